From an optimization exercise on the open Yosys and OpenROAD flow, aimed at small area; shortcuts taken in it are not production practice. At most, simulation tests tie the RTL to the original design; equivalence was not proved. Order is by start time. A run may have started before the one above it ended, and the first run may already hold edits. The series may have gaps, and a smaller design here may also do less where the tests do not look. The RTL of runs 2, 5 and 6 was laid out without a check of its function. The clock cells of runs 5 to 11 and 14 to 18 come from the design's own scripts or RTL, not from TritonCTS. No driver is modelled on the clock port, so clock power and skew are understated where the tree is cut down; a real chip needs a root buffer or a tree. Power is estimated from default activity; no workload was simulated.

**design/flow/design.v**
```verilog
module alarm_clock_pv (input CLK,SW5,SW4,SW3,SW2,SW1,SW0,KEY1,KEY0,
output logic [6:0] SEC_LSB,SEC_MSB,MIN_LSB,MIN_MSB,HR_LSB,HR_MSB,
output logic LED7,LED5,LED4,LED3,LED2,LED1,LED0);
parameter DIV_SIZE = 4;
parameter [DIV_SIZE-1:0] DIV_MAX_1HZ = 4'd12;
parameter [DIV_SIZE-1:0] DIV_MAX_2HZ = 4'd6;
logic clk,reset,clkout,time_set,alarm_set,sethrs1min0,run_clock,activatealarm,alarmreset,runset,alrmA,alrm,clkout1,carry,Maxval,count2,clkt;
logic tick1,tick2,rise2;
logic [7:0]sec,min,hrs,min_alrm,hrs_alrm,secH,secL,minH,minL,hrsH,hrsL,AminH,AminL,AhrsH,AhrsL;
logic [7:0] count2_full;
logic [DIV_SIZE-1:0]count_max,count,count_max1,count1;
logic [6:0] HexSeg0,HexSeg1,HexSeg2,HexSeg3,HexSeg4,HexSeg5;
assign count_max = DIV_MAX_1HZ;
assign count_max1 = DIV_MAX_2HZ;
assign clk = CLK;
assign alarmreset = KEY0;
assign runset = KEY1;
assign activatealarm = SW5;
assign run_clock = SW4;
assign sethrs1min0 = SW3;
assign alarm_set = SW2;
assign time_set = SW1;
assign reset = SW0;
assign SEC_LSB = HexSeg0;
assign SEC_MSB = HexSeg1;
assign MIN_LSB = HexSeg2;
assign MIN_MSB = HexSeg3;
assign HR_LSB = HexSeg4;
assign HR_MSB = HexSeg5;
assign Maxval = 1'b1;
assign count2 = count2_full[0];
always_comb begin
clkt = tick1;
	if (time_set || alarm_set)
	clkt = tick2;
	else
	clkt = tick1;
end
always_comb begin
	HexSeg0 = 0;
	if (alarm_set == 1)
		HexSeg0 [6] = 1;
	 else if (secL == 8'b0)begin
		HexSeg0[6] = 1;
		end
	else if (secL == 8'd1)begin
		HexSeg0[0] = 1; HexSeg0[3] = 1; HexSeg0[4] = 1; HexSeg0[5] = 1; HexSeg0[6] = 1;
		end
	else if (secL == 8'd2)begin
		HexSeg0[2] = 1; HexSeg0[5] = 1;
		end
	else if (secL == 8'd3)begin
		HexSeg0[4] = 1; HexSeg0[5] = 1;
		end
	else if (secL == 8'd4)begin
		HexSeg0[0] = 1; HexSeg0[3] = 1; HexSeg0[4] = 1;
		end
	else if (secL == 8'd5)begin
		HexSeg0[1] = 1; HexSeg0[4] = 1;
		end
	else if (secL == 8'd6)begin
		HexSeg0[1] = 1;
		end
	else if (secL == 8'd7)begin
		HexSeg0[3] = 1; HexSeg0[4] = 1; HexSeg0[5] = 1; HexSeg0[6] = 1;
		end
	else if (secL == 8'd8)begin
		end
	else if (secL == 8'd9)begin
		HexSeg0[4] = 1;
		end
   end
always_comb begin
	HexSeg1 = 0;
	if (alarm_set == 1)
		HexSeg1[6] = 1;
	else if (secH == 8'b0)begin
		HexSeg1[6] = 1;
		end
	else if (secH == 8'd1)begin
		HexSeg1[0] = 1; HexSeg1[3] = 1; HexSeg1[4] = 1; HexSeg1[5] = 1; HexSeg1[6] = 1;
		end
	else if (secH == 8'd2)begin
		HexSeg1[2] = 1; HexSeg1[5] = 1;
		end
	else if (secH == 8'd3)begin
		HexSeg1[4] = 1; HexSeg1[5] = 1;
		end
	else if (secH == 8'd4)begin
		HexSeg1[0] = 1; HexSeg1[3] = 1; HexSeg1[4] = 1;
		end
	else if (secH == 8'd5)begin
		HexSeg1[1] = 1; HexSeg1[4] = 1;
		end
	else if (secH == 8'd6)begin
		HexSeg1[1] = 1;
		end
	else if (secH == 8'd7)begin
		HexSeg1[3] = 1; HexSeg1[4] = 1; HexSeg1[5] = 1; HexSeg1[6] = 1;
		end
	else if (secH == 8'd8)begin
		end
	else if (secH == 8'd9)begin
		HexSeg1[4] = 1;
		end
   end
always_comb begin
	HexSeg2 = 0;
	     if (alarm_set == 1 && AminL == 8'b0)begin
		HexSeg2[6] = 1;
		end
	else if (alarm_set == 0 && minL == 8'b0)begin
		HexSeg2[6] = 1;
		end
	else if (alarm_set == 1 && AminL == 8'd1)begin
		HexSeg2[0] = 1; HexSeg2[3] = 1; HexSeg2[4] = 1; HexSeg2[5] = 1; HexSeg2[6] = 1;
		end
	else if (alarm_set == 0 && minL == 8'd1)begin
		HexSeg2[0] = 1; HexSeg2[3] = 1; HexSeg2[4] = 1; HexSeg2[5] = 1; HexSeg2[6] = 1;
		end
	else if (alarm_set == 1 && AminL == 8'd2)begin
		HexSeg2[2] = 1; HexSeg2[5] = 1;
		end
	else if (alarm_set == 0 && minL == 8'd2)begin
		HexSeg2[2] = 1; HexSeg2[5] = 1;
		end
	else if (alarm_set == 1 && AminL == 8'd3)begin
		HexSeg2[4] = 1; HexSeg2[5] = 1;
		end
	else if (alarm_set == 0 && minL == 8'd3)begin
		HexSeg2[4] = 1; HexSeg2[5] = 1;
		end
	else if (alarm_set == 1 && AminL == 8'd4)begin
		HexSeg2[0] = 1; HexSeg2[3] = 1; HexSeg2[4] = 1;
		end
	else if (alarm_set == 0 && minL == 8'd4)begin
		HexSeg2[0] = 1; HexSeg2[3] = 1; HexSeg2[4] = 1;
		end
	else if (alarm_set == 1 && AminL == 8'd5)begin
		HexSeg2[1] = 1; HexSeg2[4] = 1;
		end
	else if (alarm_set == 0 && minL == 8'd5)begin
		HexSeg2[1] = 1; HexSeg2[4] = 1;
		end
	else if (alarm_set == 1 && AminL == 8'd6)begin
		HexSeg2[1] = 1;
		end
	else if (alarm_set == 0 && minL == 8'd6)begin
		HexSeg2[1] = 1;
		end
	else if (alarm_set == 1 && AminL == 8'd7)begin
		HexSeg2[3] = 1; HexSeg2[4] = 1; HexSeg2[5] = 1; HexSeg2[6] = 1;
		end
	else if (alarm_set == 0 && minL == 8'd7)begin
		HexSeg2[3] = 1; HexSeg2[4] = 1; HexSeg2[5] = 1; HexSeg2[6] = 1;
		end
	else if (alarm_set == 1 && AminL == 8'd8)begin
		end
	else if (alarm_set == 0 && minL == 8'd8)begin
		end
	else if (alarm_set == 1 && AminL == 8'd9)begin
		HexSeg2[4] = 1;
		end
	else if (alarm_set == 0 && minL == 8'd9)begin
		HexSeg2[4] = 1;
		end
   end
always_comb begin
	HexSeg3 = 0;
	     if (alarm_set == 1 && AminH == 8'b0)begin
		HexSeg3[6] = 1;
		end
	else if (alarm_set == 0 && minH == 8'b0)begin
		HexSeg3[6] = 1;
		end
	else if (alarm_set == 1 && AminH == 8'd1)begin
		HexSeg3[0] = 1; HexSeg3[3] = 1; HexSeg3[4] = 1; HexSeg3[5] = 1; HexSeg3[6] = 1;
		end
	else if (alarm_set == 0 && minH == 8'd1)begin
		HexSeg3[0] = 1; HexSeg3[3] = 1; HexSeg3[4] = 1; HexSeg3[5] = 1; HexSeg3[6] = 1;
		end
	else if (alarm_set == 1 && AminH == 8'd2)begin
		HexSeg3[2] = 1; HexSeg3[5] = 1;
		end
	else if (alarm_set == 0 && minH == 8'd2)begin
		HexSeg3[2] = 1; HexSeg3[5] = 1;
		end
	else if (alarm_set == 1 && AminH == 8'd3)begin
		HexSeg3[4] = 1; HexSeg3[5] = 1;
		end
	else if (alarm_set == 0 && minH == 8'd3)begin
		HexSeg3[4] = 1; HexSeg3[5] = 1;
		end
	else if (alarm_set == 1 && AminH == 8'd4)begin
		HexSeg3[0] = 1; HexSeg3[3] = 1; HexSeg3[4] = 1;
		end
	else if (alarm_set == 0 && minH == 8'd4)begin
		HexSeg3[0] = 1; HexSeg3[3] = 1; HexSeg3[4] = 1;
		end
	else if (alarm_set == 1 && AminH == 8'd5)begin
		HexSeg3[1] = 1; HexSeg3[4] = 1;
		end
	else if (alarm_set == 0 && minH == 8'd5)begin
		HexSeg3[1] = 1; HexSeg3[4] = 1;
		end
	else if (alarm_set == 1 && AminH == 8'd6)begin
		HexSeg3[1] = 1;
		end
	else if (alarm_set == 0 && minH == 8'd6)begin
		HexSeg3[1] = 1;
		end
	else if (alarm_set == 1 && AminH == 8'd7)begin
		HexSeg3[3] = 1; HexSeg3[4] = 1; HexSeg3[5] = 1; HexSeg3[6] = 1;
		end
	else if (alarm_set == 0 && minH == 8'd7)begin
		HexSeg3[3] = 1; HexSeg3[4] = 1; HexSeg3[5] = 1; HexSeg3[6] = 1;
		end
	else if (alarm_set == 1 && AminH == 8'd8)begin
		end
	else if (alarm_set == 0 && minH == 8'd8)begin
		end
	else if (alarm_set == 1 && AminH == 8'd9)begin
		HexSeg3[4] = 1;
		end
	else if (alarm_set == 0 && minH == 8'd9)begin
		HexSeg3[4] = 1;
		end
   end
always_comb begin
	HexSeg4 = 0;
	     if (alarm_set == 1 && AhrsL == 8'b0)begin
		HexSeg4[6] = 1;
		end
	else if (alarm_set == 0 && hrsL == 8'b0)begin
		HexSeg4[6] = 1;
		end
	else if (alarm_set == 1 && AhrsL == 8'd1)begin
		HexSeg4[0] = 1; HexSeg4[3] = 1; HexSeg4[4] = 1; HexSeg4[5] = 1; HexSeg4[6] = 1;
		end
	else if (alarm_set == 0 && hrsL == 8'd1)begin
		HexSeg4[0] = 1; HexSeg4[3] = 1; HexSeg4[4] = 1; HexSeg4[5] = 1; HexSeg4[6] = 1;
		end
	else if (alarm_set == 1 && AhrsL == 8'd2)begin
		HexSeg4[2] = 1; HexSeg4[5] = 1;
		end
	else if (alarm_set == 0 && hrsL == 8'd2)begin
		HexSeg4[2] = 1; HexSeg4[5] = 1;
		end
	else if (alarm_set == 1 && AhrsL == 8'd3)begin
		HexSeg4[4] = 1; HexSeg4[5] = 1;
		end
	else if (alarm_set == 0 && hrsL == 8'd3)begin
		HexSeg4[4] = 1; HexSeg4[5] = 1;
		end
	else if (alarm_set == 1 && AhrsL == 8'd4)begin
		HexSeg4[0] = 1; HexSeg4[3] = 1; HexSeg4[4] = 1;
		end
	else if (alarm_set == 0 && hrsL == 8'd4)begin
		HexSeg4[0] = 1; HexSeg4[3] = 1; HexSeg4[4] = 1;
		end
	else if (alarm_set == 1 && AhrsL == 8'd5)begin
		HexSeg4[1] = 1; HexSeg4[4] = 1;
		end
	else if (alarm_set == 0 && hrsL == 8'd5)begin
		HexSeg4[1] = 1; HexSeg4[4] = 1;
		end
	else if (alarm_set == 1 && AhrsL == 8'd6)begin
		HexSeg4[1] = 1;
		end
	else if (alarm_set == 0 && hrsL == 8'd6)begin
		HexSeg4[1] = 1;
		end
	else if (alarm_set == 1 && AhrsL == 8'd7)begin
		HexSeg4[3] = 1; HexSeg4[4] = 1; HexSeg4[5] = 1; HexSeg4[6] = 1;
		end
	else if (alarm_set == 0 && hrsL == 8'd7)begin
		HexSeg4[3] = 1; HexSeg4[4] = 1; HexSeg4[5] = 1; HexSeg4[6] = 1;
		end
	else if (alarm_set == 1 && AhrsL == 8'd8)begin
		end
	else if (alarm_set == 0 && hrsL == 8'd8)begin
		end
	else if (alarm_set == 1 && AhrsL == 8'd9)begin
		HexSeg4[4] = 1;
		end
	else if (alarm_set == 0 && hrsL == 8'd9)begin
		HexSeg4[4] = 1;
		end
   end
always_comb begin
	HexSeg5 = 0;
	     if (alarm_set == 1 && AhrsH == 8'b0) begin
		HexSeg5[6] = 1;
		end
	else if (alarm_set == 0 && hrsH == 8'b0)begin
		HexSeg5[6] = 1;
		end
	else if (alarm_set == 1 && AhrsH == 8'd1)begin
		HexSeg5[0] = 1; HexSeg5[3] = 1; HexSeg5[4] = 1; HexSeg5[5] = 1; HexSeg5[6] = 1;
		end
	else if (alarm_set == 0 && hrsH == 8'd1)begin
		HexSeg5[0] = 1; HexSeg5[3] = 1; HexSeg5[4] = 1; HexSeg5[5] = 1; HexSeg5[6] = 1;
		end
	else if (alarm_set == 1 && AhrsH == 8'd2)begin
		HexSeg5[2] = 1; HexSeg5[5] = 1;
		end
	else if (alarm_set == 0 && hrsH == 8'd2)begin
		HexSeg5[2] = 1; HexSeg5[5] = 1;
		end
	else if (alarm_set == 1 && AhrsH == 8'd3)begin
		HexSeg5[4] = 1; HexSeg5[5] = 1;
		end
	else if (alarm_set == 0 && hrsH == 8'd3)begin
		HexSeg5[4] = 1; HexSeg5[5] = 1;
		end
	else if (alarm_set == 1 && AhrsH == 8'd4)begin
		HexSeg5[0] = 1; HexSeg5[3] = 1; HexSeg5[4] = 1;
		end
	else if (alarm_set == 0 && hrsH == 8'd4)begin
		HexSeg5[0] = 1; HexSeg5[3] = 1; HexSeg5[4] = 1;
		end
	else if (alarm_set == 1 && AhrsH == 8'd5)begin
		HexSeg5[1] = 1; HexSeg5[4] = 1;
		end
	else if (alarm_set == 0 && hrsH == 8'd5)begin
		HexSeg5[1] = 1; HexSeg5[4] = 1;
		end
	else if (alarm_set == 1 && AhrsH == 8'd6)begin
		HexSeg5[1] = 1;
		end
	else if (alarm_set == 0 && hrsH == 8'd6)begin
		HexSeg5[1] = 1;
		end
	else if (alarm_set == 1 && AhrsH == 8'd7)begin
		HexSeg5[3] = 1; HexSeg5[4] = 1; HexSeg5[5] = 1; HexSeg5[6] = 1;
		end
	else if (alarm_set == 0 && hrsH == 8'd7)begin
		HexSeg5[3] = 1; HexSeg5[4] = 1; HexSeg5[5] = 1; HexSeg5[6] = 1;
		end
	else if (alarm_set == 1 && AhrsH == 8'd8)begin
		end
	else if (alarm_set == 0 && hrsH == 8'd8)begin
		end
	else if (alarm_set == 1 && AhrsH == 8'd9)begin
		HexSeg5[4] = 1;
		end
	else if (alarm_set == 0 && hrsH == 8'd9)begin
		HexSeg5[4] = 1;
		end
end
always_comb begin
	LED0 = 0;LED1 = 0; LED2 =0; LED3 = 0; LED4 = 0; LED5 = 0;
	if (SW5)
	LED5 = 1;
	if (SW4)
	LED4 = 1;
	if (SW3)
	LED3 = 1;
	if (SW2)
	LED2 = 1;
	if (SW1)
	LED1 = 1;
	if (SW0)
	LED0 = 1;
   end
always_ff @ (posedge clk or posedge reset) begin
	if (reset)
		LED7 <= 1'b0;
	else if (tick2) begin
		if (alrm == 1)
			LED7 <= count2;
		else
			LED7 <= 1'b0;
		end
   end
alarm_clock A1 (clk,clkt,reset,time_set,alarm_set,sethrs1min0,run_clock,activatealarm,alarmreset,runset,sec,min,hrs,min_alrm,hrs_alrm,alrm);
FreqDiv #(DIV_SIZE) F1 (clk, reset, count_max, count, clkout, tick1);
FreqDiv #(DIV_SIZE) F2 (clk, reset, count_max1, count1, clkout1, tick2);
mlsb_finder s1 (sec,secH,secL);
mlsb_finder m1 (min,minH,minL);
mlsb_finder h1 (hrs,hrsH,hrsL);
mlsb_finder Am1 (min_alrm,AminH,AminL);
mlsb_finder Ah1 (hrs_alrm,AhrsH,AhrsL);
clocktime c1(clk,tick2,alrm,reset,1'b0,{7'b0,Maxval},count2_full,carry,rise2);
endmodule
module alarm_clock(input clk,tick,reset,time_set,alarm_set,sethrs1min0,run_clock,activatealarm,alarmreset,runset,
output logic [7:0] sec,min,hrs,min_alrm,hrs_alrm,
output logic alrm);
logic carry_scl_1,carry_mcl_1,carry_hcl_1,carry_scl_2,carry_mcl_2,carry_hcl_2,minset,hrset,minsetA,hrsetA,runset_A;
logic [7:0] sec2;
	always_comb begin
	minset = 0; hrset =0;
		if (sethrs1min0 == 1 && time_set == 1 && runset == 0)begin
			minset = 0;
			hrset  = 1;
			end
		if (sethrs1min0 == 0 && time_set == 1 && runset == 0)begin
			minset = 1;
			hrset = 0;
			end
		end
	always_comb begin
	minsetA = 0; hrsetA = 0;
		if (sethrs1min0 == 1 && alarm_set == 1 && runset == 0)begin
			minsetA = 0;
			hrsetA  = 1;
			end
		if (sethrs1min0 == 0 && alarm_set == 1 && runset == 0)begin
			minsetA = 1;
			hrsetA  = 0;
			end
		end
	always_comb 
		begin
		alrm = 0;
		if (run_clock == 1 && activatealarm == 1 && alarmreset == 1 && hrs_alrm == hrs && min_alrm == min && hrs != 0 && min != 0)begin
			alrm = 1;
			end
		else if (run_clock == 1 && alarmreset == 0)begin
			alrm = 0;
			end
		end
timer t1 (clk,tick,run_clock,reset,1'b0,time_set,minset,hrset,sec,min,hrs,carry_scl_1,carry_mcl_1,carry_hcl_1);
timer a1 (clk,tick,!runset,reset,!alarmreset,alarm_set,minsetA,hrsetA,sec2,min_alrm,hrs_alrm,carry_scl_2,carry_mcl_2,carry_hcl_2);
endmodule
module timer (input clk, tick, freerun_t, reset_t, clear_t, set, minset, hrset, output logic [7:0] seconds,minutes,hours, output carry_scl_1, carry_mcl_1, carry_hcl_1);
localparam fiftynine = 8'd59, twentythree = 8'd23;
logic set_min_t,set_hr_t,carry_scl, carry_mcl, carry_hcl, carry_scl_, carry_mcl_;
logic rise_scl, rise_mcl, rise_hcl;
assign set_min_t = minset;
assign set_hr_t = hrset;
assign carry_scl_1 = carry_scl;
assign carry_mcl_1 = carry_mcl;
assign carry_hcl_1 = carry_hcl;
	always_comb begin
		if (set&&minset)
		carry_scl_ = tick;
		else
		carry_scl_ = rise_scl;
		end
	always_comb begin
		if (set&&hrset)
		carry_mcl_ = tick;
		else
		carry_mcl_ = rise_mcl;
		end
clocktime SecClock (clk, tick, freerun_t, reset_t, clear_t, fiftynine, seconds, carry_scl, rise_scl);
clocktime MinClock (clk, carry_scl_, freerun_t|set_min_t,reset_t, clear_t, fiftynine, minutes, carry_mcl, rise_mcl);
clocktime HrClock (clk, carry_mcl_, freerun_t|set_hr_t,reset_t, clear_t, twentythree, hours, carry_hcl, rise_hcl);
endmodule
module clocktime (input clk, en, freerun, reset, clear, input [7:0] Maxval, output logic [7:0] count, output logic carry, output logic rise);
   always_ff @ (posedge clk or posedge reset)begin
	if (reset) begin
	   count <= 0;
	   carry <= 0;
	   end
	else if (clear) begin
	   count <= 0;
	   carry <= 0;
	   end
	else if (en)
	   if (freerun)
		if (count < Maxval) begin
		   count <= count + 8'd1;
		   carry <= 0;
		   end
		else begin
		    count <=0;
		    carry <=1;
		    end
	end
   assign rise = en && freerun && !clear && !(count < Maxval) && !carry;
endmodule
module FreqDiv #(parameter Size = 5)(input clk, reset, input [Size-1:0] count_max, output logic [Size-1:0] count, output logic clkout, output logic tick);
always_ff @ (posedge clk or posedge reset)begin
	if (reset) begin
		count <= {Size{1'b0}};
		clkout <= 1'b0;
		end
	else if(count < count_max)
		count <= count + {{(Size-1){1'b0}},1'b1};
	else 	begin 
		count <= {Size{1'b0}};
		clkout <= ~clkout;
		end
	end
assign tick = !(count < count_max) && !clkout;
endmodule
module mlsb_finder (input [7:0] num, output logic [7:0] numH, numL);
function [7:0] msblsb;
input [7:0] A;
integer i;
msblsb = 0;
for (i=0;i<=9;i=i+1)
	if (A>=8'd10*(i[7:0]+8'd1))
	   msblsb = i[7:0]+8'd1;
endfunction
always_comb begin
	numH = msblsb(num);
	numL = num-numH*10;
end
endmodule
```
**design/flow/config.mk**
```make
export PLATFORM = sky130hd
export DESIGN_NAME = alarm_clock_pv
export DESIGN_NICKNAME = alarm_clock_pv
export VERILOG_FILES = /design/flow/design.v
export SDC_FILE = /design/flow/constraint.sdc
export NUM_CORES = 4
export LEC_CHECK = 0
export CAP_MARGIN = 20
export CORE_MARGIN = 2
export CORE_UTILIZATION = 40
export SLEW_MARGIN = 20
```
**design/flow/run.sh**
```bash
#!/bin/bash
# synth_recipe.tcl (not shown) runs the flow's synth.tcl, then flattens the netlist and writes it again
# the make line also repeats each setting of config.mk as NAME=value (left out here)
make -C /OpenROAD-flow-scripts/flow DESIGN_CONFIG=/design/flow/config.mk WORK_HOME=/design/flow/orfs CLKGATE_MAP_FILE= SYNTH_SCRIPT=/design/flow/synth_recipe.tcl finish
```
**design/flow/constraint.sdc**
```tcl
create_clock -name core_clock -period 50.0 [get_ports {CLK}]
set_input_delay 10.0000 -clock core_clock [delete_from_list [all_inputs] [get_ports {CLK}]]
set_output_delay 10.0000 -clock core_clock [all_outputs]
set_load 0.01 [all_outputs]
```
==> results of run 1 <==
-- Yosys cell counts (24+ instances only) --
| master | number |
|---|---|
| dfrtp_1 | 71 |
| nand2b_1 | 30 |
| a21oi_1 | 74 |
| nor2_1 | 62 |
| inv_1 | 66 |
| xor2_1 | 34 |
| ha_1 | 68 |
| nor3_1 | 37 |
| nand2_1 | 76 |
| o21ai_0 | 57 |
| clkbuf_1 | 54 |
| nand3_1 | 36 |
| and2_1 | 24 |
-- worst paths after layout --
| kind | startpoint | end | cells after the start |
|---|---|---|---|
| worst max-delay path | SW2 | MIN_LSB[5] | 9 |
| worst min register to register | F2.count[3]$_DFF_PP0_ | F2.count[2]$_DFF_PP0_ | 1 |
| max in group asynchronous | SW0 | A1.a1.MinClock.count[4]$_DFFE_PP0P_ | 3 |
| worst max register to register | F2.count[1]$_DFF_PP0_ | A1.a1.HrClock.count[3]$_DFFE_PP0P_ | 7 |
| min in group asynchronous | SW0 | c1.count[2]$_DFFE_PP0P_ | 3 |
| worst min-delay path | F2.count[3]$_DFF_PP0_ | F2.count[2]$_DFF_PP0_ | 1 |
-- sequential cells by signal (all words and copies together), names as in the netlist, 4 cells and up --
signal,cells
c1.count,8
F1.count,4
A1.a1.HrClock.count,8
A1.a1.MinClock.count,8
A1.a1.SecClock.count,8
A1.t1.SecClock.count,8
F2.count,4
A1.t1.MinClock.count,8
A1.t1.HrClock.count,8
-- per-stage QoR --
step	std cells	area [um^2]	util (%)	total power [W]	setup slack, ns
finish	1284	8800	45.4	0.000378	27.11
global route	1284	8800	45.4	0.000416	26.97
CTS	1283	8800	45.4	0.000379	27.20
detailed placement	1269	8510	43.9	0.000315	27.20
global placement	1268	8510	43.9	0.000315	27.28
floorplan	1015	7900	-	0.000260	28.65
-- placed cells by master (no fill, tap or decap), types with 11 or more instances in the layout --
cell type,count
nand2b_1,30
nor4_1,11
o31ai_1,15
xor2_1,34
a21o_1,13
and2_1,24
o21ai_0,57
or3_1,11
nor2_1,62
and3_1,13
a21oi_1,74
inv_1,65
ha_1,68
dfrtp_1,71
nor2b_1,18
clkdlybuf4s50_1,57
nand3_1,36
xnor2_1,19
nor3_1,37
nand2_1,76
a31oi_1,13
-- area by class of cell --
cell class	instances	share of cell area, %
multi-input combinational	805	63.1
sequential	71	20.2
timing repair buffer	61	6.80
clock inverter	5	0.697
antenna	1	0.0284
clock buffer	9	2.56
inverter	67	2.86
tap	265	3.77
-- cell families after synthesis --
kind of cell             count (synthesis)  synth area share (%)
AND/OR/NAND/NOR                        372                  25.0
AO/OA/AOI/OAI                          286                  24.0
buffers and inverters                  139                  7.16
adder cells (fa/ha/maj)                 81                  13.7
flip-flops                              71                  22.5
XOR/XNOR                                53                  5.88
multiplexers                            12                  1.73
other                                    1                0.0475
-- metal layers --
metal | vias up | global-route usage (%) | share of wire [%]
met3 | 10 | 2.58 | 3.6
met4 | 0 | 3.47 | 0.58
li1 | 3683 | - | -
met5 | - | 0 | 0
met2 | 143 | 29.1 | 45
met1 | 3377 | 28.0 | 50
-- report_power, final --
part,leakage [nW],internal (W),switching (W)
logic,2.73,0.000105,0.000126
registers,0.922,0.0000642,0.0000206
clock network,0.130,0.0000381,0.0000238
-- critical path: stages --
cell	delay [ns]
clkdlybuf4s50_1	0.39
buf_4	0.26
inv_1	0.37
o221a_2	0.26
o221ai_1	0.12
nor3_1	0.50
a32oi_1	0.25
o211ai_1	0.15
clkdlybuf4s50_1	0.56
==> summary.txt, run 1 <==
Skew-Pair Late Insertion Delay - 0.33 ns
Antenna-violating nets left - 0
CP arrival - 12.89 ns
Via count - 7213
Gpl congestion - 0.883
Final setup TNS - 0 ns
H-Tree Level Count - 3
R2r setup slk - 47.25 ns
I/O Pins - 58
Share of the synthesized area in the top cell type - 22.5%
Die Width - 145 um
Die H - 145 um
Clk pin slew, worst setup/hold paths - 0.06 ns
Relative slew slack - 35.3%
DR DRC count - 0
# port buffers - 57
Wire per inst - 14.9 um
Die Area - 20900 um^2
CTS Sinks - 71
Final Hold Viols - 0
Total Wirelength - 19.1 mm
CTS tree - built
Final Net Count - 1102
CTS Buf Count - 9
Yosys top cell by area - dfrtp_1
Largest driver fanout on the critical path - 36
Pwr Density - 42.9 nW/um^2
Drt first pass iters - 5
Synth Flop Type - dfrtp_1
Routed vias/inst - 5.62
Final slew viol count - 0
DP HPWL - 13.9 mm
Critical path class - input pin to output pin
Tightest Hold Check Type - flop to flop
Maximum operating frequency - 43.7 MHz
Startpoint Class - input pin
Synthesized area per cell - 7.78 um^2
Total track usage - 18.8%
# hold bufs at CTS - 0
Mapped Area - 7900 um^2
Post-CTS setup buffer count - 0
Hold_ws - 0.429 ns
Leakage power - 3.78 nW
CTS Buffer Depth - 2
EDFF count, synth - 0
Final setup fails - 0
Num rows - 51
WP data required - 40.00 ns
Synth Instances - 1015
Sequential Area - 1780 um^2
Core box area - 19400 um^2
Area of the multi-input gates - 5550 um^2
Tcrit/Tclk final - 45.8%
Sequential share of the synthesized area - 22.5%
Least-Margin Pin Slew - 0.955 ns
Fill count - 1973
Fraction of layout instances using a drive strength above 1 - 3.93%
Post-cts resize count - 0
Clock Tree Root - clkbuf_16
Distinct cell type count after synthesis - 85
Yosys reg bits - 71
Initial DRC count - 510
Number of global-route vias before repair - 6508
Setup Skew - 0.00795 ns
Worst setup EP type - output pin
Top post-synthesis cells by area - dfrtp_1 23%, ha_1 11%, a21oi_1 4.7%
Period minus WS final - 22.89 ns
Global-route wire length before repair - 32.3 mm
Worst IR Drop VDD - 0.0727 mV
Yosys warnings - 6
Status - complete, no violations
GRT overflow - 0
Ys async rst share - 100%
RSZ-0062 raised after global routing - false
Largest net degree at the start of global routing - 72
Initial antenna violation count - 1
Max-cap violations - 0
Area grow syn2layout - 11.5%
Initial core utilization - 40.7%
==> run 2: changes to the inputs <==
==> design/flow/design.v (replaced) <==
module alarm_clock_pv (input CLK,SW5,SW4,SW3,SW2,SW1,SW0,KEY1,KEY0,
output logic [6:0] SEC_LSB,SEC_MSB,MIN_LSB,MIN_MSB,HR_LSB,HR_MSB,
output logic LED7,LED5,LED4,LED3,LED2,LED1,LED0);
function automatic [3:0] inc4(input [3:0] v);   
  case (v)
    4'd0: inc4 = 4'd1;  4'd1: inc4 = 4'd2;  4'd2: inc4 = 4'd3;  4'd3: inc4 = 4'd4;
    4'd4: inc4 = 4'd5;  4'd5: inc4 = 4'd6;  4'd6: inc4 = 4'd7;  4'd7: inc4 = 4'd8;
    4'd8: inc4 = 4'd9;  4'd9: inc4 = 4'd10; 4'd10: inc4 = 4'd11; 4'd11: inc4 = 4'd12;
    4'd12: inc4 = 4'd13; 4'd13: inc4 = 4'd14; 4'd14: inc4 = 4'd15; default: inc4 = 4'd0;
  endcase
endfunction
function automatic [2:0] inc3(input [2:0] v);
  case (v)
    3'd0: inc3 = 3'd1; 3'd1: inc3 = 3'd2; 3'd2: inc3 = 3'd3; 3'd3: inc3 = 3'd4;
    3'd4: inc3 = 3'd5; 3'd5: inc3 = 3'd6; 3'd6: inc3 = 3'd7; default: inc3 = 3'd0;
  endcase
endfunction
function automatic [1:0] inc2(input [1:0] v);
  inc2 = {v[1] ^ v[0], ~v[0]};
endfunction
logic [3:0] d1; logic k1;
logic [2:0] d2; logic k2;
logic tick1, tick2, tick;
always_ff @(posedge CLK or posedge SW0)
  if (SW0) begin d1 <= 0; k1 <= 0; d2 <= 0; k2 <= 0; end
  else begin
    if (d1 == 4'd12) begin d1 <= 0; k1 <= ~k1; end else d1 <= inc4(d1);
    if (d2 == 3'd6)  begin d2 <= 0; k2 <= ~k2; end else d2 <= inc3(d2);
  end
assign tick1 = (d1 == 4'd12) && !k1;
assign tick2 = (d2 == 3'd6) && !k2;
assign tick = (SW1 || SW2) ? tick2 : tick1;
wire minset_in = !SW3 && !KEY1;
wire hrset_in  = SW3 && !KEY1;
logic [3:0] tso, tmo, tho; logic [2:0] tst, tmt; logic [1:0] tht;
wire t_minset = SW1 && minset_in;
wire t_hrset  = SW1 && hrset_in;
wire ts_max = tso == 4'd9 && tst == 3'd5;
wire tm_max = tmo == 4'd9 && tmt == 3'd5;
wire th_max = tho == 4'd3 && tht == 2'd2;
wire ts_step = tick && SW4;
wire ts_wrap = ts_step && ts_max;
wire tm_step = (t_minset ? tick : ts_wrap) && (SW4 || t_minset);
wire tm_wrap = tm_step && tm_max;
wire th_step = (t_hrset ? tick : tm_wrap) && (SW4 || t_hrset);
always_ff @(posedge CLK or posedge SW0)
  if (SW0) begin tso <= 0; tst <= 0; tmo <= 0; tmt <= 0; tho <= 0; tht <= 0; end
  else begin
    if (ts_step) begin
      tso <= (tso == 4'd9) ? 4'd0 : inc4(tso);
      if (tso == 4'd9) tst <= (tst == 3'd5) ? 3'd0 : inc3(tst);
    end
    if (tm_step) begin
      tmo <= (tmo == 4'd9) ? 4'd0 : inc4(tmo);
      if (tmo == 4'd9) tmt <= (tmt == 3'd5) ? 3'd0 : inc3(tmt);
    end
    if (th_step) begin
      tho <= (tho == 4'd9 || th_max) ? 4'd0 : inc4(tho);
      if (tho == 4'd9 || th_max) tht <= th_max ? 2'd0 : inc2(tht);
    end
  end
logic [5:0] as; logic [3:0] amo, aho; logic [2:0] amt; logic [1:0] aht;
wire a_run = !KEY1;
wire a_clr = !KEY0;
wire a_minset = SW2 && minset_in;
wire a_hrset  = SW2 && hrset_in;
wire as_max = as == 6'd59;
wire am_max = amo == 4'd9 && amt == 3'd5;
wire ah_max = aho == 4'd3 && aht == 2'd2;
wire as_step = tick && a_run;
wire as_wrap = as_step && as_max;
wire am_step = (a_minset ? tick : as_wrap) && a_run;
wire am_wrap = am_step && am_max;
wire ah_step = (a_hrset ? tick : am_wrap) && a_run;
always_ff @(posedge CLK or posedge SW0)
  if (SW0) begin as <= 0; amo <= 0; amt <= 0; aho <= 0; aht <= 0; end
  else if (a_clr) begin as <= 0; amo <= 0; amt <= 0; aho <= 0; aht <= 0; end
  else begin
    if (as_step) as <= as_max ? 6'd0 : {as[3:0] == 4'd15 ? inc2(as[5:4]) : as[5:4], inc4(as[3:0])};
    if (am_step) begin
      amo <= (amo == 4'd9) ? 4'd0 : inc4(amo);
      if (amo == 4'd9) amt <= (amt == 3'd5) ? 3'd0 : inc3(amt);
    end
    if (ah_step) begin
      aho <= (aho == 4'd9 || ah_max) ? 4'd0 : inc4(aho);
      if (aho == 4'd9 || ah_max) aht <= ah_max ? 2'd0 : inc2(aht);
    end
  end
wire alrm = SW4 && SW5 && KEY0 && ({aht,aho} == {tht,tho}) && ({amt,amo} == {tmt,tmo})
            && ({tht,tho} != 0) && ({tmt,tmo} != 0);
logic f;
always_ff @(posedge CLK or posedge SW0)
  if (SW0) begin f <= 0; LED7 <= 0; end
  else if (tick2) begin
    if (alrm) f <= ~f;
    LED7 <= alrm ? f : 1'b0;
  end
function automatic [6:0] seg(input [3:0] v);
  case (v)
    4'd0: seg = 7'b1000000; 4'd1: seg = 7'b1111001; 4'd2: seg = 7'b0100100;
    4'd3: seg = 7'b0110000; 4'd4: seg = 7'b0011001; 4'd5: seg = 7'b0010010;
    4'd6: seg = 7'b0000010; 4'd7: seg = 7'b1111000; 4'd8: seg = 7'b0000000;
    4'd9: seg = 7'b0010000; default: seg = 7'b0000000;
  endcase
endfunction
wire [3:0] dmo = SW2 ? amo : tmo;
wire [2:0] dmt = SW2 ? amt : tmt;
wire [3:0] dho = SW2 ? aho : tho;
wire [1:0] dht = SW2 ? aht : tht;
assign SEC_LSB = seg(SW2 ? 4'd0 : tso);
assign SEC_MSB = seg(SW2 ? 4'd0 : {1'b0,tst});
assign MIN_LSB = seg(dmo);
assign MIN_MSB = seg({1'b0,dmt});
assign HR_LSB = seg(dho);
assign HR_MSB = seg({2'b0,dht});
assign {LED5,LED4,LED3,LED2,LED1,LED0} = {SW5,SW4,SW3,SW2,SW1,SW0};
endmodule
==> run 2 against run 1 <==
Compared with the run above:
- flip-flop and latch count down 21
- sequential share of layout area rose by 5.1 points
- fmax up 2.2%
- via count is 51% lower
- routed wire length down 51%
- sequential power fell by 43%
- cell area is 44% lower
- largest cell class unchanged
- clock power fell by 53%
- setup slack improved by 0.50 ns
- critical endpoint is now HR_LSB[3]
- synthesized area decreased by 46%
==> summary.txt, run 2 <==
Final Total Pwr - 0.000112 W (-70%)
Ys async rst share - 100% (unchanged)
DR DRC count - 0 (unchanged)
Sequential share of the synthesized area - 29.5% (+7.0 points)
Sequential Area - 1250 um^2 (-30%)
CTS Buffer Depth - 2 (unchanged)
Pwr Density - 22.7 nW/um^2 (-47%)
Delay-heaviest family, CP - buffers and inverters
Number of global-route vias before repair - 3380 (-48%)
Die H - 107 um (-26%)
Largest register FFs - 6
Drt first pass iters - 4 (-1)
Final worst slack - 27.61 ns (+0.501 ns)
Yosys warnings - 1 (-5)
CTS Sinks - 50 (-30%)
Fraction of layout instances using a drive strength above 1 - 4.91% (+0.98 points)
Via count - 3570 (-51%)
Setup Skew - 0.00397 ns (-0.00398 ns)
Commonest cells after routing, fill and taps aside - 56 x clkdlybuf4s50_1, 54 x ha_1, 50 x dfrtp_1
Final Net Count - 592 (-46%)
Largest stage delay, worst path - 0.53 ns (-0.03 ns)
CTS Buf Count - 5 (-4)
Tightest Hold Check Type - flop to flop
Max-cap violations - 0 (unchanged)
Top post-synthesis cells by area - dfrtp_1 29%, ha_1 16%, nand2_1 4.2%
Final slew viol count - 0 (unchanged)
Clk pwr share - 25.9% (+9.5 points)
Leakage power - 2.14 nW (-43%)
Global-route wire length before repair - 15.9 mm (-51%)
I/O Pins - 58 (unchanged)
Status - complete, no violations
# port buffers - 56 (-1.8%)
Cell Int Power - 0.0000755 W (-63%)
Initial antenna violation count - 0 (-1)
Ant diodes - 0 (-1)
Share of the synthesized area in the top cell type - 29.5% (+7.0 points)
Area grow syn2layout - 16.4%
CTS tree - built
Fill count - 1010 (-49%)
GRT overflow - 0 (unchanged)
Least-Margin Pin Slew - 0.811 ns (-0.144 ns)
Crit-path cells - clkdlybuf4s50_1 > buf_4 > nand2_1 > o21ai_0 > inv_1 > ha_1 > o21ai_0 > and2_1 > clkdlybuf4s50_1
Die Width - 107 um (-26%)
Skew-Pair Late Insertion Delay - 0.30 ns (-0.03 ns)
WP data required - 40.00 ns (about the same)
Routed vias/inst - 5.36 (-4.6%)
WP buf/inv - 4 (unchanged)
Largest driver fanout on the critical path - 31 (-14%)
Startpoint Class - input pin
H-Tree Level Count - 2 (-1)
Distinct cell type count after synthesis - 64 (-25%)
Die Area - 11500 um^2 (-45%)
Total track usage - 16.9% (-1.9 points)
Clock Tree Root - clkbuf_8
DP HPWL - 7.06 mm (-49%)
Critical path class - input pin to output pin
Wire per inst - 14.1 um (-4.8%)
Initial DRC count - 192 (-62%)
Synthesized area per cell - 8.60 um^2 (+11%)
Initial core utilization - 41.1% (+0.44 points)
Biggest register - as
# hold bufs at CTS - 0 (unchanged)
Gpl congestion - 0.773 (-12%)
Maximum operating frequency - 44.7 MHz (+2.2%)
Yosys top cell by area - dfrtp_1
Largest net degree at the start of global routing - 51 (-29%)
Slowest library cell on the worst path - clkdlybuf4s50_1
Final Hold Viols - 0 (unchanged)
Tcrit/Tclk final - 44.8% (-1.0 points)
Psw - 0.0000369 W (-78%)
Comb pwr share - 31.1% (-30 points)
Clk pin slew, worst setup/hold paths - 0.09 ns (+0.03 ns)
Share of power burned in registers - 43.0% (+21 points)
Area of the multi-input gates - 2700 um^2 (-51%)
Count leader, synth - ha_1
Period minus WS final - 22.39 ns (-0.501 ns)
EDFF count, synth - 0 (unchanged)
Commonest non-fill, non-tap cell in the layout - clkdlybuf4s50_1
Final setup fails - 0 (unchanged)
Post-CTS setup buffer count - 0 (unchanged)
Worst IR Drop VDD - 0.0129 mV (-82%)
Synth Flop Type - dfrtp_1
Switching Share - 32.8% (-12 points)
Post-synth top cells - 54 x ha_1, 50 x dfrtp_1, 47 x nand2_1
Mapped Area - 4250 um^2 (-46%)
CP arrival - 12.39 ns (-0.50 ns)
Num rows - 37 (-27%)
Synth Instances - 494 (-51%)
Total Wirelength - 9.41 mm (-51%)
Final setup TNS - 0 ns (unchanged)
Pre-CTS setup slack - 27.60 ns (+0.404 ns)
Yosys reg bits - 50 (-30%)
RSZ-0062 raised after global routing - false
Relative slew slack - 45.5% (+10 points)
Core box area - 10300 um^2 (-47%)
Post-cts resize count - 0 (unchanged)
Antenna-violating nets left - 0 (unchanged)
Worst setup EP type - output pin
run 2: changes by cell type after synthesis, sizes merged, moves of 29 or more:
cell	change
a21oi	-49
clkbuf	-40
xor2	-32
nor3	-30
nand2b	-29
run 2: final timing paths:
path	to	from	slack, ns	depth (start not counted)
hold / removal	f$_DFFE_PP0P_	f$_DFFE_PP0P_	0.48	1
max in group asynchronous	aho[0]$_DFFE_PP0P_	SW0	39.34	3
setup reg to reg	tmt[1]$_DFFE_PP0P_	d2[0]$_DFF_PP0_	47.36	5
setup / recovery	HR_LSB[3]	SW2	27.61	9
min in group asynchronous	tst[0]$_DFFE_PP0P_	SW0	10.22	3
hold reg to reg	f$_DFFE_PP0P_	f$_DFFE_PP0P_	0.48	1
run 2: cell families (layout without fill, tap and decap cells):
| family | count (synthesis) | in the layout | synth area share [%] |
|---|---|---|---|
| buffers and inverters | 68 | 104 | 7.07 |
| other | 1 | 1 | 0.0883 |
| adder cells (fa/ha/maj) | 54 | 54 | 15.9 |
| flip-flops | 50 | 50 | 29.5 |
| AND/OR/NAND/NOR | 165 | 165 | 20.2 |
| XOR/XNOR | 19 | 19 | 3.92 |
| AO/OA/AOI/OAI | 117 | 117 | 18.4 |
| multiplexers | 20 | 20 | 4.98 |
run 2: layer usage:
metal	part of all wire (%)	global-route usage [%]	wire length [um]
met3	3.9	2.74	364
met4	0.88	3.71	83
met5	0	0	0
met2	47	28.3	4410
met1	48	22.9	4560
run 2: metrics by stage:
stage	instances	utilization, %	hold WS [ns]	instance area, um^2
after floorplan	494	-	0.442	4250
after global placement	658	46.8	0.455	4840
after detailed placement	658	46.8	0.466	4840
after CTS	666	47.9	0.483	4950
after global routing	666	47.9	0.498	4950
final	666	47.9	0.480	4950
run 2: power groups by stage:
| stage | sequential, W | clock (W) | combinational, W |
|---|---|---|---|
| 2_1_floorplan | 0.0000463 | 0 | 0.0000235 |
| 3_3_place_gp | 0.0000490 | 0 | 0.0000348 |
| 3_5_place_dp | 0.0000491 | 0 | 0.0000353 |
| 4_1_cts | 0.0000484 | 0.0000301 | 0.0000354 |
| 5_1_grt | 0.0000491 | 0.0000315 | 0.0000391 |
| 6_report | 0.0000483 | 0.0000292 | 0.0000349 |
run 2: worst register-to-register path, cell delays in order (launching register included):
cell,delay (ns)
dfrtp_1,0.43
nand4bb_1,0.55
o22ai_2,0.60
a22o_1,0.44
nand3_1,0.19
mux2_1,0.33
run 2: final cells by class:
cell class	instances	share of cell area, %
Clock buffer	6	1.47
Clock inverter	2	0.759
Inverter	38	2.88
Multi-Input combinational cell	376	54.5
Sequential cell	50	25.3
Tap cell	136	3.44
Timing Repair Buffer	58	11.6
==> run 3: changes to the inputs <==
==> design/flow/design.v (replaced) <==
module alarm_clock_pv (input CLK,SW5,SW4,SW3,SW2,SW1,SW0,KEY1,KEY0,
output logic [6:0] SEC_LSB,SEC_MSB,MIN_LSB,MIN_MSB,HR_LSB,HR_MSB,
output logic LED7,LED5,LED4,LED3,LED2,LED1,LED0);
function automatic [3:0] nx13(input [3:0] q);
  nx13 = {((q[2])), ((q[1])), ((q[0])), ~((q[3] & ~q[0]) | (~q[3] & q[0]) | (~q[2] & q[1] & ~q[0]))};
endfunction
function automatic last13(input [3:0] q);
  last13 = ((q[3] & ~q[2] & ~q[0]));
endfunction
function automatic [2:0] nx7(input [2:0] q);
  nx7 = {((q[1])), ((q[0])), ((~q[2] & ~q[0]) | (q[2] & q[0]))};
endfunction
function automatic last7(input [2:0] q);
  last7 = ((q[2] & ~q[1] & ~q[0]));
endfunction
function automatic [3:0] nxo(input [3:0] q);
  nxo = {((q[2])), ((q[1])), ((q[0])), ((~q[3] & q[2]) | (~q[3] & ~q[0]) | (~q[2] & q[1]))};
endfunction
function automatic is9(input [3:0] q);
  is9 = ((q[3] & ~q[2] & ~q[0]));
endfunction
function automatic is3(input [3:0] q);
  is3 = ((~q[3] & q[2] & ~q[1]));
endfunction
function automatic is0o(input [3:0] q);
  is0o = ((~q[3] & ~q[1] & ~q[0]));
endfunction
function automatic [2:0] nxj(input [2:0] q);
  nxj = {((q[1])), ((q[0])), ((~q[2]))};
endfunction
function automatic is5(input [2:0] q);
  is5 = ((q[2] & ~q[1]));
endfunction
function automatic is0j(input [2:0] q);
  is0j = ((~q[2] & ~q[0]));
endfunction
function automatic [1:0] nxh(input [1:0] q);
  nxh = {((~q[1] & q[0])), ((~q[1]))};
endfunction
function automatic is2(input [1:0] q);
  is2 = ((q[1]));
endfunction
function automatic is0h(input [1:0] q);
  is0h = ((~q[0]));
endfunction
function automatic [6:0] sego(input [3:0] q);
  sego = {((~q[3] & ~q[2] & ~q[1]) | (q[3] & q[1] & ~q[0])), ((~q[1] & q[0]) | (q[1] & ~q[0])), ((~q[3] & q[0]) | (q[3] & ~q[2]) | (q[2] & q[1] & ~q[0])), ((~q[2] & q[0]) | (q[2] & q[1] & ~q[0])), ((~q[3] & q[1] & ~q[0])), ((q[2] & q[1] & q[0])), ((~q[2] & q[0]))};
endfunction
function automatic [6:0] segj(input [2:0] q);
  segj = {((~q[2] & ~q[1])), ((q[0])), ((q[2]) | (~q[1] & q[0])), ((~q[1] & q[0]) | (q[1] & ~q[0])), ((~q[2] & q[1])), ((q[2] & ~q[1])), ((~q[1] & q[0]) | (q[1] & ~q[0]))};
endfunction
function automatic [6:0] segh(input [1:0] q);
  segh = {((~q[1])), ((q[0])), ((~q[1] & q[0])), ((~q[1] & q[0])), ((q[1])), (1'b0), ((~q[1] & q[0]))};
endfunction
function automatic [1:0] nx4(input [1:0] q);
  nx4 = {((q[0])), ((~q[1]))};
endfunction
function automatic last4(input [1:0] q);
  last4 = ((q[1] & ~q[0]));
endfunction
function automatic [3:0] nx15(input [3:0] q);
  nx15 = {((q[2])), ((q[1])), ((q[0])), ((~q[3] & ~q[0]) | (q[3] & q[0]))};
endfunction
function automatic last15(input [3:0] q);
  last15 = ((q[3] & ~q[2] & ~q[1] & ~q[0]));
endfunction
logic p; logic [3:0] m13; logic [2:0] m7;
always_ff @(posedge CLK or posedge SW0)
  if (SW0) begin p <= 1'b0; m13 <= 4'd0; m7 <= 3'd0; end
  else begin p <= ~p; m13 <= nx13(m13); m7 <= nx7(m7); end
wire tick1 = ~p & last13(m13);
wire tick2 = ~p & last7(m7);
wire tick = (SW1 | SW2) ? tick2 : tick1;
wire minset_in = ~SW3 & ~KEY1;
wire hrset_in  = SW3 & ~KEY1;
logic [3:0] tso, tmo, tho; logic [2:0] tst, tmt; logic [1:0] tht;
wire t_minset = SW1 & minset_in;
wire t_hrset  = SW1 & hrset_in;
wire ts_step = tick & SW4;
wire ts_wrap = ts_step & is9(tso) & is5(tst);
wire tm_step = (t_minset ? tick : ts_wrap) & (SW4 | t_minset);
wire tm_wrap = tm_step & is9(tmo) & is5(tmt);
wire th_step = (t_hrset ? tick : tm_wrap) & (SW4 | t_hrset);
wire th_23 = is3(tho) & is2(tht);
always_ff @(posedge CLK or posedge SW0)
  if (SW0) begin tso <= 4'd0; tst <= 3'd0; tmo <= 4'd0; tmt <= 3'd0; tho <= 4'd0; tht <= 2'd0; end
  else begin
    if (ts_step) begin tso <= nxo(tso); if (is9(tso)) tst <= nxj(tst); end
    if (tm_step) begin tmo <= nxo(tmo); if (is9(tmo)) tmt <= nxj(tmt); end
    if (th_step) begin
      if (th_23) begin tho <= 4'd0; tht <= 2'd0; end
      else begin tho <= nxo(tho); if (is9(tho)) tht <= nxh(tht); end
    end
  end
logic [1:0] as4; logic [3:0] as15;
logic [3:0] amo, aho; logic [2:0] amt; logic [1:0] aht;
wire a_run = ~KEY1;
wire a_minset = SW2 & minset_in;
wire a_hrset  = SW2 & hrset_in;
wire as_step = tick & a_run;
wire as_wrap = as_step & last4(as4) & last15(as15);
wire am_step = (a_minset ? tick : as_wrap) & a_run;
wire am_wrap = am_step & is9(amo) & is5(amt);
wire ah_step = (a_hrset ? tick : am_wrap) & a_run;
wire ah_23 = is3(aho) & is2(aht);
always_ff @(posedge CLK or posedge SW0)
  if (SW0) begin as4 <= 2'd0; as15 <= 4'd0; amo <= 4'd0; amt <= 3'd0; aho <= 4'd0; aht <= 2'd0; end
  else if (~KEY0) begin as4 <= 2'd0; as15 <= 4'd0; amo <= 4'd0; amt <= 3'd0; aho <= 4'd0; aht <= 2'd0; end
  else begin
    if (as_step) begin as4 <= nx4(as4); as15 <= nx15(as15); end
    if (am_step) begin amo <= nxo(amo); if (is9(amo)) amt <= nxj(amt); end
    if (ah_step) begin
      if (ah_23) begin aho <= 4'd0; aht <= 2'd0; end
      else begin aho <= nxo(aho); if (is9(aho)) aht <= nxh(aht); end
    end
  end
wire alrm = SW4 & SW5 & KEY0 & (aho == tho) & (aht == tht) & (amo == tmo) & (amt == tmt)
            & ~(is0o(tho) & is0h(tht)) & ~(is0o(tmo) & is0j(tmt));
logic f;
always_ff @(posedge CLK or posedge SW0)
  if (SW0) begin f <= 1'b0; LED7 <= 1'b0; end
  else if (tick2) begin
    if (alrm) f <= ~f;
    LED7 <= alrm & f;
  end
assign SEC_LSB = SW2 ? 7'b1000000 : sego(tso);
assign SEC_MSB = SW2 ? 7'b1000000 : segj(tst);
assign MIN_LSB = sego(SW2 ? amo : tmo);
assign MIN_MSB = segj(SW2 ? amt : tmt);
assign HR_LSB = sego(SW2 ? aho : tho);
assign HR_MSB = segh(SW2 ? aht : tht);
always_comb begin
  LED0 = 0; LED1 = 0; LED2 = 0; LED3 = 0; LED4 = 0; LED5 = 0;
  if (SW5) LED5 = 1;
  if (SW4) LED4 = 1;
  if (SW3) LED3 = 1;
  if (SW2) LED2 = 1;
  if (SW1) LED1 = 1;
  if (SW0) LED0 = 1;
end
endmodule
==> run 3 against run 2 <==
Compared with the run above:
- still clean on timing, DRC and antenna
- critical path depth is 3 lower
- cell area shrank 25%
- utilization is 2.8 points higher
- synthesized cell count shrank 33%
- clock power barely moved
- clock skew is 0.0080 ns higher
- combinational power shrank 44%
- final cell count shrank 30%
- sequential power shrank 7.7%
- non-clock buffer count shrank 1
- die area is 27% lower
- register-to-register slack worse by 0.14 ns
- largest cell class unchanged
==> summary.txt, run 3 <==
WP data required - 40.00 ns (about the same)
Slowest library cell on the worst path - clkdlybuf4s50_1
Critical path class - input pin to output pin
Yosys warnings - 1 (unchanged)
Final slew viol count - 0 (unchanged)
Sequential Area - 1230 um^2 (-2.0%)
Relative slew slack - 43.9% (-1.6 points)
Maximum operating frequency - 45.0 MHz (+0.75%)
Ys async rst share - 100% (unchanged)
Status - complete, no violations
Sequential share of the synthesized area - 40.0% (+11 points)
Largest net degree at the start of global routing - 50 (-2.0%)
I/O Pins - 58 (unchanged)
Num rows - 31 (-16%)
Global-route met3 utilization - 2.99% (+0.25 points)
Comb pwr share - 20.8% (-10 points)
EDFF count, synth - 0 (unchanged)
Final setup TNS - 0 ns (unchanged)
Setup Skew - 0.0120 ns (+0.00801 ns)
Commonest cells after routing, fill and taps aside - 56 x clkdlybuf4s50_1, 49 x dfrtp_1, 35 x nor2_1
Top post-synthesis cells by area - dfrtp_1 40%, mux2i_1 7.2%, mux2_2 4.8%
GR Util met1 - 24.7% (+1.8 points)
Post-synth top cells - 49 x dfrtp_1, 35 x nor2_1, 22 x mux2i_1
Number of global-route vias before repair - 2220 (-34%)
Cell Int Power - 0.0000671 W (-11%)
# port buffers - 56 (unchanged)
Skew-Pair Late Insertion Delay - 0.30 ns (about the same)
Area grow syn2layout - 21.2%
Largest driver fanout on the critical path - 35 (+13%)
CTS Buf Count - 5 (unchanged)
Die Width - 91.6 um (-14%)
RSZ-0062 raised after global routing - false
Area of the multi-input gates - 1610 um^2 (-40%)
Commonest non-fill, non-tap cell in the layout - clkdlybuf4s50_1
Wire per inst - 14.4 um (+2.0%)
Mapped Area - 3070 um^2 (-28%)
Initial core utilization - 41.9% (+0.70 points)
# hold bufs at CTS - 0 (unchanged)
Startpoint Class - input pin
Die H - 91.6 um (-14%)
Worst setup EP type - output pin
Tcrit/Tclk final - 44.4% (-0.34 points)
Least-Margin Pin Slew - 0.841 ns (+0.0300 ns)
Largest stage delay, worst path - 0.57 ns (+0.04 ns)
Yosys reg bits - 49 (-2.0%)
Clk pwr share - 31.4% (+5.5 points)
Placed Area - 3600 um^2 (-26%)
Core box area - 7330 um^2 (-29%)
Post-CTS setup buffer count - 0 (unchanged)
Clock Tree Root - clkbuf_8
Initial antenna violation count - 0 (unchanged)
CTS Buffer Depth - 2 (unchanged)
Final Cell Area - 3720 um^2 (-25%)
Pwr Density - 25.1 nW/um^2 (+10%)
Ant diodes - 0 (unchanged)
Tightest Hold Check Type - flop to flop
Count leader, synth - dfrtp_1
Die Area - 8390 um^2 (-27%)
CTS Sinks - 49 (-2.0%)
CTS tree - built
Psw - 0.0000262 W (-29%)
Final setup fails - 0 (unchanged)
Final Net Count - 375 (-37%)
Synth Flop Type - dfrtp_1
Non-Filler Instances - 464 (-30%)
Leakage power - 1.55 nW (-27%)
Distinct cell type count after synthesis - 54 (-16%)
Switching Share - 28.0% (-4.8 points)
GR Util met2 - 25.2% (-3.0 points)
Clk pin slew, worst setup/hold paths - 0.10 ns (about the same)
Total track usage - 16.5% (-0.37 points)
GR peak layer - met2
Cell mode on critical path - clkdlybuf4s50_1
Fill count - 694 (-31%)
Period minus WS final - 22.22 ns (-0.168 ns)
H-Tree Level Count - 2 (unchanged)
DP HPWL - 4.88 mm (-31%)
Max-cap violations - 0 (unchanged)
Fraction of layout instances using a drive strength above 1 - 10.1% (+5.2 points)
Antenna-violating nets left - 0 (unchanged)
Worst IR Drop VDD - 0.0143 mV (+11%)
Via count - 2431 (-32%)
Yosys top cell by area - dfrtp_1
Total Wirelength - 6.69 mm (-29%)
Global-route wire length before repair - 11.3 mm (-29%)
Routed vias/inst - 5.24 (-2.3%)
Share of the synthesized area in the top cell type - 40.0% (+11 points)
Drt first pass iters - 4 (unchanged)
CP arrival - 12.22 ns (-0.17 ns)
Share of power burned in registers - 47.9% (+4.9 points)
DR DRC count - 0 (unchanged)
Placed Instances - 456 (-31%)
Post-cts resize count - 0 (unchanged)
Synthesized area per cell - 9.30 um^2 (+8.1%)
Crit-path cells - clkdlybuf4s50_1 > buf_4 > mux2i_1 > nand2b_1 > o21ai_0 > clkdlybuf4s50_1
Gpl congestion - 0.739 (-4.4%)
Synth Instances - 330 (-33%)
Initial DRC count - 61 (-68%)
Final Hold Viols - 0 (unchanged)
GRT overflow - 0 (unchanged)
run 3: cell types whose count changed in the layout (fill, tap and decap cells not counted), moves of 6 or more:
cell      delta
nand2_1     -28
a22o_1       -6
and2_1       -7
and3_1       -6
a31oi_1      -6
nand3_1      -8
inv_1       -19
ha_1        -52
nand3b_1     -6
xnor2_1      -6
a21oi_1     -16
mux2i_1     +11
o21ai_0     -14
run 3: logic make-up (layout without fill, tap and decap cells):
logic type      count (synthesis)  after routing  share of synthesized area [%]
mux                            36             36                           12.4
fa+ha+maj                       2              2                          0.816
compound gates                 62             62                           14.5
simple gates                  114            114                           19.7
xor+xnor                       17             17                           4.85
other cells                     1              1                          0.122
flops                          49             49                           40.0
buf+inv                        49             84                           7.63
run 3: routing by layer:
metal,wire (um),vias up
met5,0,-
met4,23,0
met1,3410,1172
met3,194,2
met2,3060,42
li1,-,1215
run 3: metrics by stage:
| stage | setup slack, ns | util, % | hold slack [ns] | total power [W] |
|---|---|---|---|---|
| 2_1_floorplan | 27.97 | - | 0.350 | 0.0000567 |
| 3_3_place_gp | 27.86 | 49.1 | 0.354 | 0.0000648 |
| 3_5_place_dp | 27.78 | 49.1 | 0.367 | 0.0000649 |
| 4_1_cts | 27.78 | 50.7 | 0.392 | 0.0000945 |
| 5_1_grt | 27.58 | 50.7 | 0.404 | 0.0000986 |
| 6_report | 27.78 | 50.7 | 0.390 | 0.0000932 |
run 3: worst paths after layout:
kind | from | endpoint | slack, ns | depth (start not counted)
min in group asynchronous | SW0 | m13[2]$_DFF_PP0_ | 10.18 | 2
worst max register to register | p$_DFF_PP0_ | tht[1]$_DFFE_PP0P_ | 47.22 | 5
max in group asynchronous | SW0 | tmt[2]$_DFFE_PP0P_ | 39.32 | 2
worst min-delay path | m13[1]$_DFF_PP0_ | m13[2]$_DFF_PP0_ | 0.39 | 0
worst max-delay path | SW2 | MIN_LSB[6] | 27.78 | 6
worst min register to register | m13[1]$_DFF_PP0_ | m13[2]$_DFF_PP0_ | 0.39 | 0
run 3: worst max-delay path, delay by kind of cell:
family | cells | cell delay, ns
buffers and inverters | 3 | 1.38
multiplexers | 1 | 0.45
AO/OA/AOI/OAI | 1 | 0.20
AND/OR/NAND/NOR | 1 | 0.17
run 3: power by group through the flow:
stage | Combinational [W] | Clock, W | Sequential (W)
floorplan | 0.0000135 | 0 | 0.0000431
finish | 0.0000194 | 0.0000292 | 0.0000446
global placement | 0.0000194 | 0 | 0.0000454
CTS | 0.0000197 | 0.0000303 | 0.0000446
global route | 0.0000214 | 0.0000321 | 0.0000451
detailed placement | 0.0000196 | 0 | 0.0000454
run 3: final cells by class:
type / count / area share (%)
multi-input cells: 232 / 43.3
flip-flops and latches: 49 / 33.0
repair buffers: 57 / 15.3
well taps: 99 / 3.33
inverters: 19 / 1.95
clock buffers: 5 / 1.85
clock inverters: 3 / 1.35
==> run 4: changes to the inputs <==
==> design/flow/flow/run.sh (new file) <==
#!/bin/bash
# Own layout flow: the standard flow, with an area-oriented synthesis
# (ABC area script, no half-adder extraction), the smallest buffer on
# every port and a smaller clock tree. Each tool's output goes to a log here.
set -uo pipefail
R=orfs/results/$FLOW_PLATFORM/alarm_clock_pv/base

bash standard.sh synth > log_1_standard_synth.log 2>&1 || exit 1
cp $R/1_2_yosys.v std_1_2_yosys.v

# 2. own synthesis: same yosys script with another ABC script and no adder mapping
rm -rf myscripts; cp -r $FLOW_HOME/scripts myscripts
cp flow/abc_area.script myscripts/abc_speed.script
mkdir -p std_results; cp $R/1_* std_results/
rm -f $R/1_*
if bash standard.sh ADDER_MAP_FILE= SCRIPTS_DIR=$PWD/myscripts synth > log_2_own_synth.log 2>&1 \
   && python3 flow/cmpff.py std_1_2_yosys.v $R/1_2_yosys.v > log_2_cmpff.log 2>&1; then
  echo "own synthesis used" >> log_2_cmpff.log
else
  echo "own synthesis rejected, using the standard one" >> log_2_cmpff.log
  rm -f $R/1_*; cp std_results/1_* $R/
fi

# 3. layout
bash standard.sh \
  BUFFER_PORTS_ARGS="-buffer_cell sky130_fd_sc_hd__buf_1" \
  CTS_ARGS="-sink_clustering_enable -repair_clock_nets -dont_use_dummy_load -buf_list sky130_fd_sc_hd__clkbuf_8 -sink_clustering_size 30 -sink_clustering_max_diameter 100" \
  finish > log_3_layout.log 2>&1
==> design/flow/flow/abc_area.script (new file) <==
strash
&get -n
&deepsyn -T 20
&put
dch -f
amap
==> design/flow/flow/cmpff.py (new file) <==
# Compare the flip-flops of two synthesized netlists: same instance names, same cell
# types up to drive strength. Exit 1 if they differ.
import re, sys
def ffs(path):
    src = open(path).read()
    out = {}
    for typ, name in re.findall(r'^\s*(sky130_fd_sc_hd__\w+)\s+(\\?\S+)\s*\(', src, re.M):
        base = re.sub(r'_\d+$', '', typ)
        if re.search(r'__(df|sdf|edf|dl|sedf)', typ):
            out[name] = base
    return out
a, b = ffs(sys.argv[1]), ffs(sys.argv[2])
if a != b or not a:
    print('flip-flops differ:', len(a), len(b), sorted(set(a.items()) ^ set(b.items()))[:10])
    sys.exit(1)
print('flip-flops match:', len(a))
==> design/flow/standard.sh (new file) <==
#!/bin/bash
# synth_recipe.tcl (not shown) runs the flow's synth.tcl, then flattens the netlist and writes it again
# the make line also repeats each setting of config.mk as NAME=value (left out here)
make -C /OpenROAD-flow-scripts/flow DESIGN_CONFIG=/design/flow/config.mk WORK_HOME=/design/flow/orfs CLKGATE_MAP_FILE= SYNTH_SCRIPT=/design/flow/synth_recipe.tcl "${@:-finish}"
removed: design/flow/run.sh
==> run 4 against run 3 <==
Compared with the run above:
- synthesized cell count down 2.7%
- register-to-register slack lost 2.1 ns
- critical endpoint is now MIN_LSB[4]
- clock-buffer cell count is the same
- flip-flop and latch count stayed put
- combinational power grew 11%
- hold slack worse by 0.026 ns
- total power down 6.1%
- sequential power grew 0.9%
- die area shrank 14%
- final cell count shrank 3.2%
==> summary.txt, run 4 <==
Worst R2R End - tht[1]$_DFFE_PP0P_
Final Cell Area - 2920 um^2 (-22%)
Final Net Count - 383 (+2.1%)
Hold path depth - 0 (unchanged)
WP data required - 40.00 ns (about the same)
Ys async rst share - 100% (unchanged)
CP arrival - 11.94 ns (-0.28 ns)
Yosys reg bits - 49 (unchanged)
Period minus WS final - 21.94 ns (-0.277 ns)
Tightest Hold Check Type - flop to flop
Clk pin slew, worst setup/hold paths - 0.10 ns (about the same)
Placed Area - 2850 um^2 (-21%)
Hold endpoint - m7[2]$_DFF_PP0_
R2r setup slk - 45.08 ns (-2.14 ns)
Startpoint Class - input pin
Count leader, synth - clkinv_1
Die Width - 84.8 um (-7.4%)
Synth Instances - 321 (-2.7%)
Crit-path cells - buf_1 > buf_4 > clkinv_1 > o22ai_1 > clkinv_1 > nor2_1 > nor2_1 > o22ai_1 > buf_1
Via count - 2441 (+0.41%)
Final setup TNS - 0 ns (unchanged)
DR DRC count - 0 (unchanged)
Initial core utilization - 41.2% (-0.69 points)
Synth Flop Type - dfrtp_1
Worst setup EP type - output pin
GRT overflow - 0 (unchanged)
Leakage power - 1.11 nW (-29%)
Sequential share of the synthesized area - 46.9% (+6.9 points)
Mapped Area - 2610 um^2 (-15%)
Slowest library cell on the worst path - clkinv_1
Ant diodes - 0 (unchanged)
Final Total Pwr - 0.0000876 W (-6.1%)
Initial DRC count - 130 (+110%)
Distinct cell type count after synthesis - 30 (-44%)
Drt first pass iters - 4 (unchanged)
Routed vias/inst - 5.44 (+3.8%)
Fill count - 664 (-4.3%)
Sequential Area - 1230 um^2 (unchanged)
Non-Filler Instances - 449 (-3.2%)
WP buf/inv - 5 (+2)
Core Util, Final - 45.9% (-4.8 points)
Top post-synthesis cells by area - dfrtp_1 47%, o22ai_1 11%, clkinv_1 9.3%
Clock Tree Root - clkbuf_8
Skew-Pair Late Insertion Delay - 0.31 ns (about the same)
Antenna-violating nets left - 0 (unchanged)
Post-CTS setup buffer count - 0 (unchanged)
Commonest non-fill, non-tap cell in the layout - clkinv_1
Placed Instances - 444 (-2.6%)
Area grow syn2layout - 11.5%
Least-Margin Pin Slew - 0.888 ns (+0.0469 ns)
Share of the synthesized area in the top cell type - 46.9% (+6.9 points)
Status - complete, no violations
Pwr Density - 30.0 nW/um^2 (+20%)
Gpl congestion - 0.835 (+13%)
Reg2reg path depth - 20 (+15)
CTS Buffer Depth - 2 (unchanged)
Num rows - 29 (-6.5%)
Synthesized area per cell - 8.14 um^2 (-12%)
EDFF count, synth - 0 (unchanged)
CTS Sinks - 49 (unchanged)
Maximum operating frequency - 45.6 MHz (+1.3%)
RSZ-0062 raised after global routing - false
Critical path class - input pin to output pin
Largest stage delay, worst path - 0.49 ns (-0.08 ns)
Post-synth top cells - 65 x clkinv_1, 55 x nor2_1, 49 x dfrtp_1
Relative slew slack - 40.2% (-3.7 points)
Worst Hold Launch - m7[1]$_DFF_PP0_
Core box area - 6350 um^2 (-13%)
Final slew viol count - 0 (unchanged)
Final setup fails - 0 (unchanged)
Largest driver fanout on the critical path - 21 (-40%)
Global-route wire length before repair - 10.8 mm (-4.5%)
Wire per inst - 14.1 um (-2.0%)
Worst IR Drop VDD - 0.0128 mV (-10%)
Final Hold Viols - 0 (unchanged)
Fraction of layout instances using a drive strength above 1 - 1.88% (-8.3 points)
Total track usage - 18.7% (+2.2 points)
# port buffers - 56 (unchanged)
Initial antenna violation count - 0 (unchanged)
Tcrit/Tclk final - 43.9% (-0.55 points)
CTS Buf Count - 5 (unchanged)
Total Wirelength - 6.34 mm (-5.1%)
Post-cts resize count - 0 (unchanged)
Yosys top cell by area - dfrtp_1
CTS tree - built
Setup Skew - 0.0202 ns (+0.00818 ns)
Die H - 84.8 um (-7.4%)
DP HPWL - 4.72 mm (-3.3%)
Yosys warnings - 1 (unchanged)
Number of global-route vias before repair - 2248 (+1.3%)
Die Area - 7200 um^2 (-14%)
I/O Pins - 58 (unchanged)
# hold bufs at CTS - 0 (unchanged)
Commonest cells after routing, fill and taps aside - 64 x clkinv_1, 56 x buf_1, 55 x nor2_1
Area of the multi-input gates - 1060 um^2 (-34%)
Delay-heaviest family, CP - buffers and inverters
Worst r2r src - m7[2]$_DFF_PP0_
H-Tree Level Count - 2 (unchanged)
Largest net degree at the start of global routing - 50 (unchanged)
Max-cap violations - 0 (unchanged)
-- run 4: where the power goes --
group	switching (W)	internal, W	total [W]
Clock	0.0000121	0.00000905	0.0000211
Combinational	0.0000143	0.00000712	0.0000215
Sequential	0.00000271	0.0000423	0.0000450
-- run 4: final cells by class --
class	instances	share of cell area, %
Clock buffer	5	2.36
Multi-Input combinational cell	196	36.4
Tap cell	77	3.30
Sequential cell	49	42.1
Timing Repair Buffer	57	7.47
Inverter	65	8.41
-- run 4: kinds of logic (layout without fill, tap and decap cells) --
logic type / Yosys count / in the layout / synth area share [%]
other: 1 / 1 / 0.143
and+or+nand+nor: 96 / 96 / 15.9
DFF: 49 / 49 / 46.9
buffers and inverters: 76 / 127 / 12.5
AOI/OAI and AO/OA: 99 / 99 / 24.6
-- run 4: routing by layer --
| layer | track usage (%) | wire, um | vias up |
|---|---|---|---|
| met2 | 28.8 | 2820 | 61 |
| li1 | - | - | 1222 |
| met5 | 0 | 0 | - |
| met4 | 6.93 | 141 | 0 |
| met3 | 3.50 | 287 | 10 |
| met1 | 26.6 | 3100 | 1148 |
-- run 4: worst max path at each step --
stage               slack [ns]  from          to  cells after the start
floorplan                28.77   SW2  MIN_MSB[3]                      5
global placement         28.21   SW2  MIN_LSB[2]                      8
detailed placement       28.11   SW2  MIN_LSB[4]                      9
CTS                      28.10   SW2  MIN_LSB[4]                      9
global route             27.88   SW2  MIN_LSB[4]                      9
finish                   28.06   SW2  MIN_LSB[4]                      9
-- run 4: worst reg2reg max path, stage by stage (launching register included) --
cell	delay, ns
dfrtp_1	0.35
clkinv_1	0.08
nor2_1	0.14
nand2_1	0.11
nor2_1	0.10
a41oi_1	0.06
nor2b_1	0.43
nand3_1	0.28
o32ai_1	0.71
clkinv_1	0.32
nor2_1	0.21
clkinv_1	0.13
nor3_1	0.33
clkinv_1	0.21
nor2_1	0.16
nand3_1	0.09
o21ai_0	0.35
clkinv_1	0.35
nor2_1	0.24
nand2_1	0.09
o22ai_1	0.10
-- run 4: stage by stage --
stage | hold WS [ns] | setup slack [ns]
after floorplan | 0.355 | 28.77
after global placement | 0.361 | 28.21
after detailed placement | 0.371 | 28.11
after CTS | 0.360 | 28.10
after global routing | 0.385 | 27.88
final | 0.364 | 28.06
==> run 5: changes to the inputs <==
--- a/design/flow/design.v
+++ b/design/flow/design.v
@@ -14,13 +14,13 @@
   last7 = ((q[2] & ~q[1] & ~q[0]));
 endfunction
 function automatic [3:0] nxo(input [3:0] q);
-  nxo = {((q[2])), ((q[1])), ((q[0])), ((~q[3] & q[2]) | (~q[3] & ~q[0]) | (~q[2] & q[1]))};
+  nxo = {((q[2])), ((q[1])), ((~q[3] & ~q[2])), ((~q[0]))};
 endfunction
 function automatic is9(input [3:0] q);
-  is9 = ((q[3] & ~q[2] & ~q[0]));
+  is9 = ((q[3] & ~q[2] & q[0]));
 endfunction
 function automatic is3(input [3:0] q);
-  is3 = ((~q[3] & q[2] & ~q[1]));
+  is3 = ((q[2] & ~q[1] & q[0]));
 endfunction
 function automatic is0o(input [3:0] q);
   is0o = ((~q[3] & ~q[1] & ~q[0]));
@@ -44,7 +44,7 @@
   is0h = ((~q[0]));
 endfunction
 function automatic [6:0] sego(input [3:0] q);
-  sego = {((~q[3] & ~q[2] & ~q[1]) | (q[3] & q[1] & ~q[0])), ((~q[1] & q[0]) | (q[1] & ~q[0])), ((~q[3] & q[0]) | (q[3] & ~q[2]) | (q[2] & q[1] & ~q[0])), ((~q[2] & q[0]) | (q[2] & q[1] & ~q[0])), ((~q[3] & q[1] & ~q[0])), ((q[2] & q[1] & q[0])), ((~q[2] & q[0]))};
+  sego = {((q[1] & q[0]) | (~q[3] & ~q[1] & ~q[0])), ((~q[3] & q[2]) | (q[2] & q[0]) | (q[1] & q[0])), ((q[0]) | (q[3] & ~q[2])), ((q[1] & q[0]) | (q[3] & ~q[2] & ~q[0])), ((~q[3] & q[2] & ~q[0])), ((~q[3] & ~q[1] & q[0]) | (~q[2] & q[1] & ~q[0])), ((q[3] & ~q[2] & ~q[0]) | (~q[2] & q[1] & q[0]))};
 endfunction
 function automatic [6:0] segj(input [2:0] q);
   segj = {((~q[2] & ~q[1])), ((q[0])), ((q[2]) | (~q[1] & q[0])), ((~q[1] & q[0]) | (q[1] & ~q[0])), ((~q[2] & q[1])), ((q[2] & ~q[1])), ((~q[1] & q[0]) | (q[1] & ~q[0]))};
--- a/design/flow/flow/run.sh
+++ b/design/flow/flow/run.sh
@@ -1,7 +1,8 @@
 #!/bin/bash
 # Own layout flow: the standard flow, with an area-oriented synthesis
 # (ABC area script, no half-adder extraction), the smallest buffer on
-# every port and a smaller clock tree. Each tool's output goes to a log here.
+# every port and a small hand-built clock tree. Each tool's output goes
+# to a log file here.
 set -uo pipefail
 R=orfs/results/$FLOW_PLATFORM/alarm_clock_pv/base
 
@@ -21,8 +22,11 @@
   rm -f $R/1_*; cp std_results/1_* $R/
 fi
 
-# 3. layout
-bash standard.sh \
+# 3. layout; clock_tree_synthesis replaced by manual_cts
+CTS_K=${CTS_K:-4}; CTS_CELL=${CTS_CELL:-sky130_fd_sc_hd__clkbuf_8}
+[ -f flow/cts.conf ] && . flow/cts.conf
+sed -i "s|^log_cmd clock_tree_synthesis.*|source $PWD/flow/manual_cts.tcl\nmanual_cts CLK $CTS_K $CTS_CELL\nset_propagated_clock [all_clocks]|" myscripts/cts.tcl
+grep -n manual_cts myscripts/cts.tcl > log_3_cts_patch.log
+bash standard.sh SCRIPTS_DIR=$PWD/myscripts \
   BUFFER_PORTS_ARGS="-buffer_cell sky130_fd_sc_hd__buf_1" \
-  CTS_ARGS="-sink_clustering_enable -repair_clock_nets -dont_use_dummy_load -buf_list sky130_fd_sc_hd__clkbuf_8 -sink_clustering_size 30 -sink_clustering_max_diameter 100" \
   finish > log_3_layout.log 2>&1
==> design/flow/flow/cts.conf (new file) <==
CTS_K=4; CTS_CELL=sky130_fd_sc_hd__clkbuf_8
==> design/flow/flow/manual_cts.tcl (new file) <==
# Clock buffering in place of clock_tree_synthesis: the flip-flops are split
# into k groups of equal size by recursive bisection of their locations, and
# each group gets one clock buffer at its centroid, driven by the clock port.
proc mcts_split {pts k} {
  if {$k <= 1} { return [list $pts] }
  set xs {}; set ys {}
  foreach q $pts { lappend xs [lindex $q 1]; lappend ys [lindex $q 2] }
  set dx [expr {[tcl::mathfunc::max {*}$xs] - [tcl::mathfunc::min {*}$xs]}]
  set dy [expr {[tcl::mathfunc::max {*}$ys] - [tcl::mathfunc::min {*}$ys]}]
  set idx [expr {$dx >= $dy ? 1 : 2}]
  set s [lsort -real -index $idx $pts]
  set k1 [expr {$k / 2}]
  set n1 [expr {int(round([llength $s] * double($k1) / $k))}]
  return [concat [mcts_split [lrange $s 0 [expr {$n1 - 1}]] $k1] \
                 [mcts_split [lrange $s $n1 end] [expr {$k - $k1}]]]
}
proc manual_cts {clk k cell} {
  set pts {}
  foreach p [get_pins -of_objects [get_nets $clk]] {
    if {[get_property $p direction] != "input"} continue
    set b [[sta::sta_to_db_inst [get_cells -of_objects $p]] getBBox]
    lappend pts [list $p [expr {([$b xMin] + [$b xMax]) / 2000.0}] [expr {([$b yMin] + [$b yMax]) / 2000.0}]]
  }
  set j 0
  foreach grp [mcts_split $pts $k] {
    set lp {}; set sx 0; set sy 0
    foreach q $grp { lappend lp [lindex $q 0]; set sx [expr {$sx + [lindex $q 1]}]; set sy [expr {$sy + [lindex $q 2]}] }
    set n [llength $grp]
    set loc [list [expr {$sx / $n}] [expr {$sy / $n}]]
    puts "manual_cts: group $j, $n sinks, buffer at $loc"
    insert_buffer -buffer_cell $cell -load_pins $lp -location $loc -buffer_name clkbuf_m_$j -net_name clknet_m_$j
    incr j
  }
}
--- a/design/flow/config.mk
+++ b/design/flow/config.mk
@@ -7,5 +7,6 @@
 export LEC_CHECK = 0
 export CAP_MARGIN = 20
 export CORE_MARGIN = 2
-export CORE_UTILIZATION = 40
+export CORE_UTILIZATION = 70
+export PLACE_DENSITY = 0.8
 export SLEW_MARGIN = 20
==> run 5 against run 4 <==
Compared with the run above:
- still clean
- sequential share of layout area rose by 1.9 points
- die area fell by 43%
- total power fell by 7.4%
- sequential power fell by 1%
- critical path depth fell by 1
- utilization rose by 36 points
- fmax fell by 3.9%
- clock power fell by 18%
- hold slack improved by 0.032 ns
- synthesized cell count fell by 5.3%
- critical endpoint is now HR_LSB[1]
==> summary.txt, run 5 <==
Worst IR Drop VDD - 0.0228 mV (+77%)
Routed vias/inst - 6.08 (+12%)
Final slew viol count - 0 (unchanged)
Mapped Area - 2550 um^2 (-2.6%)
Critical path class - input pin to output pin
Least-Margin Pin Slew - 0.914 ns (+0.0260 ns)
Synth Instances - 304 (-5.3%)
Initial antenna violation count - 0 (unchanged)
Largest family of logic cells by synthesized area - compound AO/OA/AOI/OAI gates
Initial DRC count - 222 (+71%)
Largest net degree at the start of global routing - 50 (unchanged)
Count leader, synth - clkinv_1
Sequential share of the synthesized area - 48.2% (+1.2 points)
Top post-synthesis cells by area - dfrtp_1 48%, o22ai_1 10%, clkinv_1 9.4%
Pre-CTS setup slack - 27.32 ns (-0.793 ns)
Delay-heaviest family, CP - buffers and inverters
Core box area - 3420 um^2 (-46%)
Yosys reg bits - 49 (unchanged)
GRT overflow - 0 (unchanged)
Die H - 64.3 um (-24%)
# hold bufs at CTS - 0 (unchanged)
WP data required - 40.00 ns (about the same)
Slowest library cell on the worst path - clkinv_1
Synth Flop Type - dfrtp_1
Commonest cells after routing, fill and taps aside - 63 x clkinv_1, 56 x buf_1, 49 x dfrtp_1
Total track usage - 29.9% (+11 points)
EDFF count, synth - 0 (unchanged)
Initial core utilization - 74.5% (+33 points)
Yosys top cell by area - dfrtp_1
Global-route wire length before repair - 10.1 mm (-6.9%)
Final setup TNS - 0 ns (unchanged)
Crit-path cells - buf_1 > clkinv_1 > o22ai_1 > clkinv_1 > nor2_1 > nor2_1 > a32o_1 > buf_1
Final setup fails - 0 (unchanged)
CP arrival - 12.83 ns (+0.89 ns)
Yosys warnings - 1 (unchanged)
Setup Skew - 0.0115 ns (-0.00866 ns)
Largest stage delay, worst path - 0.80 ns (+0.31 ns)
Status - complete, no violations
Ant diodes - 0 (unchanged)
Synthesized area per cell - 8.38 um^2 (+2.9%)
I/O Pins - 58 (unchanged)
Share of the synthesized area in the top cell type - 48.2% (+1.2 points)
Final worst slack - 27.17 ns (-0.887 ns)
Adder-cell area share of the yosys netlist - 0% (unchanged)
Gpl congestion - 0.884 (+5.8%)
Total Wirelength - 5.81 mm (-8.4%)
Num rows - 21 (-28%)
Final Net Count - 364 (-5.0%)
Maximum operating frequency - 43.8 MHz (-3.9%)
Period minus WS final - 22.83 ns (+0.887 ns)
Tcrit/Tclk final - 45.7% (+1.8 points)
DP HPWL - 4.42 mm (-6.3%)
Commonest non-fill, non-tap cell in the layout - clkinv_1
Relative slew slack - 39.1% (-1.1 points)
Wire per inst - 14.6 um (+3.1%)
Area grow syn2layout - 9.48%
Final Hold Viols - 0 (unchanged)
Skew-Pair Late Insertion Delay - 0.15 ns (-0.16 ns)
Non-Filler Instances - 399 (-11%)
Post-synthesis mux area share - 0% (unchanged)
Pwr Density - 29.1 nW/um^2 (-3.2%)
Synth Area in Compound Gates - 24.3% (-0.28 points)
Startpoint Class - input pin
# port buffers - 56 (unchanged)
Die Width - 64.3 um (-24%)
Worst setup EP type - output pin
Post-CTS setup buffer count - 0 (unchanged)
Max-cap violations - 0 (unchanged)
Antenna-violating nets left - 0 (unchanged)
Largest driver fanout on the critical path - 20 (-4.8%)
Clk pin slew, worst setup/hold paths - 0.07 ns (-0.03 ns)
Final Total Pwr - 0.0000811 W (-7.4%)
DR DRC count - 0 (unchanged)
Synth Area in Simple Gates - 14.7% (-1.2 points)
Drt first pass iters - 4 (unchanged)
Fraction of layout instances using a drive strength above 1 - 1.42% (-0.47 points)
Post-synth top cells - 64 x clkinv_1, 49 x dfrtp_1, 42 x o22ai_1
Placed Instances - 395 (-11%)
Number of global-route vias before repair - 2306 (+2.6%)
Ys async rst share - 100% (unchanged)
WP buf/inv - 4 (-1)
Die Area - 4140 um^2 (-43%)
Post-cts resize count - 0 (unchanged)
Distinct cell type count after synthesis - 32 (+6.7%)
Fill count - 255 (-62%)
Leakage power - 1.09 nW (-1.6%)
XOR/XNOR share of the synthesized area - 0% (unchanged)
Via count - 2426 (-0.61%)
RSZ-0062 raised after global routing - false
Tightest Hold Check Type - flop to flop
[run 5: changes by cell type after synthesis, sizes merged, moves of 3 or more]
| cell | delta |
|---|---|
| nor3 | +4 |
| o32ai | +3 |
| a21oi | -5 |
| nor4 | -3 |
| nand3 | -3 |
| nand2 | +9 |
| nor2 | -19 |
| a22oi | -4 |
[run 5: path summary, 6_finish.rpt]
path                                   from            endpoint  slack, ns  depth (start not counted)
max                                     SW2           HR_LSB[1]      27.17                          8
min in group asynchronous               SW0  amt[0]$_DFFE_PP0P_       9.98                          2
max reg2reg                m13[0]$_DFF_PP0_  tht[1]$_DFFE_PP0P_      46.09                         16
max in group asynchronous               SW0  tht[1]$_DFFE_PP0P_      39.53                          2
min reg2reg                 m7[1]$_DFF_PP0_     m7[2]$_DFF_PP0_       0.40                          0
min                         m7[1]$_DFF_PP0_     m7[2]$_DFF_PP0_       0.40                          0
[run 5: layout make-up, without the clock buffers]
type                            count  area [um^2]  area share (%)
Multi-Input combinational cell    180          997            35.8
Sequential cell                    49         1230            44.0
Inverter                           64          241            8.66
Tap cell                           46         57.6            2.06
Timing Repair Buffer               56          210            7.54
[run 5: power by group]
group          internal (W)   total, W  switching (W)
Combinational    0.00000630  0.0000192      0.0000129
Sequential        0.0000421  0.0000445     0.00000246
Clock            0.00000734  0.0000173     0.00000998
Total             0.0000557  0.0000811      0.0000254
[run 5: metal layers]
metal	track usage [%]	share of wire [%]	wire length [um]	vias to the layer above
li1	-	-	-	1160
met1	40.2	42	2420	1152
met2	52.6	49	2830	106
met3	3.52	8.1	470	8
met4	6.38	1.6	91	0
met5	0	0	0	-
[run 5: logic make-up after synthesis]
family | count (synthesis)
other | 1
flip-flops | 49
buffers and inverters | 75
AND/OR/NAND/NOR | 86
AO/OA/AOI/OAI | 93
[run 5: metrics by stage]
stage / area (um^2) / hold slack [ns] / util (%)
3_5_place_dp: 2730 / 0.363 / 80.0
5_1_grt: 2790 / 0.407 / 81.6
2_1_floorplan: 2550 / 0.354 / -
6_report: 2790 / 0.396 / 81.6
4_1_cts: 2790 / 0.393 / 81.6
3_3_place_gp: 2730 / 0.362 / 80.0
==> run 6: changes to the inputs <==
--- a/design/flow/config.mk
+++ b/design/flow/config.mk
@@ -7,6 +7,5 @@
 export LEC_CHECK = 0
 export CAP_MARGIN = 20
 export CORE_MARGIN = 2
-export CORE_UTILIZATION = 70
-export PLACE_DENSITY = 0.8
+export CORE_UTILIZATION = 40
 export SLEW_MARGIN = 20
==> run 6 against run 5 <==
Compared with the run above:
- highest routed layer unchanged
- utilization down 36 points
- largest cell class unchanged
- sequential power about the same
- setup slack better by 0.58 ns
==> summary.txt, run 6 <==
Status - complete, no violations
Largest net degree at the start of global routing - 50 (unchanged)
Total Wirelength - 5.90 mm (+1.6%)
EDFF count, synth - 0 (unchanged)
Crit-path cells - buf_1 > buf_4 > clkinv_1 > o22ai_1 > clkinv_1 > nor2_1 > nor2_1 > a32o_1 > buf_1
Pwr Density - 28.7 nW/um^2 (-1.4%)
Final setup TNS - 0 ns (unchanged)
Number of global-route vias before repair - 2063 (-11%)
DP HPWL - 4.42 mm (+0.12%)
Ant diodes - 0 (unchanged)
Max-cap violations - 0 (unchanged)
Hold_ws - 0.381 ns (-0.0147 ns)
Final slew viol count - 0 (unchanged)
Yosys top cell by area - dfrtp_1
Slowest library cell on the worst path - o22ai_1
Clk pin slew, worst setup/hold paths - 0.08 ns (about the same)
Largest stage delay, worst path - 0.56 ns (-0.24 ns)
Period minus WS final - 22.24 ns (-0.585 ns)
Post-synth top cells - 64 x clkinv_1, 49 x dfrtp_1, 42 x o22ai_1
Antenna-violating nets left - 0 (unchanged)
Commonest non-fill, non-tap cell in the layout - clkinv_1
Die Width - 83.8 um (+30%)
Tightest Hold Check Type - flop to flop
Ys async rst share - 100% (unchanged)
Placed Instances - 427 (+8.1%)
Least-Margin Pin Slew - 0.842 ns (-0.0718 ns)
Global-route wire length before repair - 9.87 mm (-1.9%)
# port buffers - 56 (unchanged)
Post-CTS setup buffer count - 0 (unchanged)
Drt first pass iters - 4 (unchanged)
Count leader, synth - clkinv_1
Leakage power - 1.10 nW (+0.44%)
Tcrit/Tclk final - 44.5% (-1.2 points)
Synth Instances - 304 (unchanged)
Initial core utilization - 40.8% (-34 points)
Mapped Area - 2550 um^2 (unchanged)
Gpl congestion - 0.827 (-6.4%)
Yosys warnings - 1 (unchanged)
WP data required - 40.00 ns (about the same)
Critical path class - input pin to output pin
Share of the synthesized area in the top cell type - 48.2% (unchanged)
# hold bufs at CTS - 0 (unchanged)
Final Net Count - 365 (+0.27%)
Initial antenna violation count - 0 (unchanged)
CP arrival - 12.24 ns (-0.59 ns)
Area grow syn2layout - 11.3%
Distinct cell type count after synthesis - 32 (unchanged)
Final Hold Viols - 0 (unchanged)
Die H - 83.8 um (+30%)
GRT overflow - 0 (unchanged)
Die Area - 7020 um^2 (+70%)
Worst setup EP type - output pin
Top post-synthesis cells by area - dfrtp_1 48%, o22ai_1 10%, clkinv_1 9.4%
Maximum operating frequency - 45.0 MHz (+2.6%)
Non-Filler Instances - 431 (+8.0%)
Wire per inst - 13.7 um (-6.0%)
Routed vias/inst - 5.34 (-12%)
Via count - 2302 (-5.1%)
Post-cts resize count - 0 (unchanged)
Relative slew slack - 43.8% (+4.7 points)
Placed Area - 2780 um^2 (+1.7%)
Commonest cells after routing, fill and taps aside - 63 x clkinv_1, 56 x buf_1, 49 x dfrtp_1
Final setup fails - 0 (unchanged)
Fill count - 611 (+140%)
Yosys reg bits - 49 (unchanged)
Startpoint Class - input pin
DR DRC count - 0 (unchanged)
Worst IR Drop VDD - 0.0195 mV (-15%)
Fraction of layout instances using a drive strength above 1 - 1.69% (+0.28 points)
RSZ-0062 raised after global routing - false
Num rows - 29 (+38%)
Total track usage - 16.6% (-13 points)
Skew-Pair Late Insertion Delay - 0.14 ns (about the same)
I/O Pins - 58 (unchanged)
Largest driver fanout on the critical path - 20 (unchanged)
Final Cell Area - 2830 um^2 (+1.7%)
Synth Flop Type - dfrtp_1
Sequential share of the synthesized area - 48.2% (unchanged)
Core box area - 6240 um^2 (+83%)
Setup Skew - 0.00707 ns (-0.00443 ns)
Initial DRC count - 125 (-44%)
Synthesized area per cell - 8.38 um^2 (unchanged)
==> run 6: changes by cell type in the layout (fill, tap and decap cells not counted), sizes merged <==
| cell | change |
|---|---|
| buf | +1 |
==> run 6: path summary, 6_finish.rpt <==
kind,startpoint,to,slack [ns],cells past startpoint
setup / recovery,SW2,HR_LSB[1],27.76,9
hold / removal,m13[1]$_DFF_PP0_,m13[2]$_DFF_PP0_,0.38,0
setup reg to reg,m13[0]$_DFF_PP0_,tht[1]$_DFFE_PP0P_,46.21,16
hold reg to reg,m13[1]$_DFF_PP0_,m13[2]$_DFF_PP0_,0.38,0
max in group asynchronous,SW0,amt[0]$_DFFE_PP0P_,39.52,2
min in group asynchronous,SW0,as4[1]$_DFFE_PP0P_,9.99,2
==> run 6: kinds of logic (layout without fill, tap and decap cells) <==
| kind of cell | count (synthesis) | in the layout | share of synthesized area [%] |
|---|---|---|---|
| AO/OA/AOI/OAI | 93 | 93 | 24.3 |
| flip-flops | 49 | 49 | 48.2 |
| buffers and inverters | 75 | 125 | 12.7 |
| AND/OR/NAND/NOR | 86 | 86 | 14.7 |
| other | 1 | 1 | 0.147 |
==> run 6: where the power goes <==
| group | switching (W) | internal [W] | total, W |
|---|---|---|---|
| combinational | 0.0000132 | 0.00000636 | 0.0000195 |
| sequential | 0.00000233 | 0.0000421 | 0.0000444 |
| clock | 0.0000101 | 0.00000734 | 0.0000174 |
==> run 6: final cells by class, without the clock buffers <==
cell class                 count  area [um^2]  share of cell area (%)
sequential                    49         1230                    43.3
tap                           77         96.3                    3.40
multi-input combinational    180          997                    35.2
inverter                      64          241                    8.52
timing repair buffer          57          218                    7.68
==> run 6: metal layers <==
layer | vias to the layer above | global-route usage [%] | wire length [um]
met3 | 2 | 1.29 | 332
met5 | - | 0 | 0
li1 | 1159 | - | -
met1 | 1082 | 24.3 | 2840
met4 | 0 | 1.47 | 14
met2 | 59 | 28.1 | 2720
==> run 6: worst max-delay path: cells and delay by family <==
kind | cells | cell delay, ns
AO/OA/AOI/OAI | 2 | 0.79
AND/OR/NAND/NOR | 2 | 0.26
buffers and inverters | 5 | 1.18
==> run 6: metrics by stage <==
stage	utilization, %	total power [W]	setup slack [ns]
after floorplan	-	0.0000589	28.70
after global placement	44.5	0.0000644	27.93
after detailed placement	44.5	0.0000646	27.79
after CTS	45.4	0.0000819	27.78
after global routing	45.4	0.0000865	27.48
final	45.4	0.0000813	27.76
==> run 7: changes to the inputs <==
--- a/design/flow/design.v
+++ b/design/flow/design.v
@@ -14,13 +14,13 @@
   last7 = ((q[2] & ~q[1] & ~q[0]));
 endfunction
 function automatic [3:0] nxo(input [3:0] q);
-  nxo = {((q[2])), ((q[1])), ((~q[3] & ~q[2])), ((~q[0]))};
+  nxo = {((q[2])), ((q[1])), ((q[0])), ((~q[3] & q[2]) | (~q[3] & ~q[0]) | (~q[2] & q[1]))};
 endfunction
 function automatic is9(input [3:0] q);
-  is9 = ((q[3] & ~q[2] & q[0]));
+  is9 = ((q[3] & ~q[2] & ~q[0]));
 endfunction
 function automatic is3(input [3:0] q);
-  is3 = ((q[2] & ~q[1] & q[0]));
+  is3 = ((~q[3] & q[2] & ~q[1]));
 endfunction
 function automatic is0o(input [3:0] q);
   is0o = ((~q[3] & ~q[1] & ~q[0]));
@@ -44,7 +44,7 @@
   is0h = ((~q[0]));
 endfunction
 function automatic [6:0] sego(input [3:0] q);
-  sego = {((q[1] & q[0]) | (~q[3] & ~q[1] & ~q[0])), ((~q[3] & q[2]) | (q[2] & q[0]) | (q[1] & q[0])), ((q[0]) | (q[3] & ~q[2])), ((q[1] & q[0]) | (q[3] & ~q[2] & ~q[0])), ((~q[3] & q[2] & ~q[0])), ((~q[3] & ~q[1] & q[0]) | (~q[2] & q[1] & ~q[0])), ((q[3] & ~q[2] & ~q[0]) | (~q[2] & q[1] & q[0]))};
+  sego = {((~q[3] & ~q[2] & ~q[1]) | (q[3] & q[1] & ~q[0])), ((~q[1] & q[0]) | (q[1] & ~q[0])), ((~q[3] & q[0]) | (q[3] & ~q[2]) | (q[2] & q[1] & ~q[0])), ((~q[2] & q[0]) | (q[2] & q[1] & ~q[0])), ((~q[3] & q[1] & ~q[0])), ((q[2] & q[1] & q[0])), ((~q[2] & q[0]))};
 endfunction
 function automatic [6:0] segj(input [2:0] q);
   segj = {((~q[2] & ~q[1])), ((q[0])), ((q[2]) | (~q[1] & q[0])), ((~q[1] & q[0]) | (q[1] & ~q[0])), ((~q[2] & q[1])), ((q[2] & ~q[1])), ((~q[1] & q[0]) | (q[1] & ~q[0]))};
@@ -64,6 +64,18 @@
 function automatic last15(input [3:0] q);
   last15 = ((q[3] & ~q[2] & ~q[1] & ~q[0]));
 endfunction
+function automatic [4:0] nxhr(input [4:0] q);
+  nxhr = {~((~q[4] & q[2]) | (~q[4] & ~q[3]) | (~q[4] & q[0]) | (q[3] & q[2] & ~q[1] & q[0])), ~((~q[2]) | (q[3] & ~q[1] & q[0])), ((q[1]) | (q[4] & q[3] & ~q[2])), ~((~q[0]) | (q[3] & q[2] & ~q[1])), ((~q[3] & q[2]) | (~q[3] & ~q[0]) | (~q[2] & q[1]))};
+endfunction
+function automatic is0hr(input [4:0] q);
+  is0hr = ((~q[4] & ~q[3] & ~q[1] & ~q[0]));
+endfunction
+function automatic [6:0] seghro(input [3:0] q);
+  seghro = {((~q[2] & ~q[1] & q[0]) | (~q[3] & ~q[1] & ~q[0]) | (q[3] & q[1] & ~q[0])), ((~q[1] & q[0]) | (q[1] & ~q[0])), ~((~q[3] & ~q[0]) | (q[2] & ~q[1] & ~q[0]) | (q[3] & q[2] & q[1] & q[0])), ((~q[2] & q[0]) | (q[3] & q[1] & ~q[0])), ((~q[3] & q[1] & ~q[0])), ((q[2] & q[1] & q[0])), ((~q[2] & q[0]))};
+endfunction
+function automatic [6:0] seghrt(input [4:0] q);
+  seghrt = {~((~q[3] & q[2] & ~q[0]) | (q[3] & ~q[1] & q[0])), ((q[4])), ~((~q[4]) | (~q[3] & q[2] & ~q[0]) | (q[3] & ~q[1] & q[0])), ~((~q[4]) | (~q[3] & q[2] & ~q[0]) | (q[3] & ~q[1] & q[0])), ((~q[3] & q[2] & ~q[0]) | (q[3] & ~q[1] & q[0])), (1'b0), ~((~q[4]) | (~q[3] & q[2] & ~q[0]) | (q[3] & ~q[1] & q[0]))};
+endfunction
 logic p; logic [3:0] m13; logic [2:0] m7;
 always_ff @(posedge CLK or posedge SW0)
   if (SW0) begin p <= 1'b0; m13 <= 4'd0; m7 <= 3'd0; end
@@ -73,7 +85,7 @@
 wire tick = (SW1 | SW2) ? tick2 : tick1;
 wire minset_in = ~SW3 & ~KEY1;
 wire hrset_in  = SW3 & ~KEY1;
-logic [3:0] tso, tmo, tho; logic [2:0] tst, tmt; logic [1:0] tht;
+logic [3:0] tso, tmo; logic [2:0] tst, tmt; logic [4:0] th;
 wire t_minset = SW1 & minset_in;
 wire t_hrset  = SW1 & hrset_in;
 wire ts_step = tick & SW4;
@@ -81,19 +93,15 @@
 wire tm_step = (t_minset ? tick : ts_wrap) & (SW4 | t_minset);
 wire tm_wrap = tm_step & is9(tmo) & is5(tmt);
 wire th_step = (t_hrset ? tick : tm_wrap) & (SW4 | t_hrset);
-wire th_23 = is3(tho) & is2(tht);
 always_ff @(posedge CLK or posedge SW0)
-  if (SW0) begin tso <= 4'd0; tst <= 3'd0; tmo <= 4'd0; tmt <= 3'd0; tho <= 4'd0; tht <= 2'd0; end
+  if (SW0) begin tso <= 4'd0; tst <= 3'd0; tmo <= 4'd0; tmt <= 3'd0; th <= 5'd0; end
   else begin
     if (ts_step) begin tso <= nxo(tso); if (is9(tso)) tst <= nxj(tst); end
     if (tm_step) begin tmo <= nxo(tmo); if (is9(tmo)) tmt <= nxj(tmt); end
-    if (th_step) begin
-      if (th_23) begin tho <= 4'd0; tht <= 2'd0; end
-      else begin tho <= nxo(tho); if (is9(tho)) tht <= nxh(tht); end
-    end
+    if (th_step) th <= nxhr(th);
   end
 logic [1:0] as4; logic [3:0] as15;
-logic [3:0] amo, aho; logic [2:0] amt; logic [1:0] aht;
+logic [3:0] amo; logic [2:0] amt; logic [4:0] ah;
 wire a_run = ~KEY1;
 wire a_minset = SW2 & minset_in;
 wire a_hrset  = SW2 & hrset_in;
@@ -102,20 +110,16 @@
 wire am_step = (a_minset ? tick : as_wrap) & a_run;
 wire am_wrap = am_step & is9(amo) & is5(amt);
 wire ah_step = (a_hrset ? tick : am_wrap) & a_run;
-wire ah_23 = is3(aho) & is2(aht);
 always_ff @(posedge CLK or posedge SW0)
-  if (SW0) begin as4 <= 2'd0; as15 <= 4'd0; amo <= 4'd0; amt <= 3'd0; aho <= 4'd0; aht <= 2'd0; end
-  else if (~KEY0) begin as4 <= 2'd0; as15 <= 4'd0; amo <= 4'd0; amt <= 3'd0; aho <= 4'd0; aht <= 2'd0; end
+  if (SW0) begin as4 <= 2'd0; as15 <= 4'd0; amo <= 4'd0; amt <= 3'd0; ah <= 5'd0; end
+  else if (~KEY0) begin as4 <= 2'd0; as15 <= 4'd0; amo <= 4'd0; amt <= 3'd0; ah <= 5'd0; end
   else begin
     if (as_step) begin as4 <= nx4(as4); as15 <= nx15(as15); end
     if (am_step) begin amo <= nxo(amo); if (is9(amo)) amt <= nxj(amt); end
-    if (ah_step) begin
-      if (ah_23) begin aho <= 4'd0; aht <= 2'd0; end
-      else begin aho <= nxo(aho); if (is9(aho)) aht <= nxh(aht); end
-    end
+    if (ah_step) ah <= nxhr(ah);
   end
-wire alrm = SW4 & SW5 & KEY0 & (aho == tho) & (aht == tht) & (amo == tmo) & (amt == tmt)
-            & ~(is0o(tho) & is0h(tht)) & ~(is0o(tmo) & is0j(tmt));
+wire alrm = SW4 & SW5 & KEY0 & (ah == th) & (amo == tmo) & (amt == tmt)
+            & ~is0hr(th) & ~(is0o(tmo) & is0j(tmt));
 logic f;
 always_ff @(posedge CLK or posedge SW0)
   if (SW0) begin f <= 1'b0; LED7 <= 1'b0; end
@@ -127,8 +131,9 @@
 assign SEC_MSB = SW2 ? 7'b1000000 : segj(tst);
 assign MIN_LSB = sego(SW2 ? amo : tmo);
 assign MIN_MSB = segj(SW2 ? amt : tmt);
-assign HR_LSB = sego(SW2 ? aho : tho);
-assign HR_MSB = segh(SW2 ? aht : tht);
+wire [4:0] dh = SW2 ? ah : th;
+assign HR_LSB = seghro(dh[3:0]);
+assign HR_MSB = seghrt(dh);
 always_comb begin
   LED0 = 0; LED1 = 0; LED2 = 0; LED3 = 0; LED4 = 0; LED5 = 0;
   if (SW5) LED5 = 1;
--- a/design/flow/config.mk
+++ b/design/flow/config.mk
@@ -7,5 +7,6 @@
 export LEC_CHECK = 0
 export CAP_MARGIN = 20
 export CORE_MARGIN = 2
-export CORE_UTILIZATION = 40
+export CORE_UTILIZATION = 70
+export PLACE_DENSITY = 0.8
 export SLEW_MARGIN = 20
==> run 7 against run 6 <==
Compared with the run above:
- clock power is 7% lower
- cell area shrank 2.6%
- global-route usage rose by 13 points
==> summary.txt, run 7 <==
Top post-synthesis cells by area - dfrtp_1 47%, o22ai_1 11%, clkinv_1 9.0%
Synth Instances - 302 (-0.66%)
Period minus WS final - 22.03 ns (-0.213 ns)
Ant diodes - 0 (unchanged)
Reg2reg path depth - 15 (-1)
Share of the synthesized area in the top cell type - 47.0% (-1.2 points)
Clk pin slew, worst setup/hold paths - 0.07 ns (about the same)
R2r setup slk - 44.76 ns (-1.45 ns)
Skew-Pair Late Insertion Delay - 0.14 ns (about the same)
Yosys reg bits - 47 (-4.1%)
Clk pwr share - 14.7% (-6.7 points)
Worst IR Drop VDD - 0.0288 mV (+48%)
Leakage power - 1.04 nW (-5.3%)
Post-synth top cells - 60 x clkinv_1, 47 x dfrtp_1, 43 x o22ai_1
DP HPWL - 4.19 mm (-5.2%)
Sequential Area - 1180 um^2 (-4.1%)
Ys async rst share - 100% (unchanged)
Cell Int Power - 0.0000657 W (+18%)
Antenna-violating nets left - 0 (unchanged)
Startpoint Class - input pin
GRT overflow - 0 (unchanged)
Switching Share - 39.6% (+8.2 points)
Total track usage - 29.1% (+13 points)
CP arrival - 12.03 ns (-0.21 ns)
Maximum operating frequency - 45.4 MHz (+0.97%)
Comb pwr share - 35.9% (+12 points)
Global-route wire length before repair - 9.70 mm (-1.7%)
RSZ-0062 raised after global routing - false
Post-cts resize count - 0 (unchanged)
Setup Skew - 0.00569 ns (-0.00138 ns)
# hold bufs at CTS - 0 (unchanged)
Post-CTS setup buffer count - 0 (unchanged)
Area of the multi-input gates - 1020 um^2 (+2.3%)
Final Total Pwr - 0.000109 W (+34%)
Hold_ws - 0.377 ns (-0.00409 ns)
Biggest registers after layout - ah: 5 flops, th: 5 flops
Critical path class - input pin to output pin
Yosys warnings - 1 (unchanged)
Worst setup EP type - output pin
Tightest Hold Check Type - flop to flop
Psw - 0.0000432 W (+69%)
Synth Flop Type - dfrtp_1
Die Width - 63.8 um (-24%)
Share of power burned in registers - 49.3% (-5.3 points)
Worst R2R End - th[4]$_DFFE_PP0P_
Initial antenna violation count - 0 (unchanged)
WP data required - 40.00 ns (about the same)
I/O Pins - 58 (unchanged)
Wire per inst - 14.2 um (+3.5%)
Drt first pass iters - 5 (+1)
Initial DRC count - 182 (+46%)
Via count - 2414 (+4.9%)
Tcrit/Tclk final - 44.1% (-0.43 points)
Relative slew slack - 45.2% (+1.3 points)
Synthesized area per cell - 8.29 um^2 (-1.0%)
Sequential share of the synthesized area - 47.0% (-1.2 points)
Gpl congestion - 0.915 (+11%)
Mapped Area - 2500 um^2 (-1.7%)
Hold endpoint - m7[2]$_DFF_PP0_
DR DRC count - 0 (unchanged)
Commonest cells after routing, fill and taps aside - 60 x clkinv_1, 56 x buf_1, 47 x dfrtp_1
Pwr Density - 39.5 nW/um^2 (+38%)
Largest net degree at the start of global routing - 48 (-4.0%)
Final setup TNS - 0 ns (unchanged)
Distinct cell type count after synthesis - 35 (+9.4%)
Area grow syn2layout - 10.2%
Status - complete, no violations
Die Area - 4070 um^2 (-42%)
EDFF count, synth - 0 (unchanged)
Initial core utilization - 73.9% (+33 points)
Final Hold Viols - 0 (unchanged)
Largest driver fanout on the critical path - 21 (+5.0%)
Least-Margin Pin Slew - 0.820 ns (-0.0218 ns)
Fraction of layout instances using a drive strength above 1 - 1.70% (+0.0048 points)
Hold path depth - 0 (unchanged)
Core box area - 3390 um^2 (-46%)
Num rows - 21 (-28%)
Max-cap violations - 0 (unchanged)
Number of global-route vias before repair - 2151 (+4.3%)
Commonest non-fill, non-tap cell in the layout - clkinv_1
Total Wirelength - 5.66 mm (-4.2%)
Final setup fails - 0 (unchanged)
Fill count - 231 (-62%)
Final slew viol count - 0 (unchanged)
# port buffers - 56 (unchanged)
Yosys top cell by area - dfrtp_1
Final Net Count - 364 (-0.27%)
Worst r2r src - m7[2]$_DFF_PP0_
Routed vias/inst - 6.05 (+13%)
Die H - 63.8 um (-24%)
Worst Hold Launch - m7[1]$_DFF_PP0_
Count leader, synth - clkinv_1
==> run 7: cell count changes after synthesis, moves of 3 or more <==
cell	change
a21oi_1	+6
nor3_1	-5
a22oi_1	-4
clkinv_1	-4
nand2_1	-4
nor4_1	+3
==> run 7: layout make-up, without the clock buffers <==
class	count	area share (%)
Sequential cell	47	42.6
Tap cell	46	2.09
Timing Repair Buffer	58	8.16
Multi-Input combinational cell	184	37.0
Inverter	60	8.16
==> run 7: kinds of logic (layout without fill, tap and decap cells) <==
logic type / Yosys count / in the layout / synth area share, %
compound gates: 102 / 102 / 26.4
simple gates: 81 / 81 / 14.1
buf+inv: 71 / 122 / 12.3
flops: 47 / 47 / 47.0
other cells: 1 / 1 / 0.150
==> run 7: worst max-delay path by stage <==
stage | to | start | cells past startpoint | slack, ns
detailed placement | HR_MSB[4] | SW2 | 9 | 28.01
global route | HR_MSB[4] | SW2 | 9 | 27.74
global placement | HR_MSB[0] | SW2 | 9 | 28.10
finish | HR_MSB[4] | SW2 | 9 | 27.97
floorplan | HR_MSB[3] | SW2 | 7 | 28.46
CTS | HR_MSB[4] | SW2 | 9 | 28.01
==> run 7: power groups by stage <==
stage	combinational, W	clock [W]	sequential, W
final	0.0000392	0.0000161	0.0000537
after global routing	0.0000443	0.0000178	0.0000545
after CTS	0.0000388	0.0000163	0.0000530
after detailed placement	0.0000384	0	0.0000536
after global placement	0.0000375	0	0.0000535
after floorplan	0.0000297	0	0.0000514
==> run 7: metal layers <==
metal	vias up	share of wire (%)	GRT usage, %
met2	123	47	48.3
met5	-	0	0
met4	0	2.5	7.34
li1	1176	-	-
met3	17	7.1	2.29
met1	1098	43	42.0
==> run 7: worst max-delay path, stage by stage <==
cell      delay [ns]
buf_1           0.07
buf_4           0.24
clkinv_1        0.43
o22ai_1         0.37
clkinv_1        0.17
or2_0           0.27
o22ai_1         0.24
nor2_1          0.10
buf_1           0.14
==> run 7: stage by stage <==
| stage | worst slack [ns] | util, % | area [um^2] | std cells |
|---|---|---|---|---|
| 6_report | 27.97 | 81.4 | 2760 | 399 |
| 5_1_grt | 27.74 | 81.4 | 2760 | 399 |
| 4_1_cts | 28.01 | 81.4 | 2760 | 399 |
| 3_5_place_dp | 28.01 | 79.8 | 2700 | 395 |
| 3_3_place_gp | 28.10 | 79.8 | 2700 | 395 |
| 2_1_floorplan | 28.46 | - | 2500 | 302 |
==> run 8: changes to the inputs <==
==> design/flow/flow/cts.conf (replaced) <==
CTS_K=3; CTS_CELL=sky130_fd_sc_hd__clkbuf_8
==> run 8 against run 7 <==
Compared with the run above:
- total power decreased by 2.3%
- register-to-register slack got worse by 0.21 ns
- critical path depth unchanged
- setup slack got worse by 0.0021 ns
- flip-flop and latch count unchanged
- synthesized area unchanged
==> summary.txt, run 8 <==
Drt first pass iters - 4 (-1)
Die H - 63.8 um (unchanged)
Tcrit/Tclk final - 44.1% (about the same)
Critical path class - input pin to output pin
Fraction of layout instances using a drive strength above 1 - 1.42% (-0.28 points)
Antenna-violating nets left - 0 (unchanged)
Core box area - 3390 um^2 (unchanged)
Maximum operating frequency - 45.4 MHz (about the same)
Die Width - 63.8 um (unchanged)
Via count - 2372 (-1.7%)
Ys async rst share - 100% (unchanged)
Initial core utilization - 73.9% (unchanged)
Total track usage - 28.4% (-0.69 points)
Clk pin slew, worst setup/hold paths - 0.09 ns (+0.02 ns)
Global-route wire length before repair - 9.51 mm (-2.0%)
DP HPWL - 4.19 mm (unchanged)
Sequential share of the synthesized area - 47.0% (unchanged)
Sequential Area - 1180 um^2 (unchanged)
Commonest non-fill, non-tap cell in the layout - clkinv_1
Share of the synthesized area in the top cell type - 47.0% (unchanged)
Final setup TNS - 0 ns (unchanged)
Count leader, synth - clkinv_1
# hold bufs at CTS - 0 (unchanged)
Yosys reg bits - 47 (unchanged)
Synthesized area per cell - 8.29 um^2 (unchanged)
Ant diodes - 0 (unchanged)
Worst IR Drop VDD - 0.0249 mV (-14%)
Gpl congestion - 0.915 (unchanged)
Status - complete, no violations
Yosys warnings - 1 (unchanged)
Commonest cells after routing, fill and taps aside - 60 x clkinv_1, 56 x buf_1, 47 x dfrtp_1
Pwr Density - 38.7 nW/um^2 (-1.9%)
GRT overflow - 0 (unchanged)
Max-cap violations - 0 (unchanged)
Top post-synthesis cells by area - dfrtp_1 47%, o22ai_1 11%, clkinv_1 9.0%
Largest driver fanout on the critical path - 21 (unchanged)
Synth Flop Type - dfrtp_1
RSZ-0062 raised after global routing - false
Largest net degree at the start of global routing - 48 (unchanged)
# port buffers - 56 (unchanged)
Biggest registers after layout - ah: 5 flops, th: 5 flops
Die Area - 4070 um^2 (unchanged)
Final slew viol count - 0 (unchanged)
Least-Margin Pin Slew - 0.827 ns (+0.00683 ns)
Num rows - 21 (unchanged)
EDFF count, synth - 0 (unchanged)
Post-CTS setup buffer count - 0 (unchanged)
Wire per inst - 13.9 um (-2.2%)
Initial DRC count - 207 (+14%)
Setup Skew - 0.00211 ns (-0.00358 ns)
Initial antenna violation count - 0 (unchanged)
CP arrival - 12.03 ns (about the same)
Period minus WS final - 22.03 ns (+0.00210 ns)
Final setup fails - 0 (unchanged)
Leakage power - 1.03 nW (-0.69%)
Routed vias/inst - 5.96 (-1.5%)
Relative slew slack - 44.7% (-0.46 points)
Worst setup EP type - output pin
Area grow syn2layout - 9.65%
Hold_ws - 0.383 ns (+0.00538 ns)
Mapped Area - 2500 um^2 (unchanged)
Tightest Hold Check Type - flop to flop
Area of the multi-input gates - 1020 um^2 (unchanged)
DR DRC count - 0 (unchanged)
Startpoint Class - input pin
Yosys top cell by area - dfrtp_1
Distinct cell type count after synthesis - 35 (unchanged)
Fill count - 234 (+1.3%)
Post-synth top cells - 60 x clkinv_1, 47 x dfrtp_1, 43 x o22ai_1
Number of global-route vias before repair - 2111 (-1.9%)
Post-cts resize count - 0 (unchanged)
WP data required - 40.00 ns (about the same)
Final Hold Viols - 0 (unchanged)
Skew-Pair Late Insertion Delay - 0.15 ns (about the same)
Final Net Count - 363 (-0.27%)
I/O Pins - 58 (unchanged)
Synth Instances - 302 (unchanged)
Total Wirelength - 5.52 mm (-2.4%)
[run 8: cell count changes in the layout (fill, tap and decap cells not counted), sizes merged]
cell / delta
clkbuf: -1
[run 8: area by class of cell, without the clock buffers]
class / count / share of cell area (%)
sequential: 47 / 42.8
timing repair buffer: 58 / 8.20
multi-input combinational: 184 / 37.1
inverter: 60 / 8.20
tap: 46 / 2.10
[run 8: cell families (layout without fill, tap and decap cells)]
logic type	after synthesis	after routing	synth area share, %
other cells	1	1	0.150
buf+inv	71	121	12.3
simple gates	81	81	14.1
compound gates	102	102	26.4
flops	47	47	47.0
[run 8: metal layers]
metal / up-vias / GRT usage, % / part of all wire, %
met3: 10 / 2.46 / 8.2
met2: 115 / 46.9 / 47
met5: - / 0 / 0
met1: 1075 / 41.8 / 43
met4: 0 / 5.71 / 1.8
li1: 1172 / - / -
[run 8: worst max-delay path, cell delays in order]
cell      delay (ns)
buf_1           0.07
buf_4           0.24
clkinv_1        0.43
o22ai_1         0.36
clkinv_1        0.17
or2_0           0.27
o22ai_1         0.24
nor2_1          0.10
buf_1           0.14
[run 8: through the flow]
stage / power [W] / util, % / cell area [um^2] / instances / setup WS (ns)
CTS: 0.000106 / 81.0 / 2750 / 398 / 28.01
global placement: 0.0000911 / 79.8 / 2700 / 395 / 28.10
finish: 0.000106 / 81.0 / 2750 / 398 / 27.97
floorplan: 0.0000811 / - / 2500 / 302 / 28.46
global route: 0.000115 / 81.0 / 2750 / 398 / 27.74
detailed placement: 0.0000921 / 79.8 / 2700 / 395 / 28.01
[run 8: worst paths after layout]
check | startpoint | end | cells past startpoint | slack [ns]
worst max-delay path | SW2 | HR_MSB[4] | 9 | 27.97
worst min-delay path | m7[1]$_DFF_PP0_ | m7[2]$_DFF_PP0_ | 0 | 0.38
worst max register to register | m7[2]$_DFF_PP0_ | th[4]$_DFFE_PP0P_ | 15 | 44.55
worst min register to register | m7[1]$_DFF_PP0_ | m7[2]$_DFF_PP0_ | 0 | 0.38
max in group asynchronous | SW0 | amo[0]$_DFFE_PP0P_ | 3 | 39.67
min in group asynchronous | SW0 | m13[3]$_DFF_PP0_ | 3 | 9.96
[run 8: power by group]
group | switching [W] | total [W] | internal [W]
Clock | 0.00000887 | 0.0000144 | 0.00000555
Combinational | 0.0000249 | 0.0000387 | 0.0000139
Sequential | 0.00000868 | 0.0000532 | 0.0000446
==> run 9: changes to the inputs <==
==> design/flow/flow/run.sh (replaced) <==
#!/bin/bash
# Own layout flow: the standard flow, with an area-oriented synthesis
# (several ABC area scripts, the smallest result kept, no half-adder
# extraction), the smallest buffer on every port and a small hand-built
# clock tree. Each tool's output goes to a log file here.
set -uo pipefail
R=orfs/results/$FLOW_PLATFORM/alarm_clock_pv/base

bash standard.sh synth > log_1_standard_synth.log 2>&1 || exit 1
cp $R/1_2_yosys.v std_1_2_yosys.v

# 2. own synthesis: ORFS's yosys script with the ABC step replaced and no adder mapping
rm -rf myscripts; cp -r $FLOW_HOME/scripts myscripts
sed -i "s|^\(\s*\)log_cmd abc {\*}\$abc_args|\1source $PWD/flow/multi_abc.tcl|" myscripts/synth.tcl
grep -n multi_abc myscripts/synth.tcl > log_2_synth_patch.log
mkdir -p std_results; cp $R/1_* std_results/
rm -f $R/1_*
if MULTI_ABC_DIR=$PWD/flow bash standard.sh ADDER_MAP_FILE= SCRIPTS_DIR=$PWD/myscripts synth > log_2_own_synth.log 2>&1 \
   && python3 flow/cmpff.py std_1_2_yosys.v $R/1_2_yosys.v > log_2_cmpff.log 2>&1; then
  echo "own synthesis used" >> log_2_cmpff.log
else
  echo "own synthesis rejected, using the standard one" >> log_2_cmpff.log
  rm -f $R/1_*; cp std_results/1_* $R/
fi

# 3. layout; clock_tree_synthesis replaced by manual_cts
CTS_K=4; CTS_CELL=sky130_fd_sc_hd__clkbuf_8
[ -f flow/cts.conf ] && . flow/cts.conf
sed -i "s|^log_cmd clock_tree_synthesis.*|source $PWD/flow/manual_cts.tcl\nmanual_cts CLK $CTS_K $CTS_CELL\nset_propagated_clock [all_clocks]|" myscripts/cts.tcl
grep -n manual_cts myscripts/cts.tcl > log_3_cts_patch.log
bash standard.sh SCRIPTS_DIR=$PWD/myscripts \
  BUFFER_PORTS_ARGS="-buffer_cell sky130_fd_sc_hd__buf_1" \
  finish > log_3_layout.log 2>&1
==> design/flow/flow/abc_try_1.script (new file) <==
strash
balance; rewrite; refactor; balance; rewrite; rewrite -z; balance; refactor -z; rewrite -z; balance
dch -f
amap
==> design/flow/flow/abc_try_2.script (new file) <==
strash
balance; rewrite; refactor; balance; rewrite; rewrite -z; balance; refactor -z; rewrite -z; balance
dch -f
amap -F 100 -A 100
==> design/flow/flow/abc_try_3.script (new file) <==
strash
&get -n
&deepsyn -T 20
&put
dch -f
amap
==> design/flow/flow/abc_try_4.script (new file) <==
strash
&get -n
&deepsyn -T 20
&put
balance; rewrite; refactor; balance; rewrite; rewrite -z; balance; refactor -z; rewrite -z; balance
dch -f
amap -F 100 -A 100
==> design/flow/flow/abc_try_5.script (new file) <==
strash
balance; rewrite; refactor; balance; rewrite; rewrite -z; balance; refactor -z; rewrite -z; balance
if -K 4 -a
mfs2
strash
dch -f
amap
==> design/flow/flow/abc_try_6.script (new file) <==
strash
dc2
dc2
dc2
dch -f
amap -F 100 -A 100
==> design/flow/flow/abc_try_7.script (new file) <==
strash
&get -n
&deepsyn -T 20 -S 11
&put
balance; rewrite; refactor; balance; rewrite; rewrite -z; balance; refactor -z; rewrite -z; balance
dch -f
amap -F 100 -A 100
==> design/flow/flow/abc_try_8.script (new file) <==
strash
&get -n
&deepsyn -T 30 -S 23
&put
dch -f
amap
==> design/flow/flow/multi_abc.tcl (new file) <==
# Run ABC with each abc_try_*.script in flow/ on the same design and keep the
# mapping with the smallest cell area (replaces the single abc call in synth.tcl).
design -save pre_multi_abc
set best_area 1e30
set best_script ""
foreach s [lsort [glob $::env(MULTI_ABC_DIR)/abc_try_*.script]] {
  design -load pre_multi_abc
  abc {*}[lreplace $abc_args 1 1 $s]
  set st [tee -q -s result.string stat {*}$lib_args]
  if {[regexp {Chip area for module[^:]*:\s+([0-9.eE+]+)} $st -> area]} {
    puts "multi_abc: $s area $area"
    if {$area < $best_area} {
      set best_area $area; set best_script $s
      design -save best_multi_abc
    }
  }
}
design -load best_multi_abc
puts "multi_abc: using $best_script area $best_area"
removed: design/flow/flow/abc_area.script
==> run 9 against run 8 <==
Compared with the run above:
- still clean
- synthesized area decreased by 1.1%
- setup slack got worse by 0.20 ns
- global-route usage increased by 0.81 points
- register-to-register slack improved by 0.38 ns
- flip-flop and latch count unchanged
- clock power increased by 4%
- utilization decreased by 0.19 points
- clock skew increased by 0.0020 ns
- first-iteration DRC count increased by 25%
- sequential share of layout area increased by 0.43 points
- die area decreased by 1.0%
- critical path type unchanged
==> summary.txt, run 9 <==
Status - complete, no violations
Maximum operating frequency - 45.0 MHz (-0.89%)
Commonest non-fill, non-tap cell in the layout - clkinv_1
Relative slew slack - 30.9% (-14 points)
Startpoint Class - input pin
Max-cap violations - 0 (unchanged)
Via count - 2388 (+0.67%)
Worst IR Drop VDD - 0.0190 mV (-24%)
CP arrival - 12.23 ns (+0.20 ns)
GRT overflow - 0 (unchanged)
Placed Area - 2680 um^2 (-1.0%)
Post-cts resize count - 0 (unchanged)
Die Area - 4030 um^2 (-1.0%)
Final Hold Viols - 0 (unchanged)
Yosys top cell by area - dfrtp_1
Skew-Pair Late Insertion Delay - 0.15 ns (about the same)
Tcrit/Tclk final - 44.5% (+0.40 points)
Mapped Area - 2480 um^2 (-1.1%)
Num rows - 21 (unchanged)
Sequential share of the synthesized area - 47.5% (+0.52 points)
Reg2reg path depth - 16 (+1)
Initial antenna violation count - 0 (unchanged)
Leakage power - 0.991 nW (-3.9%)
Final slew viol count - 0 (unchanged)
Fill count - 252 (+7.7%)
Critical path class - input pin to output pin
Placed Instances - 384 (-2.8%)
EDFF count, synth - 0 (unchanged)
Number of global-route vias before repair - 2153 (+2.0%)
Final worst slack - 27.77 ns (-0.198 ns)
Worst R2R End - th[4]$_DFFE_PP0P_
Die H - 63.5 um (-0.52%)
# port buffers - 56 (unchanged)
Largest stage delay, worst path - 0.50 ns (+0.07 ns)
# hold bufs at CTS - 0 (unchanged)
Drt first pass iters - 5 (+1)
Area grow syn2layout - 9.75% (about the same)
Antenna-violating nets left - 0 (unchanged)
Pwr Density - 30.9 nW/um^2 (-20%)
WP data required - 40.00 ns (about the same)
Fraction of layout instances using a drive strength above 1 - 1.47% (+0.046 points)
Worst setup EP type - output pin
Crit path launch - SW2
Yosys warnings - 1 (unchanged)
Non-Filler Instances - 387 (-2.8%)
Area of the multi-input gates - 992 um^2 (-2.7%)
Ys async rst share - 100% (unchanged)
Initial core utilization - 73.6% (-0.24 points)
Post-synth top cells - 60 x clkinv_1, 52 x o22ai_1, 47 x dfrtp_1
Commonest cells after routing, fill and taps aside - 60 x clkinv_1, 56 x buf_1, 52 x o22ai_1
Ant diodes - 0 (unchanged)
Synth Instances - 291 (-3.6%)
Wire per inst - 14.6 um (+5.2%)
Yosys reg bits - 47 (unchanged)
Post-CTS setup buffer count - 0 (unchanged)
Synth Flop Type - dfrtp_1
RSZ-0062 raised after global routing - false
Hold path depth - 0 (unchanged)
R2r setup slk - 44.93 ns (+0.38 ns)
Final Cell Area - 2720 um^2 (-1.0%)
Count leader, synth - clkinv_1
Biggest registers after layout - ah: 5 flops, th: 5 flops
Final setup fails - 0 (unchanged)
Gpl congestion - 0.917 (+0.23%)
Die Width - 63.5 um (-0.52%)
Total track usage - 29.2% (+0.81 points)
Tightest Hold Check Type - flop to flop
Total Wirelength - 5.64 mm (+2.2%)
DP HPWL - 4.24 mm (+1.1%)
DR DRC count - 0 (unchanged)
Synthesized area per cell - 8.51 um^2 (+2.6%)
Routed vias/inst - 6.17 (+3.5%)
Final Net Count - 352 (-3.0%)
Global-route wire length before repair - 9.69 mm (+1.9%)
Clk pin slew, worst setup/hold paths - 0.09 ns (about the same)
Share of the synthesized area in the top cell type - 47.5% (+0.52 points)
Top post-synthesis cells by area - dfrtp_1 47%, o22ai_1 13%, clkinv_1 9.1%
Period minus WS final - 22.23 ns (+0.198 ns)
Largest driver fanout on the critical path - 23 (+9.5%)
Least-Margin Pin Slew - 1.03 ns (+0.207 ns)
Sequential Area - 1180 um^2 (unchanged)
Initial DRC count - 258 (+25%)
Final setup TNS - 0 ns (unchanged)
Distinct cell type count after synthesis - 32 (-8.6%)
Crit-path cells - buf_1 > buf_4 > clkinv_1 > o22ai_1 > clkinv_1 > o32ai_1 > nor2b_1 > buf_1
I/O Pins - 58 (unchanged)
Final Total Pwr - 0.0000839 W (-21%)
Pre-CTS setup slack - 27.81 ns (-0.198 ns)
Setup Skew - 0.00410 ns (+0.00199 ns)
Worst r2r src - m7[2]$_DFF_PP0_
Slowest library cell on the worst path - o32ai_1
Core box area - 3360 um^2 (-0.78%)
Largest net degree at the start of global routing - 48 (unchanged)
Worst Setup EP - HR_MSB[3]
==> run 9: changes by cell type in the layout (fill, tap and decap cells not counted), moves of 3 or more <==
cell	delta
nor2_1	-15
o22ai_1	+9
a21oi_1	-5
nand2_1	-5
nor3_1	+3
o21ai_0	+3
==> run 9: stage by stage <==
step / utilization, % / hold slack, ns
after global routing: 80.8 / 0.412
after floorplan: - / 0.354
after global placement: 79.6 / 0.368
after detailed placement: 79.6 / 0.363
final: 80.8 / 0.389
after CTS: 80.8 / 0.393
==> run 9: routing by layer <==
layer  share of wire [%]  wire length [um]  global-route usage (%)
met5                   0                 0                       0
met3                 7.4               416                    1.43
met4                 1.0                57                    2.99
met1                  44              2480                    43.9
met2                  48              2690                    49.3
==> run 9: cells by family (layout without fill, tap and decap cells) <==
family / after synthesis / in the layout / share of synthesized area (%)
compound gates: 107 / 107 / 27.8
flops: 47 / 47 / 47.5
other cells: 1 / 1 / 0.151
simple gates: 65 / 65 / 12.1
buf+inv: 71 / 121 / 12.4
==> run 9: how the worst min path moves through the flow <==
stage,startpoint,endpoint
after CTS,m13[1]$_DFF_PP0_,m13[2]$_DFF_PP0_
after detailed placement,m13[1]$_DFF_PP0_,m13[2]$_DFF_PP0_
after floorplan,m13[1]$_DFF_PP0_,m13[2]$_DFF_PP0_
after global routing,m13[1]$_DFF_PP0_,m13[2]$_DFF_PP0_
final,m13[1]$_DFF_PP0_,m13[2]$_DFF_PP0_
after global placement,m13[2]$_DFF_PP0_,m13[3]$_DFF_PP0_
==> run 9: critical path, delay by kind of cell <==
kind	cells	cell delay (ns)
buffers and inverters	5	1.16
AO/OA/AOI/OAI	2	0.93
AND/OR/NAND/NOR	1	0.13
==> run 9: report_power, final <==
group	total, W	switching, W	internal, W
Clock	0.0000150	0.00000948	0.00000556
Sequential	0.0000444	0.00000336	0.0000411
Combinational	0.0000244	0.0000164	0.00000807
==> run 9: final cells by class, without the clock buffers <==
| type | instances | area share (%) |
|---|---|---|
| inverters | 60 | 8.29 |
| multi-input cells | 173 | 36.5 |
| flip-flops and latches | 47 | 43.3 |
| well taps | 46 | 2.12 |
| repair buffers | 58 | 8.29 |
==> run 10: changes to the inputs <==
--- a/design/flow/flow/run.sh
+++ b/design/flow/flow/run.sh
@@ -28,6 +28,6 @@
 [ -f flow/cts.conf ] && . flow/cts.conf
 sed -i "s|^log_cmd clock_tree_synthesis.*|source $PWD/flow/manual_cts.tcl\nmanual_cts CLK $CTS_K $CTS_CELL\nset_propagated_clock [all_clocks]|" myscripts/cts.tcl
 grep -n manual_cts myscripts/cts.tcl > log_3_cts_patch.log
-bash standard.sh SCRIPTS_DIR=$PWD/myscripts \
+bash standard.sh SCRIPTS_DIR=$PWD/myscripts MATCH_CELL_FOOTPRINT=0 \
   BUFFER_PORTS_ARGS="-buffer_cell sky130_fd_sc_hd__buf_1" \
   finish > log_3_layout.log 2>&1
==> run 10 against run 9 <==
Compared with the run above:
- synthesized area did not move
- sequential power barely moved
- global-route usage did not move
- fmax did not move
- register-to-register slack barely moved
- via count did not move
- sequential share of layout area did not move
- largest cell class unchanged
- hold slack did not move
- critical path depth did not move
- die area did not move
- first-iteration DRC count did not move
- final cell count did not move
==> summary.txt, run 10 <==
Final Net Count - 352 (unchanged)
Worst R2R End - th[4]$_DFFE_PP0P_
Distinct cell type count after synthesis - 32 (unchanged)
Final worst slack - 27.77 ns (unchanged)
Area grow syn2layout - 9.75% (unchanged)
Status - complete, no violations
Fraction of layout instances using a drive strength above 1 - 1.47% (unchanged)
Final Cell Area - 2720 um^2 (unchanged)
WP data required - 40.00 ns (about the same)
Gpl congestion - 0.917 (unchanged)
DR DRC count - 0 (unchanged)
Initial core utilization - 73.6% (unchanged)
Synth Instances - 291 (unchanged)
Share of the synthesized area in the top cell type - 47.5% (unchanged)
Startpoint Class - input pin
Final setup fails - 0 (unchanged)
Yosys reg bits - 47 (unchanged)
Synth Flop Type - dfrtp_1
Post-cts resize count - 0 (unchanged)
Num rows - 21 (unchanged)
Die H - 63.5 um (unchanged)
Via count - 2388 (unchanged)
Clk pin slew, worst setup/hold paths - 0.09 ns (about the same)
Number of global-route vias before repair - 2153 (unchanged)
GR peak layer - met2
Global-route wire length before repair - 9.69 mm (unchanged)
Setup Skew - 0.00410 ns (unchanged)
Max-cap violations - 0 (unchanged)
Placed Area - 2680 um^2 (unchanged)
R2r setup slk - 44.93 ns (about the same)
Post-synth top cells - 60 x clkinv_1, 52 x o22ai_1, 47 x dfrtp_1
Largest net degree at the start of global routing - 48 (unchanged)
GR Util met1 - 43.9% (unchanged)
Period minus WS final - 22.23 ns (unchanged)
Top post-synthesis cells by area - dfrtp_1 47%, o22ai_1 13%, clkinv_1 9.1%
Hold_ws - 0.389 ns (unchanged)
Leakage power - 0.991 nW (unchanged)
Yosys top cell by area - dfrtp_1
Wire per inst - 14.6 um (unchanged)
Worst Setup EP - HR_MSB[3]
Least-Margin Pin Slew - 1.03 ns (unchanged)
Worst r2r src - m7[2]$_DFF_PP0_
I/O Pins - 58 (unchanged)
Core box area - 3360 um^2 (unchanged)
Mapped Area - 2480 um^2 (unchanged)
Total Wirelength - 5.64 mm (unchanged)
Final slew viol count - 0 (unchanged)
RSZ-0062 raised after global routing - false
Tightest Hold Check Type - flop to flop
Post-CTS setup buffer count - 0 (unchanged)
Critical path class - input pin to output pin
Count leader, synth - clkinv_1
Skew-Pair Late Insertion Delay - 0.15 ns (about the same)
Initial antenna violation count - 0 (unchanged)
Commonest cells after routing, fill and taps aside - 60 x clkinv_1, 56 x buf_1, 52 x o22ai_1
EDFF count, synth - 0 (unchanged)
Die Width - 63.5 um (unchanged)
CP arrival - 12.23 ns (about the same)
Ys async rst share - 100% (unchanged)
Routed vias/inst - 6.17 (unchanged)
Reg2reg path depth - 16 (unchanged)
Die Area - 4030 um^2 (unchanged)
Largest driver fanout on the critical path - 23 (unchanged)
DP HPWL - 4.24 mm (unchanged)
Relative slew slack - 30.9% (unchanged)
Sequential share of the synthesized area - 47.5% (unchanged)
Commonest non-fill, non-tap cell in the layout - clkinv_1
Synthesized area per cell - 8.51 um^2 (unchanged)
Yosys warnings - 1 (unchanged)
Antenna-violating nets left - 0 (unchanged)
Pwr Density - 30.9 nW/um^2 (unchanged)
Final setup TNS - 0 ns (unchanged)
Non-Filler Instances - 387 (unchanged)
# hold bufs at CTS - 0 (unchanged)
# port buffers - 56 (unchanged)
Worst IR Drop VDD - 0.0190 mV (unchanged)
Biggest registers after layout - ah: 5 flops, th: 5 flops
GR Util met2 - 49.3% (unchanged)
Total track usage - 29.2% (unchanged)
Pre-CTS setup slack - 27.81 ns (unchanged)
Placed Instances - 384 (unchanged)
Drt first pass iters - 5 (unchanged)
Final Hold Viols - 0 (unchanged)
Ant diodes - 0 (unchanged)
Initial DRC count - 258 (unchanged)
Maximum operating frequency - 45.0 MHz (unchanged)
GRT overflow - 0 (unchanged)
Tcrit/Tclk final - 44.5% (unchanged)
Worst setup EP type - output pin
Global-route met3 utilization - 1.43% (unchanged)
Crit path launch - SW2
-- run 10: cell counts after synthesis --
Identical to the previous run, type by type.
-- run 10: power by group --
group	internal [W]	switching, W	total [W]
Combinational	0.00000807	0.0000164	0.0000244
Clock	0.00000556	0.00000948	0.0000150
Sequential	0.0000411	0.00000336	0.0000444
-- run 10: kinds of logic (layout without fill, tap and decap cells) --
family | after synthesis | count (layout) | synth area share (%)
compound gates | 107 | 107 | 27.8
buf+inv | 71 | 121 | 12.4
other cells | 1 | 1 | 0.151
simple gates | 65 | 65 | 12.1
flops | 47 | 47 | 47.5
-- run 10: worst max-delay path: stages --
cell      delay [ns]
buf_1           0.06
buf_4           0.25
clkinv_1        0.47
o22ai_1         0.43
clkinv_1        0.23
o32ai_1         0.50
nor2b_1         0.13
buf_1           0.15
-- run 10: stage by stage --
stage,power [W],util (%)
final,0.0000839,80.8
after global routing,0.0000888,80.8
after CTS,0.0000837,80.8
after detailed placement,0.0000692,79.6
after global placement,0.0000688,79.6
after floorplan,0.0000622,-
-- run 10: worst min-delay path by stage --
stage                     slack [ns]  depth (start not counted)             start                to
after floorplan                 0.35                          0  m13[1]$_DFF_PP0_  m13[2]$_DFF_PP0_
after global placement          0.37                          0  m13[2]$_DFF_PP0_  m13[3]$_DFF_PP0_
after detailed placement        0.36                          0  m13[1]$_DFF_PP0_  m13[2]$_DFF_PP0_
after CTS                       0.39                          0  m13[1]$_DFF_PP0_  m13[2]$_DFF_PP0_
after global routing            0.41                          0  m13[1]$_DFF_PP0_  m13[2]$_DFF_PP0_
final                           0.39                          0  m13[1]$_DFF_PP0_  m13[2]$_DFF_PP0_
-- run 10: final cells by class, without the clock buffers --
cell class              count  area (um^2)
fillers                   252          646
inverters                  60          225
multi-input cells         173          992
flip-flops and latches     47         1180
well taps                  46         57.6
repair buffers             58          225
-- run 10: metal layers --
| layer | vias to the layer above | wire [um] |
|---|---|---|
| met1 | 1119 | 2480 |
| li1 | 1154 | - |
| met5 | - | 0 |
| met2 | 103 | 2690 |
| met4 | 0 | 57 |
| met3 | 12 | 416 |
==> run 11: changes to the inputs <==
--- a/design/flow/flow/run.sh
+++ b/design/flow/flow/run.sh
@@ -28,6 +28,6 @@
 [ -f flow/cts.conf ] && . flow/cts.conf
 sed -i "s|^log_cmd clock_tree_synthesis.*|source $PWD/flow/manual_cts.tcl\nmanual_cts CLK $CTS_K $CTS_CELL\nset_propagated_clock [all_clocks]|" myscripts/cts.tcl
 grep -n manual_cts myscripts/cts.tcl > log_3_cts_patch.log
-bash standard.sh SCRIPTS_DIR=$PWD/myscripts MATCH_CELL_FOOTPRINT=0 \
+bash standard.sh SCRIPTS_DIR=$PWD/myscripts REMOVE_ABC_BUFFERS=1 \
   BUFFER_PORTS_ARGS="-buffer_cell sky130_fd_sc_hd__buf_1" \
   finish > log_3_layout.log 2>&1
--- a/design/flow/config.mk
+++ b/design/flow/config.mk
@@ -8,5 +8,6 @@
 export CAP_MARGIN = 20
 export CORE_MARGIN = 2
 export CORE_UTILIZATION = 70
+export GPL_TIMING_DRIVEN = 0
 export PLACE_DENSITY = 0.8
 export SLEW_MARGIN = 20
==> run 11 against run 10 <==
Compared with the run above:
- utilization rose by 0.19 points
- clock power barely moved
- first-iteration DRC count fell by 26%
- flip-flop and latch count did not move
- sequential share of layout area fell by 0.099 points
- synthesized area did not move
- via count fell by 0.54%
- cell area rose by 0.23%
- combinational power barely moved
- highest routed layer unchanged
==> summary.txt, run 11 <==
Status - complete, no violations
Number of global-route vias before repair - 2160 (+0.33%)
Die Area - 4030 um^2 (unchanged)
Crit-path cells - buf_1 > clkinv_1 > o22ai_1 > clkinv_1 > o32ai_1 > nor2b_1 > buf_1
Synth Flop Type - dfrtp_1
Final setup fails - 0 (unchanged)
# port buffers - 56 (unchanged)
Final slew viol count - 0 (unchanged)
Global-route wire length before repair - 9.74 mm (+0.50%)
Skew-Pair Late Insertion Delay - 0.15 ns (about the same)
# hold bufs at CTS - 0 (unchanged)
Delay-heaviest family, CP - buffers and inverters
Final Hold Viols - 0 (unchanged)
Synthesized area per cell - 8.51 um^2 (unchanged)
Post-synth top cells - 60 x clkinv_1, 52 x o22ai_1, 47 x dfrtp_1
Core Util, Final - 81.0% (+0.19 points)
Gpl congestion - 0.894 (-2.5%)
Cell Int Power - 0.0000548 W (about the same)
Routed vias/inst - 6.15 (-0.29%)
GRT overflow - 0 (unchanged)
Relative slew slack - 27.4% (-3.4 points)
Pwr Density - 30.8 nW/um^2 (-0.40%)
Die Width - 63.5 um (unchanged)
Commonest cells after routing, fill and taps aside - 59 x clkinv_1, 56 x buf_1, 52 x o22ai_1
Largest stage delay, worst path - 0.83 ns (+0.33 ns)
CP arrival - 13.07 ns (+0.84 ns)
Setup Skew - 0.00619 ns (+0.00209 ns)
Ys async rst share - 100% (unchanged)
Num rows - 21 (unchanged)
DP HPWL - 4.11 mm (-2.9%)
Max-cap violations - 0 (unchanged)
WP data required - 40.00 ns (about the same)
Final Net Count - 351 (-0.28%)
Total track usage - 29.7% (+0.48 points)
I/O Pins - 58 (unchanged)
Antenna-violating nets left - 0 (unchanged)
Worst IR Drop VDD - 0.0248 mV (+30%)
EDFF count, synth - 0 (unchanged)
Count leader, synth - clkinv_1
Die H - 63.5 um (unchanged)
Tcrit/Tclk final - 46.1% (+1.7 points)
Clk pin slew, worst setup/hold paths - 0.09 ns (about the same)
Clk pwr share - 17.7% (-0.2 points)
Critical path class - input pin to output pin
Tightest Hold Check Type - flop to flop
Core box area - 3360 um^2 (unchanged)
Post-CTS setup buffer count - 0 (unchanged)
Least-Margin Pin Slew - 1.09 ns (+0.0548 ns)
Top post-synthesis cells by area - dfrtp_1 47%, o22ai_1 13%, clkinv_1 9.1%
Leakage power - 0.993 nW (+0.22%)
Wire per inst - 14.6 um (+0.44%)
Drt first pass iters - 4 (-1)
Largest net degree at the start of global routing - 28 (-42%)
Post-cts resize count - 0 (unchanged)
Maximum operating frequency - 43.3 MHz (-3.6%)
Initial core utilization - 73.6% (unchanged)
Sequential share of the synthesized area - 47.5% (unchanged)
Yosys top cell by area - dfrtp_1
Commonest non-fill, non-tap cell in the layout - clkinv_1
Biggest registers after layout - ah: 5 flops, th: 5 flops
Total Wirelength - 5.65 mm (+0.18%)
Period minus WS final - 23.07 ns (+0.840 ns)
Distinct cell type count after synthesis - 32 (unchanged)
Share of the synthesized area in the top cell type - 47.5% (unchanged)
WP buf/inv - 4 (-1)
Ant diodes - 0 (unchanged)
Switching Share - 34.6% (-0.16 points)
Worst setup EP type - output pin
Share of power burned in registers - 53.1% (about the same)
Initial DRC count - 191 (-26%)
Largest driver fanout on the critical path - 23 (unchanged)
Synth Instances - 291 (unchanged)
Yosys reg bits - 47 (unchanged)
RSZ-0062 raised after global routing - false
Fraction of layout instances using a drive strength above 1 - 1.47% (+0.0043 points)
Slowest library cell on the worst path - clkinv_1
Yosys warnings - 1 (unchanged)
Area grow syn2layout - 10.0%
Startpoint Class - input pin
Mapped Area - 2480 um^2 (unchanged)
Psw - 0.0000290 W (-0.64%)
Initial antenna violation count - 0 (unchanged)
Via count - 2375 (-0.54%)
Final setup TNS - 0 ns (unchanged)
Comb pwr share - 29.2% (about the same)
DR DRC count - 0 (unchanged)
==> run 11: cell counts after synthesis <==
No cell type changed its count.
==> run 11: layout make-up, without the clock buffers <==
| class | count | area [um^2] |
|---|---|---|
| inverter | 60 | 226 |
| timing repair buffer | 57 | 230 |
| multi-input combinational | 173 | 992 |
| tap | 46 | 57.6 |
| fill | 258 | 639 |
| sequential | 47 | 1180 |
==> run 11: through the flow <==
| step | worst slack [ns] | hold slack [ns] | power (W) | area, um^2 | cells |
|---|---|---|---|---|---|
| 2_1_floorplan | 28.40 | 0.354 | 0.0000609 | 2390 | 280 |
| 3_5_place_dp | 27.04 | 0.373 | 0.0000691 | 2680 | 383 |
| 6_report | 26.93 | 0.401 | 0.0000838 | 2720 | 386 |
| 5_1_grt | 26.61 | 0.408 | 0.0000889 | 2720 | 386 |
| 3_3_place_gp | 27.11 | 0.357 | 0.0000682 | 2660 | 382 |
| 4_1_cts | 26.98 | 0.397 | 0.0000837 | 2720 | 386 |
==> run 11: worst reg2reg max path, stage by stage, from the launching register on <==
cell	delay (ns)
dfrtp_1	0.34
clkinv_1	0.07
nor2_1	0.13
nand2_1	0.13
o32a_1	0.22
nor2b_1	0.30
clkinv_1	0.25
nor3_1	0.47
clkinv_1	0.25
o32ai_1	0.55
clkinv_1	0.29
nor4_1	0.81
nand4_1	0.16
o21ai_0	0.36
nand2_1	0.17
nor4_1	0.34
o32ai_1	0.14
==> run 11: power groups by stage <==
| stage | Sequential, W | Combinational (W) | Clock [W] |
|---|---|---|---|
| after floorplan | 0.0000442 | 0.0000167 | 0 |
| after global placement | 0.0000450 | 0.0000233 | 0 |
| final | 0.0000445 | 0.0000245 | 0.0000148 |
| after detailed placement | 0.0000450 | 0.0000241 | 0 |
| after CTS | 0.0000443 | 0.0000243 | 0.0000150 |
| after global routing | 0.0000450 | 0.0000276 | 0.0000163 |
==> run 11: cells by family (layout without fill, tap and decap cells) <==
| logic type | Yosys count | after routing | share of synthesized area (%) |
|---|---|---|---|
| AO/OA/AOI/OAI | 107 | 107 | 27.8 |
| flip-flops | 47 | 47 | 47.5 |
| other | 1 | 1 | 0.151 |
| AND/OR/NAND/NOR | 65 | 65 | 12.1 |
| buffers and inverters | 71 | 120 | 12.4 |
==> run 11: final timing paths <==
kind                                  startpoint  slack (ns)  cells past startpoint                 end
worst min register to register  m13[2]$_DFF_PP0_        0.40                      0    m13[3]$_DFF_PP0_
worst max-delay path                         SW2       26.93                      7           HR_MSB[4]
worst min-delay path            m13[2]$_DFF_PP0_        0.40                      0    m13[3]$_DFF_PP0_
max in group asynchronous                    SW0       39.75                      3  tso[1]$_DFFE_PP0P_
min in group asynchronous                    SW0        9.80                      2  amt[0]$_DFFE_PP0P_
worst max register to register   m7[2]$_DFF_PP0_       44.89                     16   th[4]$_DFFE_PP0P_
==> run 11: routing by layer <==
layer	wire [um]	GRT usage [%]
met1	2580	44.3
met2	2540	47.4
met3	427	1.79
met4	102	9.24
met5	0	0
==> run 12: changes to the inputs <==
--- a/design/flow/flow/run.sh
+++ b/design/flow/flow/run.sh
@@ -28,6 +28,6 @@
 [ -f flow/cts.conf ] && . flow/cts.conf
 sed -i "s|^log_cmd clock_tree_synthesis.*|source $PWD/flow/manual_cts.tcl\nmanual_cts CLK $CTS_K $CTS_CELL\nset_propagated_clock [all_clocks]|" myscripts/cts.tcl
 grep -n manual_cts myscripts/cts.tcl > log_3_cts_patch.log
-bash standard.sh SCRIPTS_DIR=$PWD/myscripts REMOVE_ABC_BUFFERS=1 \
+bash standard.sh SCRIPTS_DIR=$PWD/myscripts \
   BUFFER_PORTS_ARGS="-buffer_cell sky130_fd_sc_hd__buf_1" \
   finish > log_3_layout.log 2>&1
==> design/flow/flow/cts.conf (replaced) <==
CTS_K=2; CTS_CELL=sky130_fd_sc_hd__clkbuf_8
--- a/design/flow/config.mk
+++ b/design/flow/config.mk
@@ -7,7 +7,6 @@
 export LEC_CHECK = 0
 export CAP_MARGIN = 20
 export CORE_MARGIN = 2
-export CORE_UTILIZATION = 70
-export GPL_TIMING_DRIVEN = 0
-export PLACE_DENSITY = 0.8
+export CORE_UTILIZATION = 85
+export PLACE_DENSITY = 0.92
 export SLEW_MARGIN = 20
==> run 12 against run 11 <==
Compared with the run above:
- the flow now stops in global placement without I/O (3_1_place_gp_skip_io)
- synthesized cell count is the same
- synthesized area stayed put
==> summary.txt, run 12 <==
EDFF count, synth - 0 (unchanged)
Yosys top cell by area - dfrtp_1
Exit stage - global placement without I/O (3_1_place_gp_skip_io)
Yosys warnings - 1 (unchanged)
Synth Instances - 291 (unchanged)
Initial core utilization - 89.8% (+16 points)
Synthesized area per cell - 8.51 um^2 (unchanged)
Num rows - 19 (-9.5%)
Sequential share of the synthesized area - 47.5% (unchanged)
Post-synth top cells - 60 x clkinv_1, 52 x o22ai_1, 47 x dfrtp_1
First Err - [ERROR GPL-0301] Utilization 102.136 % exceeds 100%.
Yosys reg bits - 47 (unchanged)
Count leader, synth - clkinv_1
Ys async rst share - 100% (unchanged)
Share of the synthesized area in the top cell type - 47.5% (unchanged)
Top post-synthesis cells by area - dfrtp_1 47%, o22ai_1 13%, clkinv_1 9.1%
Die H - 58.0 um (-8.7%)
Die Width - 58.0 um (-8.7%)
Status - did not finish
Synth Flop Type - dfrtp_1
Mapped Area - 2480 um^2 (unchanged)
Distinct cell type count after synthesis - 32 (unchanged)
==> run 12: cells by family after synthesis <==
| logic type | share of synthesized area, % |
|---|---|
| other cells | 0.151 |
| buf+inv | 12.4 |
| flops | 47.5 |
| compound gates | 27.8 |
| simple gates | 12.1 |
==> run 13: changes to the inputs <==
==> design/flow/flow/cts.conf (replaced) <==
CTS_K=3; CTS_CELL=sky130_fd_sc_hd__clkbuf_8
==> run 13 against run 12 <==
Compared with the run above:
- the run again fails in global placement without I/O (3_1_place_gp_skip_io)
- synthesized area unchanged
- synthesized cell count stayed put
==> summary.txt, run 13 <==
Adder-cell area share of the yosys netlist - 0% (unchanged)
Synth Area in Compound Gates - 27.8% (unchanged)
Sequential share of the synthesized area - 47.5% (unchanged)
Yosys reg bits - 47 (unchanged)
Ys async rst share - 100% (unchanged)
Status - did not finish
Initial core utilization - 89.8% (unchanged)
Die H - 58.0 um (unchanged)
Exit stage - global placement without I/O (3_1_place_gp_skip_io)
Top post-synthesis cells by area - dfrtp_1 47%, o22ai_1 13%, clkinv_1 9.1%
Yosys warnings - 1 (unchanged)
Mapped Area - 2480 um^2 (unchanged)
First Err - [ERROR GPL-0301] Utilization 102.136 % exceeds 100%.
XOR/XNOR share of the synthesized area - 0% (unchanged)
Num rows - 19 (unchanged)
Post-synth top cells - 60 x clkinv_1, 52 x o22ai_1, 47 x dfrtp_1
Share of the synthesized area in the top cell type - 47.5% (unchanged)
Distinct cell type count after synthesis - 32 (unchanged)
EDFF count, synth - 0 (unchanged)
Synth Instances - 291 (unchanged)
Die Width - 58.0 um (unchanged)
Yosys top cell by area - dfrtp_1
Count leader, synth - clkinv_1
Synthesized area per cell - 8.51 um^2 (unchanged)
Synth Area in Simple Gates - 12.1% (unchanged)
Synth Flop Type - dfrtp_1
Largest family of logic cells by synthesized area - compound AO/OA/AOI/OAI gates
Post-synthesis mux area share - 0% (unchanged)
==> run 13: cell counts after synthesis <==
No cell type changed its count.
==> run 13: logic make-up after synthesis <==
family	after synthesis
AOI/OAI and AO/OA	107
buffers and inverters	71
and+or+nand+nor	65
DFF	47
other	1
==> run 14: changes to the inputs <==
==> design/flow/flow/cts.conf (replaced) <==
CTS_K=4; CTS_CELL=sky130_fd_sc_hd__buf_4
--- a/design/flow/config.mk
+++ b/design/flow/config.mk
@@ -7,6 +7,6 @@
 export LEC_CHECK = 0
 export CAP_MARGIN = 20
 export CORE_MARGIN = 2
-export CORE_UTILIZATION = 85
-export PLACE_DENSITY = 0.92
+export CORE_UTILIZATION = 70
+export PLACE_DENSITY = 0.8
 export SLEW_MARGIN = 20
==> run 14 against run 13 <==
Compared with the run above:
- the run now finishes clean
- synthesized cell count stayed put
- synthesized area unchanged
==> summary.txt, run 14 <==
Status - complete, no violations
GR Util met2 - 49.3%
Switching Share - 35.2%
RSZ-0062 raised after global routing - false
Initial DRC count - 292
Synth Flop Type - dfrtp_1
Final slew viol count - 0
Final worst slack - 27.76 ns
Ant diodes - 0
EDFF count, synth - 0 (unchanged)
Startpoint Class - input pin
Largest stage delay, worst path - 0.51 ns
Biggest registers after layout - ah: 5 flops, th: 5 flops
Mapped Area - 2480 um^2 (unchanged)
Ys async rst share - 100% (unchanged)
DP HPWL - 4.24 mm
I/O Pins - 58
Crit-path cells - buf_1 > buf_4 > clkinv_1 > o22ai_1 > clkinv_1 > o32ai_1 > nor2b_1 > buf_1
Initial core utilization - 73.6% (-16 points)
Tightest Hold Check Type - flop to flop
Num rows - 21 (+2)
Area of the multi-input gates - 992 um^2
Number of global-route vias before repair - 2160
Area grow syn2layout - 9.30%
Share of power burned in registers - 54.0%
Post-cts resize count - 0
Clk pin slew, worst setup/hold paths - 0.10 ns
# hold bufs at CTS - 0
Yosys warnings - 1 (unchanged)
Cell Int Power - 0.0000534 W
Psw - 0.0000289 W
Sequential Area - 1180 um^2
Maximum operating frequency - 45.0 MHz
Pre-CTS setup slack - 27.81 ns
DR DRC count - 0
Skew-Pair Late Insertion Delay - 0.14 ns
Core box area - 3360 um^2
Delay-heaviest family, CP - buffers and inverters
Least-Margin Pin Slew - 1.01 ns
Final setup TNS - 0 ns
Sequential share of the synthesized area - 47.5% (unchanged)
Comb pwr share - 29.8%
WP buf/inv - 5
Yosys top cell by area - dfrtp_1
Top post-synthesis cells by area - dfrtp_1 47%, o22ai_1 13%, clkinv_1 9.1%
Pwr Density - 30.4 nW/um^2
Commonest cells after routing, fill and taps aside - 60 x clkinv_1, 56 x buf_1, 52 x o22ai_1
Final Hold Viols - 0
Yosys reg bits - 47 (unchanged)
Slowest library cell on the worst path - o32ai_1
GR Util met1 - 43.1%
Global-route met3 utilization - 2.32%
Initial antenna violation count - 0
CP arrival - 12.24 ns
Commonest non-fill, non-tap cell in the layout - clkinv_1
Distinct cell type count after synthesis - 32 (unchanged)
Routed vias/inst - 6.12
Largest net degree at the start of global routing - 48
Wire per inst - 14.7 um
Post-CTS setup buffer count - 0
Antenna-violating nets left - 0
Drt first pass iters - 4
Count leader, synth - clkinv_1
Leakage power - 0.988 nW
Final Net Count - 353
GRT overflow - 0
Die Area - 4030 um^2
Fill count - 254
Synthesized area per cell - 8.51 um^2 (unchanged)
WP data required - 40.00 ns
Gpl congestion - 0.917
Global-route wire length before repair - 9.67 mm
Period minus WS final - 22.24 ns
Synth Instances - 291 (unchanged)
Share of the synthesized area in the top cell type - 47.5% (unchanged)
Worst setup EP type - output pin
Tcrit/Tclk final - 44.5%
Fraction of layout instances using a drive strength above 1 - 1.75%
Largest driver fanout on the critical path - 23
Max-cap violations - 0
Setup Skew - 0.00503 ns
Die H - 63.5 um (+9.5%)
Die Width - 63.5 um (+9.5%)
GR peak layer - met2
Final Total Pwr - 0.0000823 W
Relative slew slack - 32.2%
Total Wirelength - 5.70 mm
Critical path class - input pin to output pin
Clk pwr share - 16.2%
Final setup fails - 0
Total track usage - 29.4%
Worst IR Drop VDD - 0.0278 mV
Via count - 2376
Post-synth top cells - 60 x clkinv_1, 52 x o22ai_1, 47 x dfrtp_1
# port buffers - 56
-- run 14: cell counts after synthesis --
No cell type changed its count.
-- run 14: kinds of logic after synthesis --
group / after synthesis / synth area share, %
other: 1 / 0.151
buffers and inverters: 71 / 12.4
AO/OA/AOI/OAI: 107 / 27.8
flip-flops: 47 / 47.5
AND/OR/NAND/NOR: 65 / 12.1
-- run 14: through the flow --
stage	hold slack [ns]	util, %	cells	instance area [um^2]
final	0.391	80.5	388	2710
after CTS	0.395	80.5	388	2710
after detailed placement	0.363	79.6	384	2680
after global routing	0.411	80.5	388	2710
after global placement	0.368	79.6	384	2680
after floorplan	0.354	-	291	2480
-- run 14: area by class of cell, without the clock buffers --
cell class	count	share of cell area, %
inverters	60	8.32
multi-input cells	173	36.7
flip-flops and latches	47	43.5
well taps	46	2.13
repair buffers	58	8.32
-- run 14: per-layer routing --
metal  share of wire, %  routed length (um)  vias to the layer above
li1                   -                   -                     1154
met5                  0                   0                        -
met1                 43                2470                     1110
met3                7.6                 435                        6
met2                 48                2730                      106
met4                1.1                  63                        0
-- run 14: worst paths after layout --
| kind | start | to | cells past startpoint | slack [ns] |
|---|---|---|---|---|
| max | SW2 | HR_MSB[3] | 8 | 27.76 |
| min | m13[1]$_DFF_PP0_ | m13[2]$_DFF_PP0_ | 0 | 0.39 |
| max reg2reg | m7[2]$_DFF_PP0_ | th[4]$_DFFE_PP0P_ | 16 | 44.87 |
| min reg2reg | m13[1]$_DFF_PP0_ | m13[2]$_DFF_PP0_ | 0 | 0.39 |
| max in group asynchronous | SW0 | amt[0]$_DFFE_PP0P_ | 3 | 39.64 |
| min in group asynchronous | SW0 | f$_DFFE_PP0P_ | 3 | 9.97 |
-- run 14: worst reg2reg max path, delay by kind of cell, from the launching register on --
kind | cells | cell delay (ns)
buffers and inverters | 4 | 0.86
flip-flops | 1 | 0.34
AO/OA/AOI/OAI | 4 | 1.38
AND/OR/NAND/NOR | 8 | 2.44
-- run 14: power by group through the flow --
stage	combinational, W	sequential (W)	clock, W
final	0.0000245	0.0000444	0.0000133
after global routing	0.0000275	0.0000449	0.0000149
after CTS	0.0000243	0.0000443	0.0000136
after detailed placement	0.0000242	0.0000450	0
after global placement	0.0000237	0.0000450	0
after floorplan	0.0000180	0.0000442	0
==> run 15: changes to the inputs <==
==> design/flow/flow/cts.conf (replaced) <==
CTS_K=3; CTS_CELL=sky130_fd_sc_hd__buf_6
==> run 15 against run 14 <==
Compared with the run above:
- cell area up 0.14%
- highest routed layer unchanged
- utilization up 0.11 points
- sequential power about the same
- critical path type unchanged
- hold slack worse by 0.0013 ns
- still clean on timing, DRC and antenna
- clock power up 8%
- largest cell class unchanged
==> summary.txt, run 15 <==
Status - complete, no violations
Yosys warnings - 1 (unchanged)
GRT overflow - 0 (unchanged)
Worst Setup EP - HR_MSB[3]
Commonest cells after routing, fill and taps aside - 60 x clkinv_1, 56 x buf_1, 52 x o22ai_1
Post-synth top cells - 60 x clkinv_1, 52 x o22ai_1, 47 x dfrtp_1
Wire per inst - 14.6 um (-0.83%)
Die H - 63.5 um (unchanged)
Final Cell Area - 2710 um^2 (+0.14%)
Worst IR Drop VDD - 0.0189 mV (-32%)
Yosys top cell by area - dfrtp_1
Largest driver fanout on the critical path - 23 (unchanged)
Fill count - 253 (-0.39%)
Maximum operating frequency - 45.0 MHz (+0.11%)
Core box area - 3360 um^2 (unchanged)
Final setup fails - 0 (unchanged)
Post-cts resize count - 0 (unchanged)
Worst setup EP type - output pin
# port buffers - 56 (unchanged)
Global-route wire length before repair - 9.69 mm (+0.22%)
Drt first pass iters - 5 (+1)
I/O Pins - 58 (unchanged)
Num rows - 21 (unchanged)
Placed Area - 2680 um^2 (unchanged)
Initial DRC count - 291 (-0.34%)
Area grow syn2layout - 9.45%
CP arrival - 12.21 ns (-0.03 ns)
Pwr Density - 30.7 nW/um^2 (+1.1%)
Biggest registers after layout - ah: 5 flops, th: 5 flops
Mapped Area - 2480 um^2 (unchanged)
WP data required - 40.00 ns (about the same)
Synth Flop Type - dfrtp_1
Period minus WS final - 22.21 ns (-0.0239 ns)
EDFF count, synth - 0 (unchanged)
Startpoint Class - input pin
Synthesized area per cell - 8.51 um^2 (unchanged)
Routed vias/inst - 6.15 (+0.38%)
Crit path launch - SW2
Skew-Pair Late Insertion Delay - 0.14 ns (about the same)
Initial antenna violation count - 0 (unchanged)
Post-CTS setup buffer count - 0 (unchanged)
Max-cap violations - 0 (unchanged)
Total Wirelength - 5.63 mm (-1.1%)
Top post-synthesis cells by area - dfrtp_1 47%, o22ai_1 13%, clkinv_1 9.1%
Largest net degree at the start of global routing - 48 (unchanged)
Tcrit/Tclk final - 44.4% (-0.048 points)
Initial core utilization - 73.6% (unchanged)
Die Width - 63.5 um (unchanged)
Share of the synthesized area in the top cell type - 47.5% (unchanged)
Antenna-violating nets left - 0 (unchanged)
DP HPWL - 4.24 mm (unchanged)
Tightest Hold Check Type - flop to flop
# hold bufs at CTS - 0 (unchanged)
Setup Skew - 0.00888 ns (+0.00385 ns)
Yosys reg bits - 47 (unchanged)
Distinct cell type count after synthesis - 32 (unchanged)
Number of global-route vias before repair - 2153 (-0.32%)
Clk pin slew, worst setup/hold paths - 0.10 ns (about the same)
RSZ-0062 raised after global routing - false
Die Area - 4030 um^2 (unchanged)
Relative slew slack - 29.2% (-3.0 points)
Worst R2R End - th[4]$_DFFE_PP0P_
DR DRC count - 0 (unchanged)
Final Net Count - 352 (-0.28%)
Via count - 2379 (+0.13%)
Count leader, synth - clkinv_1
Gpl congestion - 0.917 (unchanged)
Critical path class - input pin to output pin
Final setup TNS - 0 ns (unchanged)
Reg2reg path depth - 16 (unchanged)
Sequential share of the synthesized area - 47.5% (unchanged)
Total track usage - 29.2% (-0.14 points)
Commonest non-fill, non-tap cell in the layout - clkinv_1
Leakage power - 0.987 nW (-0.11%)
Fraction of layout instances using a drive strength above 1 - 1.47% (-0.29 points)
Final slew viol count - 0 (unchanged)
Ys async rst share - 100% (unchanged)
R2r setup slk - 44.88 ns (about the same)
Worst r2r src - m7[2]$_DFF_PP0_
Final Hold Viols - 0 (unchanged)
Synth Instances - 291 (unchanged)
Ant diodes - 0 (unchanged)
Least-Margin Pin Slew - 1.06 ns (+0.0456 ns)
## run 15: cell counts after synthesis
No cell type changed its count.
## run 15: worst max-delay path, cell delays in order
cell and delay (ns):
buf_1 0.06, buf_4 0.25, clkinv_1 0.46, o22ai_1 0.42, clkinv_1 0.23, o32ai_1 0.50, nor2b_1 0.13, buf_1 0.15
## run 15: power breakdown
| part | switching (W) | internal [W] |
|---|---|---|
| clock | 0.00000956 | 0.00000485 |
| combinational | 0.0000164 | 0.00000807 |
| sequential | 0.00000335 | 0.0000411 |
| total | 0.0000293 | 0.0000540 |
## run 15: metrics by stage
stage	util [%]	hold WS (ns)	setup slack, ns	cells	total power, W
after floorplan	-	0.354	28.29	291	0.0000622
after detailed placement	79.6	0.363	27.81	384	0.0000692
after global routing	80.6	0.414	27.52	387	0.0000881
final	80.6	0.390	27.79	387	0.0000833
after global placement	79.6	0.368	27.98	384	0.0000688
after CTS	80.6	0.395	27.80	387	0.0000830
## run 15: per-layer routing
layer  global-route usage [%]  wire length, um  up-vias
met5                        0                0        -
met4                     2.99               46        0
met3                     1.43              439        7
met2                     49.3             2660      108
met1                     43.8             2490     1108
li1                         -                -     1156
## run 15: logic make-up after synthesis
group | share of synthesized area [%]
compound gates | 27.8
flops | 47.5
other cells | 0.151
simple gates | 12.1
buf+inv | 12.4
## run 15: how the worst min path moves through the flow
stage | startpoint | endpoint | slack (ns) | depth (start not counted)
2_1_floorplan | m13[1]$_DFF_PP0_ | m13[2]$_DFF_PP0_ | 0.35 | 0
3_3_place_gp | m13[2]$_DFF_PP0_ | m13[3]$_DFF_PP0_ | 0.37 | 0
3_5_place_dp | m13[1]$_DFF_PP0_ | m13[2]$_DFF_PP0_ | 0.36 | 0
4_1_cts | m13[1]$_DFF_PP0_ | m13[2]$_DFF_PP0_ | 0.40 | 0
5_1_grt | m13[1]$_DFF_PP0_ | m13[2]$_DFF_PP0_ | 0.41 | 0
6_report | m13[1]$_DFF_PP0_ | m13[2]$_DFF_PP0_ | 0.39 | 0
## run 15: cell type report, without the clock buffers
class,instances,area (um^2),area share (%)
inverters,60,225,8.31
repair buffers,58,225,8.31
multi-input cells,173,992,36.6
flip-flops and latches,47,1180,43.4
well taps,46,57.6,2.12
==> run 16: changes to the inputs <==
--- a/design/flow/flow/run.sh
+++ b/design/flow/flow/run.sh
@@ -23,11 +23,14 @@
   rm -f $R/1_*; cp std_results/1_* $R/
 fi
 
-# 3. layout; clock_tree_synthesis replaced by manual_cts
+# 3. layout; clock_tree_synthesis replaced by manual_cts, high-fanout drivers
+#    upsized after port buffering
 CTS_K=4; CTS_CELL=sky130_fd_sc_hd__clkbuf_8
 [ -f flow/cts.conf ] && . flow/cts.conf
 sed -i "s|^log_cmd clock_tree_synthesis.*|source $PWD/flow/manual_cts.tcl\nmanual_cts CLK $CTS_K $CTS_CELL\nset_propagated_clock [all_clocks]|" myscripts/cts.tcl
 grep -n manual_cts myscripts/cts.tcl > log_3_cts_patch.log
+sed -i "s|^\(\s*\)buffer_ports {\*}\[env_var_or_empty BUFFER_PORTS_ARGS\]|&\n\1source $PWD/flow/upsize.tcl|" myscripts/global_place.tcl
+grep -n -A1 'buffer_ports {' myscripts/global_place.tcl >> log_3_cts_patch.log
 bash standard.sh SCRIPTS_DIR=$PWD/myscripts \
   BUFFER_PORTS_ARGS="-buffer_cell sky130_fd_sc_hd__buf_1" \
   finish > log_3_layout.log 2>&1
==> design/flow/flow/cts.conf (replaced) <==
CTS_K=4; CTS_CELL=sky130_fd_sc_hd__buf_4
==> design/flow/flow/upsize.tcl (new file) <==
# Give the drivers of high-fanout nets (the reset inverter, busy input
# buffers) a stronger cell of the same or nearly the same area, so that
# placement does not add buffers to repair their load capacitance.
proc upsize_high_fanout {min_fanout} {
  set swap {
    sky130_fd_sc_hd__clkinv_1 sky130_fd_sc_hd__inv_2
    sky130_fd_sc_hd__inv_1    sky130_fd_sc_hd__inv_2
    sky130_fd_sc_hd__buf_1    sky130_fd_sc_hd__buf_2
    sky130_fd_sc_hd__clkbuf_1 sky130_fd_sc_hd__buf_2
  }
  foreach inst [get_cells *] {
    set m [get_property $inst ref_name]
    if {![dict exists $swap $m]} continue
    foreach pin [get_pins -of_objects $inst -filter "direction==output"] {
      set net [get_nets -of_objects $pin]
      if {$net == ""} continue
      set fo [llength [get_pins -of_objects $net -filter "direction==input"]]
      if {$fo >= $min_fanout} {
        puts "upsize_high_fanout: [get_property $inst full_name] $m -> [dict get $swap $m] (fanout $fo)"
        replace_cell $inst [dict get $swap $m]
      }
    }
  }
}
upsize_high_fanout 12
==> run 16 against run 15 <==
Compared with the run above:
- largest power group unchanged
- cell area down 0.65%
- routed wire length is 0.57% higher
- critical endpoint is now HR_MSB[4]
- critical path type unchanged
- clock skew up 0.0012 ns
- critical path depth decreased by 1
==> summary.txt, run 16 <==
Status - complete, no violations
Worst Hold Launch - m13[1]$_DFF_PP0_
GR Util met1 - 39.8% (-3.9 points)
Tcrit/Tclk final - 43.7% (-0.77 points)
DR DRC count - 0 (unchanged)
Psw - 0.0000290 W (-1.0%)
Via count - 2406 (+1.1%)
Final slew viol count - 0 (unchanged)
Num rows - 21 (unchanged)
R2r setup slk - 44.95 ns (+0.07 ns)
Wire per inst - 14.7 um (+0.83%)
Fraction of layout instances using a drive strength above 1 - 2.06% (+0.59 points)
Initial DRC count - 233 (-20%)
Routed vias/inst - 6.23 (+1.4%)
Critical path class - input pin to output pin
Die H - 63.5 um (unchanged)
I/O Pins - 58 (unchanged)
Global-route met3 utilization - 1.25% (-0.18 points)
Final setup fails - 0 (unchanged)
Yosys top cell by area - dfrtp_1
WP data required - 40.00 ns (about the same)
Largest net degree at the start of global routing - 48 (unchanged)
Mapped Area - 2480 um^2 (unchanged)
Post-cts resize count - 0 (unchanged)
Post-synth top cells - 60 x clkinv_1, 52 x o22ai_1, 47 x dfrtp_1
Fill count - 266 (+5.1%)
Distinct cell type count after synthesis - 32 (unchanged)
Skew-Pair Late Insertion Delay - 0.15 ns (about the same)
GR Util met2 - 52.0% (+2.6 points)
# port buffers - 56 (unchanged)
Ant diodes - 0 (unchanged)
Antenna-violating nets left - 0 (unchanged)
Drt first pass iters - 7 (+2)
Hold endpoint - m13[2]$_DFF_PP0_
Initial antenna violation count - 0 (unchanged)
Least-Margin Pin Slew - 0.968 ns (-0.0915 ns)
Crit path launch - SW2
Core box area - 3360 um^2 (unchanged)
Largest driver fanout on the critical path - 23 (unchanged)
Ys async rst share - 100% (unchanged)
GR peak layer - met2
# hold bufs at CTS - 0 (unchanged)
Sequential share of the synthesized area - 47.5% (unchanged)
Startpoint Class - input pin
Leakage power - 0.987 nW (about the same)
Final setup TNS - 0 ns (unchanged)
Biggest registers after layout - ah: 5 flops, th: 5 flops
Commonest cells after routing, fill and taps aside - 58 x clkinv_1, 55 x buf_1, 52 x o22ai_1
Clk pwr share - 16.3% (-1.0 points)
Tightest Hold Check Type - flop to flop
CP arrival - 11.83 ns (-0.38 ns)
Clk pin slew, worst setup/hold paths - 0.11 ns (about the same)
Worst IR Drop VDD - 0.0225 mV (+19%)
Placed Instances - 382 (-0.52%)
EDFF count, synth - 0 (unchanged)
Gpl congestion - 0.895 (-2.4%)
Area grow syn2layout - 8.74%
Final Hold Viols - 0 (unchanged)
Share of power burned in registers - 54.0% (+0.7 points)
Initial core utilization - 73.6% (unchanged)
Number of global-route vias before repair - 2183 (+1.4%)
Final Net Count - 351 (-0.28%)
Yosys reg bits - 47 (unchanged)
Die Width - 63.5 um (unchanged)
Setup Skew - 0.0101 ns (+0.00118 ns)
Worst setup EP type - output pin
Commonest non-fill, non-tap cell in the layout - clkinv_1
Count leader, synth - clkinv_1
Hold path depth - 0 (unchanged)
Non-Filler Instances - 386 (-0.26%)
Reg2reg path depth - 16 (unchanged)
Synth Flop Type - dfrtp_1
Pwr Density - 30.6 nW/um^2 (-0.58%)
Synth Instances - 291 (unchanged)
Total Wirelength - 5.67 mm (+0.57%)
Synthesized area per cell - 8.51 um^2 (unchanged)
DP HPWL - 4.31 mm (+1.8%)
Comb pwr share - 29.6% (+0.2 points)
GRT overflow - 0 (unchanged)
Maximum operating frequency - 45.8 MHz (+1.8%)
Period minus WS final - 21.83 ns (-0.386 ns)
Total track usage - 28.8% (-0.36 points)
Post-CTS setup buffer count - 0 (unchanged)
Global-route wire length before repair - 9.56 mm (-1.3%)
Share of the synthesized area in the top cell type - 47.5% (unchanged)
Cell Int Power - 0.0000533 W (-1.3%)
Die Area - 4030 um^2 (unchanged)
Yosys warnings - 1 (unchanged)
Worst R2R End - th[4]$_DFFE_PP0P_
Hold_ws - 0.384 ns (-0.00636 ns)
Switching Share - 35.3% (+0.080 points)
Top post-synthesis cells by area - dfrtp_1 47%, o22ai_1 13%, clkinv_1 9.1%
Max-cap violations - 0 (unchanged)
RSZ-0062 raised after global routing - false
Worst r2r src - m7[2]$_DFF_PP0_
Relative slew slack - 35.4% (+6.2 points)
[run 16: cell counts after synthesis]
No cell type changed its count.
[run 16: through the flow]
step           util [%]  instance area, um^2  total power (W)  worst slack, ns
2_1_floorplan         -                 2480        0.0000622            28.29
3_3_place_gp       79.2                 2660        0.0000687            28.26
3_5_place_dp       79.2                 2660        0.0000694            28.21
4_1_cts            80.1                 2690        0.0000823            28.20
5_1_grt            80.1                 2690        0.0000870            27.98
6_report           80.1                 2690        0.0000823            28.17
[run 16: area by class of cell, without the clock buffers]
| cell class | instances | area, um^2 | area share [%] |
|---|---|---|---|
| Inverter | 60 | 225 | 8.36 |
| Multi-Input combinational cell | 173 | 992 | 36.8 |
| Sequential cell | 47 | 1180 | 43.7 |
| Tap cell | 46 | 57.6 | 2.14 |
| Timing Repair Buffer | 56 | 211 | 7.85 |
[run 16: kinds of logic after synthesis]
| logic type | count (synthesis) | synth area share (%) |
|---|---|---|
| flops | 47 | 47.5 |
| other cells | 1 | 0.151 |
| simple gates | 65 | 12.1 |
| compound gates | 107 | 27.8 |
| buf+inv | 71 | 12.4 |
[run 16: power by group through the flow]
| stage | logic [W] | clock network (W) | registers [W] |
|---|---|---|---|
| 6_report | 0.0000244 | 0.0000135 | 0.0000445 |
| 5_1_grt | 0.0000272 | 0.0000148 | 0.0000450 |
| 4_1_cts | 0.0000243 | 0.0000136 | 0.0000444 |
| 3_5_place_dp | 0.0000242 | 0 | 0.0000451 |
| 3_3_place_gp | 0.0000237 | 0 | 0.0000450 |
| 2_1_floorplan | 0.0000180 | 0 | 0.0000442 |
[run 16: critical path, cell delays in order]
cell      delay [ns]
buf_2           0.35
inv_2           0.24
o22ai_1         0.30
clkinv_1        0.21
o32ai_1         0.45
nor2b_1         0.13
buf_1           0.15
[run 16: how the worst max path moves through the flow]
stage                           end  slack [ns]  cells past startpoint
after floorplan           HR_MSB[3]       28.29                      6
after global placement    HR_MSB[3]       28.26                      7
after detailed placement  HR_MSB[4]       28.21                      7
after CTS                 HR_MSB[4]       28.20                      7
after global routing      HR_MSB[4]       27.98                      7
final                     HR_MSB[4]       28.17                      7
[run 16: routing by layer]
metal	part of all wire [%]	vias up
li1	-	1166
met1	42	1132
met2	50	100
met3	6.8	8
met4	1.4	0
met5	0	-
==> run 17: changes to the inputs <==
--- a/design/flow/config.mk
+++ b/design/flow/config.mk
@@ -7,6 +7,6 @@
 export LEC_CHECK = 0
 export CAP_MARGIN = 20
 export CORE_MARGIN = 2
-export CORE_UTILIZATION = 70
-export PLACE_DENSITY = 0.8
+export CORE_UTILIZATION = 78
+export PLACE_DENSITY = 0.9
 export SLEW_MARGIN = 20
==> run 17 against run 16 <==
Compared with the run above:
- critical path depth did not move
- clock skew rose by 0.00072 ns
- critical endpoint is now HR_MSB[3]
- global-route usage rose by 6.7 points
- total power rose by 0.77%
- setup slack got worse by 0.027 ns
- clock power rose by 3%
==> summary.txt, run 17 <==
Sequential Area - 1180 um^2 (unchanged)
Synth Instances - 291 (unchanged)
Yosys reg bits - 47 (unchanged)
Period minus WS final - 21.85 ns (+0.0269 ns)
Final Net Count - 351 (unchanged)
Tightest Hold Check Type - flop to flop
Fraction of layout instances using a drive strength above 1 - 2.06% (unchanged)
R2r setup slk - 44.55 ns (-0.40 ns)
Initial core utilization - 81.8% (+8.2 points)
Wire per inst - 16.2 um (+10%)
DR DRC count - 0 (unchanged)
Total track usage - 35.5% (+6.7 points)
GRT overflow - 0 (unchanged)
Number of global-route vias before repair - 2236 (+2.4%)
Commonest cells after routing, fill and taps aside - 58 x clkinv_1, 55 x buf_1, 52 x o22ai_1
Worst r2r src - m7[2]$_DFF_PP0_
Ant diodes - 0 (unchanged)
Skew-Pair Late Insertion Delay - 0.15 ns (about the same)
Clk pin slew, worst setup/hold paths - 0.10 ns (about the same)
Status - complete, no violations
# port buffers - 56 (unchanged)
Distinct cell type count after synthesis - 32 (unchanged)
Critical path class - input pin to output pin
Reg2reg path depth - 16 (unchanged)
Core box area - 3030 um^2 (-10%)
Gpl congestion - 0.875 (-2.3%)
Via count - 2474 (+2.8%)
Die Width - 60.3 um (-4.9%)
Maximum operating frequency - 45.8 MHz (-0.12%)
Non-Filler Instances - 384 (-0.52%)
Count leader, synth - clkinv_1
Largest driver fanout on the critical path - 23 (unchanged)
Biggest registers after layout - ah: 5 flops, th: 5 flops
EDFF count, synth - 0 (unchanged)
Commonest non-fill, non-tap cell in the layout - clkinv_1
Largest net degree at the start of global routing - 48 (unchanged)
Area of the multi-input gates - 992 um^2 (unchanged)
Least-Margin Pin Slew - 1.02 ns (+0.0534 ns)
CP arrival - 11.85 ns (+0.02 ns)
Fill count - 176 (-34%)
Top post-synthesis cells by area - dfrtp_1 47%, o22ai_1 13%, clkinv_1 9.1%
Ys async rst share - 100% (unchanged)
Pwr Density - 30.8 nW/um^2 (+0.86%)
Relative slew slack - 31.7% (-3.7 points)
Initial antenna violation count - 0 (unchanged)
Die Area - 3640 um^2 (-9.6%)
Final Hold Viols - 0 (unchanged)
Startpoint Class - input pin
Final setup fails - 0 (unchanged)
Area grow syn2layout - 8.64% (about the same)
Drt first pass iters - 5 (-2)
RSZ-0062 raised after global routing - false
Antenna-violating nets left - 0 (unchanged)
Placed Instances - 380 (-0.52%)
Tcrit/Tclk final - 43.7% (+0.054 points)
Share of the synthesized area in the top cell type - 47.5% (unchanged)
Worst setup EP type - output pin
Crit path launch - SW2
Total Wirelength - 6.21 mm (+9.7%)
Placed Area - 2660 um^2 (about the same)
Num rows - 20 (-4.8%)
Post-CTS setup buffer count - 0 (unchanged)
WP data required - 40.00 ns (about the same)
Sequential share of the synthesized area - 47.5% (unchanged)
DP HPWL - 4.60 mm (+6.7%)
Setup Skew - 0.0108 ns (+0.000721 ns)
Worst Setup EP - HR_MSB[3]
Global-route wire length before repair - 9.85 mm (+3.0%)
Yosys warnings - 1 (unchanged)
Initial DRC count - 297 (+27%)
Hold_ws - 0.404 ns (+0.0205 ns)
Leakage power - 0.987 nW (unchanged)
Final Cell Area - 2690 um^2 (about the same)
I/O Pins - 58 (unchanged)
Worst R2R End - th[4]$_DFFE_PP0P_
# hold bufs at CTS - 0 (unchanged)
Mapped Area - 2480 um^2 (unchanged)
Synthesized area per cell - 8.51 um^2 (unchanged)
Post-synth top cells - 60 x clkinv_1, 52 x o22ai_1, 47 x dfrtp_1
Routed vias/inst - 6.44 (+3.4%)
Max-cap violations - 0 (unchanged)
Worst IR Drop VDD - 0.0224 mV (-0.20%)
Final setup TNS - 0 ns (unchanged)
Synth Flop Type - dfrtp_1
Yosys top cell by area - dfrtp_1
Post-cts resize count - 0 (unchanged)
Die H - 60.3 um (-4.9%)
Final slew viol count - 0 (unchanged)
==> run 17: cell counts after synthesis <==
Identical to the previous run, type by type.
==> run 17: routing by layer <==
layer | vias to the layer above | share of wire, % | global-route usage, %
li1 | 1151 | - | -
met5 | - | 0 | 0
met1 | 1138 | 39 | 48.8
met4 | 0 | 2.0 | 11.4
met2 | 169 | 50 | 59.9
met3 | 16 | 8.7 | 3.84
==> run 17: final cells by class, without the clock buffers <==
| cell class | instances | share of cell area (%) |
|---|---|---|
| sequential | 47 | 43.7 |
| tap | 44 | 2.05 |
| multi-input combinational | 173 | 36.9 |
| timing repair buffer | 56 | 7.86 |
| inverter | 60 | 8.37 |
==> run 17: where the power goes <==
part	internal, W	leakage (nW)	switching, W	total (W)
Sequential	0.0000411	0.568	0.00000334	0.0000444
Clock	0.00000423	0.0192	0.00000969	0.0000139
Combinational	0.00000797	0.399	0.0000166	0.0000246
Total	0.0000533	0.987	0.0000296	0.0000829
==> run 17: worst max-delay path, stage by stage <==
cell and delay [ns]:
buf_2 0.37, inv_2 0.26, o22ai_1 0.30, clkinv_1 0.21, o32ai_1 0.43, nor2b_1 0.12, buf_1 0.15
==> run 17: worst min-delay path by stage <==
stage	from	to	slack (ns)	cells after the start
detailed placement	m13[1]$_DFF_PP0_	m13[2]$_DFF_PP0_	0.38	0
finish	m13[1]$_DFF_PP0_	m13[2]$_DFF_PP0_	0.40	0
floorplan	m13[1]$_DFF_PP0_	m13[2]$_DFF_PP0_	0.35	0
global route	m13[1]$_DFF_PP0_	m13[2]$_DFF_PP0_	0.42	0
global placement	m13[1]$_DFF_PP0_	m13[2]$_DFF_PP0_	0.36	0
CTS	m13[1]$_DFF_PP0_	m13[2]$_DFF_PP0_	0.40	0
==> run 17: per-stage QoR <==
stage | utilization (%) | power, W | worst slack (ns)
final | 88.8 | 0.0000829 | 28.15
after global routing | 88.8 | 0.0000872 | 27.94
after CTS | 88.8 | 0.0000818 | 28.19
after detailed placement | 87.9 | 0.0000692 | 28.19
after global placement | 87.9 | 0.0000683 | 28.26
after floorplan | - | 0.0000622 | 28.29
==> run 17: kinds of logic after synthesis <==
kind of cell           after synthesis  share of synthesized area [%]
and+or+nand+nor                     65                           12.1
AOI/OAI and AO/OA                  107                           27.8
buffers and inverters               71                           12.4
other                                1                          0.151
DFF                                 47                           47.5
==> run 18: changes to the inputs <==
==> design/flow/flow/abc_try_m3.script (new file) <==
strash
&get -n
&deepsyn -T 20
&put
balance; rewrite; refactor; balance; rewrite; rewrite -z; balance; refactor -z; rewrite -z; balance
&get -n
&dch -f
&nf -R 1000
&put
topo
strash
balance; rewrite; refactor; balance; rewrite; rewrite -z; balance; refactor -z; rewrite -z; balance
dch -f
amap -F 100 -A 100
==> design/flow/flow/abc_try_m5.script (new file) <==
strash
&get -n
&deepsyn -T 20
&put
balance; rewrite; refactor; balance; rewrite; rewrite -z; balance; refactor -z; rewrite -z; balance
&get -n
&dch -f
&nf -R 1000
&put
topo
strash
balance; rewrite; refactor; balance; rewrite; rewrite -z; balance; refactor -z; rewrite -z; balance
dch -f
amap -F 100 -A 100
topo
strash
dch -f
amap -F 100 -A 100
==> design/flow/flow/abc_try_m6.script (new file) <==
strash
&get -n
&deepsyn -T 20
&put
balance; rewrite; refactor; balance; rewrite; rewrite -z; balance; refactor -z; rewrite -z; balance
dch -f
amap -F 100 -A 100
topo
strash
balance; rewrite; refactor; balance; rewrite; rewrite -z; balance; refactor -z; rewrite -z; balance
dch -f
amap -F 100 -A 100
==> design/flow/flow/abc_try_m7.script (new file) <==
strash
&get -n
&deepsyn -T 20
&put
balance; rewrite; refactor; balance; rewrite; rewrite -z; balance; refactor -z; rewrite -z; balance
&get -n
&dch -f
&nf -R 1000
&put
topo
strash
&get -n
&deepsyn -T 10
&put
dch -f
amap -F 100 -A 100
--- a/design/flow/config.mk
+++ b/design/flow/config.mk
@@ -7,6 +7,6 @@
 export LEC_CHECK = 0
 export CAP_MARGIN = 20
 export CORE_MARGIN = 2
-export CORE_UTILIZATION = 78
-export PLACE_DENSITY = 0.9
+export CORE_UTILIZATION = 70
+export PLACE_DENSITY = 0.8
 export SLEW_MARGIN = 20
==> run 18 against run 17 <==
Compared with the run above:
- cell area is essentially flat
- total power shrank 0.76%
- utilization shrank 8.8 points
- critical endpoint is now HR_MSB[4]
- largest cell class unchanged
==> summary.txt, run 18 <==
Cell Int Power - 0.0000533 W (about the same)
Pwr Density - 30.6 nW/um^2 (-0.85%)
Placed Instances - 382 (+0.53%)
Count leader, synth - clkinv_1
Initial DRC count - 233 (-22%)
Number of global-route vias before repair - 2183 (-2.4%)
Max-cap violations - 0 (unchanged)
Hold_ws - 0.384 ns (-0.0205 ns)
GRT overflow - 0 (unchanged)
Die Width - 63.5 um (+5.2%)
I/O Pins - 58 (unchanged)
Initial core utilization - 73.6% (-8.2 points)
Crit-path cells - buf_2 > inv_2 > o22ai_1 > clkinv_1 > o32ai_1 > nor2b_1 > buf_1
Ys async rst share - 100% (unchanged)
Global-route wire length before repair - 9.56 mm (-2.9%)
Hold path depth - 0 (unchanged)
Setup Skew - 0.0101 ns (-0.000721 ns)
Commonest non-fill, non-tap cell in the layout - clkinv_1
Non-Filler Instances - 386 (+0.52%)
# port buffers - 56 (unchanged)
Final setup TNS - 0 ns (unchanged)
Tcrit/Tclk final - 43.7% (-0.054 points)
EDFF count, synth - 0 (unchanged)
Largest net degree at the start of global routing - 48 (unchanged)
Final Hold Viols - 0 (unchanged)
RSZ-0062 raised after global routing - false
Tightest Hold Check Type - flop to flop
Period minus WS final - 21.83 ns (-0.0269 ns)
Startpoint Class - input pin
Worst IR Drop VDD - 0.0225 mV (+0.20%)
Final slew viol count - 0 (unchanged)
Synth Instances - 291 (unchanged)
Slowest library cell on the worst path - o32ai_1
Reg2reg path depth - 16 (unchanged)
Top post-synthesis cells by area - dfrtp_1 47%, o22ai_1 13%, clkinv_1 9.1%
# hold bufs at CTS - 0 (unchanged)
Critical path class - input pin to output pin
Sequential Area - 1180 um^2 (unchanged)
Gpl congestion - 0.895 (+2.3%)
Delay-heaviest family, CP - buffers and inverters
Num rows - 21 (+5.0%)
Routed vias/inst - 6.23 (-3.3%)
Least-Margin Pin Slew - 0.968 ns (-0.0534 ns)
Worst r2r src - m7[2]$_DFF_PP0_
CP arrival - 11.83 ns (-0.02 ns)
Wire per inst - 14.7 um (-9.3%)
Comb pwr share - 29.6% (about the same)
Post-synth top cells - 60 x clkinv_1, 52 x o22ai_1, 47 x dfrtp_1
DR DRC count - 0 (unchanged)
Yosys reg bits - 47 (unchanged)
Relative slew slack - 35.4% (+3.7 points)
Hold endpoint - m13[2]$_DFF_PP0_
Worst R2R End - th[4]$_DFFE_PP0P_
Die H - 63.5 um (+5.2%)
Yosys top cell by area - dfrtp_1
Core box area - 3360 um^2 (+11%)
Post-CTS setup buffer count - 0 (unchanged)
Worst setup EP type - output pin
Switching Share - 35.3% (-0.48 points)
Leakage power - 0.987 nW (unchanged)
WP buf/inv - 4 (unchanged)
DP HPWL - 4.31 mm (-6.3%)
Clk pwr share - 16.3% (-0.5 points)
Final Net Count - 351 (unchanged)
Area of the multi-input gates - 992 um^2 (unchanged)
Drt first pass iters - 7 (+2)
Worst Hold Launch - m13[1]$_DFF_PP0_
Fill count - 266 (+51%)
R2r setup slk - 44.95 ns (+0.40 ns)
Largest driver fanout on the critical path - 23 (unchanged)
Mapped Area - 2480 um^2 (unchanged)
Commonest cells after routing, fill and taps aside - 58 x clkinv_1, 55 x buf_1, 52 x o22ai_1
Fraction of layout instances using a drive strength above 1 - 2.06% (unchanged)
Final setup fails - 0 (unchanged)
Post-cts resize count - 0 (unchanged)
Share of power burned in registers - 54.0% (+0.4 points)
Total track usage - 28.8% (-6.7 points)
Distinct cell type count after synthesis - 32 (unchanged)
Via count - 2406 (-2.7%)
Area grow syn2layout - 8.74% (about the same)
Clk pin slew, worst setup/hold paths - 0.11 ns (about the same)
Psw - 0.0000290 W (-2.1%)
Status - complete, no violations
Antenna-violating nets left - 0 (unchanged)
Synth Flop Type - dfrtp_1
Share of the synthesized area in the top cell type - 47.5% (unchanged)
Maximum operating frequency - 45.8 MHz (+0.12%)
Initial antenna violation count - 0 (unchanged)
Largest stage delay, worst path - 0.45 ns (+0.02 ns)
Sequential share of the synthesized area - 47.5% (unchanged)
Biggest registers after layout - ah: 5 flops, th: 5 flops
Yosys warnings - 1 (unchanged)
WP data required - 40.00 ns (about the same)
Total Wirelength - 5.67 mm (-8.8%)
Ant diodes - 0 (unchanged)
Die Area - 4030 um^2 (+11%)
Skew-Pair Late Insertion Delay - 0.15 ns (about the same)
Synthesized area per cell - 8.51 um^2 (unchanged)
==> run 18: power groups by stage <==
stage | Clock [W] | Combinational, W | Sequential [W]
2_1_floorplan | 0 | 0.0000180 | 0.0000442
3_3_place_gp | 0 | 0.0000237 | 0.0000450
3_5_place_dp | 0 | 0.0000242 | 0.0000451
4_1_cts | 0.0000136 | 0.0000243 | 0.0000444
5_1_grt | 0.0000148 | 0.0000272 | 0.0000450
6_report | 0.0000135 | 0.0000244 | 0.0000445
==> run 18: area by class of cell, without the clock buffers <==
| class | instances | area share, % |
|---|---|---|
| sequential | 47 | 43.7 |
| multi-input combinational | 173 | 36.8 |
| inverter | 60 | 8.36 |
| timing repair buffer | 56 | 7.85 |
| tap | 46 | 2.14 |
==> run 18: cell families after synthesis <==
kind of cell           share of synthesized area [%]
AO/OA/AOI/OAI                                   27.8
buffers and inverters                           12.4
AND/OR/NAND/NOR                                 12.1
flip-flops                                      47.5
other                                          0.151
==> run 18: routing by layer <==
metal	global-route usage, %	vias to the layer above	part of all wire (%)
met3	1.25	8	6.8
li1	-	1166	-
met4	4.08	0	1.4
met5	0	-	0
met1	39.8	1132	42
met2	52.0	100	50
==> run 18: worst max-delay path by stage <==
stage	start	end	slack (ns)	cells after the start
detailed placement	SW2	HR_MSB[4]	28.21	7
CTS	SW2	HR_MSB[4]	28.20	7
finish	SW2	HR_MSB[4]	28.17	7
floorplan	SW2	HR_MSB[3]	28.29	6
global placement	SW2	HR_MSB[3]	28.26	7
global route	SW2	HR_MSB[4]	27.98	7
==> run 18: stage by stage <==
step	utilization, %	setup WS, ns	power, W	instance area (um^2)
6_report	80.1	28.17	0.0000823	2690
5_1_grt	80.1	27.98	0.0000870	2690
4_1_cts	80.1	28.20	0.0000823	2690
3_5_place_dp	79.2	28.21	0.0000694	2660
3_3_place_gp	79.2	28.26	0.0000687	2660
2_1_floorplan	-	28.29	0.0000622	2480

[separate check: timing with driven ports]
The flow's constraints put no driver on any port. The routed layouts listed below were extracted and timed again, unchanged, in two steps. Step 1, drivers: a clkbuf_16 drives CLK and a buf_2 each remaining input, both assumed. Step 2 times the ports against the registers' clock, not the clock port: input delays grow and output delays shrink by t, the midpoint of the rising clock arrivals with the driver on. Three values: ideal ports, drivers, drivers and shift; two values: the first two.
run	t (ns)	slack for setup (ns)	hold slack, ns	latest minus earliest clock arrival (ns)	worst data-port slew with drivers (ns)
run 1	0.362	27.112 / 27.092 / 27.092	0.429 / 0.429 / 0.429	0.008 / 0.008	0.07
run 2	0.335	27.613 / 27.586 / 27.586	0.480 / 0.480 / 0.480	0.004 / 0.004	0.04
run 3	0.322	27.781 / 27.758 / 27.758	0.390 / 0.390 / 0.390	0.012 / 0.012	0.03
run 4	0.330	28.058 / 28.035 / 28.035	0.364 / 0.364 / 0.364	0.021 / 0.020	0.03
run 5	0.197	27.171 / 27.129 / 27.129	0.396 / 0.396 / 0.396	0.012 / 0.011	0.04
run 6	0.199	27.755 / 27.732 / 27.732	0.381 / 0.381 / 0.381	0.008 / 0.008	0.04
run 7	0.192	27.968 / 27.942 / 27.942	0.377 / 0.377 / 0.377	0.005 / 0.006	0.03
run 8	0.199	27.966 / 27.940 / 27.940	0.383 / 0.383 / 0.383	0.002 / 0.002	0.03
run 9	0.201	27.768 / 27.746 / 27.746	0.389 / 0.389 / 0.389	0.004 / 0.004	0.03
run 10	0.201	27.768 / 27.746 / 27.746	0.389 / 0.389 / 0.389	0.004 / 0.004	0.03
run 11	0.197	26.928 / 26.898 / 26.898	0.401 / 0.401 / 0.401	0.006 / 0.006	0.03
run 14	0.194	27.764 / 27.742 / 27.742	0.391 / 0.391 / 0.391	0.005 / 0.005	0.03
run 15	0.182	27.788 / 27.766 / 27.766	0.390 / 0.390 / 0.390	0.009 / 0.009	0.03
run 16	0.192	28.174 / 28.151 / 28.151	0.384 / 0.384 / 0.384	0.010 / 0.010	0.03
run 17	0.196	28.148 / 28.115 / 28.115	0.404 / 0.404 / 0.404	0.011 / 0.010	0.03
run 18	0.192	28.174 / 28.151 / 28.151	0.384 / 0.384 / 0.384	0.010 / 0.010	0.03
After both steps setup and hold are still met in every run listed. For run 5, which loses most, drivers alone change the setup slack by -0.042 ns; drivers and shift together by -0.042 ns.
